From an optimization exercise on the open Yosys and OpenROAD flow, aimed at small area, a short achievable clock period and few clock cycles; shortcuts taken in it are not production practice.
Where RTL was checked, it was by simulation tests only, not by an equivalence proof against the original.
Order is by start time. A run may have started before the one above it ended, and the first run may already hold edits.
Some runs may be left out. An edit can pass the tests and still lose a function that they never use.
For runs 2, 4, 5, 22 and 23, only the layout was checked, not whether the RTL still works.

File: config.mk
export PLATFORM = sky130hd
export DESIGN_NAME = filter2d
export DESIGN_NICKNAME = filter2d
export VERILOG_FILES = /design/flow/design.v
export SDC_FILE = /design/flow/constraint.sdc
export NUM_CORES = 4
export LEC_CHECK = 0
export CAP_MARGIN = 20
export CORE_MARGIN = 2
export CORE_UTILIZATION = 40
export SLEW_MARGIN = 20
File: constraint.sdc
create_clock -name core_clock -period 10.0 [get_ports {clk}]
set_input_delay 2.0000 -clock core_clock [delete_from_list [all_inputs] [get_ports {clk}]]
set_output_delay 2.0000 -clock core_clock [all_outputs]
set_load 0.01 [all_outputs]
File: design.v
module filter2d(
                input           clk,
                input           rstn,
                input           start,
                output reg      finish,
                output          cs,
                output          we,
                output [16:0]   addr,
                output [7:0]    din,
                input  [7:0]    dout,
                input           h_write,
                input  [3:0]    h_idx,
                input  [7:0]    h_data   
);
reg       on_proc;
reg [3:0] cnt;
reg [7:0] cnt_x;
reg [7:0] cnt_y;
always @(posedge clk or negedge rstn) begin
    if (!rstn) begin
        on_proc <= 1'b0;
        cnt     <= 1'b0;
        cnt_x   <= 1'b0;
        cnt_y   <= 1'b0;
        finish  <= 1'b0;
    end else begin
        if (start == 1'b1) on_proc <= 1'b1;
        else if ((cnt == 11) && (cnt_x == 255) && (cnt_y == 255)) on_proc <= 1'b0;
        if (on_proc == 1'b1) begin
            cnt <= (cnt == 11) ? 0 : cnt+1;
            if (cnt == 11) begin
                cnt_x <= (cnt_x == 255) ? 0 : cnt_x+1;
                if (cnt_x == 255) begin
                    cnt_y <= (cnt_y == 255) ? 0 : cnt_y+1;
                end
            end
        end
        finish <= ((cnt == 11) && (cnt_x == 255) && (cnt_y == 255));
    end
end
reg [15:0] rd_addr;
wire       mem_rd = (cnt >= 0) && (cnt <= 8) && (on_proc == 1'b1);
always @(*) begin
    case(cnt)  
        4'd0:    rd_addr = (cnt_y-1)*256 + cnt_x-1;
        4'd1:    rd_addr = (cnt_y-1)*256 + cnt_x;
        4'd2:    rd_addr = (cnt_y-1)*256 + cnt_x+1;
        4'd3:    rd_addr = (cnt_y  )*256 + cnt_x-1;
        4'd4:    rd_addr = (cnt_y  )*256 + cnt_x;
        4'd5:    rd_addr = (cnt_y  )*256 + cnt_x+1;
        4'd6:    rd_addr = (cnt_y+1)*256 + cnt_x-1;
        4'd7:    rd_addr = (cnt_y+1)*256 + cnt_x;
        4'd8:    rd_addr = (cnt_y+1)*256 + cnt_x+1;
        default: rd_addr = 'bx;
    endcase
end
reg [7:0] pd;
wire pd_en = (cnt >= 1) && (cnt <= 9);  
always @(posedge clk or negedge rstn) begin
    if (!rstn) begin
        pd <= 0;
    end else begin
        if (pd_en == 1'b1) pd <= dout;
    end
end
reg signed [7:0] h[0:8];
always @(posedge clk or negedge rstn) begin
    if (!rstn) begin
        h[0] <= 8'h08;
        h[1] <= 8'h10;
        h[2] <= 8'h08;
        h[3] <= 8'h10;
        h[4] <= 8'h20;
        h[5] <= 8'h10;
        h[6] <= 8'h08;
        h[7] <= 8'h10;
        h[8] <= 8'h08;
    end else begin
        if (h_write == 1'b1) begin
            h[h_idx] <= h_data;
        end
    end
end
wire signed [7:0]  coeff = h[cnt-2];
wire signed [15:0] mul   = pd *coeff;
reg  signed [19:0] acc;
wire signed [19:0] acc_in = (cnt == 1) ? 0 : mul + acc;
reg                acc_en;
always @(*) begin
    acc_en = 1'b0;
    case(cnt)
        4'd 1: acc_en =  1'b1;
        4'd 2: if((cnt_y >   0) && (cnt_x >   0)) acc_en = 1'b1;
        4'd 3: if( cnt_y >   0                  ) acc_en = 1'b1;
        4'd 4: if((cnt_y >   0) && (cnt_x < 255)) acc_en = 1'b1;
        4'd 5: if( cnt_x >   0                  ) acc_en = 1'b1;
        4'd 6:                                    acc_en = 1'b1;
        4'd 7: if( cnt_x < 255                  ) acc_en = 1'b1;
        4'd 8: if((cnt_y < 255) && (cnt_x >   0)) acc_en = 1'b1;
        4'd 9: if( cnt_y < 255                  ) acc_en = 1'b1;
        4'd10: if((cnt_y < 255) && (cnt_x < 255)) acc_en = 1'b1;
        default:                                  acc_en = 1'b0;
    endcase
end
always @(posedge clk or negedge rstn) begin
    if (!rstn) begin
        acc <= 'b0;
    end else begin
        if (acc_en == 1'b1) acc <= acc_in;
    end
end
wire [19:0] pd_rnd_1 = acc + (1<<6);
wire [12:0] pd_rnd   = pd_rnd_1[19:7];
wire [7:0]  pd_out   = (pd_rnd <   0) ? 0
                     : (pd_rnd > 255) ? 255
                     :  pd_rnd[7:0];
assign din = pd_out;
wire mem_wr = (cnt == 11);
wire [16:0] wr_addr = cnt_y * 256 + cnt_x + 256*256;
assign cs = mem_rd | mem_wr;
assign we = mem_wr;
assign addr = (mem_rd == 1'b1) ? rd_addr : wr_addr;
endmodule
File: run.sh
#!/bin/bash
# synth_recipe.tcl (not shown) runs the flow's synth.tcl, then flattens the netlist and writes it again
# the make line also repeats each setting of config.mk as NAME=value (left out here)
make -C /OpenROAD-flow-scripts/flow DESIGN_CONFIG=/design/flow/config.mk WORK_HOME=/design/flow/orfs CLKGATE_MAP_FILE= SYNTH_SCRIPT=/design/flow/synth_recipe.tcl finish
==> results.py, run 1 <==
metrics = {
    "cells_and_area": {
        "seq_area_sq_um": 3060,
        "drive_gt1_share_pct": 12.6,
        "diodes": 0,
        "fill_cells": 2385,
        "multiInputGateArea_sq_um": 6640,
        "layout.nets": 1302,
        "area_delta_synth_final_pct": 13.3,
        "post-route-util_pct": 46.1,
    },
    "timing": {
        "setup_viol": 0,
        "slew_violations": 0,
        "hold_viol_final": 0,
        "setup_tns_ns": 0,
        "period_needed_ns": 8.63,
        "fmax_mhz": 116,
        "finalCritPeriodShare_pct": 86.3,
        "grt_setup_unrepaired": "false",
        "slew_headroom_pct": 19.6,
        "setup_slack_ns": 1.37,
        "hold_ws_ns": 0.487,
        "worstMarginPinSlew_ns": 1.19,
        "fin_skew_ns": 0.0124,
    },
    "setup_path": {
        "path_class": "reg2reg",
        "cp.arrival_ns": 8.93,
        "worst-path-max-fanout": 20,
        "cpMostUsedCell": "inv_1",
        "critPathSlowestCell": "dfrtp_1",
        "start_kind": "register",
        "crit_path_max_incr_delay_ns": 0.66,
        "critPathRequiredTime_ns": 10.31,
        "endpoint_kind": "register",
    },
    "cts": {
        "cts_max_path_buffers": 2,
        "cts_buffers": 17,
        "clkTransAtPathRegs_ns": 0.07,
        "post_cts_buffers": 0,
        "cts_resized": 0,
        "htreeDepth": 4,
        "cts_sinks": 122,
        "hold_buffers": 0,
        "insertion_delay_ns": 0.43,
        "cts_root_buf": "clkbuf_16",
        "tritoncts": "done",
    },
    "global_routing": {
        "use_met1_pct": 28.3,
        "track_usage_pct": 20.8,
        "grt_max_degree": 80,
        "grt_pass1_vias": 8286,
        "use_met2_pct": 34.5,
        "antenna_found_initial": 0,
        "gr-usage-met3_pct": 2.98,
        "grt_busiest_layer": "met2",
        "grt_pass1_wl_um": 44000,
        "overflow": 0,
    },
    "place": {
        "post-place-ws_ns": 1.21,
        "place_congestion": 0.898,
        "portBuffers": 51,
        "dp_hpwl_um": 19600,
    },
    "routing": {
        "viasPerCell": 5.73,
        "firstDrtPassIters": 6,
        "drtIter0Drc": 646,
        "drc": 0,
        "antenna_left": 0,
        "finalWirelength_um": 27100,
        "via_count": 8682,
        "wl_per_cell_um": 17.9,
    },
    "floorplan": {
        "die-area_sq_um": 26900,
        "initial_core_util_pct": 40.7,
        "core_sq_um": 25200,
        "die_h_um": 164,
        "ios": 52,
        "die_x_um": 164,
        "row_count": 58,
    },
    "synth": {
        "syn_avg_cell_area_sq_um": 8.93,
        "synth.distinct_cells": 71,
        "synthFlopType": "dfrtp_1",
        "async_flop_share_pct": 100,
        "yosys_warnings": 2,
        "yosysSeqAreaShare_pct": 29.9,
        "synth-seq-cells": 122,
        "netlist_area_sq_um": 10200,
        "synthCells": 1146,
        "syn-num-nets": 1276,
        "synth_edf_count": 0,
    },
    "job": {
        "drv_cap": 0,
    },
    "worst_hold_path": {
        "hp-class": "reg2reg",
    },
    "run_status": {
        "run_status": "finished clean",
    },
}
-- worst max-delay path: cells and delay by family (launching register included) --
family | cells | cell delay [ns]
flip-flops | 1 | 0.66
buffers and inverters | 5 | 0.43
AND/OR/NAND/NOR | 6 | 1.49
XOR/XNOR | 2 | 0.93
adder cells (fa/ha/maj) | 7 | 2.98
AO/OA/AOI/OAI | 9 | 1.99
-- cell type report --
cell class	instances	area share (%)
inverters	81	2.62
well taps	330	3.56
repair buffers	61	5.20
clock inverters	15	1.33
multi-input cells	889	57.2
flip-flops and latches	122	26.4
clock buffers	17	3.67
-- synthesized netlist by cell type, drive strengths merged, types with 19 or more instances --
master | number | area [sq um]
o21ai | 82 | 410
nand2 | 95 | 357
fa | 37 | 741
xor2 | 20 | 175
o31ai | 20 | 150
ha | 69 | 863
a21oi | 43 | 215
dfrtp | 113 | 2830
nor2 | 106 | 400
a22oi | 19 | 143
or3 | 19 | 119
clkbuf | 40 | 150
xnor2 | 35 | 307
and3 | 21 | 131
nand3 | 26 | 130
mux2 | 76 | 856
nor3 | 26 | 140
inv | 78 | 293
-- flip-flops by register name, summed over array words and instances, names as in the netlist --
name     cells
on_proc      1
h           72
cnt_y        8
cnt_x        8
pd           8
cnt          4
acc         20
finish       1
-- metal layers --
| metal | vias to the layer above | routed length [um] |
|---|---|---|
| met3 | 27 | 1140 |
| met1 | 4270 | 12600 |
| li1 | 4175 | - |
| met4 | 0 | 342 |
| met2 | 210 | 13000 |
| met5 | - | 0 |
-- final timing paths --
check | cells past startpoint | start | slack (ns) | endpoint
max in group asynchronous | 3 | rstn | 7.29 | h[8][3]
min in group asynchronous | 1 | rstn | 1.57 | cnt_y[6]
min | 2 | acc[0] | 0.49 | acc[0]
max reg2reg | 29 | cnt[2] | 1.37 | acc[19]
max | 29 | cnt[2] | 1.37 | acc[19]
min reg2reg | 2 | acc[0] | 0.49 | acc[0]
-- cells by family (layout without fill, tap and decap cells) --
family / count (synthesis) / after routing / share of synthesized area (%)
xor gates and xnor gates: 55 / 55 / 4.70
AOI/OAI and AO/OA: 280 / 280 / 18.1
DFF: 122 / 122 / 29.9
muxes: 79 / 79 / 8.65
and+or+nand+nor: 369 / 369 / 17.6
adders and majority gates: 106 / 106 / 15.7
buffers and inverters: 135 / 174 / 5.32
-- cell usage in the layout, fill, tap and decap left out, types with 11 or more instances in the layout --
cell type / n
dfrtp_1: 113
nor2_1: 105
nand2_1: 95
inv_1: 78
mux2_2: 76
o21ai_0: 74
ha_1: 69
clkdlybuf4s50_1: 50
a21oi_1: 43
fa_1: 37
xnor2_1: 35
nand3_1: 26
nor3_1: 24
and3_1: 21
xor2_1: 20
o31ai_1: 20
or3_1: 19
a22oi_1: 19
clkbuf_16: 17
nand4_1: 14
a22o_1: 14
a211oi_1: 13
a21o_1: 12
a221oi_1: 11
-- stage by stage --
stage	std cells	instance area (sq um)
floorplan	1146	10200
finish	1515	11600
detailed placement	1482	11000
global route	1515	11600
CTS	1514	11600
global placement	1482	11000
Testbench counts, summed over its fixed seeds: cycles 6,291,464.
Power of run 1 is not shown: the default activity estimate is doubtful for this run.
==> run 2: changes to the inputs <==
==> design.v (replaced) <==
module filter2d(
                input           clk,
                input           rstn,
                input           start,
                output reg      finish,
                output          cs,
                output          we,
                output [16:0]   addr,
                output [7:0]    din,
                input  [7:0]    dout,
                input           h_write,
                input  [3:0]    h_idx,
                input  [7:0]    h_data
);
reg        run;
reg  [2:0] t;
reg  [7:0] s;
reg  [7:0] b;
wire t_last = (t == 3'd5);
wire done   = (t == 3'd5) && (s == 8'd1) && b[7];
always @(posedge clk or negedge rstn) begin
    if (!rstn) begin
        run    <= 1'b0;
        t      <= 3'd0;
        s      <= 8'd0;
        b      <= 8'd0;
        finish <= 1'b0;
    end else begin
        finish <= run & done;
        if (start) begin
            run <= 1'b1;
            t   <= 3'd1;
            s   <= 8'd0;
            b   <= 8'd0;
        end else if (run) begin
            if (done) run <= 1'b0;
            t <= t_last ? 3'd0 : t + 3'd1;
            if (t_last) begin
                s <= s + 8'd1;
                if (s == 8'd255) b <= b + 8'd1;
            end
        end
    end
end
reg         cs_q, we_q;
reg  [16:0] addr_q;
reg  [7:0]  din_q;
assign cs   = cs_q;
assign we   = we_q;
assign addr = addr_q;
assign din  = din_q;
wire [6:0] bm1 = b[6:0] - 7'd1;
wire [6:0] bp1 = b[6:0] + 7'd1;
wire       wprev = (s[7:1] == 7'd0);           
wire [6:0] bw  = wprev ? bm1 : b[6:0];
wire [7:0] sw  = s - 8'd2;
reg        n_cs, n_we;
reg [16:0] n_addr;
always @(*) begin
    n_we = 1'b0;
    case (t)
        3'd0: begin n_addr = {1'b0, bm1,    1'b1, s};  n_cs = (b != 8'd0) && !b[7]; end
        3'd1: begin n_addr = {1'b0, b[6:0], 1'b0, s};  n_cs = !b[7]; end
        3'd2: begin n_addr = {1'b1, bw,     1'b0, sw}; n_cs = !((b == 8'd0) && wprev); n_we = 1'b1; end
        3'd3: begin n_addr = {1'b0, b[6:0], 1'b1, s};  n_cs = !b[7]; end
        3'd4: begin n_addr = {1'b1, bw,     1'b1, sw}; n_cs = !((b == 8'd0) && wprev); n_we = 1'b1; end
        default: begin n_addr = {1'b0, bp1, 1'b0, s};  n_cs = (b[6:0] != 7'd127) && !b[7]; end
    endcase
end
always @(posedge clk or negedge rstn) begin
    if (!rstn) begin
        cs_q <= 1'b0;
        we_q <= 1'b0;
    end else begin
        cs_q <= run & n_cs;
        we_q <= run & n_cs & n_we;
    end
end
always @(posedge clk) addr_q <= n_addr;
reg [7:0] h0, h1, h2, h3, h4, h5, h6, h7, h8;
always @(posedge clk or negedge rstn) begin
    if (!rstn) begin
        h0 <= 8'h08; h1 <= 8'h10; h2 <= 8'h08;
        h3 <= 8'h10; h4 <= 8'h20; h5 <= 8'h10;
        h6 <= 8'h08; h7 <= 8'h10; h8 <= 8'h08;
    end else if (h_write) begin
        case (h_idx)
            4'd0: h0 <= h_data;
            4'd1: h1 <= h_data;
            4'd2: h2 <= h_data;
            4'd3: h3 <= h_data;
            4'd4: h4 <= h_data;
            4'd5: h5 <= h_data;
            4'd6: h6 <= h_data;
            4'd7: h7 <= h_data;
            4'd8: h8 <= h_data;
            default: ;
        endcase
    end
end
reg       rv;
reg [7:0] pd;
wire      pd_en = (t == 3'd2) || (t == 3'd3) || (t == 3'd5) || (t == 3'd1);
always @(posedge clk) begin
    rv <= cs_q;
    if (pd_en) pd <= rv ? dout : 8'd0;
end
reg  [2:0] ksel, ksel2;
reg        mfirst;
wire [2:0] kdec = (t == 3'd2 || t == 3'd3) ? 3'b001 :
                  (t == 3'd4 || t == 3'd5) ? 3'b010 : 3'b100;
wire       mfirst_n = (t == 3'd2) ? (s == 8'd0) : mfirst;
always @(posedge clk) begin
    ksel   <= kdec;
    mfirst <= mfirst_n;
    ksel2  <= mfirst_n ? 3'b000 : kdec;
end
wire [7:0] c0 = ({8{ksel[0]}}  & h0) | ({8{ksel[1]}}  & h3) | ({8{ksel[2]}}  & h6);
wire [7:0] c1 = ({8{ksel[0]}}  & h1) | ({8{ksel[1]}}  & h4) | ({8{ksel[2]}}  & h7);
wire [7:0] c2 = ({8{ksel2[0]}} & h2) | ({8{ksel2[1]}} & h5) | ({8{ksel2[2]}} & h8);
reg [15:0] p0, p1, p2;
always @(posedge clk) begin
    p0 <= pd * c0;
    p1 <= pd * c1;
    p2 <= pd * c2;
end
localparam [19:0] K  = 20'hB8040;
localparam [19:0] KM = 20'hD0040;
reg  [2:0] ka;        
reg        mk;        
reg        afirst;
wire [2:0] kadec = (t == 3'd3 || t == 3'd4) ? 3'b001 :
                   (t == 3'd5 || t == 3'd0) ? 3'b010 : 3'b100;
wire       afirst_n = (t == 3'd3) ? (s == 8'd0) : afirst;
always @(posedge clk) begin
    ka     <= kadec;
    afirst <= afirst_n;
    mk     <= afirst_n & kadec[0];
end
wire [19:0] q0 = {4'd0, ~p0[15], p0[14:0]};
wire [19:0] q1 = {4'd0, ~p1[15], p1[14:0]};
wire [19:0] q2 = {4'd0, ~p2[15], p2[14:0]};
reg [19:0] fa, fb, ma, mb, na, nb;
wire [19:0] fres = fa + q2;
wire [19:0] mres = (mk    ? KM : ma) + q1;
wire [19:0] nres = (ka[0] ? K : na) + q0;
always @(posedge clk) begin
    fa <= fb;
    ma <= mb;
    na <= nb;
    fb <= ka[2] ? mres : fres;
    mb <= ka[2] ? nres : mres;
    nb <= nres;
end
wire [7:0] pix = (fres[19:15] != 5'd0) ? 8'hff : fres[14:7];
always @(posedge clk) if (ka[2]) din_q <= pix;
endmodule
==> results.py, run 2 <==
metrics = {
    "run_status": {
        "run_status": "finished clean",
    },
    "worst_hold_path": {
        "worstHoldStart": "fb[5]",
        "hp-class": "reg2reg",
        "hold_depth": 0,
        "hold_end": "fa[5]",
    },
    "cts": {
        "cts_max_path_buffers": 3,
        "cts_buffers": 36,
        "hold_buffers": 0,
        "post_cts_buffers": 0,
        "clkTransAtPathRegs_ns": 0.06,
        "tritoncts": "done",
        "insertion_delay_ns": 0.53,
        "cts_resized": 0,
        "cts_root_buf": "clkbuf_16",
        "cts_sinks": 308,
        "htreeDepth": 2,
    },
    "global_routing": {
        "grt_pass1_wl_um": 69200,
        "grt_max_degree": 80,
        "track_usage_pct": 17.1,
        "antenna_found_initial": 0,
        "grt_pass1_vias": 13600,
        "overflow": 0,
    },
    "routing": {
        "wl_per_cell_um": 16.1,
        "firstDrtPassIters": 9,
        "viasPerCell": 5.18,
        "antenna_left": 0,
        "via_count": 13300,
        "drc": 0,
        "drtIter0Drc": 737,
        "finalWirelength_um": 41400,
    },
    "place": {
        "place_inst": 2501,
        "place_congestion": 0.830,
        "portBuffers": 51,
        "dp_hpwl_um": 30800,
    },
    "synth": {
        "synth.top_cells.by_area": "dfxtp_1, fa_1, dfrtp_1",
        "yosysTopAreaCellShare_pct": 20.7,
        "synth_top_family_by_area": "adder cells",
        "synth_fa_ha_area_share_pct": 22.5,
        "syn_avg_cell_area_sq_um": 10.1,
        "yosysSeqAreaShare_pct": 35.8,
        "syn-num-nets": 2188,
        "synthCells": 1888,
        "yosys_warnings": 1,
        "synth_xor_area_share_pct": 3.86,
        "synth-seq-cells": 308,
        "synth_edf_count": 16,
        "synth.distinct_cells": 72,
        "netlist_area_sq_um": 19100,
        "synth_common_cells": "dfxtp_1, inv_1, nor2b_1",
        "async_flop_share_pct": 30.8,
        "synth.area.mux_share_pct": 5.66,
        "yosysMostFrequentCell": "dfxtp_1",
        "yosysTopAreaCell": "dfxtp_1",
        "synth-simple-area-share_pct": 16.7,
        "synth_compound_area_share_pct": 10.7,
        "synthFlopType": "dfxtp_1",
    },
    "setup_path": {
        "r2r_start": "ksel[0]",
        "r2r_slack_ns": 4.51,
        "worst-path-max-fanout": 16,
        "start_kind": "register",
        "critPathRequiredTime_ns": 10.45,
        "reg2reg_to": "p0[15]",
        "cp.arrival_ns": 5.94,
        "path_class": "reg2reg",
        "r2r_cells": 16,
        "endpoint_kind": "register",
    },
    "cells_and_area": {
        "final_cell_mix": "dfxtp_1, inv_1, nor2b_1, ha_1, fa_1",
        "layout.nets": 2238,
        "diodes": 0,
        "final_common_cell": "dfxtp_1",
        "layout.cells.non_filler": 2571,
        "area_delta_synth_final_pct": 12.6,
        "drive_gt1_share_pct": 10.2,
    },
    "timing": {
        "finalCritPeriodShare_pct": 54.9,
        "hold_viol_final": 0,
        "slew_headroom_pct": 26.8,
        "grt_setup_unrepaired": "false",
        "setup_viol": 0,
        "worstMarginPinSlew_ns": 1.10,
        "fmax_mhz": 182,
        "setup_tns_ns": 0,
        "period_needed_ns": 5.49,
        "fin_skew_ns": 0.0105,
        "slew_violations": 0,
    },
    "floorplan": {
        "ios": 52,
        "die_x_um": 222,
        "die_h_um": 222,
        "initial_core_util_pct": 40.8,
        "core_sq_um": 46800,
        "row_count": 79,
        "die-area_sq_um": 49400,
    },
    "job": {
        "drv_cap": 0,
    },
}
==> run 2: cell types whose count changed after synthesis, sizes merged, moves of 16 or more <==
cell	before	now
edfxtp	0	16
dfrtp	113	86
ha	69	165
and2	6	31
xnor2	35	60
a222oi	1	21
o21ai	82	59
a21oi	43	68
nand2b	3	50
inv	78	189
nor2b	10	182
fa	37	111
dfxtp	0	197
==> run 2: how the worst max path moves through the flow <==
| stage | from | to | slack (ns) | cells past startpoint |
|---|---|---|---|---|
| 2_1_floorplan | ksel[1] | p0[15] | 4.94 | 18 |
| 3_3_place_gp | ksel[0] | p0[15] | 4.64 | 16 |
| 3_5_place_dp | ksel[0] | p0[15] | 4.49 | 16 |
| 4_1_cts | ksel[0] | p0[15] | 4.45 | 16 |
| 5_1_grt | ksel[0] | p0[15] | 4.07 | 16 |
| 6_report | ksel[0] | p0[15] | 4.51 | 16 |
==> run 2: cell type report <==
type	instances	area, sq um
fillers	4411	25300
multi-input cells	1331	11300
flip-flops and latches	308	6810
clock buffers	43	998
well taps	607	759
inverters	190	713
repair buffers	71	643
clock inverters	21	230
==> run 2: critical path, stage by stage (launching register included) <==
cell      delay (ns)
dfxtp_1         0.49
a222oi_1        1.00
nand2b_1        0.24
fa_1            0.45
fa_1            0.49
inv_1           0.05
fa_1            0.53
inv_1           0.05
fa_1            0.53
inv_1           0.04
ha_1            0.29
inv_1           0.09
a21oi_1         0.08
o41a_1          0.35
a41o_1          0.26
o41ai_1         0.30
xnor2_1         0.16
==> run 2: per-stage QoR <==
step / hold WS [ns] / instance area (sq um) / worst slack, ns / util (%)
floorplan: 0.310 / 19100 / 4.94 / -
global placement: 0.310 / 20200 / 4.64 / 43.2
detailed placement: 0.312 / 20200 / 4.49 / 43.2
CTS: 0.320 / 21400 / 4.45 / 45.8
global route: 0.326 / 21500 / 4.07 / 45.9
finish: 0.321 / 21500 / 4.51 / 45.9
==> run 2: cells by family after synthesis <==
family                   count (synthesis)
flip-flops                             308
XOR/XNOR                                84
AND/OR/NAND/NOR                        582
AO/OA/AOI/OAI                          292
buffers and inverters                  249
multiplexers                            97
adder cells (fa/ha/maj)                276
==> run 2: per-layer routing <==
metal / GRT usage, % / vias up / wire (um) / share of wire [%]
met5: 0 / - / 0 / 0
met4: 5.60 / 0 / 1090 / 2.6
met3: 2.31 / 64 / 1550 / 3.7
met2: 28.3 / 259 / 18900 / 46
met1: 23.3 / 6506 / 19900 / 48
li1: - / 6493 / - / -
Power of run 2 is not shown: the default activity estimate is doubtful for this run.
==> run 3: changes to the inputs <==
--- a/design.v
+++ b/design.v
@@ -105,27 +105,28 @@
     rv <= cs_q;
     if (pd_en) pd <= rv ? dout : 8'd0;
 end
-reg  [2:0] ksel, ksel2;
+reg  [7:0] cr0, cr1, cr2;
 reg        mfirst;
 wire [2:0] kdec = (t == 3'd2 || t == 3'd3) ? 3'b001 :
                   (t == 3'd4 || t == 3'd5) ? 3'b010 : 3'b100;
 wire       mfirst_n = (t == 3'd2) ? (s == 8'd0) : mfirst;
 always @(posedge clk) begin
-    ksel   <= kdec;
     mfirst <= mfirst_n;
-    ksel2  <= mfirst_n ? 3'b000 : kdec;
-end
-wire [7:0] c0 = ({8{ksel[0]}}  & h0) | ({8{ksel[1]}}  & h3) | ({8{ksel[2]}}  & h6);
-wire [7:0] c1 = ({8{ksel[0]}}  & h1) | ({8{ksel[1]}}  & h4) | ({8{ksel[2]}}  & h7);
-wire [7:0] c2 = ({8{ksel2[0]}} & h2) | ({8{ksel2[1]}} & h5) | ({8{ksel2[2]}} & h8);
-reg [15:0] p0, p1, p2;
-always @(posedge clk) begin
-    p0 <= pd * c0;
-    p1 <= pd * c1;
-    p2 <= pd * c2;
-end
-localparam [19:0] K  = 20'hB8040;
-localparam [19:0] KM = 20'hD0040;
+    cr0 <= ({8{kdec[0]}} & h0) | ({8{kdec[1]}} & h3) | ({8{kdec[2]}} & h6);
+    cr1 <= ({8{kdec[0]}} & h1) | ({8{kdec[1]}} & h4) | ({8{kdec[2]}} & h7);
+    cr2 <= (({8{kdec[0]}} & h2) | ({8{kdec[1]}} & h5) | ({8{kdec[2]}} & h8)) & {8{~mfirst_n}};
+end
+wire [15:0] ms0, mc0, ms1, mc1, ms2, mc2;
+mul8cs u_m0 (.a(pd), .b(cr0), .s(ms0), .c(mc0));
+mul8cs u_m1 (.a(pd), .b(cr1), .s(ms1), .c(mc1));
+mul8cs u_m2 (.a(pd), .b(cr2), .s(ms2), .c(mc2));
+reg [15:0] ps0, pc0, ps1, pc1, ps2, pc2;
+always @(posedge clk) begin
+    ps0 <= ms0; pc0 <= mc0;
+    ps1 <= ms1; pc1 <= mc1;
+    ps2 <= ms2; pc2 <= mc2;
+end
+localparam [19:0] K = 20'd64;
 reg  [2:0] ka;        
 reg        mk;        
 reg        afirst;
@@ -137,13 +138,19 @@
     afirst <= afirst_n;
     mk     <= afirst_n & kadec[0];
 end
-wire [19:0] q0 = {4'd0, ~p0[15], p0[14:0]};
-wire [19:0] q1 = {4'd0, ~p1[15], p1[14:0]};
-wire [19:0] q2 = {4'd0, ~p2[15], p2[14:0]};
+function [19:0] macc;
+    input [19:0] x;
+    input [15:0] ps, pc;
+    reg   [15:0] p;
+    begin
+        p    = ps + pc;
+        macc = x + {4'd0, ps} + {4'd0, pc} + {{4{p[15]}}, 16'd0};
+    end
+endfunction
 reg [19:0] fa, fb, ma, mb, na, nb;
-wire [19:0] fres = fa + q2;
-wire [19:0] mres = (mk    ? KM : ma) + q1;
-wire [19:0] nres = (ka[0] ? K : na) + q0;
+wire [19:0] fres = macc(fa, ps2, pc2);
+wire [19:0] mres = macc(mk    ? K : ma, ps1, pc1);
+wire [19:0] nres = macc(ka[0] ? K : na, ps0, pc0);
 always @(posedge clk) begin
     fa <= fb;
     ma <= mb;
@@ -155,3 +162,155 @@
 wire [7:0] pix = (fres[19:15] != 5'd0) ? 8'hff : fres[14:7];
 always @(posedge clk) if (ka[2]) din_q <= pix;
 endmodule
+module mul8cs(input [7:0] a, input [7:0] b, output [15:0] s, output [15:0] c);
+wire pp0_0 = a[0] & b[0];
+wire pp0_1 = a[1] & b[0];
+wire pp0_2 = a[2] & b[0];
+wire pp0_3 = a[3] & b[0];
+wire pp0_4 = a[4] & b[0];
+wire pp0_5 = a[5] & b[0];
+wire pp0_6 = a[6] & b[0];
+wire pp0_7 = a[7] & b[0];
+wire pp1_0 = a[0] & b[1];
+wire pp1_1 = a[1] & b[1];
+wire pp1_2 = a[2] & b[1];
+wire pp1_3 = a[3] & b[1];
+wire pp1_4 = a[4] & b[1];
+wire pp1_5 = a[5] & b[1];
+wire pp1_6 = a[6] & b[1];
+wire pp1_7 = a[7] & b[1];
+wire pp2_0 = a[0] & b[2];
+wire pp2_1 = a[1] & b[2];
+wire pp2_2 = a[2] & b[2];
+wire pp2_3 = a[3] & b[2];
+wire pp2_4 = a[4] & b[2];
+wire pp2_5 = a[5] & b[2];
+wire pp2_6 = a[6] & b[2];
+wire pp2_7 = a[7] & b[2];
+wire pp3_0 = a[0] & b[3];
+wire pp3_1 = a[1] & b[3];
+wire pp3_2 = a[2] & b[3];
+wire pp3_3 = a[3] & b[3];
+wire pp3_4 = a[4] & b[3];
+wire pp3_5 = a[5] & b[3];
+wire pp3_6 = a[6] & b[3];
+wire pp3_7 = a[7] & b[3];
+wire pp4_0 = a[0] & b[4];
+wire pp4_1 = a[1] & b[4];
+wire pp4_2 = a[2] & b[4];
+wire pp4_3 = a[3] & b[4];
+wire pp4_4 = a[4] & b[4];
+wire pp4_5 = a[5] & b[4];
+wire pp4_6 = a[6] & b[4];
+wire pp4_7 = a[7] & b[4];
+wire pp5_0 = a[0] & b[5];
+wire pp5_1 = a[1] & b[5];
+wire pp5_2 = a[2] & b[5];
+wire pp5_3 = a[3] & b[5];
+wire pp5_4 = a[4] & b[5];
+wire pp5_5 = a[5] & b[5];
+wire pp5_6 = a[6] & b[5];
+wire pp5_7 = a[7] & b[5];
+wire pp6_0 = a[0] & b[6];
+wire pp6_1 = a[1] & b[6];
+wire pp6_2 = a[2] & b[6];
+wire pp6_3 = a[3] & b[6];
+wire pp6_4 = a[4] & b[6];
+wire pp6_5 = a[5] & b[6];
+wire pp6_6 = a[6] & b[6];
+wire pp6_7 = a[7] & b[6];
+wire pp7_0 = a[0] & b[7];
+wire pp7_1 = a[1] & b[7];
+wire pp7_2 = a[2] & b[7];
+wire pp7_3 = a[3] & b[7];
+wire pp7_4 = a[4] & b[7];
+wire pp7_5 = a[5] & b[7];
+wire pp7_6 = a[6] & b[7];
+wire pp7_7 = a[7] & b[7];
+wire w1 = pp0_6 ^ pp1_5;
+wire w2 = pp0_6 & pp1_5;
+wire w3 = pp0_7 ^ pp1_6 ^ pp2_5;
+wire w4 = (pp0_7 & pp1_6) | (pp0_7 & pp2_5) | (pp1_6 & pp2_5);
+wire w5 = pp3_4 ^ pp4_3;
+wire w6 = pp3_4 & pp4_3;
+wire w7 = pp1_7 ^ pp2_6 ^ pp3_5;
+wire w8 = (pp1_7 & pp2_6) | (pp1_7 & pp3_5) | (pp2_6 & pp3_5);
+wire w9 = pp4_4 ^ pp5_3;
+wire w10 = pp4_4 & pp5_3;
+wire w11 = pp2_7 ^ pp3_6 ^ pp4_5;
+wire w12 = (pp2_7 & pp3_6) | (pp2_7 & pp4_5) | (pp3_6 & pp4_5);
+wire w13 = pp0_4 ^ pp1_3;
+wire w14 = pp0_4 & pp1_3;
+wire w15 = pp0_5 ^ pp1_4 ^ pp2_3;
+wire w16 = (pp0_5 & pp1_4) | (pp0_5 & pp2_3) | (pp1_4 & pp2_3);
+wire w17 = pp3_2 ^ pp4_1;
+wire w18 = pp3_2 & pp4_1;
+wire w19 = w1 ^ pp2_4 ^ pp3_3;
+wire w20 = (w1 & pp2_4) | (w1 & pp3_3) | (pp2_4 & pp3_3);
+wire w21 = pp4_2 ^ pp5_1 ^ pp6_0;
+wire w22 = (pp4_2 & pp5_1) | (pp4_2 & pp6_0) | (pp5_1 & pp6_0);
+wire w23 = w2 ^ w3 ^ w5;
+wire w24 = (w2 & w3) | (w2 & w5) | (w3 & w5);
+wire w25 = pp5_2 ^ pp6_1 ^ pp7_0;
+wire w26 = (pp5_2 & pp6_1) | (pp5_2 & pp7_0) | (pp6_1 & pp7_0);
+wire w27 = w4 ^ w6 ^ w7;
+wire w28 = (w4 & w6) | (w4 & w7) | (w6 & w7);
+wire w29 = w9 ^ pp6_2 ^ pp7_1;
+wire w30 = (w9 & pp6_2) | (w9 & pp7_1) | (pp6_2 & pp7_1);
+wire w31 = w8 ^ w10 ^ w11;
+wire w32 = (w8 & w10) | (w8 & w11) | (w10 & w11);
+wire w33 = pp5_4 ^ pp6_3 ^ pp7_2;
+wire w34 = (pp5_4 & pp6_3) | (pp5_4 & pp7_2) | (pp6_3 & pp7_2);
+wire w35 = w12 ^ pp3_7 ^ pp4_6;
+wire w36 = (w12 & pp3_7) | (w12 & pp4_6) | (pp3_7 & pp4_6);
+wire w37 = pp5_5 ^ pp6_4 ^ pp7_3;
+wire w38 = (pp5_5 & pp6_4) | (pp5_5 & pp7_3) | (pp6_4 & pp7_3);
+wire w39 = pp4_7 ^ pp5_6 ^ pp6_5;
+wire w40 = (pp4_7 & pp5_6) | (pp4_7 & pp6_5) | (pp5_6 & pp6_5);
+wire w41 = pp0_3 ^ pp1_2;
+wire w42 = pp0_3 & pp1_2;
+wire w43 = w13 ^ pp2_2 ^ pp3_1;
+wire w44 = (w13 & pp2_2) | (w13 & pp3_1) | (pp2_2 & pp3_1);
+wire w45 = w14 ^ w15 ^ w17;
+wire w46 = (w14 & w15) | (w14 & w17) | (w15 & w17);
+wire w47 = w16 ^ w18 ^ w19;
+wire w48 = (w16 & w18) | (w16 & w19) | (w18 & w19);
+wire w49 = w20 ^ w22 ^ w23;
+wire w50 = (w20 & w22) | (w20 & w23) | (w22 & w23);
+wire w51 = w24 ^ w26 ^ w27;
+wire w52 = (w24 & w26) | (w24 & w27) | (w26 & w27);
+wire w53 = w28 ^ w30 ^ w31;
+wire w54 = (w28 & w30) | (w28 & w31) | (w30 & w31);
+wire w55 = w32 ^ w34 ^ w35;
+wire w56 = (w32 & w34) | (w32 & w35) | (w34 & w35);
+wire w57 = w36 ^ w38 ^ w39;
+wire w58 = (w36 & w38) | (w36 & w39) | (w38 & w39);
+wire w59 = w40 ^ pp5_7 ^ pp6_6;
+wire w60 = (w40 & pp5_7) | (w40 & pp6_6) | (pp5_7 & pp6_6);
+wire w61 = pp0_2 ^ pp1_1;
+wire w62 = pp0_2 & pp1_1;
+wire w63 = w41 ^ pp2_1 ^ pp3_0;
+wire w64 = (w41 & pp2_1) | (w41 & pp3_0) | (pp2_1 & pp3_0);
+wire w65 = w42 ^ w43 ^ pp4_0;
+wire w66 = (w42 & w43) | (w42 & pp4_0) | (w43 & pp4_0);
+wire w67 = w44 ^ w45 ^ pp5_0;
+wire w68 = (w44 & w45) | (w44 & pp5_0) | (w45 & pp5_0);
+wire w69 = w46 ^ w47 ^ w21;
+wire w70 = (w46 & w47) | (w46 & w21) | (w47 & w21);
+wire w71 = w48 ^ w49 ^ w25;
+wire w72 = (w48 & w49) | (w48 & w25) | (w49 & w25);
+wire w73 = w50 ^ w51 ^ w29;
+wire w74 = (w50 & w51) | (w50 & w29) | (w51 & w29);
+wire w75 = w52 ^ w53 ^ w33;
+wire w76 = (w52 & w53) | (w52 & w33) | (w53 & w33);
+wire w77 = w54 ^ w55 ^ w37;
+wire w78 = (w54 & w55) | (w54 & w37) | (w55 & w37);
+wire w79 = w56 ^ w57 ^ pp7_4;
+wire w80 = (w56 & w57) | (w56 & pp7_4) | (w57 & pp7_4);
+wire w81 = w58 ^ w59 ^ pp7_5;
+wire w82 = (w58 & w59) | (w58 & pp7_5) | (w59 & pp7_5);
+wire w83 = w60 ^ pp6_7 ^ pp7_6;
+wire w84 = (w60 & pp6_7) | (w60 & pp7_6) | (pp6_7 & pp7_6);
+assign s = {1'b0, w84, w82, w80, w78, w76, w74, w72, w70, w68, w66, w64, w62, w61, pp0_1, pp0_0};
+assign c = {1'b0, pp7_7, w83, w81, w79, w77, w75, w73, w71, w69, w67, w65, w63, pp2_0, pp1_0, 1'b0};
+endmodule
==> results.py, run 3 <==
metrics = {
    "timing": {
        "setup_viol": 0,
        "fin_skew_ns": 0.0204,
        "worstMarginPinSlew_ns": 1.10,
        "hold_viol_final": 0,
        "slew_headroom_pct": 26.7,
        "period_needed_ns": 4.06,
        "grt_setup_unrepaired": "false",
        "setup_tns_ns": 0,
        "slew_violations": 0,
        "fmax_mhz": 246,
        "finalCritPeriodShare_pct": 40.6,
    },
    "setup_path": {
        "cp_top_family": "compound AO/OA/AOI/OAI gates",
        "path_buf_inv": 1,
        "crit_path_max_incr_delay_ns": 0.83,
        "endpoint_kind": "register",
        "worst-path-max-fanout": 20,
        "critPathRequiredTime_ns": 10.40,
        "start_kind": "register",
        "critPathSlowestCell": "dfxtp_1",
        "path_cells": "nor2b_1 -> fa_1 -> ha_1 -> inv_1 -> fa_1 -> nor2b_1 -> o31a_1 -> o21ai_0 -> o31ai_1 -> a21oi_1 -> o31ai_1 -> xnor2_1 -> mux2i_1",
        "cp.arrival_ns": 4.46,
        "r2r_slack_ns": 5.94,
        "path_class": "reg2reg",
    },
    "global_routing": {
        "track_usage_pct": 17.2,
        "overflow": 0,
        "antenna_found_initial": 0,
        "grt_pass1_vias": 13200,
        "grt_pass1_wl_um": 69700,
        "grt_max_degree": 75,
    },
    "routing": {
        "antenna_left": 0,
        "firstDrtPassIters": 5,
        "drc": 0,
        "via_count": 12600,
        "wl_per_cell_um": 16.9,
        "drtIter0Drc": 691,
        "finalWirelength_um": 42300,
        "viasPerCell": 5.06,
    },
    "cts": {
        "htreeDepth": 2,
        "tritoncts": "done",
        "cts_buffers": 40,
        "hold_buffers": 0,
        "cts_sinks": 365,
        "insertion_delay_ns": 0.54,
        "cts_resized": 0,
        "cts_root_buf": "clkbuf_16",
        "post_cts_buffers": 0,
        "cts_max_path_buffers": 3,
        "clkTransAtPathRegs_ns": 0.06,
    },
    "place": {
        "place_inst": 2420,
        "place_congestion": 0.851,
        "dp_hpwl_um": 31400,
        "portBuffers": 51,
    },
    "cells_and_area": {
        "layout.nets": 2149,
        "final_common_cell": "dfxtp_1",
        "final_cell_mix": "dfxtp_1, and2_1, fa_1, inv_1, ha_1",
        "layout.cells.non_filler": 2494,
        "diodes": 0,
        "area_delta_synth_final_pct": 13.0,
        "drive_gt1_share_pct": 9.78,
    },
    "job": {
        "drv_cap": 0,
    },
    "floorplan": {
        "die_x_um": 225,
        "die_h_um": 225,
        "die-area_sq_um": 50700,
        "ios": 52,
        "initial_core_util_pct": 40.2,
        "row_count": 81,
        "core_sq_um": 48600,
    },
    "synth": {
        "async_flop_share_pct": 26.0,
        "synth.top_cells.by_area": "dfxtp_1, fa_1, dfrtp_1",
        "yosysSeqAreaShare_pct": 40.7,
        "syn-num-nets": 2108,
        "yosys_warnings": 1,
        "yosysMostFrequentCell": "dfxtp_1",
        "synthCells": 1799,
        "yosysTopAreaCellShare_pct": 26.0,
        "synth_common_cells": "dfxtp_1, and2_1, fa_1",
        "syn_avg_cell_area_sq_um": 10.9,
        "synth_edf_count": 16,
        "synth-seq-cells": 365,
        "netlist_area_sq_um": 19600,
        "yosysTopAreaCell": "dfxtp_1",
        "synth.distinct_cells": 71,
        "synthFlopType": "dfxtp_1",
    },
    "run_status": {
        "run_status": "finished clean",
    },
    "worst_hold_path": {
        "hp-class": "reg2reg",
    },
}
## run 3: cell types whose count changed in the layout (fill, tap and decap cells not counted), moves of 30 or more
cell	previous run	this run
nor2b_1	182	47
and2_1	31	163
dfxtp_1	196	253
inv_1	189	142
nand2b_1	50	8
nand2_1	80	121
fa_1	111	150
ha_1	165	135
## run 3: cells by family after synthesis
group	count (synthesis)	share of synthesized area (%)
flip-flops	365	40.7
buffers and inverters	201	4.00
multiplexers	115	6.41
XOR/XNOR	63	2.89
AO/OA/AOI/OAI	251	8.10
AND/OR/NAND/NOR	518	13.9
adder cells (fa/ha/maj)	286	24.0
## run 3: through the flow
step | area, sq um | worst slack, ns | hold slack [ns] | utilization (%)
global route | 22100 | 5.56 | 0.325 | 45.4
global placement | 20600 | 5.90 | 0.310 | 42.4
detailed placement | 20600 | 5.87 | 0.312 | 42.4
finish | 22100 | 5.94 | 0.325 | 45.4
CTS | 22100 | 5.94 | 0.319 | 45.4
floorplan | 19600 | 6.43 | 0.310 | -
## run 3: cell type report
type	instances	area, sq um
clock inverters	25	354
inverters	144	541
clock buffers	49	1100
well taps	622	778
flip-flops and latches	365	7960
multi-input cells	1233	10800
fillers	4554	26500
repair buffers	56	546
## run 3: worst reg2reg max path: stages (launching register included)
cell and delay (ns):
dfxtp_1 0.83, nor2b_1 0.14, fa_1 0.51, ha_1 0.20
inv_1 0.07, fa_1 0.39, nor2b_1 0.18, o31a_1 0.20
o21ai_0 0.24, o31ai_1 0.40, a21oi_1 0.17, o31ai_1 0.32
xnor2_1 0.18, mux2i_1 0.09
## run 3: final timing paths
check	startpoint	to	cells past startpoint
min in group asynchronous	rstn	b[0]	1
max in group asynchronous	rstn	h8[4]	2
worst max-delay path	mk	mb[19]	13
worst max register to register	mk	mb[19]	13
worst min register to register	mb[13]	ma[13]	0
worst min-delay path	mb[13]	ma[13]	0
## run 3: layer usage
layer  vias to the layer above  global-route usage, %  part of all wire [%]
met3                        59                   2.31                   3.8
met1                      6250                   24.1                    48
met2                       225                   28.2                    46
li1                       6089                      -                     -
met5                         -                      0                     0
met4                         0                   4.32                   1.9
Testbench counts for the RTL of run 3, summed over its fixed seeds: cycles 1,572,960.
Power of run 3 is not shown: the default activity estimate is doubtful for this run.
==> run 4: changes to the inputs <==
--- a/design.v
+++ b/design.v
@@ -147,17 +147,19 @@
         macc = x + {4'd0, ps} + {4'd0, pc} + {{4{p[15]}}, 16'd0};
     end
 endfunction
-reg [19:0] fa, fb, ma, mb, na, nb;
+reg [19:0] fa, fb;
+reg [18:0] ma, mb;
+reg [17:0] na, nb;
 wire [19:0] fres = macc(fa, ps2, pc2);
-wire [19:0] mres = macc(mk    ? K : ma, ps1, pc1);
-wire [19:0] nres = macc(ka[0] ? K : na, ps0, pc0);
+wire [19:0] mres = macc(mk    ? K : {ma[18], ma}, ps1, pc1);
+wire [19:0] nres = macc(ka[0] ? K : {{2{na[17]}}, na}, ps0, pc0);
 always @(posedge clk) begin
     fa <= fb;
     ma <= mb;
     na <= nb;
     fb <= ka[2] ? mres : fres;
-    mb <= ka[2] ? nres : mres;
-    nb <= nres;
+    mb <= ka[2] ? nres[18:0] : mres[18:0];
+    nb <= nres[17:0];
 end
 wire [7:0] pix = (fres[19:15] != 5'd0) ? 8'hff : fres[14:7];
 always @(posedge clk) if (ka[2]) din_q <= pix;
==> flow/run.sh (new file) <==
#!/bin/bash
# Standard layout, with the timing repair aimed at a shorter period than the
# clock's (the SDC is unchanged; only repair_timing's setup margin is raised).
set -euo pipefail
bash standard.sh SETUP_SLACK_MARGIN=6.8 TNS_END_PERCENT=100 finish > standard.log 2>&1
==> standard.sh (new file) <==
#!/bin/bash
# synth_recipe.tcl (not shown) runs the flow's synth.tcl, then flattens the netlist and writes it again
# the make line also repeats each setting of config.mk as NAME=value (left out here)
make -C /OpenROAD-flow-scripts/flow DESIGN_CONFIG=/design/flow/config.mk WORK_HOME=/design/flow/orfs CLKGATE_MAP_FILE= SYNTH_SCRIPT=/design/flow/synth_recipe.tcl "${@:-finish}"
removed: run.sh
==> results.py, run 4 <==
metrics = {
    "global_routing": {
        "antenna_found_initial": 0,
        "grt_max_degree": 79,
        "track_usage_pct": 17.5,
        "grt_pass1_vias": 13600,
        "grt_pass1_wl_um": 70700,
        "overflow": 0,
    },
    "timing": {
        "setup_tns_ns": 0,
        "setup_viol": 0,
        "slew_violations": 0,
        "grt_setup_unrepaired": "true",
        "fin_skew_ns": 0.0274,
        "worstMarginPinSlew_ns": 1.02,
        "finalCritPeriodShare_pct": 34.9,
        "slew_headroom_pct": 32.3,
        "fmax_mhz": 287,
        "period_needed_ns": 3.49,
        "hold_viol_final": 0,
    },
    "place": {
        "portBuffers": 51,
        "dp_hpwl_um": 30800,
        "place_congestion": 0.829,
    },
    "setup_path": {
        "critPathSlowestCell": "fa_1",
        "endpoint_kind": "register",
        "cp.arrival_ns": 3.78,
        "path_class": "reg2reg",
        "worst-path-max-fanout": 8,
        "path_cells": "buf_4 -> fa_1 -> ha_4 -> and3_4 -> nand4_1 -> a2111o_1 -> and3b_1 -> o311ai_4 -> o211ai_2 -> a2111oi_4 -> buf_6 -> nand2_2",
        "critPathRequiredTime_ns": 10.29,
        "start_kind": "register",
        "crit_path_max_incr_delay_ns": 0.49,
    },
    "synth": {
        "async_flop_share_pct": 26.5,
        "synth.distinct_cells": 71,
        "synth_common_cells": "dfxtp_1, nand2_1, and2_1",
        "netlist_area_sq_um": 19400,
        "synth.top_cells.by_area": "dfxtp_1, fa_1, dfrtp_1",
        "synth_top_family_by_area": "adder cells",
        "synth_xor_area_share_pct": 2.22,
        "yosysSeqAreaShare_pct": 40.5,
        "synthCells": 1825,
        "syn_avg_cell_area_sq_um": 10.6,
        "yosysMostFrequentCell": "dfxtp_1",
        "synth.area.mux_share_pct": 5.08,
        "yosysTopAreaCell": "dfxtp_1",
        "synth-seq-cells": 359,
        "synth_compound_area_share_pct": 9.06,
        "synth_fa_ha_area_share_pct": 24.1,
        "syn-num-nets": 2132,
        "synth_edf_count": 16,
        "yosys_warnings": 1,
        "synth-simple-area-share_pct": 15.2,
        "synthFlopType": "dfxtp_1",
        "yosysTopAreaCellShare_pct": 25.6,
    },
    "floorplan": {
        "die_h_um": 224,
        "ios": 52,
        "row_count": 80,
        "core_sq_um": 47700,
        "die-area_sq_um": 50200,
        "initial_core_util_pct": 40.6,
        "die_x_um": 224,
    },
    "cells_and_area": {
        "drive_gt1_share_pct": 18.0,
        "largest_registers": "fa x20, fb x20",
        "diodes": 0,
        "layout.nets": 2228,
        "final_common_cell": "dfxtp_1",
        "final_cell_mix": "dfxtp_1, and2_1, nand2_1, fa_1, inv_1",
        "area_delta_synth_final_pct": 18.8,
    },
    "cts": {
        "tritoncts": "done",
        "htreeDepth": 2,
        "cts_buffers": 39,
        "clkTransAtPathRegs_ns": 0.06,
        "insertion_delay_ns": 0.56,
        "cts_sinks": 359,
        "hold_buffers": 0,
        "cts_max_path_buffers": 3,
        "cts_root_buf": "clkbuf_16",
    },
    "routing": {
        "viasPerCell": 5.05,
        "met1_length_um": 20100,
        "via_count": 13000,
        "wl_met2_um": 20800,
        "drtIter0Drc": 682,
        "finalWirelength_um": 43200,
        "wl_met3_um": 1120,
        "antenna_left": 0,
        "wl_per_cell_um": 16.8,
        "firstDrtPassIters": 5,
        "top_layer": "met4",
        "drc": 0,
    },
    "job": {
        "drv_cap": 0,
    },
    "worst_hold_path": {
        "hp-class": "reg2reg",
    },
    "run_status": {
        "run_status": "finished clean",
    },
}
[run 4: changes by cell type in the layout (fill, tap and decap cells not counted), moves of 13 or more]
cell	change
ha_1	-32
nand2_1	+39
dfxtp_1	-15
ha_4	+23
clkdlybuf4s50_1	-29
nor2b_1	-19
dlygate4sd2_1	+17
a31oi_1	+15
mux2i_1	-27
buf_4	+41
o21ai_0	-13
[run 4: kinds of logic (layout without fill, tap and decap cells)]
logic type / count (synthesis) / count (layout)
mux: 88 / 88
buf+inv: 199 / 326
simple gates: 576 / 576
flops: 359 / 359
fa+ha+maj: 283 / 283
compound gates: 271 / 271
xor+xnor: 49 / 49
[run 4: per-layer routing]
layer | track usage, % | vias to the layer above
met2 | 29.8 | 169
met4 | 5.96 | 0
met5 | 0 | -
met3 | 2.27 | 67
li1 | - | 6298
met1 | 23.0 | 6425
[run 4: layout make-up]
cell class / count / area (sq um)
inverter: 147 / 552
clock buffer: 60 / 1140
multi-input combinational: 1267 / 11600
timing repair buffer: 107 / 946
tap: 615 / 769
fill: 4305 / 24700
sequential: 359 / 7850
clock inverter: 12 / 166
[run 4: critical path: cells and delay by family, from the launching register on]
kind                     cells  cell delay (ns)
flip-flops                   1             0.35
AND/OR/NAND/NOR              4             0.60
adder cells (fa/ha/maj)      2             0.81
AO/OA/AOI/OAI                4             1.14
buffers and inverters        2             0.32
[run 4: final timing paths]
kind	start	to	slack, ns	depth (start not counted)
setup / recovery	pc2[12]	din_q[0]	6.51	12
hold / removal	fb[18]	fa[18]	0.32	0
setup reg to reg	pc2[12]	din_q[0]	6.51	12
hold reg to reg	fb[18]	fa[18]	0.32	0
max in group asynchronous	rstn	h8[0]	7.44	2
min in group asynchronous	rstn	s[0]	1.30	1
[run 4: timing repair]
item	4_1_cts	5_1_grt
setup endpoints to repair	150	105
resized for setup	133	72
buffers inserted	31	15
pin swaps	42	42
cloned	0	0
[run 4: stage by stage]
stage / std cells / utilization, % / hold slack (ns) / setup slack (ns) / instance area (sq um)
floorplan: 1825 / - / 0.310 / 6.59 / 19400
global placement: 2449 / 43.1 / 0.310 / 5.69 / 20600
detailed placement: 2449 / 43.1 / 0.312 / 5.55 / 20600
CTS: 2552 / 47.3 / 0.318 / 6.45 / 22600
global route: 2567 / 48.2 / 0.324 / 6.40 / 23000
finish: 2567 / 48.2 / 0.317 / 6.51 / 23000
Power of run 4 is not shown: the default activity estimate is doubtful for this run.
==> run 5: changes to the inputs <==
==> flow/run.sh (replaced) <==
#!/bin/bash
# Standard layout, with the timing repair aimed at a shorter period than the
# clock's (the SDC is unchanged; only repair_timing's setup margin is raised).
set -euo pipefail
bash standard.sh SETUP_SLACK_MARGIN=6.5 TNS_END_PERCENT=100 finish > standard.log 2>&1
==> results.py, run 5 <==
metrics = {
    "run_status": {
        "run_status": "finished clean",
    },
    "routing": {
        "wl_per_cell_um": 16.5,
        "via_count": 12800,
        "drtIter0Drc": 574,
        "antenna_left": 0,
        "finalWirelength_um": 41900,
        "drc": 0,
        "viasPerCell": 5.06,
        "firstDrtPassIters": 5,
    },
    "synth": {
        "yosys_warnings": 1,
        "synth.distinct_cells": 71,
        "synth.top_cells.by_area": "dfxtp_1, fa_1, dfrtp_1",
        "synthFlopType": "dfxtp_1",
        "yosysTopAreaCell": "dfxtp_1",
        "yosysMostFrequentCell": "dfxtp_1",
        "yosysSeqAreaShare_pct": 40.5,
        "async_flop_share_pct": 26.5,
        "netlist_area_sq_um": 19400,
        "synth_common_cells": "dfxtp_1, nand2_1, and2_1",
        "synth_edf_count": 16,
        "syn_avg_cell_area_sq_um": 10.6,
        "synthCells": 1825,
        "syn-num-nets": 2132,
        "yosysTopAreaCellShare_pct": 25.6,
        "synth-seq-cells": 359,
    },
    "global_routing": {
        "overflow": 0,
        "grt_pass1_wl_um": 69500,
        "grt_pass1_vias": 13300,
        "grt_max_degree": 79,
        "track_usage_pct": 17.2,
        "antenna_found_initial": 0,
    },
    "cells_and_area": {
        "drive_gt1_share_pct": 13.1,
        "largest_registers": "fa x20, fb x20",
        "area_delta_synth_final_pct": 15.4,
        "fill_cells": 4277,
        "final_common_cell": "dfxtp_1",
        "final_cell_mix": "dfxtp_1, nand2_1, and2_1, fa_1, inv_1",
        "diodes": 0,
        "layout.nets": 2195,
    },
    "timing": {
        "fmax_mhz": 285,
        "setup_viol": 0,
        "hold_viol_final": 0,
        "fin_skew_ns": 0.0262,
        "grt_setup_unrepaired": "true",
        "setup_tns_ns": 0,
        "slew_headroom_pct": 30.1,
        "slew_violations": 0,
        "worstMarginPinSlew_ns": 1.05,
        "period_needed_ns": 3.51,
        "finalCritPeriodShare_pct": 35.1,
    },
    "setup_path": {
        "r2r_cells": 14,
        "critPathRequiredTime_ns": 10.30,
        "path_class": "reg2reg",
        "r2r_slack_ns": 6.49,
        "worst-path-max-fanout": 8,
        "cp.arrival_ns": 3.81,
        "reg2reg_to": "din_q[0]",
        "r2r_start": "ps2[12]",
        "endpoint_kind": "register",
        "start_kind": "register",
    },
    "cts": {
        "insertion_delay_ns": 0.56,
        "htreeDepth": 2,
        "cts_root_buf": "clkbuf_16",
        "cts_buffers": 39,
        "hold_buffers": 0,
        "clkTransAtPathRegs_ns": 0.06,
        "cts_sinks": 359,
        "tritoncts": "done",
        "cts_max_path_buffers": 3,
    },
    "place": {
        "place_congestion": 0.847,
        "dp_hpwl_um": 30400,
        "portBuffers": 51,
    },
    "floorplan": {
        "die_h_um": 224,
        "die_x_um": 224,
        "core_sq_um": 47700,
        "ios": 52,
        "initial_core_util_pct": 40.6,
        "die-area_sq_um": 50200,
        "row_count": 80,
    },
    "worst_hold_path": {
        "hold_depth": 0,
        "worstHoldStart": "nb[5]",
        "hp-class": "reg2reg",
        "hold_end": "na[5]",
    },
    "job": {
        "drv_cap": 0,
    },
}
-- run 5: changes by cell type in the layout (fill, tap and decap cells not counted), moves of 10 or more --
cell,change
clkdlybuf4s50_1,+27
clkinv_2,+10
ha_1,+15
buf_4,-26
nand2_1,+10
ha_4,-10
dlygate4sd2_1,-17
-- run 5: per-layer routing --
metal  wire length, um  global-route usage, %  part of all wire [%]  up-vias
met3              1270                   2.28                   3.0       71
met4              1040                   5.48                   2.5        0
met2             20000                   28.6                    48      211
li1                  -                      -                     -     6223
met1             19600                   23.2                    47     6306
met5                 0                      0                     0        -
-- run 5: worst max-delay path by stage --
stage | end | startpoint
global placement | b[6] | start
detailed placement | b[5] | start
finish | din_q[0] | ps2[12]
floorplan | din_q[0] | ps2[12]
global route | din_q[2] | ps2[12]
CTS | din_q[1] | ps2[12]
-- run 5: kinds of logic (layout without fill, tap and decap cells) --
kind of cell	after synthesis	in the layout	synth area share [%]
flip-flops	359	359	40.5
XOR/XNOR	49	49	2.22
AND/OR/NAND/NOR	576	576	15.2
AO/OA/AOI/OAI	271	271	9.06
adder cells (fa/ha/maj)	283	283	24.1
multiplexers	88	88	5.08
buffers and inverters	199	293	3.89
-- run 5: metrics by stage --
step / hold slack, ns / cell area (sq um) / utilization (%) / setup slack [ns] / instances
after floorplan: 0.310 / 19400 / - / 6.54 / 1825
after global placement: 0.310 / 20500 / 42.9 / 5.71 / 2447
after detailed placement: 0.314 / 20500 / 43.0 / 5.54 / 2447
after CTS: 0.324 / 22100 / 46.3 / 6.49 / 2526
after global routing: 0.328 / 22400 / 46.8 / 6.36 / 2534
final: 0.323 / 22400 / 46.8 / 6.49 / 2534
-- run 5: final cells by class --
cell class              instances  area (sq um)  area share, %
multi-input cells            1267         11200           50.1
inverters                     147           552           2.47
clock buffers                  54          1120           5.03
well taps                     615           769           3.44
clock inverters                18           160          0.716
repair buffers                 74           696           3.11
flip-flops and latches        359          7850           35.1
-- run 5: critical path, cell delays in order, from the launching register on --
cell and delay [ns]:
dfxtp_4 0.36, ha_4 0.23, a21o_1 0.17, a21o_1 0.18, a221oi_2 0.33, o21ai_4 0.16, ha_4 0.25, ha_4 0.18
or3_4 0.35, o32ai_4 0.31, a31oi_4 0.06, xnor2_2 0.19, a2111oi_4 0.22, buf_6 0.18, nand2_1 0.06
-- run 5: what timing repair did --
action | 4_1_cts | 5_1_grt
pin swaps | 11 | 17
setup endpoints to repair | 48 | 20
buffers inserted | 7 | 8
gates resized for setup | 46 | 39
Power of run 5 is not shown: the default activity estimate is doubtful for this run.
==> run 6: changes to the inputs <==
--- a/design.v
+++ b/design.v
@@ -12,36 +12,40 @@
                 input  [3:0]    h_idx,
                 input  [7:0]    h_data
 );
-reg        run;
+reg        run, pend;
 reg  [2:0] t;
 reg  [7:0] s;
 reg  [7:0] b;
 wire t_last = (t == 3'd5);
-wire done   = (t == 3'd5) && (s == 8'd1) && b[7];
+wire done   = t_last && (s == 8'd1) && b[7];
+wire go     = (start | pend) && (t_last || (t == 3'd0));
 always @(posedge clk or negedge rstn) begin
     if (!rstn) begin
         run    <= 1'b0;
+        pend   <= 1'b0;
         t      <= 3'd0;
-        s      <= 8'd0;
-        b      <= 8'd0;
         finish <= 1'b0;
     end else begin
+        t      <= t_last ? 3'd0 : t + 3'd1;
         finish <= run & done;
-        if (start) begin
-            run <= 1'b1;
-            t   <= 3'd1;
-            s   <= 8'd0;
-            b   <= 8'd0;
-        end else if (run) begin
-            if (done) run <= 1'b0;
-            t <= t_last ? 3'd0 : t + 3'd1;
-            if (t_last) begin
-                s <= s + 8'd1;
-                if (s == 8'd255) b <= b + 8'd1;
-            end
+        if (go) begin
+            run  <= 1'b1;
+            pend <= 1'b0;
+        end else begin
+            if (start) pend <= 1'b1;
+            if (done)  run  <= 1'b0;
         end
     end
 end
+always @(posedge clk) begin
+    if (go) begin
+        s <= 8'd0;
+        b <= 8'd0;
+    end else if (run && t_last) begin
+        s <= s + 8'd1;
+        if (s == 8'd255) b <= b + 8'd1;
+    end
+end
 reg         cs_q, we_q;
 reg  [16:0] addr_q;
 reg  [7:0]  din_q;
@@ -60,9 +64,9 @@
     n_we = 1'b0;
     case (t)
         3'd0: begin n_addr = {1'b0, bm1,    1'b1, s};  n_cs = (b != 8'd0) && !b[7]; end
-        3'd1: begin n_addr = {1'b0, b[6:0], 1'b0, s};  n_cs = !b[7]; end
+        3'd1: begin n_addr = {1'b0, b[6:0], 1'b1, s};  n_cs = !b[7]; end
         3'd2: begin n_addr = {1'b1, bw,     1'b0, sw}; n_cs = !((b == 8'd0) && wprev); n_we = 1'b1; end
-        3'd3: begin n_addr = {1'b0, b[6:0], 1'b1, s};  n_cs = !b[7]; end
+        3'd3: begin n_addr = {1'b0, b[6:0], 1'b0, s};  n_cs = !b[7]; end
         3'd4: begin n_addr = {1'b1, bw,     1'b1, sw}; n_cs = !((b == 8'd0) && wprev); n_we = 1'b1; end
         default: begin n_addr = {1'b0, bp1, 1'b0, s};  n_cs = (b[6:0] != 7'd127) && !b[7]; end
     endcase
@@ -77,25 +81,64 @@
     end
 end
 always @(posedge clk) addr_q <= n_addr;
-reg [7:0] h0, h1, h2, h3, h4, h5, h6, h7, h8;
+reg  [7:0] q00, q01, q02, q10, q11, q12, q20, q21, q22;
+reg  [1:0] tm3;                       
+always @(*) begin
+    case (t)
+        3'd0, 3'd3: tm3 = 2'd0;
+        3'd1, 3'd4: tm3 = 2'd1;
+        default:    tm3 = 2'd2;
+    endcase
+end
+reg  [1:0] wr, wc;
+reg        wv;
+always @(*) begin
+    wv = h_write;
+    case (h_idx)
+        4'd0: begin wr = 2'd0; wc = 2'd0; end
+        4'd1: begin wr = 2'd0; wc = 2'd1; end
+        4'd2: begin wr = 2'd0; wc = 2'd2; end
+        4'd3: begin wr = 2'd1; wc = 2'd0; end
+        4'd4: begin wr = 2'd1; wc = 2'd1; end
+        4'd5: begin wr = 2'd1; wc = 2'd2; end
+        4'd6: begin wr = 2'd2; wc = 2'd0; end
+        4'd7: begin wr = 2'd2; wc = 2'd1; end
+        4'd8: begin wr = 2'd2; wc = 2'd2; end
+        default: begin wr = 2'd0; wc = 2'd0; wv = 1'b0; end
+    endcase
+end
+reg  [1:0] wp;
+always @(*) begin
+    case ({wr, tm3})
+        {2'd0, 2'd0}, {2'd1, 2'd1}, {2'd2, 2'd2}: wp = 2'd2;
+        {2'd1, 2'd0}, {2'd2, 2'd1}, {2'd0, 2'd2}: wp = 2'd0;
+        default:                                  wp = 2'd1;
+    endcase
+end
+wire w00 = wv && wp == 2'd0 && wc == 2'd0;
+wire w01 = wv && wp == 2'd0 && wc == 2'd1;
+wire w02 = wv && wp == 2'd0 && wc == 2'd2;
+wire w10 = wv && wp == 2'd1 && wc == 2'd0;
+wire w11 = wv && wp == 2'd1 && wc == 2'd1;
+wire w12 = wv && wp == 2'd1 && wc == 2'd2;
+wire w20 = wv && wp == 2'd2 && wc == 2'd0;
+wire w21 = wv && wp == 2'd2 && wc == 2'd1;
+wire w22 = wv && wp == 2'd2 && wc == 2'd2;
 always @(posedge clk or negedge rstn) begin
     if (!rstn) begin
-        h0 <= 8'h08; h1 <= 8'h10; h2 <= 8'h08;
-        h3 <= 8'h10; h4 <= 8'h20; h5 <= 8'h10;
-        h6 <= 8'h08; h7 <= 8'h10; h8 <= 8'h08;
-    end else if (h_write) begin
-        case (h_idx)
-            4'd0: h0 <= h_data;
-            4'd1: h1 <= h_data;
-            4'd2: h2 <= h_data;
-            4'd3: h3 <= h_data;
-            4'd4: h4 <= h_data;
-            4'd5: h5 <= h_data;
-            4'd6: h6 <= h_data;
-            4'd7: h7 <= h_data;
-            4'd8: h8 <= h_data;
-            default: ;
-        endcase
+        q00 <= 8'h08; q01 <= 8'h10; q02 <= 8'h08;
+        q10 <= 8'h10; q11 <= 8'h20; q12 <= 8'h10;
+        q20 <= 8'h08; q21 <= 8'h10; q22 <= 8'h08;
+    end else begin
+        q00 <= w00 ? h_data : q10;
+        q01 <= w01 ? h_data : q11;
+        q02 <= w02 ? h_data : q12;
+        q10 <= w10 ? h_data : q20;
+        q11 <= w11 ? h_data : q21;
+        q12 <= w12 ? h_data : q22;
+        q20 <= w20 ? h_data : q00;
+        q21 <= w21 ? h_data : q01;
+        q22 <= w22 ? h_data : q02;
     end
 end
 reg       rv;
@@ -105,21 +148,14 @@
     rv <= cs_q;
     if (pd_en) pd <= rv ? dout : 8'd0;
 end
-reg  [7:0] cr0, cr1, cr2;
 reg        mfirst;
-wire [2:0] kdec = (t == 3'd2 || t == 3'd3) ? 3'b001 :
-                  (t == 3'd4 || t == 3'd5) ? 3'b010 : 3'b100;
 wire       mfirst_n = (t == 3'd2) ? (s == 8'd0) : mfirst;
-always @(posedge clk) begin
-    mfirst <= mfirst_n;
-    cr0 <= ({8{kdec[0]}} & h0) | ({8{kdec[1]}} & h3) | ({8{kdec[2]}} & h6);
-    cr1 <= ({8{kdec[0]}} & h1) | ({8{kdec[1]}} & h4) | ({8{kdec[2]}} & h7);
-    cr2 <= (({8{kdec[0]}} & h2) | ({8{kdec[1]}} & h5) | ({8{kdec[2]}} & h8)) & {8{~mfirst_n}};
-end
+always @(posedge clk) mfirst <= mfirst_n;
+wire [7:0] cf2 = q02 & {8{~mfirst}};
 wire [15:0] ms0, mc0, ms1, mc1, ms2, mc2;
-mul8cs u_m0 (.a(pd), .b(cr0), .s(ms0), .c(mc0));
-mul8cs u_m1 (.a(pd), .b(cr1), .s(ms1), .c(mc1));
-mul8cs u_m2 (.a(pd), .b(cr2), .s(ms2), .c(mc2));
+mul8cs u_m0 (.a(pd), .b(q00), .s(ms0), .c(mc0));
+mul8cs u_m1 (.a(pd), .b(q01), .s(ms1), .c(mc1));
+mul8cs u_m2 (.a(pd), .b(cf2), .s(ms2), .c(mc2));
 reg [15:0] ps0, pc0, ps1, pc1, ps2, pc2;
 always @(posedge clk) begin
     ps0 <= ms0; pc0 <= mc0;
==> flow/run.sh (replaced) <==
#!/bin/bash
# Standard layout, with the timing repair aimed at a shorter period than the
# clock's (the SDC is unchanged; only repair_timing's setup margin is raised).
set -euo pipefail
bash standard.sh SETUP_SLACK_MARGIN=7 TNS_END_PERCENT=100 finish > standard.log 2>&1
==> results.py, run 6 <==
metrics = {
    "run_status": {
        "run_status": "finished clean",
    },
    "routing": {
        "drtIter0Drc": 596,
        "finalWirelength_um": 44800,
        "wl_per_cell_um": 18.0,
        "drc": 0,
        "firstDrtPassIters": 5,
        "via_count": 12600,
        "antenna_left": 0,
        "viasPerCell": 5.08,
    },
    "cts": {
        "clkTransAtPathRegs_ns": 0.06,
        "cts_sinks": 336,
        "cts_root_buf": "clkbuf_16",
        "htreeDepth": 2,
        "tritoncts": "done",
        "cts_buffers": 38,
        "cts_max_path_buffers": 3,
        "insertion_delay_ns": 0.56,
    },
    "timing": {
        "fmax_mhz": 304,
        "period_needed_ns": 3.29,
        "hold_ws_ns": 0.313,
        "setup_tns_ns": 0,
        "grt_setup_unrepaired": "true",
        "hold_viol_final": 0,
        "slew_headroom_pct": 29.6,
        "fin_skew_ns": 0.0227,
        "worstMarginPinSlew_ns": 1.06,
        "slew_violations": 0,
        "setup_viol": 0,
        "setup_slack_ns": 6.71,
        "finalCritPeriodShare_pct": 32.9,
    },
    "global_routing": {
        "grt_pass1_wl_um": 70800,
        "antenna_found_initial": 0,
        "grt_max_degree": 81,
        "grt_pass1_vias": 13200,
        "overflow": 0,
        "track_usage_pct": 18.7,
    },
    "setup_path": {
        "cpMostUsedCell": "ha_4",
        "endpoint_kind": "register",
        "crit_path_max_incr_delay_ns": 0.46,
        "cp_top_family": "compound AO/OA/AOI/OAI gates",
        "worst-path-max-fanout": 8,
        "path_cells": "ha_4 -> a2111o_1 -> nor2_1 -> o21ai_2 -> a21o_4 -> ha_4 -> nor2b_1 -> a221oi_2 -> o311ai_4 -> a2111oi_4 -> buf_4 -> o211ai_2",
        "start_kind": "register",
        "critPathSlowestCell": "a2111o_1",
        "path_buf_inv": 1,
        "cp.arrival_ns": 3.59,
        "path_class": "reg2reg",
        "critPathRequiredTime_ns": 10.29,
    },
    "synth": {
        "synth.top_cells.by_area": "dfxtp_1, fa_1, dfrtp_1",
        "yosysTopAreaCellShare_pct": 25.6,
        "syn_avg_cell_area_sq_um": 10.8,
        "syn-num-nets": 2041,
        "yosysSeqAreaShare_pct": 39.1,
        "yosys_warnings": 1,
        "synth.distinct_cells": 78,
        "async_flop_share_pct": 23.8,
        "synth_common_cells": "dfxtp_1, and2_1, fa_1",
        "netlist_area_sq_um": 18700,
        "synth_edf_count": 17,
        "yosysTopAreaCell": "dfxtp_1",
        "synthFlopType": "dfxtp_1",
        "synthCells": 1734,
        "synth-seq-cells": 336,
        "yosysMostFrequentCell": "dfxtp_1",
    },
    "cells_and_area": {
        "diodes": 0,
        "largest_registers": "fa x20, fb x20",
        "post-route-util_pct": 50.3,
        "final_common_cell": "dfxtp_1",
        "area_delta_synth_final_pct": 24.8,
        "final_cell_mix": "dfxtp_1, and2_1, inv_1, fa_1, ha_1",
        "drive_gt1_share_pct": 26.4,
        "layout.nets": 2158,
    },
    "place": {
        "portBuffers": 51,
        "place_congestion": 0.859,
        "dp_hpwl_um": 30500,
        "post-place-ws_ns": 5.30,
    },
    "worst_hold_path": {
        "hp-class": "reg2reg",
    },
    "floorplan": {
        "initial_core_util_pct": 40.3,
        "die-area_sq_um": 48400,
        "row_count": 79,
        "die_x_um": 220,
        "ios": 52,
        "die_h_um": 220,
        "core_sq_um": 46400,
    },
    "job": {
        "drv_cap": 0,
    },
}
run 6: per-stage QoR:
step | area (sq um) | cells
2_1_floorplan | 18900 | 1734
3_3_place_gp | 20000 | 2350
3_5_place_dp | 20000 | 2351
4_1_cts | 22300 | 2464
5_1_grt | 23300 | 2488
6_report | 23300 | 2488
run 6: worst register-to-register path: cells and delay by family, from the launching register on:
kind / cells / cell delay, ns
AOI/OAI and AO/OA: 7 / 1.74
adders and majority gates: 2 / 0.54
buffers and inverters: 1 / 0.21
DFF: 1 / 0.35
and+or+nand+nor: 2 / 0.20
run 6: path summary, 6_finish.rpt:
| path | from | endpoint | slack (ns) | depth (start not counted) |
|---|---|---|---|---|
| worst max-delay path | pc2[8] | din_q[6] | 6.71 | 12 |
| min in group asynchronous | rstn | q12[6] | 1.60 | 1 |
| max in group asynchronous | rstn | q00[2] | 7.69 | 1 |
| worst min register to register | mb[4] | ma[4] | 0.31 | 0 |
| worst min-delay path | mb[4] | ma[4] | 0.31 | 0 |
| worst max register to register | pc2[8] | din_q[6] | 6.71 | 12 |
run 6: metal layers:
layer  share of wire, %  wire (um)  track usage (%)
met4                3.1       1410             5.86
met3                3.6       1610             3.00
met2                 47      21000             31.1
met1                 46      20700             25.0
met5                  0          0                0
run 6: final cells by class:
type,count,area [sq um]
Tap cell,607,759
Inverter,148,556
Multi-Input combinational cell,1207,12200
Sequential cell,336,7350
Timing Repair Buffer,120,1140
Fill cell,4059,23100
Clock inverter,17,173
Clock buffer,53,1120
run 6: timing repair:
item                                    CTS  global route
pin swaps                                74            86
hold buffers                              0             0
endpoints found under the setup margin  182           159
gates resized for setup                 328           169
cloned                                    1             1
setup buffers                            42            23
run 6: kinds of logic (layout without fill, tap and decap cells):
| logic type | Yosys count | after routing | synth area share [%] |
|---|---|---|---|
| adders and majority gates | 284 | 284 | 25.0 |
| AOI/OAI and AO/OA | 253 | 253 | 8.94 |
| muxes | 99 | 99 | 5.87 |
| and+or+nand+nor | 518 | 518 | 14.6 |
| buffers and inverters | 192 | 338 | 3.92 |
| DFF | 336 | 336 | 39.1 |
| xor gates and xnor gates | 52 | 53 | 2.48 |
Testbench counts for the RTL of run 6, summed over its fixed seeds: cycles 1,572,980.
Power of run 6 is not shown: the default activity estimate is doubtful for this run.
==> run 7: changes to the inputs <==
==> design.v: back to that of run 3 <==
==> results.py, run 7 <==
metrics = {
    "setup_path": {
        "endpoint_kind": "register",
        "cpMostUsedCell": "ha_4",
        "critPathRequiredTime_ns": 10.30,
        "reg2reg_to": "din_q[3]",
        "crit_path_max_incr_delay_ns": 0.35,
        "worst-path-max-fanout": 7,
        "r2r_cells": 15,
        "path_class": "reg2reg",
        "critPathSlowestCell": "dfxtp_2",
        "cp.arrival_ns": 3.58,
        "r2r_start": "ps2[4]",
        "r2r_slack_ns": 6.72,
        "path_cells": "ha_4 -> o21ai_2 -> o21a_1 -> o21ai_2 -> a21oi_2 -> o21ai_4 -> ha_4 -> ha_4 -> and3_4 -> nand3_4 -> o31ai_4 -> xnor2_2 -> nand4b_1 -> nor2_4 -> nand2_2",
        "setup.worst_path.start": "ps2[4]",
        "start_kind": "register",
    },
    "place": {
        "portBuffers": 51,
        "place_inst": 2419,
        "post-place-ws_ns": 6.08,
        "place_congestion": 0.825,
        "dp_hpwl_um": 31700,
    },
    "cells_and_area": {
        "drive_gt1_share_pct": 22.6,
        "final_cell_mix": "dfxtp_1, and2_1, fa_1, inv_1, nand2_1",
        "layout.cells.non_filler": 2557,
        "final_common_cell": "dfxtp_1",
        "layout.nets": 2211,
        "diodes": 0,
        "post-route-util_pct": 49.0,
        "area_delta_synth_final_pct": 21.9,
    },
    "timing": {
        "fin_skew_ns": 0.0274,
        "grt_setup_unrepaired": "true",
        "fmax_mhz": 305,
        "finalCritPeriodShare_pct": 32.8,
        "hold_viol_final": 0,
        "setup_slack_ns": 6.72,
        "slew_headroom_pct": 36.9,
        "setup_tns_ns": 0,
        "slew_violations": 0,
        "setup_viol": 0,
        "period_needed_ns": 3.28,
        "worstMarginPinSlew_ns": 0.946,
    },
    "job": {
        "drv_cap": 0,
    },
    "global_routing": {
        "grt_pass1_vias": 13700,
        "track_usage_pct": 18.1,
        "antenna_found_initial": 0,
        "grt_pass1_wl_um": 72500,
        "overflow": 0,
        "grt_max_degree": 86,
    },
    "synth": {
        "synth.area.mux_share_pct": 6.41,
        "synth_top_family_by_area": "adder cells",
        "synth_fa_ha_area_share_pct": 24.0,
        "synth_compound_area_share_pct": 8.10,
        "async_flop_share_pct": 26.0,
        "synth-seq-cells": 365,
        "synth.distinct_cells": 71,
        "synthFlopType": "dfxtp_1",
        "synth_edf_count": 16,
        "yosysTopAreaCell": "dfxtp_1",
        "synth_common_cells": "dfxtp_1, and2_1, fa_1",
        "yosysMostFrequentCell": "dfxtp_1",
        "netlist_area_sq_um": 19600,
        "syn-num-nets": 2108,
        "yosysSeqAreaShare_pct": 40.7,
        "synthCells": 1799,
        "syn_avg_cell_area_sq_um": 10.9,
        "synth-simple-area-share_pct": 13.9,
        "yosysTopAreaCellShare_pct": 26.0,
        "synth_xor_area_share_pct": 2.89,
        "synth.top_cells.by_area": "dfxtp_1, fa_1, dfrtp_1",
        "yosys_warnings": 1,
    },
    "floorplan": {
        "die_x_um": 225,
        "initial_core_util_pct": 40.2,
        "ios": 52,
        "die-area_sq_um": 50700,
        "row_count": 81,
        "core_sq_um": 48600,
        "die_h_um": 225,
    },
    "routing": {
        "drc": 0,
        "finalWirelength_um": 45300,
        "antenna_left": 0,
        "via_count": 12900,
        "firstDrtPassIters": 5,
        "drtIter0Drc": 745,
        "wl_per_cell_um": 17.7,
        "viasPerCell": 5.06,
    },
    "worst_hold_path": {
        "hold_depth": 0,
        "hp-class": "reg2reg",
        "worstHoldStart": "fb[7]",
        "hold_end": "fa[7]",
    },
    "cts": {
        "hold_buffers": 0,
        "cts_max_path_buffers": 3,
        "clkTransAtPathRegs_ns": 0.06,
        "cts_sinks": 365,
        "cts_root_buf": "clkbuf_16",
        "cts_buffers": 41,
        "tritoncts": "done",
        "htreeDepth": 2,
        "insertion_delay_ns": 0.57,
    },
    "run_status": {
        "run_status": "finished clean",
    },
}
==> run 7: cell count changes after synthesis, moves of 8 or more <==
cell / before / now
a211oi_1: 10 / 18
nand2_1: 105 / 121
clkbuf_1: 33 / 46
nor3_1: 28 / 19
mux2i_1: 15 / 33
o21ai_0: 61 / 70
nor2_1: 91 / 79
dfxtp_1: 239 / 254
dfrtp_1: 71 / 86
==> run 7: cells by family (layout without fill, tap and decap cells) <==
family,count (synthesis),count (layout)
XOR/XNOR,63,63
multiplexers,115,115
adder cells (fa/ha/maj),286,286
AO/OA/AOI/OAI,251,251
AND/OR/NAND/NOR,518,518
buffers and inverters,201,337
flip-flops,365,365
==> run 7: stage by stage <==
step / instance area (sq um) / hold slack, ns
global route: 23800 / 0.329
detailed placement: 20900 / 0.312
global placement: 20900 / 0.311
finish: 23800 / 0.318
CTS: 23200 / 0.320
floorplan: 19900 / 0.310
==> run 7: timing repair <==
| item | CTS | global route |
|---|---|---|
| resized for setup | 237 | 106 |
| endpoints found under the setup margin | 178 | 109 |
| pin swaps | 44 | 48 |
| hold endpoints to repair | 0 | 0 |
| buffers inserted | 45 | 17 |
==> run 7: final cells by class <==
type | count | area (sq um)
fillers | 4367 | 24800
clock inverters | 19 | 255
clock buffers | 57 | 1190
flip-flops and latches | 365 | 8000
inverters | 144 | 541
repair buffers | 117 | 1080
multi-input cells | 1233 | 12000
well taps | 622 | 778
==> run 7: worst max path at each step <==
stage                     endpoint
after floorplan             mb[19]
after global placement       h6[4]
after detailed placement     h5[1]
after CTS                 din_q[7]
after global routing      din_q[3]
final                     din_q[3]
==> run 7: worst max-delay path: cells and delay by family, from the launching register on <==
kind	cells	cell delay [ns]
AOI/OAI and AO/OA	6	0.95
xor gates and xnor gates	1	0.15
adders and majority gates	3	0.80
DFF	1	0.35
and+or+nand+nor	5	0.80
==> run 7: routing by layer <==
metal	routed length, um	global-route usage (%)	vias up
li1	-	-	6198
met1	21200	24.6	6485
met2	21500	29.7	204
met3	1620	2.61	62
met4	967	5.90	0
met5	0	0	-
Testbench counts for the RTL of run 7, summed over its fixed seeds: cycles 1,572,960.
Power of run 7 is not shown: the default activity estimate is doubtful for this run.
==> run 8: changes to the inputs <==
==> design.v: back to that of run 6 <==
==> flow/run.sh (replaced) <==
#!/bin/bash
# Standard layout, with the timing repair aimed at a shorter period than the
# clock's (the SDC is unchanged; only repair_timing's setup margin is raised).
set -euo pipefail
bash standard.sh SETUP_SLACK_MARGIN=7 CTS_CLUSTER_SIZE=30 CTS_CLUSTER_DIAMETER=100 finish > standard.log 2>&1
==> results.py, run 8 <==
metrics = {
    "routing": {
        "wl_per_cell_um": 17.6,
        "firstDrtPassIters": 5,
        "antenna_left": 0,
        "drc": 0,
        "viasPerCell": 5.07,
        "finalWirelength_um": 43200,
        "drtIter0Drc": 593,
        "via_count": 12400,
    },
    "synth": {
        "synth_common_cells": "dfxtp_1, and2_1, fa_1",
        "syn-num-nets": 2041,
        "synth.top_cells.by_area": "dfxtp_1, fa_1, dfrtp_1",
        "netlist_area_sq_um": 18700,
        "syn_avg_cell_area_sq_um": 10.8,
        "synth_edf_count": 17,
        "yosysMostFrequentCell": "dfxtp_1",
        "synth-seq-cells": 336,
        "yosysSeqAreaShare_pct": 39.1,
        "async_flop_share_pct": 23.8,
        "synth.distinct_cells": 78,
        "synthCells": 1734,
        "yosysTopAreaCellShare_pct": 25.6,
        "yosys_warnings": 1,
        "yosysTopAreaCell": "dfxtp_1",
        "synthFlopType": "dfxtp_1",
    },
    "cts": {
        "tritoncts": "done",
        "cts_sinks": 336,
        "clkTransAtPathRegs_ns": 0.11,
        "htreeDepth": 1,
        "cts_max_path_buffers": 3,
        "insertion_delay_ns": 0.52,
        "cts_root_buf": "clkbuf_16",
        "cts_buffers": 15,
    },
    "setup_path": {
        "cp.arrival_ns": 3.59,
        "r2r_start": "pc2[8]",
        "r2r_slack_ns": 6.69,
        "path_class": "reg2reg",
        "r2r_cells": 14,
        "endpoint_kind": "register",
        "worst-path-max-fanout": 8,
        "critPathRequiredTime_ns": 10.28,
        "reg2reg_to": "din_q[6]",
        "start_kind": "register",
    },
    "timing": {
        "setup_viol": 0,
        "slew_violations": 0,
        "setup_tns_ns": 0,
        "fmax_mhz": 302,
        "worstMarginPinSlew_ns": 1.05,
        "finalCritPeriodShare_pct": 33.1,
        "fin_skew_ns": 0.0159,
        "grt_setup_unrepaired": "true",
        "period_needed_ns": 3.31,
        "slew_headroom_pct": 29.6,
        "hold_viol_final": 0,
    },
    "cells_and_area": {
        "area_delta_synth_final_pct": 19.9,
        "final_common_cell": "dfxtp_1",
        "largest_registers": "fa x20, fb x20",
        "fill_cells": 4155,
        "final_cell_mix": "dfxtp_1, and2_1, fa_1, inv_1, ha_1",
        "drive_gt1_share_pct": 25.2,
        "diodes": 0,
        "layout.nets": 2150,
    },
    "floorplan": {
        "die_x_um": 220,
        "ios": 52,
        "initial_core_util_pct": 40.3,
        "core_sq_um": 46400,
        "die-area_sq_um": 48400,
        "row_count": 79,
        "die_h_um": 220,
    },
    "job": {
        "drv_cap": 0,
    },
    "global_routing": {
        "overflow": 0,
        "track_usage_pct": 18.0,
        "grt_pass1_wl_um": 69000,
        "grt_max_degree": 81,
        "grt_pass1_vias": 12900,
        "antenna_found_initial": 0,
    },
    "worst_hold_path": {
        "hp-class": "reg2reg",
        "hold_end": "ma[4]",
        "worstHoldStart": "mb[4]",
        "hold_depth": 0,
    },
    "place": {
        "place_congestion": 0.859,
        "portBuffers": 51,
        "dp_hpwl_um": 30500,
    },
    "run_status": {
        "run_status": "finished clean",
    },
}
==> run 8: cell types whose count changed after synthesis, sizes merged, moves of 13 or more <==
cell,change
mux2i,-18
nand2,-17
dfrtp,-15
dfxtp,-15
clkbuf,-13
==> run 8: area by class of cell <==
class / count / area, sq um / area share (%)
clock buffer: 21 / 419 / 1.87
clock inverter: 3 / 25.0 / 0.112
inverter: 148 / 558 / 2.49
multi-input combinational: 1206 / 12000 / 53.6
sequential: 336 / 7360 / 32.9
tap: 607 / 759 / 3.39
timing repair buffer: 136 / 1270 / 5.70
==> run 8: kinds of logic (layout without fill, tap and decap cells) <==
logic type,after synthesis,count (layout),synth area share (%)
fa+ha+maj,284,284,25.0
mux,99,99,5.87
xor+xnor,52,52,2.48
buf+inv,192,308,3.92
simple gates,518,518,14.6
flops,336,336,39.1
compound gates,253,253,8.94
==> run 8: timing repair <==
| action | 4_1_cts | 5_1_grt |
|---|---|---|
| buffers inserted | 47 | 33 |
| hold buffers | 0 | 0 |
| gates cloned | 0 | 1 |
| pin swaps | 60 | 81 |
| setup endpoints to repair | 181 | 152 |
| resized for setup | 306 | 153 |
==> run 8: worst max path at each step <==
stage / to / slack [ns] / startpoint / depth (start not counted)
final: din_q[6] / 6.69 / pc2[8] / 14
after global routing: din_q[3] / 6.58 / pc2[8] / 14
after CTS: din_q[6] / 6.70 / pc2[8] / 13
after detailed placement: q22[6] / 5.30 / h_idx[3] / 8
after global placement: q22[3] / 5.44 / h_idx[3] / 8
after floorplan: q22[0] / 6.37 / h_idx[2] / 9
==> run 8: critical path: stages, from the launching register on <==
cell,delay (ns)
dfxtp_4,0.37
ha_4,0.23
a2111o_1,0.41
nor2_1,0.13
o21ai_2,0.09
a21o_4,0.26
ha_4,0.29
ha_4,0.22
nand2_2,0.07
o21bai_2,0.07
buf_4,0.14
a21o_1,0.18
a2111oi_4,0.29
buf_4,0.21
o211ai_2,0.09
==> run 8: through the flow <==
step	worst slack [ns]	hold slack, ns	utilization [%]	std cells	instance area [sq um]
finish	6.69	0.329	48.3	2457	22400
global route	6.58	0.327	48.3	2457	22400
CTS	6.70	0.329	46.2	2422	21400
detailed placement	5.30	0.312	43.1	2351	20000
global placement	5.44	0.310	43.0	2350	20000
floorplan	6.37	0.310	-	1734	18900
==> run 8: metal layers <==
metal | vias up | global-route usage [%] | wire (um)
li1 | 6001 | - | -
met1 | 6176 | 24.7 | 20200
met2 | 220 | 30.9 | 20700
met3 | 50 | 1.48 | 1290
met4 | 0 | 4.36 | 960
met5 | - | 0 | 0
Testbench counts for the RTL of run 8, summed over its fixed seeds: cycles 1,572,980.
Power of run 8 is not shown: the default activity estimate is doubtful for this run.
==> run 9: changes to the inputs <==
==> flow/run.sh (replaced) <==
#!/bin/bash
# Standard layout, with the timing repair aimed at a shorter period than the
# clock's (the SDC is unchanged; only repair_timing's setup margin is raised).
set -euo pipefail
bash standard.sh SETUP_SLACK_MARGIN=7 TNS_END_PERCENT=5 CORE_UTILIZATION=55 finish > standard.log 2>&1
==> results.py, run 9 <==
metrics = {
    "floorplan": {
        "ios": 52,
        "initial_core_util_pct": 55.8,
        "die_h_um": 188,
        "row_count": 67,
        "die-area_sq_um": 35400,
        "core_sq_um": 33400,
        "die_x_um": 188,
    },
    "synth": {
        "yosysSeqAreaShare_pct": 39.1,
        "synth.area.mux_share_pct": 5.87,
        "synth_compound_area_share_pct": 8.94,
        "synthCells": 1734,
        "synth_xor_area_share_pct": 2.48,
        "yosysMostFrequentCell": "dfxtp_1",
        "netlist_area_sq_um": 18700,
        "synth.top_cells.by_area": "dfxtp_1, fa_1, dfrtp_1",
        "synth-seq-cells": 336,
        "synth-simple-area-share_pct": 14.6,
        "yosys_warnings": 1,
        "async_flop_share_pct": 23.8,
        "synth_edf_count": 17,
        "synthFlopType": "dfxtp_1",
        "synth_top_family_by_area": "adder cells",
        "syn_avg_cell_area_sq_um": 10.8,
        "syn-num-nets": 2041,
        "synth.distinct_cells": 78,
        "synth_fa_ha_area_share_pct": 25.0,
        "synth_common_cells": "dfxtp_1, and2_1, fa_1",
        "yosysTopAreaCellShare_pct": 25.6,
        "yosysTopAreaCell": "dfxtp_1",
    },
    "cts": {
        "cts_buffers": 37,
        "cts_sinks": 336,
        "cts_root_buf": "clkbuf_16",
        "tritoncts": "done",
        "htreeDepth": 2,
        "cts_max_path_buffers": 3,
        "insertion_delay_ns": 0.53,
        "clkTransAtPathRegs_ns": 0.06,
    },
    "timing": {
        "slew_headroom_pct": 31.4,
        "finalCritPeriodShare_pct": 32.9,
        "setup_tns_ns": 0,
        "grt_setup_unrepaired": "true",
        "period_needed_ns": 3.29,
        "fmax_mhz": 304,
        "worstMarginPinSlew_ns": 1.03,
        "setup_viol": 0,
        "hold_viol_final": 0,
        "slew_violations": 0,
        "hold_ws_ns": 0.322,
        "fin_skew_ns": 0.0169,
    },
    "routing": {
        "wl_per_cell_um": 18.3,
        "antenna_left": 0,
        "firstDrtPassIters": 5,
        "finalWirelength_um": 41900,
        "viasPerCell": 5.40,
        "drtIter0Drc": 543,
        "drc": 0,
        "via_count": 12400,
    },
    "global_routing": {
        "grt_pass1_wl_um": 67100,
        "overflow": 0,
        "grt_max_degree": 81,
        "track_usage_pct": 24.0,
        "antenna_found_initial": 0,
        "grt_pass1_vias": 12700,
    },
    "setup_path": {
        "crit_path_max_incr_delay_ns": 0.48,
        "critPathSlowestCell": "fa_1",
        "cp_top_family": "compound AO/OA/AOI/OAI gates",
        "cpMostUsedCell": "buf_4",
        "reg2reg_to": "din_q[6]",
        "start_kind": "register",
        "worst-path-max-fanout": 5,
        "path_cells": "fa_1 -> ha_1 -> or3_4 -> or2_0 -> o22ai_2 -> o211ai_1 -> buf_4 -> a221o_1 -> buf_4 -> xnor2_4 -> o211ai_2",
        "path_buf_inv": 2,
        "critPathRequiredTime_ns": 10.27,
        "r2r_start": "ps2[5]",
        "cp.arrival_ns": 3.56,
        "r2r_cells": 11,
        "endpoint_kind": "register",
        "path_class": "reg2reg",
        "r2r_slack_ns": 6.71,
    },
    "cells_and_area": {
        "final_common_cell": "dfxtp_1",
        "diodes": 0,
        "area_delta_synth_final_pct": 18.2,
        "drive_gt1_share_pct": 18.8,
        "design_area_sq_um": 22100,
        "final_cell_mix": "dfxtp_1, and2_1, fa_1, inv_1, ha_1",
        "largest_registers": "fa x20, fb x20",
        "layout.nets": 2123,
    },
    "worst_hold_path": {
        "hold_end": "na[12]",
        "worstHoldStart": "nb[12]",
        "hold_depth": 0,
        "hp-class": "reg2reg",
    },
    "place": {
        "dp_hpwl_um": 29800,
        "place_congestion": 0.825,
        "portBuffers": 51,
        "placed_area_sq_um": 19600,
    },
    "run_status": {
        "run_status": "finished clean",
    },
    "job": {
        "drv_cap": 0,
    },
}
run 9: cell counts after synthesis:
No cell type changed its count.
run 9: logic make-up after synthesis:
kind of cell               after synthesis
muxes                                   99
xor gates and xnor gates                52
buffers and inverters                  192
adders and majority gates              284
AOI/OAI and AO/OA                      253
DFF                                    336
and+or+nand+nor                        518
run 9: how the worst max path moves through the flow:
stage / start / to / depth (start not counted)
4_1_cts: ps2[8] / din_q[0] / 14
6_report: ps2[5] / din_q[6] / 11
3_5_place_dp: h_idx[3] / q22[3] / 8
5_1_grt: ps2[8] / din_q[3] / 13
3_3_place_gp: h_idx[3] / q22[3] / 8
2_1_floorplan: h_idx[2] / q22[0] / 9
run 9: metal layers:
metal  share of wire (%)  track usage (%)  vias up
li1                    -                -     5977
met3                 3.5             3.18       61
met2                  47             39.5      230
met4                 2.0             5.91        0
met5                   0                0        -
met1                  48             33.7     6108
run 9: through the flow:
| step | util, % | cells | setup slack, ns |
|---|---|---|---|
| after detailed placement | 58.7 | 2191 | 5.40 |
| after floorplan | - | 1734 | 6.37 |
| final | 66.0 | 2293 | 6.71 |
| after global placement | 58.7 | 2191 | 5.46 |
| after global routing | 66.0 | 2293 | 6.62 |
| after CTS | 64.5 | 2283 | 6.76 |
run 9: layout make-up:
| cell class | instances | area (sq um) |
|---|---|---|
| flip-flops and latches | 336 | 7330 |
| repair buffers | 86 | 822 |
| well taps | 448 | 561 |
| fillers | 2607 | 11400 |
| inverters | 148 | 556 |
| multi-input cells | 1207 | 11600 |
| clock inverters | 13 | 123 |
| clock buffers | 55 | 1120 |
run 9: what timing repair did:
| item | in CTS | in global routing |
|---|---|---|
| endpoints found under the setup margin | 189 | 173 |
| resized for setup | 153 | 88 |
| setup buffers | 23 | 9 |
| gates cloned | 1 | 1 |
| hold buffers | 0 | 0 |
| pin swaps | 35 | 47 |
run 9: worst reg2reg max path, cell delays in order (launching register included):
cell	delay, ns
dfxtp_1	0.34
fa_1	0.48
ha_1	0.25
or3_4	0.42
or2_0	0.23
o22ai_2	0.19
o211ai_1	0.12
buf_4	0.16
a221o_1	0.34
buf_4	0.16
xnor2_4	0.22
o211ai_2	0.12
Power of run 9 is not shown: the default activity estimate is doubtful for this run.
==> run 10: changes to the inputs <==
==> flow/run.sh (replaced) <==
#!/bin/bash
# Standard layout, with the timing repair aimed at a shorter period than the
# clock's (the SDC is unchanged; only repair_timing's setup margin is raised).
set -euo pipefail
bash standard.sh SETUP_SLACK_MARGIN=7 TNS_END_PERCENT=5 CORE_UTILIZATION=55 CTS_CLUSTER_SIZE=24 CTS_CLUSTER_DIAMETER=80 finish > standard.log 2>&1
==> results.py, run 10 <==
metrics = {
    "floorplan": {
        "die-area_sq_um": 35400,
        "die_x_um": 188,
        "initial_core_util_pct": 55.8,
        "ios": 52,
        "row_count": 67,
        "die_h_um": 188,
        "core_sq_um": 33400,
    },
    "worst_hold_path": {
        "hp-class": "reg2reg",
    },
    "place": {
        "dp_hpwl_um": 29800,
        "placed_area_sq_um": 19600,
        "place_congestion": 0.825,
        "place_inst": 2191,
        "portBuffers": 51,
    },
    "synth": {
        "synthFlopType": "dfxtp_1",
        "synth-seq-cells": 336,
        "async_flop_share_pct": 23.8,
        "syn-num-nets": 2041,
        "syn_avg_cell_area_sq_um": 10.8,
        "synth.distinct_cells": 78,
        "yosysTopAreaCellShare_pct": 25.6,
        "synth_common_cells": "dfxtp_1, and2_1, fa_1",
        "yosysTopAreaCell": "dfxtp_1",
        "yosysSeqAreaShare_pct": 39.1,
        "yosys_warnings": 1,
        "synth.top_cells.by_area": "dfxtp_1, fa_1, dfrtp_1",
        "synthCells": 1734,
        "netlist_area_sq_um": 18700,
        "yosysMostFrequentCell": "dfxtp_1",
        "synth_edf_count": 17,
    },
    "cells_and_area": {
        "layout.nets": 2103,
        "diodes": 0,
        "largest_registers": "fa x20, fb x20",
        "final_common_cell": "dfxtp_1",
        "design_area_sq_um": 21400,
        "area_delta_synth_final_pct": 14.4,
        "layout.cells.non_filler": 2256,
        "final_cell_mix": "dfxtp_1, and2_1, fa_1, inv_1, ha_1",
        "fill_cells": 2683,
        "drive_gt1_share_pct": 17.2,
    },
    "cts": {
        "insertion_delay_ns": 0.53,
        "tritoncts": "done",
        "cts_root_buf": "clkbuf_16",
        "clkTransAtPathRegs_ns": 0.09,
        "cts_buffers": 19,
        "htreeDepth": 1,
        "cts_max_path_buffers": 3,
        "cts_sinks": 336,
    },
    "timing": {
        "setup_viol": 0,
        "fin_skew_ns": 0.0184,
        "fmax_mhz": 301,
        "grt_setup_unrepaired": "true",
        "slew_headroom_pct": 31.9,
        "setup_tns_ns": 0,
        "worstMarginPinSlew_ns": 1.02,
        "hold_viol_final": 0,
        "finalCritPeriodShare_pct": 33.2,
        "period_needed_ns": 3.32,
        "slew_violations": 0,
    },
    "global_routing": {
        "overflow": 0,
        "grt_max_degree": 81,
        "grt_pass1_vias": 12400,
        "antenna_found_initial": 0,
        "track_usage_pct": 23.3,
        "grt_pass1_wl_um": 65800,
    },
    "setup_path": {
        "path_class": "in2reg",
        "endpoint_kind": "register",
        "cpMostUsedCell": "nor2_1",
        "critPathRequiredTime_ns": 10.42,
        "start_kind": "input pin",
        "crit_path_max_incr_delay_ns": 0.41,
        "critPathSlowestCell": "nor2_1",
        "cp.arrival_ns": 3.74,
        "path_cells": "buf_12 -> buf_4 -> nand2_1 -> nor2_1 -> a21oi_1 -> o21ai_2 -> nor2_1 -> nand2_2 -> mux2_2",
        "worst-path-max-fanout": 8,
    },
    "routing": {
        "firstDrtPassIters": 5,
        "finalWirelength_um": 40800,
        "drtIter0Drc": 548,
        "viasPerCell": 5.40,
        "wl_per_cell_um": 18.1,
        "via_count": 12200,
        "drc": 0,
        "antenna_left": 0,
    },
    "run_status": {
        "run_status": "finished clean",
    },
    "job": {
        "drv_cap": 0,
    },
}
run 10: cell counts after synthesis:
No cell type changed its count.
run 10: routing by layer:
| metal | track usage, % | share of wire, % | wire (um) | vias up |
|---|---|---|---|---|
| met4 | 5.15 | 2.1 | 844 | 0 |
| met2 | 38.7 | 47 | 19100 | 210 |
| met5 | 0 | 0 | 0 | - |
| met1 | 33.4 | 48 | 19700 | 6018 |
| met3 | 2.31 | 3.0 | 1210 | 46 |
| li1 | - | - | - | 5911 |
run 10: metrics by stage:
step	worst slack (ns)	hold WS (ns)	util, %
2_1_floorplan	6.37	0.310	-
3_3_place_gp	5.46	0.310	58.7
3_5_place_dp	5.40	0.312	58.7
4_1_cts	6.73	0.331	62.5
5_1_grt	6.57	0.332	63.9
6_report	6.68	0.330	63.9
run 10: timing repair:
action,4_1_cts,5_1_grt
endpoints found under the setup margin,192,170
endpoints found under the hold margin,0,0
setup buffers,22,9
pin swaps,30,48
gates cloned,1,0
hold buffers,0,0
gates resized for setup,149,77
run 10: worst paths after layout:
| path | from | end | slack, ns | cells past startpoint |
|---|---|---|---|---|
| min in group asynchronous | rstn | q12[3] | 1.61 | 1 |
| setup / recovery | h_idx[2] | q10[2] | 6.68 | 9 |
| max in group asynchronous | rstn | finish | 7.75 | 1 |
| hold reg to reg | nb[0] | na[0] | 0.33 | 0 |
| setup reg to reg | ps2[8] | din_q[0] | 6.69 | 13 |
| hold / removal | nb[0] | na[0] | 0.33 | 0 |
run 10: cell families after synthesis:
kind of cell / synth area share, %
XOR/XNOR: 2.48
AND/OR/NAND/NOR: 14.6
buffers and inverters: 3.92
multiplexers: 5.87
AO/OA/AOI/OAI: 8.94
flip-flops: 39.1
adder cells (fa/ha/maj): 25.0
run 10: final cells by class:
| type | count | area (sq um) | area share [%] |
|---|---|---|---|
| Multi-Input combinational cell | 1207 | 11500 | 53.8 |
| Tap cell | 448 | 561 | 2.62 |
| Sequential cell | 336 | 7330 | 34.3 |
| Clock buffer | 25 | 518 | 2.42 |
| Timing Repair Buffer | 84 | 786 | 3.68 |
| Inverter | 148 | 556 | 2.60 |
| Clock inverter | 8 | 118 | 0.550 |
run 10: worst max-delay path: cells and delay by family:
family,cells,cell delay (ns)
AND/OR/NAND/NOR,4,0.85
multiplexers,1,0.34
AO/OA/AOI/OAI,2,0.30
buffers and inverters,2,0.24
Power of run 10 is not shown: the default activity estimate is doubtful for this run.
==> run 11: changes to the inputs <==
==> flow/run.sh (replaced) <==
#!/bin/bash
# Standard layout, with the timing repair aimed at a shorter period than the
# clock's (the SDC is unchanged; only repair_timing's setup margin is raised).
set -euo pipefail
bash standard.sh SETUP_SLACK_MARGIN=7 TNS_END_PERCENT=5 CORE_UTILIZATION=55 CTS_CLUSTER_SIZE=24 CTS_CLUSTER_DIAMETER=80 MATCH_CELL_FOOTPRINT=0 finish > standard.log 2>&1
==> results.py, run 11 <==
metrics = {
    "floorplan": {
        "die_h_um": 188,
        "core_sq_um": 33400,
        "die_x_um": 188,
        "row_count": 67,
        "ios": 52,
        "initial_core_util_pct": 55.8,
        "die-area_sq_um": 35400,
    },
    "global_routing": {
        "antenna_found_initial": 0,
        "grt_max_degree": 81,
        "overflow": 0,
        "track_usage_pct": 23.3,
        "grt_pass1_wl_um": 66200,
        "grt_pass1_vias": 12400,
    },
    "setup_path": {
        "path_class": "reg2reg",
        "worst-path-max-fanout": 8,
        "path_cells": "ha_4 -> a2111o_1 -> nor2_1 -> o21ai_2 -> a21o_4 -> ha_4 -> ha_4 -> inv_4 -> o211ai_1 -> o311a_1 -> o21ai_2 -> a2111oi_4 -> buf_6 -> nand3b_1",
        "crit_path_max_incr_delay_ns": 0.45,
        "setup.worst_path.start": "ps2[8]",
        "critPathRequiredTime_ns": 10.26,
        "start_kind": "register",
        "critPathSlowestCell": "a2111o_1",
        "r2r_start": "ps2[8]",
        "endpoint_kind": "register",
        "cp.arrival_ns": 3.57,
        "cpMostUsedCell": "ha_4",
    },
    "cells_and_area": {
        "largest_registers": "fa x20, fb x20",
        "design_area_sq_um": 21200,
        "drive_gt1_share_pct": 15.6,
        "multiInputGateArea_sq_um": 11300,
        "final_cell_mix": "dfxtp_1, and2_1, fa_1, inv_1, ha_1",
        "layout.nets": 2100,
        "area_delta_synth_final_pct": 13.7,
        "final_common_cell": "dfxtp_1",
        "seq_area_sq_um": 7330,
        "fill_cells": 2726,
        "diodes": 0,
    },
    "cts": {
        "cts_sinks": 336,
        "clkTransAtPathRegs_ns": 0.09,
        "cts_max_path_buffers": 3,
        "cts_buffers": 19,
        "cts_root_buf": "clkbuf_16",
        "insertion_delay_ns": 0.53,
        "tritoncts": "done",
        "htreeDepth": 1,
    },
    "synth": {
        "synth_compound_area_share_pct": 8.94,
        "syn-num-nets": 2041,
        "async_flop_share_pct": 23.8,
        "synth_fa_ha_area_share_pct": 25.0,
        "yosysMostFrequentCell": "dfxtp_1",
        "yosys_warnings": 1,
        "synth-seq-cells": 336,
        "synth_xor_area_share_pct": 2.48,
        "synth_top_family_by_area": "adder cells",
        "netlist_area_sq_um": 18700,
        "synth_edf_count": 17,
        "yosysSeqAreaShare_pct": 39.1,
        "yosysTopAreaCell": "dfxtp_1",
        "synthFlopType": "dfxtp_1",
        "yosysTopAreaCellShare_pct": 25.6,
        "synth-simple-area-share_pct": 14.6,
        "syn_avg_cell_area_sq_um": 10.8,
        "synth_common_cells": "dfxtp_1, and2_1, fa_1",
        "synth.top_cells.by_area": "dfxtp_1, fa_1, dfrtp_1",
        "synth.distinct_cells": 78,
        "synth.area.mux_share_pct": 5.87,
        "synthCells": 1734,
    },
    "routing": {
        "antenna_left": 0,
        "drtIter0Drc": 517,
        "finalWirelength_um": 40300,
        "viasPerCell": 5.36,
        "wl_per_cell_um": 17.9,
        "firstDrtPassIters": 5,
        "drc": 0,
        "via_count": 12100,
    },
    "timing": {
        "fmax_mhz": 302,
        "finalCritPeriodShare_pct": 33.1,
        "period_needed_ns": 3.31,
        "hold_viol_final": 0,
        "setup_viol": 0,
        "setup_tns_ns": 0,
        "grt_setup_unrepaired": "true",
        "fin_skew_ns": 0.0207,
        "slew_violations": 0,
        "slew_headroom_pct": 27.0,
        "worstMarginPinSlew_ns": 1.09,
    },
    "place": {
        "dp_hpwl_um": 29700,
        "placed_area_sq_um": 19700,
        "place_congestion": 0.839,
        "portBuffers": 51,
    },
    "job": {
        "drv_cap": 0,
    },
    "worst_hold_path": {
        "hp-class": "reg2reg",
        "worstHoldStart": "nb[11]",
    },
    "run_status": {
        "run_status": "finished clean",
    },
}
run 11: cell counts after synthesis:
Identical to the previous run, type by type.
run 11: worst paths after layout:
kind,endpoint,cells past startpoint,slack (ns)
worst max register to register,din_q[3],14,6.69
min in group asynchronous,q02[2],1,1.35
worst min register to register,na[11],0,0.33
worst max-delay path,din_q[3],14,6.69
max in group asynchronous,q22[3],2,8.03
worst min-delay path,na[11],0,0.33
run 11: cells by family after synthesis:
group                    count (synthesis)
adder cells (fa/ha/maj)                284
AND/OR/NAND/NOR                        518
multiplexers                            99
XOR/XNOR                                52
buffers and inverters                  192
flip-flops                             336
AO/OA/AOI/OAI                          253
run 11: final cells by class:
| class | instances | area share, % |
|---|---|---|
| clock buffers | 26 | 2.41 |
| flip-flops and latches | 336 | 34.5 |
| well taps | 448 | 2.64 |
| multi-input cells | 1207 | 53.4 |
| inverters | 148 | 2.63 |
| repair buffers | 81 | 4.06 |
| clock inverters | 7 | 0.324 |
run 11: metrics by stage:
| step | util, % | hold WS [ns] | worst slack, ns | cells |
|---|---|---|---|---|
| 6_report | 63.5 | 0.332 | 6.69 | 2253 |
| 5_1_grt | 63.5 | 0.338 | 6.61 | 2253 |
| 4_1_cts | 62.6 | 0.332 | 6.73 | 2245 |
| 3_5_place_dp | 58.7 | 0.312 | 5.40 | 2193 |
| 3_3_place_gp | 58.7 | 0.310 | 5.47 | 2193 |
| 2_1_floorplan | - | 0.310 | 6.37 | 1734 |
run 11: metal layers:
metal	track usage, %	vias to the layer above	part of all wire (%)
met2	38.1	185	46
li1	-	5895	-
met3	2.18	44	3.2
met4	4.85	0	2.1
met5	0	-	0
met1	34.1	5958	49
run 11: critical path: cells and delay by family (launching register included):
family,cells,cell delay [ns]
buf+inv,2,0.22
simple gates,2,0.21
compound gates,7,1.50
flops,1,0.35
fa+ha+maj,3,0.74
run 11: repair_timing:
item                                   in CTS  in global routing
pin swaps                                  30                 25
setup buffers                              18                  7
setup endpoints to repair                 185                170
gates resized for setup                   152                 47
endpoints found under the hold margin       0                  0
cloned                                      1                  0
hold buffers                                0                  0
Power of run 11 is not shown: the default activity estimate is doubtful for this run.
==> run 12: changes to the inputs <==
==> flow/run.sh (replaced) <==
#!/bin/bash
# Standard layout, with the timing repair aimed at a shorter period than the
# clock's (the SDC is unchanged; only repair_timing's setup margin is raised).
set -euo pipefail
bash standard.sh SETUP_SLACK_MARGIN=7 TNS_END_PERCENT=5 CORE_UTILIZATION=65 CTS_CLUSTER_SIZE=24 CTS_CLUSTER_DIAMETER=80 finish > standard.log 2>&1
==> results.py, run 12 <==
metrics = {
    "timing": {
        "fin_skew_ns": 0.0143,
        "grt_setup_unrepaired": "true",
        "hold_ws_ns": 0.332,
        "setup_tns_ns": 0,
        "period_needed_ns": 3.36,
        "hold_viol_final": 0,
        "setup_viol": 0,
        "worstMarginPinSlew_ns": 1.11,
        "finalCritPeriodShare_pct": 33.6,
        "slew_headroom_pct": 26.1,
        "fmax_mhz": 297,
        "slew_violations": 0,
    },
    "setup_path": {
        "path_buf_inv": 1,
        "crit_path_max_incr_delay_ns": 0.50,
        "start_kind": "register",
        "critPathRequiredTime_ns": 10.25,
        "cp.arrival_ns": 3.62,
        "r2r_cells": 10,
        "path_cells": "buf_4 -> fa_1 -> ha_2 -> or3_4 -> or2_0 -> o22ai_4 -> o211ai_1 -> a221o_2 -> xnor2_4 -> o211ai_2",
        "path_class": "reg2reg",
        "cp_top_family": "compound AO/OA/AOI/OAI gates",
        "worst-path-max-fanout": 5,
        "r2r_slack_ns": 6.64,
        "critPathSlowestCell": "a221o_2",
        "endpoint_kind": "register",
        "worstSetupPathDepth": 10,
    },
    "global_routing": {
        "grt_pass1_wl_um": 68100,
        "overflow": 0,
        "use_met1_pct": 37.4,
        "grt_busiest_layer": "met2",
        "grt_max_degree": 81,
        "antenna_found_initial": 0,
        "gr-usage-met3_pct": 2.87,
        "grt_pass1_vias": 13200,
        "track_usage_pct": 28.5,
        "use_met2_pct": 49.9,
    },
    "synth": {
        "yosysTopAreaCellShare_pct": 25.6,
        "synth_compound_area_share_pct": 8.94,
        "synth.distinct_cells": 78,
        "synth_top_family_by_area": "adder cells",
        "yosysMostFrequentCell": "dfxtp_1",
        "synth-seq-cells": 336,
        "synth.top_cells.by_area": "dfxtp_1, fa_1, dfrtp_1",
        "synth-simple-area-share_pct": 14.6,
        "netlist_area_sq_um": 18700,
        "syn_avg_cell_area_sq_um": 10.8,
        "synthCells": 1734,
        "yosys_warnings": 1,
        "synthFlopType": "dfxtp_1",
        "yosysSeqAreaShare_pct": 39.1,
        "synth_common_cells": "dfxtp_1, and2_1, fa_1",
        "synth.area.mux_share_pct": 5.87,
        "synth_fa_ha_area_share_pct": 25.0,
        "yosysTopAreaCell": "dfxtp_1",
        "synth_edf_count": 17,
        "async_flop_share_pct": 23.8,
        "synth_xor_area_share_pct": 2.48,
        "syn-num-nets": 2041,
    },
    "cts": {
        "htreeDepth": 1,
        "cts_root_buf": "clkbuf_16",
        "cts_sinks": 336,
        "hold_buffers": 0,
        "clkTransAtPathRegs_ns": 0.09,
        "cts_buffers": 19,
        "cts_max_path_buffers": 3,
        "tritoncts": "done",
        "insertion_delay_ns": 0.53,
    },
    "routing": {
        "drtIter0Drc": 727,
        "antenna_left": 0,
        "finalWirelength_um": 42000,
        "drc": 0,
        "firstDrtPassIters": 5,
        "via_count": 12500,
        "viasPerCell": 5.69,
        "wl_per_cell_um": 19.1,
    },
    "cells_and_area": {
        "fill_cells": 2040,
        "area_delta_synth_final_pct": 13.7,
        "drive_gt1_share_pct": 17.0,
        "final_common_cell": "dfxtp_1",
        "final_cell_mix": "dfxtp_1, and2_1, inv_1, fa_1, ha_1",
        "largest_registers": "fa x20, fb x20",
        "layout.nets": 2106,
    },
    "floorplan": {
        "row_count": 62,
        "core_sq_um": 28500,
        "die_x_um": 173,
        "initial_core_util_pct": 65.6,
        "die_h_um": 173,
        "die-area_sq_um": 30100,
        "ios": 52,
    },
    "place": {
        "place_congestion": 0.900,
        "portBuffers": 51,
        "dp_hpwl_um": 30200,
    },
    "job": {
        "drv_cap": 0,
    },
    "worst_hold_path": {
        "hold_depth": 0,
        "hp-class": "reg2reg",
    },
    "run_status": {
        "run_status": "finished clean",
    },
}
## run 12: cell families after synthesis
family | Yosys count
buffers and inverters | 192
muxes | 99
DFF | 336
adders and majority gates | 284
AOI/OAI and AO/OA | 253
xor gates and xnor gates | 52
and+or+nand+nor | 518
## run 12: final cells by class
type	instances	area (sq um)	share of cell area (%)
multi-input combinational	1207	11500	54.1
sequential	336	7340	34.5
timing repair buffer	87	786	3.70
inverter	148	556	2.62
clock buffer	25	519	2.45
tap	384	480	2.26
clock inverter	7	63.8	0.300
antenna	1	2.50	0.0118
## run 12: what timing repair did
action                                  4_1_cts  5_1_grt
pin swaps                                    51       17
gates resized for setup                     168       60
setup buffers                                21        6
endpoints found under the setup margin      174      174
cloned                                        1        1
hold endpoints to repair                      0        0
## run 12: stage by stage
stage	std cells	util, %	setup WS [ns]	instance area (sq um)
3_5_place_dp	2133	68.9	5.42	19600
3_3_place_gp	2133	68.9	5.49	19600
6_report	2195	74.6	6.64	21200
4_1_cts	2187	73.4	6.75	20900
2_1_floorplan	1734	-	6.37	18700
5_1_grt	2194	74.6	6.53	21200
## run 12: final timing paths
path | from | endpoint
max in group asynchronous | rstn | q22[6]
worst min-delay path | fb[10] | fa[10]
worst max register to register | ps2[7] | din_q[6]
worst max-delay path | ps2[7] | din_q[6]
worst min register to register | fb[10] | fa[10]
min in group asynchronous | rstn | q21[5]
## run 12: metal layers
layer / up-vias / wire (um)
met2: 277 / 20500
met4: 0 / 1460
li1: 5920 / -
met1: 6210 / 18600
met3: 81 / 1450
met5: - / 0
Power of run 12 is not shown: the default activity estimate is doubtful for this run.
==> run 13: changes to the inputs <==
--- a/design.v
+++ b/design.v
@@ -82,48 +82,24 @@
 end
 always @(posedge clk) addr_q <= n_addr;
 reg  [7:0] q00, q01, q02, q10, q11, q12, q20, q21, q22;
-reg  [1:0] tm3;                       
-always @(*) begin
-    case (t)
-        3'd0, 3'd3: tm3 = 2'd0;
-        3'd1, 3'd4: tm3 = 2'd1;
-        default:    tm3 = 2'd2;
-    endcase
-end
-reg  [1:0] wr, wc;
-reg        wv;
-always @(*) begin
-    wv = h_write;
-    case (h_idx)
-        4'd0: begin wr = 2'd0; wc = 2'd0; end
-        4'd1: begin wr = 2'd0; wc = 2'd1; end
-        4'd2: begin wr = 2'd0; wc = 2'd2; end
-        4'd3: begin wr = 2'd1; wc = 2'd0; end
-        4'd4: begin wr = 2'd1; wc = 2'd1; end
-        4'd5: begin wr = 2'd1; wc = 2'd2; end
-        4'd6: begin wr = 2'd2; wc = 2'd0; end
-        4'd7: begin wr = 2'd2; wc = 2'd1; end
-        4'd8: begin wr = 2'd2; wc = 2'd2; end
-        default: begin wr = 2'd0; wc = 2'd0; wv = 1'b0; end
-    endcase
-end
-reg  [1:0] wp;
-always @(*) begin
-    case ({wr, tm3})
-        {2'd0, 2'd0}, {2'd1, 2'd1}, {2'd2, 2'd2}: wp = 2'd2;
-        {2'd1, 2'd0}, {2'd2, 2'd1}, {2'd0, 2'd2}: wp = 2'd0;
-        default:                                  wp = 2'd1;
-    endcase
-end
-wire w00 = wv && wp == 2'd0 && wc == 2'd0;
-wire w01 = wv && wp == 2'd0 && wc == 2'd1;
-wire w02 = wv && wp == 2'd0 && wc == 2'd2;
-wire w10 = wv && wp == 2'd1 && wc == 2'd0;
-wire w11 = wv && wp == 2'd1 && wc == 2'd1;
-wire w12 = wv && wp == 2'd1 && wc == 2'd2;
-wire w20 = wv && wp == 2'd2 && wc == 2'd0;
-wire w21 = wv && wp == 2'd2 && wc == 2'd1;
-wire w22 = wv && wp == 2'd2 && wc == 2'd2;
+reg  [2:0] wph;
+always @(posedge clk or negedge rstn) begin
+    if (!rstn) wph <= 3'b010;
+    else       wph <= {wph[1:0], wph[2]};
+end
+wire       hw = h_write;
+wire i0 = hw && h_idx == 4'd0, i1 = hw && h_idx == 4'd1, i2 = hw && h_idx == 4'd2;
+wire i3 = hw && h_idx == 4'd3, i4 = hw && h_idx == 4'd4, i5 = hw && h_idx == 4'd5;
+wire i6 = hw && h_idx == 4'd6, i7 = hw && h_idx == 4'd7, i8 = hw && h_idx == 4'd8;
+wire w00 = wph[0] & i0 | wph[1] & i3 | wph[2] & i6;
+wire w01 = wph[0] & i1 | wph[1] & i4 | wph[2] & i7;
+wire w02 = wph[0] & i2 | wph[1] & i5 | wph[2] & i8;
+wire w10 = wph[0] & i3 | wph[1] & i6 | wph[2] & i0;
+wire w11 = wph[0] & i4 | wph[1] & i7 | wph[2] & i1;
+wire w12 = wph[0] & i5 | wph[1] & i8 | wph[2] & i2;
+wire w20 = wph[0] & i6 | wph[1] & i0 | wph[2] & i3;
+wire w21 = wph[0] & i7 | wph[1] & i1 | wph[2] & i4;
+wire w22 = wph[0] & i8 | wph[1] & i2 | wph[2] & i5;
 always @(posedge clk or negedge rstn) begin
     if (!rstn) begin
         q00 <= 8'h08; q01 <= 8'h10; q02 <= 8'h08;
@@ -164,15 +140,12 @@
 end
 localparam [19:0] K = 20'd64;
 reg  [2:0] ka;        
-reg        mk;        
-reg        afirst;
+reg        mkm;       
 wire [2:0] kadec = (t == 3'd3 || t == 3'd4) ? 3'b001 :
                    (t == 3'd5 || t == 3'd0) ? 3'b010 : 3'b100;
-wire       afirst_n = (t == 3'd3) ? (s == 8'd0) : afirst;
 always @(posedge clk) begin
-    ka     <= kadec;
-    afirst <= afirst_n;
-    mk     <= afirst_n & kadec[0];
+    ka  <= kadec;
+    mkm <= (t == 3'd1 || t == 3'd2) && (s == 8'd0);
 end
 function [19:0] macc;
     input [19:0] x;
@@ -187,15 +160,15 @@
 reg [18:0] ma, mb;
 reg [17:0] na, nb;
 wire [19:0] fres = macc(fa, ps2, pc2);
-wire [19:0] mres = macc(mk    ? K : {ma[18], ma}, ps1, pc1);
-wire [19:0] nres = macc(ka[0] ? K : {{2{na[17]}}, na}, ps0, pc0);
+wire [19:0] mres = macc({ma[18], ma}, ps1, pc1);
+wire [19:0] nres = macc({{2{na[17]}}, na}, ps0, pc0);
 always @(posedge clk) begin
     fa <= fb;
     ma <= mb;
     na <= nb;
     fb <= ka[2] ? mres : fres;
-    mb <= ka[2] ? nres[18:0] : mres[18:0];
-    nb <= nres[17:0];
+    mb <= ka[2] ? (mkm ? K[18:0] : nres[18:0]) : mres[18:0];
+    nb <= ka[2] ? K[17:0] : nres[17:0];
 end
 wire [7:0] pix = (fres[19:15] != 5'd0) ? 8'hff : fres[14:7];
 always @(posedge clk) if (ka[2]) din_q <= pix;
==> flow/run.sh (replaced) <==
#!/bin/bash
# Standard layout, with the timing repair aimed at a shorter period than the
# clock's (the SDC is unchanged; only repair_timing's setup margin is raised).
set -euo pipefail
bash standard.sh SETUP_SLACK_MARGIN=7 TNS_END_PERCENT=5 CORE_UTILIZATION=55 CTS_CLUSTER_SIZE=24 CTS_CLUSTER_DIAMETER=80 MATCH_CELL_FOOTPRINT=0 finish > standard.log 2>&1
==> results.py, run 13 <==
metrics = {
    "worst_hold_path": {
        "hp-class": "reg2reg",
    },
    "place": {
        "placed_area_sq_um": 19300,
        "portBuffers": 51,
        "dp_hpwl_um": 28500,
        "place_congestion": 0.848,
    },
    "synth": {
        "yosysTopAreaCellShare_pct": 26.1,
        "synthCells": 1655,
        "netlist_area_sq_um": 18200,
        "syn-num-nets": 1962,
        "yosysMostFrequentCell": "dfxtp_1",
        "synth.top_cells.by_area": "dfxtp_1, fa_1, dfrtp_1",
        "synth_common_cells": "dfxtp_1, and2_1, fa_1",
        "synth.distinct_cells": 71,
        "synth_edf_count": 17,
        "synthFlopType": "dfxtp_1",
        "yosys_warnings": 1,
        "yosysTopAreaCell": "dfxtp_1",
        "async_flop_share_pct": 24.6,
        "yosysSeqAreaShare_pct": 40.4,
        "synth-seq-cells": 337,
        "syn_avg_cell_area_sq_um": 11.0,
    },
    "cells_and_area": {
        "layout.nets": 2018,
        "largest_registers": "fa x20, fb x20",
        "post-route-util_pct": 63.3,
        "design_area_sq_um": 20600,
        "final_common_cell": "dfxtp_1",
        "drive_gt1_share_pct": 14.9,
        "final_cell_mix": "dfxtp_1, and2_1, fa_1, inv_1, ha_1",
        "diodes": 0,
        "area_delta_synth_final_pct": 13.4,
    },
    "job": {
        "drv_cap": 0,
    },
    "timing": {
        "hold_viol_final": 0,
        "finalCritPeriodShare_pct": 34.5,
        "setup_viol": 0,
        "setup_tns_ns": 0,
        "fin_skew_ns": 0.0167,
        "slew_headroom_pct": 33.9,
        "grt_setup_unrepaired": "true",
        "hold_ws_ns": 0.323,
        "worstMarginPinSlew_ns": 0.991,
        "period_needed_ns": 3.45,
        "slew_violations": 0,
        "fmax_mhz": 290,
    },
    "setup_path": {
        "critPathRequiredTime_ns": 10.41,
        "cp.arrival_ns": 3.86,
        "worst-path-max-fanout": 8,
        "endpoint_kind": "register",
        "path_class": "in2reg",
        "start_kind": "input pin",
    },
    "routing": {
        "firstDrtPassIters": 5,
        "drc": 0,
        "antenna_left": 0,
        "viasPerCell": 5.44,
        "via_count": 11800,
        "finalWirelength_um": 38500,
        "drtIter0Drc": 490,
        "wl_per_cell_um": 17.8,
    },
    "global_routing": {
        "overflow": 0,
        "track_usage_pct": 23.5,
        "grt_max_degree": 84,
        "grt_pass1_vias": 12500,
        "antenna_found_initial": 1,
        "grt_pass1_wl_um": 63300,
    },
    "cts": {
        "htreeDepth": 1,
        "clkTransAtPathRegs_ns": 0.09,
        "cts_root_buf": "clkbuf_16",
        "cts_buffers": 20,
        "cts_max_path_buffers": 3,
        "insertion_delay_ns": 0.54,
        "tritoncts": "done",
        "hold_buffers": 0,
        "cts_sinks": 337,
    },
    "floorplan": {
        "die-area_sq_um": 34500,
        "initial_core_util_pct": 55.8,
        "die_h_um": 186,
        "row_count": 66,
        "ios": 52,
        "core_sq_um": 32500,
        "die_x_um": 186,
    },
    "run_status": {
        "run_status": "finished clean",
    },
}
-- run 13: cell types whose count changed after synthesis, sizes merged, moves of 9 or more --
cell   delta
mux2      -9
nand2    +16
inv      -20
o21ai    -16
xor2     +12
o22ai    +12
nor2b    -33
-- run 13: kinds of logic (layout without fill, tap and decap cells) --
group	Yosys count	after routing	synth area share [%]
xor gates and xnor gates	57	57	2.75
adders and majority gates	284	284	25.8
AOI/OAI and AO/OA	236	236	8.36
DFF	337	337	40.4
buffers and inverters	170	238	3.60
muxes	84	84	5.15
and+or+nand+nor	487	487	13.9
-- run 13: final timing paths --
path / slack (ns) / endpoint / startpoint / cells after the start
min in group asynchronous: 1.49 / we_q / rstn / 1
hold reg to reg: 0.32 / ma[6] / mb[6] / 0
hold / removal: 0.32 / ma[6] / mb[6] / 0
setup reg to reg: 6.59 / din_q[4] / fa[1] / 13
setup / recovery: 6.55 / q01[7] / h_idx[2] / 6
max in group asynchronous: 8.00 / q01[7] / rstn / 1
-- run 13: per-stage QoR --
stage / setup WS, ns / instances
global placement: 6.06 / 2112
finish: 6.55 / 2165
detailed placement: 6.01 / 2112
floorplan: 6.77 / 1655
CTS: 6.54 / 2158
global route: 6.42 / 2165
-- run 13: final cells by class --
class	instances	area [sq um]
fill	2719	11900
inverter	128	480
multi-input combinational	1148	10900
tap	442	553
clock inverter	8	106
timing repair buffer	76	713
sequential	337	7360
clock buffer	26	523
-- run 13: critical path, stage by stage --
cell	delay [ns]
clkdlybuf4s50_1	0.62
or3b_4	0.45
nor2_2	0.13
a22oi_1	0.09
nand2_2	0.20
mux2_2	0.37
-- run 13: timing repair --
item / CTS / global route
endpoints found under the setup margin: 169 / 176
buffers inserted: 12 / 7
resized for setup: 63 / 45
pin swaps: 40 / 49
cloned: 0 / 0
-- run 13: routing by layer --
metal  up-vias  share of wire, %  track usage [%]
met5         -                 0                0
met4         0               3.0             6.99
met3        72               3.2             2.47
met2       209                50             42.5
met1      5860                44             29.6
li1       5639                 -                -
Testbench counts for the RTL of run 13, summed over its fixed seeds: cycles 1,572,980.
Power of run 13 is not shown: the default activity estimate is doubtful for this run.
==> run 14: changes to the inputs <==
==> flow/run.sh (replaced) <==
#!/bin/bash
# Standard layout, with the timing repair aimed at a shorter period than the
# clock's (the SDC is unchanged; only repair_timing's setup margin is raised),
# and plain buffers on the ports.
set -euo pipefail
bash standard.sh SETUP_SLACK_MARGIN=7 TNS_END_PERCENT=5 CORE_UTILIZATION=55 CTS_CLUSTER_SIZE=24 CTS_CLUSTER_DIAMETER=80 MATCH_CELL_FOOTPRINT=0 'BUFFER_PORTS_ARGS=-buffer_cell sky130_fd_sc_hd__buf_2' finish > standard.log 2>&1
==> results.py, run 14 <==
metrics = {
    "run_status": {
        "run_status": "finished clean",
    },
    "synth": {
        "yosysSeqAreaShare_pct": 40.4,
        "netlist_area_sq_um": 18200,
        "synthFlopType": "dfxtp_1",
        "synth-seq-cells": 337,
        "synth_top_family_by_area": "adder cells",
        "yosysTopAreaCellShare_pct": 26.1,
        "async_flop_share_pct": 24.6,
        "yosys_warnings": 1,
        "syn_avg_cell_area_sq_um": 11.0,
        "synth_edf_count": 17,
        "synth.top_cells.by_area": "dfxtp_1, fa_1, dfrtp_1",
        "synth_common_cells": "dfxtp_1, and2_1, fa_1",
        "syn-num-nets": 1962,
        "synth_xor_area_share_pct": 2.75,
        "synthCells": 1655,
        "synth_compound_area_share_pct": 8.36,
        "synth-simple-area-share_pct": 13.9,
        "yosysTopAreaCell": "dfxtp_1",
        "synth.area.mux_share_pct": 5.15,
        "synth_fa_ha_area_share_pct": 25.8,
        "synth.distinct_cells": 71,
        "yosysMostFrequentCell": "dfxtp_1",
    },
    "global_routing": {
        "track_usage_pct": 23.2,
        "grt_pass1_vias": 12300,
        "overflow": 0,
        "grt_pass1_wl_um": 62400,
        "antenna_found_initial": 0,
        "grt_max_degree": 84,
    },
    "cells_and_area": {
        "largest_registers": "fa x20, fb x20",
        "diodes": 0,
        "area_delta_synth_final_pct": 13.7,
        "final_common_cell": "dfxtp_1",
        "final_cell_mix": "dfxtp_1, and2_1, fa_1, inv_1, ha_1",
        "layout.nets": 2026,
        "drive_gt1_share_pct": 18.7,
    },
    "routing": {
        "viasPerCell": 5.43,
        "drtIter0Drc": 409,
        "drc": 0,
        "wl_per_cell_um": 17.8,
        "via_count": 11800,
        "finalWirelength_um": 38800,
        "firstDrtPassIters": 5,
        "antenna_left": 0,
    },
    "setup_path": {
        "crit_path_max_incr_delay_ns": 0.38,
        "cp_top_family": "compound AO/OA/AOI/OAI gates",
        "start_kind": "register",
        "worst-path-max-fanout": 3,
        "path_class": "reg2reg",
        "endpoint_kind": "register",
        "critPathRequiredTime_ns": 10.42,
        "path_buf_inv": 0,
        "cp.arrival_ns": 3.78,
        "path_cells": "ha_4 -> a21o_1 -> a21o_1 -> a21oi_2 -> o21ai_2 -> a21oi_2 -> o21ai_2 -> a2111oi_4 -> o31ai_2 -> ha_1 -> ha_4 -> and3_4 -> a221oi_4 -> xor2_1 -> mux2_4",
        "critPathSlowestCell": "a2111oi_4",
    },
    "floorplan": {
        "die_x_um": 186,
        "row_count": 66,
        "die-area_sq_um": 34500,
        "ios": 52,
        "initial_core_util_pct": 55.8,
        "die_h_um": 186,
        "core_sq_um": 32500,
    },
    "timing": {
        "setup_tns_ns": 0,
        "fin_skew_ns": 0.0195,
        "period_needed_ns": 3.36,
        "setup_viol": 0,
        "slew_violations": 0,
        "finalCritPeriodShare_pct": 33.6,
        "slew_headroom_pct": 34.8,
        "fmax_mhz": 298,
        "grt_setup_unrepaired": "true",
        "worstMarginPinSlew_ns": 0.979,
        "hold_viol_final": 0,
    },
    "cts": {
        "htreeDepth": 1,
        "tritoncts": "done",
        "cts_root_buf": "clkbuf_16",
        "cts_max_path_buffers": 3,
        "cts_buffers": 20,
        "cts_sinks": 337,
        "clkTransAtPathRegs_ns": 0.09,
        "insertion_delay_ns": 0.53,
    },
    "place": {
        "dp_hpwl_um": 28200,
        "portBuffers": 51,
        "place_congestion": 0.831,
    },
    "job": {
        "drv_cap": 0,
    },
    "worst_hold_path": {
        "hp-class": "reg2reg",
    },
}
==> run 14: layer usage <==
metal  global-route usage [%]  wire (um)  vias to the layer above
met5                        0          0                        -
met4                     6.30        916                        0
met3                     3.05       1460                       65
met2                     41.4      19300                      179
met1                     29.6      17000                     5912
li1                         -          -                     5665
==> run 14: final cells by class <==
class,count,area (sq um)
Fill cell,2692,11900
Multi-Input combinational cell,1148,11000
Tap cell,442,553
Timing Repair Buffer,84,543
Clock inverter,9,124
Sequential cell,337,7360
Inverter,128,480
Clock buffer,27,548
==> run 14: cell families after synthesis <==
logic type	count (synthesis)
simple gates	487
flops	337
fa+ha+maj	284
compound gates	236
buf+inv	170
mux	84
xor+xnor	57
==> run 14: what timing repair did <==
item	in CTS	in global routing
resized for setup	72	56
buffers inserted	14	10
pin swaps	44	37
endpoints found under the setup margin	107	152
hold buffers	0	0
==> run 14: path summary, 6_finish.rpt <==
path	depth (start not counted)	start	slack [ns]	end
setup reg to reg	15	ps1[2]	6.64	fb[19]
hold reg to reg	0	nb[1]	0.32	na[1]
setup / recovery	15	ps1[2]	6.64	fb[19]
max in group asynchronous	1	rstn	7.99	q22[1]
hold / removal	0	nb[1]	0.32	na[1]
min in group asynchronous	1	rstn	1.48	we_q
==> run 14: stage by stage <==
stage	util, %	std cells	area (sq um)	setup WS (ns)	hold slack [ns]
after floorplan	-	1655	18400	6.77	0.310
after global placement	58.6	2115	19100	6.12	0.310
after detailed placement	58.6	2115	19100	6.11	0.312
after CTS	62.3	2165	20300	6.59	0.331
after global routing	63.4	2175	20600	6.45	0.329
final	63.4	2175	20600	6.64	0.325
Power of run 14 is not shown: the default activity estimate is doubtful for this run.
==> run 15: changes to the inputs <==
--- a/design.v
+++ b/design.v
@@ -17,7 +17,7 @@
 reg  [7:0] s;
 reg  [7:0] b;
 wire t_last = (t == 3'd5);
-wire done   = t_last && (s == 8'd1) && b[7];
+wire done   = (t == 3'd0) && (s == 8'd2) && b[7];
 wire go     = (start | pend) && (t_last || (t == 3'd0));
 always @(posedge clk or negedge rstn) begin
     if (!rstn) begin
@@ -64,11 +64,11 @@
     n_we = 1'b0;
     case (t)
         3'd0: begin n_addr = {1'b0, bm1,    1'b1, s};  n_cs = (b != 8'd0) && !b[7]; end
-        3'd1: begin n_addr = {1'b0, b[6:0], 1'b1, s};  n_cs = !b[7]; end
-        3'd2: begin n_addr = {1'b1, bw,     1'b0, sw}; n_cs = !((b == 8'd0) && wprev); n_we = 1'b1; end
-        3'd3: begin n_addr = {1'b0, b[6:0], 1'b0, s};  n_cs = !b[7]; end
-        3'd4: begin n_addr = {1'b1, bw,     1'b1, sw}; n_cs = !((b == 8'd0) && wprev); n_we = 1'b1; end
-        default: begin n_addr = {1'b0, bp1, 1'b0, s};  n_cs = (b[6:0] != 7'd127) && !b[7]; end
+        3'd1: begin n_addr = {1'b0, bp1,    1'b0, s};  n_cs = (b[6:0] != 7'd127) && !b[7]; end
+        3'd2: begin n_addr = {1'b0, b[6:0], 1'b0, s};  n_cs = !b[7]; end
+        3'd3: begin n_addr = {1'b1, bw,     1'b0, sw}; n_cs = !((b == 8'd0) && wprev); n_we = 1'b1; end
+        3'd4: begin n_addr = {1'b0, b[6:0], 1'b1, s};  n_cs = !b[7]; end
+        default: begin n_addr = {1'b1, bw,  1'b1, sw}; n_cs = !((b == 8'd0) && wprev); n_we = 1'b1; end
     endcase
 end
 always @(posedge clk or negedge rstn) begin
@@ -84,8 +84,8 @@
 reg  [7:0] q00, q01, q02, q10, q11, q12, q20, q21, q22;
 reg  [2:0] wph;
 always @(posedge clk or negedge rstn) begin
-    if (!rstn) wph <= 3'b010;
-    else       wph <= {wph[1:0], wph[2]};
+    if (!rstn) wph <= 3'b100;
+    else       wph <= {wph[0], wph[2:1]};
 end
 wire       hw = h_write;
 wire i0 = hw && h_idx == 4'd0, i1 = hw && h_idx == 4'd1, i2 = hw && h_idx == 4'd2;
@@ -106,28 +106,31 @@
         q10 <= 8'h10; q11 <= 8'h20; q12 <= 8'h10;
         q20 <= 8'h08; q21 <= 8'h10; q22 <= 8'h08;
     end else begin
-        q00 <= w00 ? h_data : q10;
-        q01 <= w01 ? h_data : q11;
-        q02 <= w02 ? h_data : q12;
-        q10 <= w10 ? h_data : q20;
-        q11 <= w11 ? h_data : q21;
-        q12 <= w12 ? h_data : q22;
-        q20 <= w20 ? h_data : q00;
-        q21 <= w21 ? h_data : q01;
-        q22 <= w22 ? h_data : q02;
+        q00 <= w00 ? h_data : q20;
+        q01 <= w01 ? h_data : q21;
+        q02 <= w02 ? h_data : q22;
+        q10 <= w10 ? h_data : q00;
+        q11 <= w11 ? h_data : q01;
+        q12 <= w12 ? h_data : q02;
+        q20 <= w20 ? h_data : q10;
+        q21 <= w21 ? h_data : q11;
+        q22 <= w22 ? h_data : q12;
     end
 end
 reg       rv;
 reg [7:0] pd;
-wire      pd_en = (t == 3'd2) || (t == 3'd3) || (t == 3'd5) || (t == 3'd1);
+wire      pd_en = (t == 3'd2) || (t == 3'd3) || (t == 3'd4) || (t == 3'd0);
 always @(posedge clk) begin
     rv <= cs_q;
     if (pd_en) pd <= rv ? dout : 8'd0;
 end
 reg        mfirst;
+reg  [7:0] cf2;
 wire       mfirst_n = (t == 3'd2) ? (s == 8'd0) : mfirst;
-always @(posedge clk) mfirst <= mfirst_n;
-wire [7:0] cf2 = q02 & {8{~mfirst}};
+always @(posedge clk) begin
+    mfirst <= mfirst_n;
+    cf2    <= q22 & {8{~mfirst_n}};
+end
 wire [15:0] ms0, mc0, ms1, mc1, ms2, mc2;
 mul8cs u_m0 (.a(pd), .b(q00), .s(ms0), .c(mc0));
 mul8cs u_m1 (.a(pd), .b(q01), .s(ms1), .c(mc1));
@@ -139,39 +142,57 @@
     ps2 <= ms2; pc2 <= mc2;
 end
 localparam [19:0] K = 20'd64;
-reg  [2:0] ka;        
-reg        mkm;       
-wire [2:0] kadec = (t == 3'd3 || t == 3'd4) ? 3'b001 :
-                   (t == 3'd5 || t == 3'd0) ? 3'b010 : 3'b100;
-always @(posedge clk) begin
-    ka  <= kadec;
-    mkm <= (t == 3'd1 || t == 3'd2) && (s == 8'd0);
-end
-function [19:0] macc;
+function [21:0] adda;                 
     input [19:0] x;
     input [15:0] ps, pc;
+    reg   [19:0] u, v;
+    reg   [10:0] lo;
+    reg   [9:0]  hi;
     reg   [15:0] p;
     begin
+        u    = x ^ {4'd0, ps} ^ {4'd0, pc};
+        v    = {(x[18:0] & {3'd0, ps[15:0]}) | (x[18:0] & {3'd0, pc[15:0]}) | ({3'd0, ps[15:0]} & {3'd0, pc[15:0]}), 1'b0};
+        lo   = {1'b0, u[9:0]} + {1'b0, v[9:0]};
+        hi   = u[19:10] + v[19:10];
         p    = ps + pc;
-        macc = x + {4'd0, ps} + {4'd0, pc} + {{4{p[15]}}, 16'd0};
+        adda = {p[15], lo[10], hi, lo[9:0]};
+    end
+endfunction
+function [19:0] fin;
+    input [21:0] a;
+    begin
+        fin = {a[19:10] + {9'd0, a[20]} + {{4{a[21]}}, 6'd0}, a[9:0]};
     end
 endfunction
-reg [19:0] fa, fb;
-reg [18:0] ma, mb;
-reg [17:0] na, nb;
-wire [19:0] fres = macc(fa, ps2, pc2);
-wire [19:0] mres = macc({ma[18], ma}, ps1, pc1);
-wire [19:0] nres = macc({{2{na[17]}}, na}, ps0, pc0);
-always @(posedge clk) begin
-    fa <= fb;
-    ma <= mb;
-    na <= nb;
-    fb <= ka[2] ? mres : fres;
-    mb <= ka[2] ? (mkm ? K[18:0] : nres[18:0]) : mres[18:0];
-    nb <= ka[2] ? K[17:0] : nres[17:0];
+reg  [19:0] fa;
+reg  [18:0] ma;
+reg  [17:0] na;
+reg  [21:0] fb;
+reg  [20:0] mb;
+reg  [19:0] nb;
+wire [21:0] fra = adda(fa, ps2, pc2);
+wire [21:0] mra = adda({ma[18], ma}, ps1, pc1);
+wire [21:0] nra = adda({{2{na[17]}}, na}, ps0, pc0);
+always @(posedge clk) begin
+    fb <= fra;
+    mb <= {mra[21:20], mra[18:0]};
+    nb <= {nra[21:20], nra[17:0]};
+end
+reg  trb, mkb;        
+always @(posedge clk) begin
+    trb <= (t == 3'd2) || (t == 3'd3);
+    mkb <= ((t == 3'd2) || (t == 3'd3)) && (s == 8'd0);
+end
+wire [19:0] ff = fin(fb);
+wire [19:0] mf = fin({mb[20:19], 1'b0, mb[18:0]});    
+wire [19:0] nf = fin({nb[19:18], 2'b0, nb[17:0]});    
+always @(posedge clk) begin
+    fa <= trb ? {mf[18], mf[18:0]} : ff;
+    ma <= trb ? (mkb ? K[18:0] : {nf[17], nf[17:0]}) : mf[18:0];
+    na <= trb ? K[17:0] : nf[17:0];
 end
-wire [7:0] pix = (fres[19:15] != 5'd0) ? 8'hff : fres[14:7];
-always @(posedge clk) if (ka[2]) din_q <= pix;
+wire [7:0] pix = (ff[19:15] != 5'd0) ? 8'hff : ff[14:7];
+always @(posedge clk) if (trb) din_q <= pix;
 endmodule
 module mul8cs(input [7:0] a, input [7:0] b, output [15:0] s, output [15:0] c);
 wire pp0_0 = a[0] & b[0];
==> results.py, run 15 <==
metrics = {
    "cts": {
        "cts_buffers": 20,
        "cts_max_path_buffers": 3,
        "cts_sinks": 351,
        "insertion_delay_ns": 0.54,
        "tritoncts": "done",
        "clkTransAtPathRegs_ns": 0.09,
        "cts_root_buf": "clkbuf_16",
        "hold_buffers": 0,
        "htreeDepth": 1,
    },
    "global_routing": {
        "grt_pass1_wl_um": 65000,
        "grt_pass1_vias": 12300,
        "antenna_found_initial": 0,
        "overflow": 0,
        "track_usage_pct": 22.8,
        "grt_max_degree": 84,
    },
    "cells_and_area": {
        "largest_register_ffs": 22,
        "layout.nets": 2053,
        "largest_registers": "fb x22, mb x21",
        "design_area_sq_um": 20400,
        "largest-register": "fb",
        "area_delta_synth_final_pct": 8.07,
        "final_common_cell": "dfxtp_1",
        "drive_gt1_share_pct": 13.4,
        "final_cell_mix": "dfxtp_1, and2_1, inv_1, fa_1, ha_1",
    },
    "setup_path": {
        "path_class": "reg2out",
        "endpoint_kind": "primary output",
        "worst-path-max-fanout": 1,
        "r2r_cells": 7,
        "path_buf_inv": 1,
        "crit_path_max_incr_delay_ns": 0.44,
        "r2r_start": "pd[3]",
        "cp_top_family": "flip-flops",
        "critPathRequiredTime_ns": 8.00,
        "r2r_slack_ns": 7.03,
        "start_kind": "register",
        "cp.arrival_ns": 1.12,
        "path_cells": "buf_6",
        "critPathSlowestCell": "edfxtp_1",
        "reg2reg_to": "pc0[7]",
    },
    "timing": {
        "period_needed_ns": 3.12,
        "finalCritPeriodShare_pct": 31.2,
        "setup_viol": 0,
        "setup_tns_ns": 0,
        "hold_ws_ns": 0.404,
        "slew_headroom_pct": 33.6,
        "fmax_mhz": 321,
        "setup_slack_ns": 6.88,
        "grt_setup_unrepaired": "true",
        "slew_violations": 0,
        "worstMarginPinSlew_ns": 0.996,
        "hold_viol_final": 0,
        "fin_skew_ns": 0.0218,
    },
    "synth": {
        "yosysMostFrequentCell": "dfxtp_1",
        "synthCells": 1707,
        "netlist_area_sq_um": 18900,
        "yosysSeqAreaShare_pct": 40.4,
        "synth-seq-cells": 351,
        "synth_common_cells": "dfxtp_1, and2_1, inv_1",
        "yosysTopAreaCellShare_pct": 26.7,
        "synthFlopType": "dfxtp_1",
        "synth.top_cells.by_area": "dfxtp_1, fa_1, dfrtp_1",
        "yosys_warnings": 1,
        "syn-num-nets": 2013,
        "async_flop_share_pct": 23.6,
        "syn_avg_cell_area_sq_um": 11.1,
        "yosysTopAreaCell": "dfxtp_1",
        "synth.distinct_cells": 85,
        "synth_edf_count": 16,
    },
    "place": {
        "placed_area_sq_um": 19600,
        "portBuffers": 51,
        "place_congestion": 0.856,
        "post-place-ws_ns": 6.49,
        "dp_hpwl_um": 29100,
    },
    "routing": {
        "firstDrtPassIters": 5,
        "antenna_left": 0,
        "drtIter0Drc": 578,
        "drc": 0,
        "via_count": 11900,
        "wl_per_cell_um": 17.9,
        "viasPerCell": 5.37,
        "finalWirelength_um": 39500,
    },
    "floorplan": {
        "die_h_um": 189,
        "ios": 52,
        "initial_core_util_pct": 56.1,
        "core_sq_um": 33600,
        "die-area_sq_um": 35800,
        "row_count": 67,
        "die_x_um": 189,
    },
    "worst_hold_path": {
        "worstHoldStart": "cs_q",
        "hp-class": "reg2reg",
        "hold_depth": 0,
        "hold_end": "rv",
    },
    "job": {
        "drv_cap": 0,
    },
    "run_status": {
        "run_status": "finished clean",
    },
}
[run 15: cell types whose count changed in the layout (fill, tap and decap cells not counted), moves of 17 or more]
cell     delta
dfxtp_1    +24
nor2_1     -21
ha_1       +17
xnor2_1    +30
buf_4      -21
inv_1      +28
ha_4       -18
[run 15: layout make-up]
type                            count  area [sq um]
Multi-Input combinational cell   1154         10600
Clock buffer                       27           547
Inverter                          157           589
Timing Repair Buffer               63           397
Fill cell                        2850         13200
Antenna cell                        2          5.00
Tap cell                          448           561
Clock inverter                      8          85.1
Sequential cell                   351          7620
[run 15: through the flow]
stage / util (%) / instances
CTS: 60.6 / 2208
global route: 60.6 / 2208
global placement: 58.4 / 2164
finish: 60.6 / 2210
detailed placement: 58.4 / 2164
floorplan: - / 1707
[run 15: worst max-delay path by stage]
stage,start,to,slack (ns),depth (start not counted)
CTS,din_q[5],din[5],6.82,1
detailed placement,h_idx[0],q00[0],6.49,6
finish,din_q[2],din[2],6.88,1
floorplan,h_idx[2],q00[0],6.77,5
global route,din_q[5],din[5],6.83,1
global placement,h_idx[0],q00[7],6.52,6
[run 15: cell families after synthesis]
logic type | synth area share, %
AND/OR/NAND/NOR | 14.4
flip-flops | 40.4
adder cells (fa/ha/maj) | 24.9
AO/OA/AOI/OAI | 7.34
buffers and inverters | 4.37
multiplexers | 5.23
XOR/XNOR | 3.44
[run 15: timing repair]
| action | in CTS | in global routing |
|---|---|---|
| buffers inserted | 9 | 0 |
| setup endpoints to repair | 47 | 61 |
| resized for setup | 0 | 1 |
[run 15: layer usage]
layer / vias to the layer above / GRT usage (%) / routed length (um)
met4: 0 / 5.92 / 1090
met2: 218 / 38.3 / 18600
li1: 5754 / - / -
met1: 5831 / 31.6 / 18400
met5: - / 0 / 0
met3: 58 / 2.45 / 1300
Testbench counts for the RTL of run 15, summed over its fixed seeds: cycles 1,573,008.
Power of run 15 is not shown: the default activity estimate is doubtful for this run.
==> run 16: changes to the inputs <==
==> flow/run.sh (replaced) <==
#!/bin/bash
# Standard layout, with the timing repair aimed at a shorter period than the
# clock's (the SDC is unchanged; only repair_timing's setup margin is raised),
# and plain buffers on the ports.
set -euo pipefail
bash standard.sh SETUP_SLACK_MARGIN=7 TNS_END_PERCENT=5 CORE_UTILIZATION=75 CTS_CLUSTER_SIZE=24 CTS_CLUSTER_DIAMETER=80 MATCH_CELL_FOOTPRINT=0 'BUFFER_PORTS_ARGS=-buffer_cell sky130_fd_sc_hd__buf_2' finish > standard.log 2>&1
==> results.py, run 16 <==
metrics = {
    "place": {
        "place_congestion": 0.883,
        "dp_hpwl_um": 26900,
        "place_inst": 2047,
        "portBuffers": 51,
    },
    "routing": {
        "wl_per_cell_um": 18.2,
        "viasPerCell": 5.83,
        "drtIter0Drc": 784,
        "firstDrtPassIters": 5,
        "via_count": 12200,
        "antenna_left": 0,
        "drc": 0,
        "finalWirelength_um": 37900,
    },
    "setup_path": {
        "path_class": "reg2out",
        "critPathSlowestCell": "dfrtp_1",
        "r2r_cells": 7,
        "crit_path_max_incr_delay_ns": 0.39,
        "cp_top_family": "flip-flops",
        "critPathRequiredTime_ns": 8.00,
        "cp.arrival_ns": 1.06,
        "path_buf_inv": 1,
        "endpoint_kind": "primary output",
        "worst-path-max-fanout": 1,
        "path_cells": "buf_2",
        "start_kind": "register",
        "worstSetupPathDepth": 1,
    },
    "synth": {
        "synth_top_family_by_area": "adder cells",
        "yosysTopAreaCell": "dfxtp_1",
        "netlist_area_sq_um": 18900,
        "synth_xor_area_share_pct": 3.44,
        "yosysMostFrequentCell": "dfxtp_1",
        "yosysSeqAreaShare_pct": 40.4,
        "synthFlopType": "dfxtp_1",
        "synth_compound_area_share_pct": 7.34,
        "synth_common_cells": "dfxtp_1, and2_1, inv_1",
        "yosys_warnings": 1,
        "synth.distinct_cells": 85,
        "syn_avg_cell_area_sq_um": 11.1,
        "async_flop_share_pct": 23.6,
        "synth.area.mux_share_pct": 5.23,
        "synth_edf_count": 16,
        "synth_fa_ha_area_share_pct": 24.9,
        "synth-seq-cells": 351,
        "synthCells": 1707,
        "synth.top_cells.by_area": "dfxtp_1, fa_1, dfrtp_1",
        "yosysTopAreaCellShare_pct": 26.7,
        "syn-num-nets": 2013,
        "synth-simple-area-share_pct": 14.4,
    },
    "timing": {
        "slew_violations": 0,
        "setup_tns_ns": 0,
        "fin_skew_ns": 0.0215,
        "worstMarginPinSlew_ns": 1.08,
        "setup_viol": 0,
        "grt_setup_unrepaired": "true",
        "finalCritPeriodShare_pct": 30.6,
        "hold_viol_final": 0,
        "fmax_mhz": 327,
        "period_needed_ns": 3.06,
        "slew_headroom_pct": 27.8,
    },
    "global_routing": {
        "overflow": 0,
        "grt_pass1_wl_um": 61900,
        "grt_pass1_vias": 12700,
        "antenna_found_initial": 0,
        "track_usage_pct": 29.4,
        "grt_max_degree": 84,
    },
    "cells_and_area": {
        "final_cell_mix": "dfxtp_1, and2_1, inv_1, fa_1, ha_1",
        "largest_register_ffs": 22,
        "layout.nets": 2053,
        "fill_cells": 1547,
        "largest_registers": "fb x22, mb x21",
        "largest-register": "fb",
        "area_delta_synth_final_pct": 6.67,
        "seq_area_sq_um": 7620,
        "layout.cells.non_filler": 2086,
        "final_common_cell": "dfxtp_1",
        "diodes": 0,
        "multiInputGateArea_sq_um": 10600,
        "drive_gt1_share_pct": 13.2,
    },
    "floorplan": {
        "die_h_um": 163,
        "ios": 52,
        "row_count": 58,
        "initial_core_util_pct": 75.6,
        "die-area_sq_um": 26400,
        "die_x_um": 163,
        "core_sq_um": 25000,
    },
    "job": {
        "drv_cap": 0,
    },
    "cts": {
        "cts_buffers": 18,
        "cts_root_buf": "clkbuf_16",
        "htreeDepth": 1,
        "hold_buffers": 0,
        "clkTransAtPathRegs_ns": 0.10,
        "cts_max_path_buffers": 3,
        "insertion_delay_ns": 0.53,
        "cts_sinks": 351,
        "tritoncts": "done",
    },
    "worst_hold_path": {
        "hp-class": "reg2reg",
        "hold_depth": 0,
    },
    "run_status": {
        "run_status": "finished clean",
    },
}
[run 16: cell types whose count changed in the layout (fill, tap and decap cells not counted), moves of 2 or more]
cell      before  now
buf_4          6   11
buf_8          2    0
clkbuf_1       5    7
clkinv_8       2    0
diode_2        2    0
inv_6          2    0
inv_8          2    0
[run 16: final timing paths]
check                       start      to  slack [ns]
setup / recovery           finish  finish        6.94
hold / removal               cs_q      rv        0.40
setup reg to reg           q01[1]  pc1[9]        7.04
hold reg to reg              cs_q      rv        0.40
max in group asynchronous    rstn  q12[5]        7.99
min in group asynchronous    rstn    we_q        1.49
[run 16: what timing repair did]
action,CTS,global route
buffers inserted,5,5
hold endpoints to repair,0,0
pin swaps,0,1
resized for setup,0,2
endpoints found under the setup margin,42,83
[run 16: final cells by class]
class                   instances  area share (%)
flip-flops and latches        351            37.9
clock buffers                  28            2.63
clock inverters                 1          0.0311
inverters                     157            2.93
well taps                     330            2.05
multi-input cells            1154            52.6
repair buffers                 65            1.88
[run 16: cell families after synthesis]
logic type | Yosys count
mux | 88
buf+inv | 202
fa+ha+maj | 283
compound gates | 213
flops | 351
xor+xnor | 74
simple gates | 496
[run 16: stage by stage]
stage	cell area (sq um)	util, %	hold slack [ns]	setup WS [ns]
floorplan	19000	-	0.352	6.77
global placement	19500	78.1	0.365	6.54
detailed placement	19500	78.1	0.373	6.48
CTS	20100	80.4	0.403	6.92
global route	20100	80.6	0.411	6.91
finish	20100	80.6	0.397	6.94
[run 16: layer usage]
| layer | track usage (%) | share of wire (%) |
|---|---|---|
| met1 | 38.3 | 42 |
| met2 | 52.8 | 51 |
| met3 | 3.31 | 4.3 |
| met4 | 7.88 | 2.6 |
| met5 | 0 | 0 |
Power of run 16 is not shown: the default activity estimate is doubtful for this run.
==> run 17: changes to the inputs <==
==> flow/run.sh (replaced) <==
#!/bin/bash
# Standard layout, with the timing repair aimed at a shorter period than the
# clock's (the SDC is unchanged; only repair_timing's setup margin is raised),
# and plain buffers on the ports.
set -euo pipefail
bash standard.sh SETUP_SLACK_MARGIN=7.3 TNS_END_PERCENT=5 CORE_UTILIZATION=65 CTS_CLUSTER_SIZE=24 CTS_CLUSTER_DIAMETER=80 MATCH_CELL_FOOTPRINT=0 'BUFFER_PORTS_ARGS=-buffer_cell sky130_fd_sc_hd__buf_2' finish > standard.log 2>&1
==> results.py, run 17 <==
metrics = {
    "run_status": {
        "run_status": "finished clean",
    },
    "synth": {
        "yosysTopAreaCellShare_pct": 26.7,
        "synth.top_cells.by_area": "dfxtp_1, fa_1, dfrtp_1",
        "synth.distinct_cells": 85,
        "synthFlopType": "dfxtp_1",
        "synth-simple-area-share_pct": 14.4,
        "yosys_warnings": 1,
        "synth_fa_ha_area_share_pct": 24.9,
        "synth_compound_area_share_pct": 7.34,
        "netlist_area_sq_um": 18900,
        "syn_avg_cell_area_sq_um": 11.1,
        "synth_common_cells": "dfxtp_1, and2_1, inv_1",
        "synth_edf_count": 16,
        "yosysSeqAreaShare_pct": 40.4,
        "syn-num-nets": 2013,
        "synth_xor_area_share_pct": 3.44,
        "yosysTopAreaCell": "dfxtp_1",
        "synth.area.mux_share_pct": 5.23,
        "synth_top_family_by_area": "adder cells",
        "synth-seq-cells": 351,
        "async_flop_share_pct": 23.6,
        "yosysMostFrequentCell": "dfxtp_1",
        "synthCells": 1707,
    },
    "cells_and_area": {
        "design_area_sq_um": 20300,
        "final_cell_mix": "dfxtp_1, and2_1, inv_1, fa_1, ha_1",
        "largest_register_ffs": 22,
        "area_delta_synth_final_pct": 7.88,
        "final_common_cell": "dfxtp_1",
        "layout.nets": 2067,
        "diodes": 0,
        "largest_registers": "fb x22, mb x21",
        "largest-register": "fb",
        "fill_cells": 2081,
        "drive_gt1_share_pct": 14.6,
    },
    "setup_path": {
        "path_class": "reg2out",
        "critPathRequiredTime_ns": 8.00,
        "path_buf_inv": 1,
        "start_kind": "register",
        "cp_top_family": "flip-flops",
        "cp.arrival_ns": 1.05,
        "worst-path-max-fanout": 1,
        "critPathSlowestCell": "dfrtp_1",
        "crit_path_max_incr_delay_ns": 0.40,
        "endpoint_kind": "primary output",
        "path_cells": "buf_2",
    },
    "cts": {
        "htreeDepth": 1,
        "cts_root_buf": "clkbuf_16",
        "clkTransAtPathRegs_ns": 0.09,
        "cts_sinks": 351,
        "tritoncts": "done",
        "cts_max_path_buffers": 3,
        "insertion_delay_ns": 0.53,
        "cts_buffers": 18,
        "hold_buffers": 0,
    },
    "floorplan": {
        "core_sq_um": 28600,
        "die_x_um": 174,
        "die-area_sq_um": 30400,
        "row_count": 62,
        "ios": 52,
        "die_h_um": 174,
        "initial_core_util_pct": 65.9,
    },
    "routing": {
        "finalWirelength_um": 37900,
        "wl_per_cell_um": 17.6,
        "viasPerCell": 5.57,
        "firstDrtPassIters": 7,
        "drtIter0Drc": 525,
        "via_count": 12000,
        "drc": 0,
        "antenna_left": 0,
    },
    "timing": {
        "setup_viol": 0,
        "hold_ws_ns": 0.442,
        "grt_setup_unrepaired": "true",
        "setup_tns_ns": 0,
        "finalCritPeriodShare_pct": 30.5,
        "fmax_mhz": 328,
        "hold_viol_final": 0,
        "period_needed_ns": 3.05,
        "slew_headroom_pct": 26.4,
        "worstMarginPinSlew_ns": 1.10,
        "slew_violations": 0,
        "fin_skew_ns": 0.0250,
    },
    "place": {
        "dp_hpwl_um": 27200,
        "place_congestion": 0.860,
        "placed_area_sq_um": 19600,
        "portBuffers": 51,
    },
    "global_routing": {
        "track_usage_pct": 25.8,
        "grt_max_degree": 84,
        "grt_pass1_vias": 12800,
        "antenna_found_initial": 0,
        "overflow": 0,
        "grt_pass1_wl_um": 62900,
    },
    "job": {
        "drv_cap": 0,
    },
    "worst_hold_path": {
        "hp-class": "reg2reg",
    },
}
==> run 17: cell counts after synthesis <==
Identical to the previous run, type by type.
==> run 17: logic make-up (layout without fill, tap and decap cells) <==
kind of cell             count (synthesis)  after routing
AO/OA/AOI/OAI                          213            213
AND/OR/NAND/NOR                        496            496
multiplexers                            88             88
buffers and inverters                  202            265
adder cells (fa/ha/maj)                283            283
XOR/XNOR                                74             74
flip-flops                             351            351
==> run 17: path summary, 6_finish.rpt <==
check | start | endpoint | slack (ns) | cells after the start
hold / removal | s[0] | addr_q[0] | 0.44 | 0
max in group asynchronous | rstn | q01[0] | 7.96 | 1
hold reg to reg | s[0] | addr_q[0] | 0.44 | 0
setup reg to reg | pd[5] | pc0[10] | 7.02 | 9
setup / recovery | finish | finish | 6.95 | 1
min in group asynchronous | rstn | we_q | 1.49 | 1
==> run 17: per-layer routing <==
metal	track usage [%]	vias up	wire length [um]
met5	0	-	0
met4	6.90	0	937
li1	-	5769	-
met3	3.63	71	1570
met1	32.9	5940	16600
met2	46.0	222	18800
==> run 17: repair_timing <==
| item | CTS | global route |
|---|---|---|
| gates cloned | 1 | 0 |
| resized for setup | 16 | 1 |
| setup buffers | 21 | 1 |
| endpoints found under the setup margin | 148 | 156 |
| pin swaps | 4 | 0 |
==> run 17: layout make-up <==
| cell class | count | area, sq um | share of cell area [%] |
|---|---|---|---|
| multi-input cells | 1154 | 10600 | 52.1 |
| flip-flops and latches | 351 | 7620 | 37.5 |
| inverters | 157 | 589 | 2.90 |
| clock buffers | 28 | 529 | 2.60 |
| repair buffers | 79 | 517 | 2.54 |
| well taps | 384 | 480 | 2.36 |
| clock inverters | 1 | 7.51 | 0.0369 |
==> run 17: per-stage QoR <==
stage / worst slack (ns) / util, % / std cells
floorplan: 6.77 / - / 1707
global placement: 6.54 / 68.4 / 2102
detailed placement: 6.48 / 68.4 / 2102
CTS: 6.91 / 71.0 / 2153
global route: 6.91 / 71.1 / 2154
finish: 6.95 / 71.1 / 2154
Power of run 17 is not shown: the default activity estimate is doubtful for this run.
==> run 18: changes to the inputs <==
==> flow/run.sh (replaced) <==
#!/bin/bash
# Standard layout, with the timing repair aimed at a shorter period than the
# clock's (the SDC is unchanged; only repair_timing's setup margin is raised),
# and plain buffers on the ports.
set -euo pipefail
bash standard.sh SETUP_SLACK_MARGIN=7 TNS_END_PERCENT=5 CORE_UTILIZATION=65 CTS_CLUSTER_SIZE=24 CTS_CLUSTER_DIAMETER=80 MATCH_CELL_FOOTPRINT=0 'BUFFER_PORTS_ARGS=-buffer_cell sky130_fd_sc_hd__buf_2' finish > standard.log 2>&1
==> results.py, run 18 <==
metrics = {
    "synth": {
        "netlist_area_sq_um": 18900,
        "synthCells": 1707,
        "syn_avg_cell_area_sq_um": 11.1,
        "synth_edf_count": 16,
        "yosysTopAreaCell": "dfxtp_1",
        "yosysSeqAreaShare_pct": 40.4,
        "syn-num-nets": 2013,
        "async_flop_share_pct": 23.6,
        "yosys_warnings": 1,
        "synth.distinct_cells": 85,
        "synthFlopType": "dfxtp_1",
        "yosysTopAreaCellShare_pct": 26.7,
        "synth_common_cells": "dfxtp_1, and2_1, inv_1",
        "synth-seq-cells": 351,
        "yosysMostFrequentCell": "dfxtp_1",
        "synth.top_cells.by_area": "dfxtp_1, fa_1, dfrtp_1",
    },
    "global_routing": {
        "grt_pass1_vias": 12600,
        "use_met2_pct": 45.7,
        "use_met1_pct": 32.7,
        "gr-usage-met3_pct": 3.26,
        "antenna_found_initial": 0,
        "grt_pass1_wl_um": 62200,
        "overflow": 0,
        "grt_max_degree": 84,
        "track_usage_pct": 25.4,
        "grt_busiest_layer": "met2",
    },
    "cts": {
        "cts_buffers": 18,
        "cts_sinks": 351,
        "hold_buffers": 0,
        "cts_root_buf": "clkbuf_16",
        "cts_resized": 0,
        "tritoncts": "done",
        "insertion_delay_ns": 0.53,
        "htreeDepth": 1,
        "cts_max_path_buffers": 3,
        "clkTransAtPathRegs_ns": 0.09,
    },
    "setup_path": {
        "crit_path_max_incr_delay_ns": 0.39,
        "r2r_slack_ns": 7.06,
        "start_kind": "register",
        "reg2reg_to": "pc1[7]",
        "critPathRequiredTime_ns": 8.00,
        "worst-path-max-fanout": 1,
        "path_buf_inv": 1,
        "critPathSlowestCell": "dfrtp_1",
        "r2r_start": "q01[0]",
        "cp.arrival_ns": 1.05,
        "cp_top_family": "flip-flops",
        "path_class": "reg2out",
        "r2r_cells": 7,
        "endpoint_kind": "primary output",
        "path_cells": "buf_2",
    },
    "worst_hold_path": {
        "hold_depth": 0,
        "worstHoldStart": "s[0]",
        "hold_end": "addr_q[0]",
        "hp-class": "reg2reg",
    },
    "routing": {
        "viasPerCell": 5.56,
        "wl_per_cell_um": 17.5,
        "via_count": 11900,
        "antenna_left": 0,
        "firstDrtPassIters": 4,
        "drtIter0Drc": 493,
        "drc": 0,
        "finalWirelength_um": 37500,
    },
    "timing": {
        "fin_skew_ns": 0.0224,
        "slew_violations": 0,
        "setup_tns_ns": 0,
        "slew_headroom_pct": 28.0,
        "grt_setup_unrepaired": "true",
        "fmax_mhz": 328,
        "setup_viol": 0,
        "finalCritPeriodShare_pct": 30.5,
        "setup_slack_ns": 6.95,
        "period_needed_ns": 3.05,
        "hold_viol_final": 0,
        "worstMarginPinSlew_ns": 1.08,
    },
    "run_status": {
        "run_status": "finished clean",
    },
    "cells_and_area": {
        "seq_area_sq_um": 7620,
        "diodes": 0,
        "final_common_cell": "dfxtp_1",
        "largest_registers": "fb x22, mb x21",
        "final_cell_mix": "dfxtp_1, and2_1, inv_1, fa_1, ha_1",
        "largest-register": "fb",
        "area_delta_synth_final_pct": 7.26,
        "largest_register_ffs": 22,
        "design_area_sq_um": 20200,
        "drive_gt1_share_pct": 13.3,
        "layout.nets": 2058,
        "layout.cells.non_filler": 2145,
        "multiInputGateArea_sq_um": 10600,
        "fill_cells": 2110,
    },
    "floorplan": {
        "die_x_um": 174,
        "row_count": 62,
        "initial_core_util_pct": 65.9,
        "core_sq_um": 28600,
        "ios": 52,
        "die-area_sq_um": 30400,
        "die_h_um": 174,
    },
    "place": {
        "post-place-ws_ns": 6.48,
        "place_inst": 2102,
        "portBuffers": 51,
        "place_congestion": 0.860,
        "dp_hpwl_um": 27200,
        "placed_area_sq_um": 19600,
    },
    "job": {
        "drv_cap": 0,
    },
}
==> run 18: stage by stage <==
stage | util, % | hold WS [ns]
floorplan | - | 0.352
detailed placement | 68.4 | 0.368
CTS | 70.4 | 0.400
global route | 70.7 | 0.452
finish | 70.7 | 0.440
global placement | 68.4 | 0.375
==> run 18: layout make-up <==
class,count,area share (%)
multi-input cells,1154,52.3
well taps,384,2.37
repair buffers,70,2.10
clock buffers,28,2.62
inverters,157,2.91
flip-flops and latches,351,37.6
clock inverters,1,0.0371
==> run 18: worst max path at each step <==
| stage | depth (start not counted) | from | slack, ns | to |
|---|---|---|---|---|
| finish | 1 | finish | 6.95 | finish |
| global route | 1 | finish | 6.91 | finish |
| CTS | 1 | finish | 6.91 | finish |
| detailed placement | 6 | h_idx[1] | 6.48 | q12[7] |
| global placement | 6 | h_idx[0] | 6.54 | q00[6] |
| floorplan | 5 | h_idx[2] | 6.77 | q00[0] |
==> run 18: timing repair <==
action | in CTS | in global routing
cloned | 0 | 0
pin swaps | 0 | 0
endpoints found under the setup margin | 40 | 80
buffers inserted | 7 | 7
==> run 18: cells by family after synthesis <==
group / share of synthesized area, %
AND/OR/NAND/NOR: 14.4
flip-flops: 40.4
adder cells (fa/ha/maj): 24.9
AO/OA/AOI/OAI: 7.34
buffers and inverters: 4.37
multiplexers: 5.23
XOR/XNOR: 3.44
==> run 18: per-layer routing <==
layer	vias to the layer above	routed length, um
met4	0	804
met1	5922	16600
met3	63	1270
met2	200	18800
li1	5746	-
met5	-	0
Power of run 18 is not shown: the default activity estimate is doubtful for this run.
==> run 19: changes to the inputs <==
==> flow/run.sh (replaced) <==
#!/bin/bash
# Standard layout, with the timing repair aimed at a shorter period than the
# clock's (the SDC is unchanged; only repair_timing's setup margin is raised),
# and plain buffers on the ports.
set -euo pipefail
bash standard.sh SETUP_SLACK_MARGIN=6.9 TNS_END_PERCENT=5 CORE_UTILIZATION=65 CTS_CLUSTER_SIZE=24 CTS_CLUSTER_DIAMETER=80 MATCH_CELL_FOOTPRINT=0 'BUFFER_PORTS_ARGS=-buffer_cell sky130_fd_sc_hd__buf_2' finish > standard.log 2>&1
==> results.py, run 19 <==
metrics = {
    "run_status": {
        "run_status": "finished clean",
    },
    "cells_and_area": {
        "diodes": 0,
        "drive_gt1_share_pct": 13.0,
        "largest_registers": "fb x22, mb x21",
        "largest_register_ffs": 22,
        "layout.nets": 2051,
        "area_delta_synth_final_pct": 7.05,
        "final_cell_mix": "dfxtp_1, and2_1, inv_1, fa_1, ha_1",
        "final_common_cell": "dfxtp_1",
        "fill_cells": 2109,
        "largest-register": "fb",
    },
    "cts": {
        "cts_resized": 0,
        "cts_max_path_buffers": 3,
        "cts_buffers": 18,
        "tritoncts": "done",
        "insertion_delay_ns": 0.53,
        "cts_root_buf": "clkbuf_16",
        "htreeDepth": 1,
        "cts_sinks": 351,
        "clkTransAtPathRegs_ns": 0.09,
    },
    "timing": {
        "hold_viol_final": 0,
        "setup_viol": 0,
        "grt_setup_unrepaired": "false",
        "fin_skew_ns": 0.0231,
        "setup_tns_ns": 0,
        "finalCritPeriodShare_pct": 30.6,
        "period_needed_ns": 3.06,
        "slew_violations": 0,
        "worstMarginPinSlew_ns": 1.07,
        "fmax_mhz": 327,
        "slew_headroom_pct": 28.6,
    },
    "setup_path": {
        "path_cells": "buf_2",
        "r2r_start": "pd[7]",
        "critPathSlowestCell": "dfrtp_1",
        "r2r_cells": 8,
        "setup.worst_path.start": "finish",
        "reg2reg_to": "pc1[7]",
        "cp_top_family": "flip-flops",
        "path_buf_inv": 1,
        "worst-path-max-fanout": 1,
        "cp.arrival_ns": 1.06,
        "path_class": "reg2out",
        "crit_path_max_incr_delay_ns": 0.40,
        "endpoint_kind": "primary output",
        "start_kind": "register",
        "critPathRequiredTime_ns": 8.00,
        "r2r_slack_ns": 7.05,
    },
    "global_routing": {
        "grt_pass1_wl_um": 62100,
        "overflow": 0,
        "track_usage_pct": 25.4,
        "antenna_found_initial": 0,
        "grt_max_degree": 84,
        "grt_pass1_vias": 12600,
    },
    "floorplan": {
        "row_count": 62,
        "die-area_sq_um": 30400,
        "initial_core_util_pct": 65.9,
        "core_sq_um": 28600,
        "die_x_um": 174,
        "ios": 52,
        "die_h_um": 174,
    },
    "synth": {
        "synth-seq-cells": 351,
        "yosysTopAreaCellShare_pct": 26.7,
        "yosysSeqAreaShare_pct": 40.4,
        "syn-num-nets": 2013,
        "synth.distinct_cells": 85,
        "synthCells": 1707,
        "yosysMostFrequentCell": "dfxtp_1",
        "async_flop_share_pct": 23.6,
        "yosysTopAreaCell": "dfxtp_1",
        "synth_common_cells": "dfxtp_1, and2_1, inv_1",
        "synthFlopType": "dfxtp_1",
        "synth_edf_count": 16,
        "synth.top_cells.by_area": "dfxtp_1, fa_1, dfrtp_1",
        "syn_avg_cell_area_sq_um": 11.1,
        "netlist_area_sq_um": 18900,
        "yosys_warnings": 1,
    },
    "routing": {
        "antenna_left": 0,
        "drtIter0Drc": 456,
        "wl_per_cell_um": 17.4,
        "firstDrtPassIters": 4,
        "via_count": 11900,
        "drc": 0,
        "viasPerCell": 5.56,
        "finalWirelength_um": 37200,
    },
    "worst_hold_path": {
        "worstHoldStart": "cs_q",
        "hold_depth": 0,
        "hold_end": "rv",
        "hp-class": "reg2reg",
    },
    "place": {
        "portBuffers": 51,
        "place_congestion": 0.860,
        "dp_hpwl_um": 27200,
    },
    "job": {
        "drv_cap": 0,
    },
}
run 19: cell counts after synthesis:
No cell type changed its count.
run 19: layout make-up:
type / count / area [sq um] / area share [%]
clock inverter: 1 / 7.51 / 0.0372
multi-input combinational: 1154 / 10600 / 52.4
inverter: 157 / 589 / 2.92
timing repair buffer: 63 / 384 / 1.90
clock buffer: 28 / 529 / 2.62
tap: 384 / 480 / 2.38
sequential: 351 / 7620 / 37.7
run 19: cell families (layout without fill, tap and decap cells):
group / Yosys count / in the layout / share of synthesized area, %
mux: 88 / 88 / 5.23
xor+xnor: 74 / 74 / 3.44
buf+inv: 202 / 249 / 4.37
compound gates: 213 / 213 / 7.34
fa+ha+maj: 283 / 283 / 24.9
simple gates: 496 / 496 / 14.4
flops: 351 / 351 / 40.4
run 19: through the flow:
step	instance area (sq um)	instances	utilization, %	hold slack [ns]	setup slack (ns)
floorplan	19000	1707	-	0.352	6.77
global placement	19600	2102	68.4	0.375	6.54
detailed placement	19600	2102	68.4	0.368	6.48
CTS	20100	2135	70.4	0.400	6.91
global route	20200	2138	70.5	0.413	6.90
finish	20200	2138	70.5	0.394	6.94
run 19: worst max-delay path by stage:
stage	end	slack (ns)	cells after the start
3_3_place_gp	q00[6]	6.54	6
4_1_cts	finish	6.91	1
5_1_grt	cs	6.90	1
2_1_floorplan	q00[0]	6.77	5
3_5_place_dp	q12[7]	6.48	6
6_report	finish	6.94	1
run 19: what timing repair did:
item	in CTS	in global routing
setup buffers	4	3
endpoints found under the setup margin	25	10
hold buffers	0	0
run 19: layer usage:
layer	vias up	track usage [%]	part of all wire, %
li1	5737	-	-
met1	5871	32.5	44
met2	221	45.7	50
met3	60	3.26	3.6
met4	0	6.23	2.1
met5	-	0	0
Power of run 19 is not shown: the default activity estimate is doubtful for this run.
==> run 20: changes to the inputs <==
==> flow/run.sh (replaced) <==
#!/bin/bash
# Standard layout, with the timing repair aimed at a shorter period than the
# clock's (the SDC is unchanged; only repair_timing's setup margin is raised),
# and plain buffers on the ports.
set -euo pipefail
bash standard.sh SETUP_SLACK_MARGIN=6.8 TNS_END_PERCENT=5 CORE_UTILIZATION=65 CTS_CLUSTER_SIZE=24 CTS_CLUSTER_DIAMETER=80 MATCH_CELL_FOOTPRINT=0 'BUFFER_PORTS_ARGS=-buffer_cell sky130_fd_sc_hd__buf_2' finish > standard.log 2>&1
==> results.py, run 20 <==
metrics = {
    "setup_path": {
        "path_class": "reg2reg",
        "endpoint_kind": "register",
        "start_kind": "register",
        "critPathRequiredTime_ns": 10.41,
        "cp.arrival_ns": 3.53,
        "worst-path-max-fanout": 24,
        "r2r_slack_ns": 6.88,
    },
    "synth": {
        "synth_edf_count": 16,
        "synth_common_cells": "dfxtp_1, and2_1, inv_1",
        "synth.distinct_cells": 85,
        "netlist_area_sq_um": 18900,
        "syn_avg_cell_area_sq_um": 11.1,
        "yosys_warnings": 1,
        "async_flop_share_pct": 23.6,
        "yosysSeqAreaShare_pct": 40.4,
        "synth-seq-cells": 351,
        "yosysMostFrequentCell": "dfxtp_1",
        "synthCells": 1707,
        "syn-num-nets": 2013,
        "synth.top_cells.by_area": "dfxtp_1, fa_1, dfrtp_1",
        "yosysTopAreaCellShare_pct": 26.7,
        "yosysTopAreaCell": "dfxtp_1",
        "synthFlopType": "dfxtp_1",
    },
    "cts": {
        "tritoncts": "done",
        "cts_resized": 0,
        "insertion_delay_ns": 0.53,
        "post_cts_buffers": 3,
        "cts_root_buf": "clkbuf_16",
        "cts_buffers": 18,
        "htreeDepth": 1,
        "cts_max_path_buffers": 3,
        "cts_sinks": 351,
        "hold_buffers": 0,
        "clkTransAtPathRegs_ns": 0.10,
    },
    "global_routing": {
        "grt_pass1_vias": 12600,
        "grt_max_degree": 84,
        "antenna_found_initial": 0,
        "track_usage_pct": 25.2,
        "overflow": 0,
        "grt_pass1_wl_um": 61800,
    },
    "floorplan": {
        "initial_core_util_pct": 65.9,
        "core_sq_um": 28600,
        "row_count": 62,
        "die_x_um": 174,
        "ios": 52,
        "die_h_um": 174,
        "die-area_sq_um": 30400,
    },
    "cells_and_area": {
        "layout.nets": 2047,
        "largest-register": "fb",
        "final_cell_mix": "dfxtp_1, and2_1, inv_1, fa_1, ha_1",
        "area_delta_synth_final_pct": 6.74,
        "largest_registers": "fb x22, mb x21",
        "fill_cells": 2119,
        "final_common_cell": "dfxtp_1",
        "drive_gt1_share_pct": 12.8,
        "diodes": 0,
        "largest_register_ffs": 22,
    },
    "worst_hold_path": {
        "hp-class": "reg2reg",
    },
    "timing": {
        "setup_tns_ns": 0,
        "grt_setup_unrepaired": "false",
        "slew_violations": 0,
        "finalCritPeriodShare_pct": 31.2,
        "period_needed_ns": 3.12,
        "worstMarginPinSlew_ns": 1.08,
        "hold_viol_final": 0,
        "fmax_mhz": 320,
        "setup_viol": 0,
        "fin_skew_ns": 0.0233,
        "slew_headroom_pct": 27.9,
    },
    "job": {
        "drv_cap": 0,
    },
    "run_status": {
        "run_status": "finished clean",
    },
    "routing": {
        "finalWirelength_um": 37000,
        "antenna_left": 0,
        "wl_per_cell_um": 17.3,
        "wl_met2_um": 18400,
        "drc": 0,
        "wl_met3_um": 1390,
        "top_layer": "met4",
        "met1_length_um": 16100,
        "firstDrtPassIters": 4,
        "viasPerCell": 5.59,
        "drtIter0Drc": 517,
        "via_count": 11900,
    },
    "place": {
        "dp_hpwl_um": 27200,
        "place_congestion": 0.860,
        "portBuffers": 51,
    },
}
[run 20: changes by cell type in the layout (fill, tap and decap cells not counted)]
cell	previous run	this run
buf_4	8	7
buf_6	3	2
buf_12	2	0
[run 20: metal layers]
| metal | vias up | global-route usage (%) |
|---|---|---|
| li1 | 5724 | - |
| met1 | 5915 | 32.2 |
| met2 | 220 | 45.2 |
| met3 | 64 | 3.19 |
| met4 | 0 | 7.04 |
| met5 | - | 0 |
[run 20: worst max-delay path: stages, from the launching register on]
cell and delay (ns):
edfxtp_1 0.99, and2_1 0.24, ha_1 0.25, fa_1 0.48, inv_1 0.05, fa_1 0.49, inv_1 0.06, fa_1 0.43
[run 20: cell type report]
type	count	area, sq um	share of cell area (%)
well taps	384	480	2.39
clock inverters	1	7.51	0.0373
flip-flops and latches	351	7620	37.8
clock buffers	28	529	2.63
repair buffers	59	325	1.62
multi-input cells	1154	10600	52.6
inverters	157	589	2.93
[run 20: final timing paths]
| kind | startpoint | endpoint | depth (start not counted) |
|---|---|---|---|
| setup / recovery | pd[4] | pc1[7] | 7 |
| hold / removal | cs_q | rv | 0 |
| setup reg to reg | pd[4] | pc1[7] | 7 |
| hold reg to reg | cs_q | rv | 0 |
| max in group asynchronous | rstn | q11[1] | 1 |
| min in group asynchronous | rstn | we_q | 1 |
[run 20: kinds of logic after synthesis]
family / share of synthesized area, %
adders and majority gates: 24.9
DFF: 40.4
and+or+nand+nor: 14.4
muxes: 5.23
xor gates and xnor gates: 3.44
AOI/OAI and AO/OA: 7.34
buffers and inverters: 4.37
[run 20: stage by stage]
stage	utilization, %	area [sq um]	hold WS, ns	cells	setup WS (ns)
floorplan	-	19000	0.352	1707	6.77
global placement	68.4	19600	0.375	2102	6.54
detailed placement	68.4	19600	0.368	2102	6.48
CTS	70.3	20100	0.400	2134	6.90
global route	70.3	20100	0.413	2134	6.80
finish	70.3	20100	0.394	2134	6.88
Power of run 20 is not shown: the default activity estimate is doubtful for this run.
==> run 21: changes to the inputs <==
==> flow/run.sh (replaced) <==
#!/bin/bash
# Standard layout, with the timing repair aimed at a shorter period than the
# clock's (the SDC is unchanged; only repair_timing's setup margin is raised),
# and plain buffers on the ports.
set -euo pipefail
bash standard.sh SETUP_SLACK_MARGIN=7 TNS_END_PERCENT=5 CORE_UTILIZATION=65 CTS_CLUSTER_SIZE=24 CTS_CLUSTER_DIAMETER=80 MATCH_CELL_FOOTPRINT=0 CAP_MARGIN=5 SLEW_MARGIN=5 'BUFFER_PORTS_ARGS=-buffer_cell sky130_fd_sc_hd__buf_2' finish > standard.log 2>&1
==> results.py, run 21 <==
metrics = {
    "run_status": {
        "run_status": "finished clean",
    },
    "setup_path": {
        "critPathSlowestCell": "dfrtp_1",
        "path_cells": "buf_2",
        "setup.worst_path.start": "finish",
        "start_kind": "register",
        "cp.arrival_ns": 1.05,
        "endpoint_kind": "primary output",
        "critPathRequiredTime_ns": 8.00,
        "r2r_start": "q01[0]",
        "path_class": "reg2out",
        "r2r_slack_ns": 7.06,
        "cp_top_family": "flip-flops",
        "crit_path_max_incr_delay_ns": 0.39,
        "path_buf_inv": 1,
        "worst-path-max-fanout": 1,
    },
    "routing": {
        "wl_per_cell_um": 17.5,
        "via_count": 11900,
        "viasPerCell": 5.56,
        "antenna_left": 0,
        "drtIter0Drc": 493,
        "drc": 0,
        "firstDrtPassIters": 4,
        "finalWirelength_um": 37500,
    },
    "global_routing": {
        "grt_max_degree": 84,
        "grt_pass1_wl_um": 62200,
        "antenna_found_initial": 0,
        "overflow": 0,
        "grt_pass1_vias": 12600,
        "track_usage_pct": 25.4,
    },
    "synth": {
        "yosys_warnings": 1,
        "netlist_area_sq_um": 18900,
        "syn-num-nets": 2013,
        "syn_avg_cell_area_sq_um": 11.1,
        "yosysTopAreaCell": "dfxtp_1",
        "synth.distinct_cells": 85,
        "synth.top_cells.by_area": "dfxtp_1, fa_1, dfrtp_1",
        "yosysTopAreaCellShare_pct": 26.7,
        "yosysSeqAreaShare_pct": 40.4,
        "synthCells": 1707,
        "synth_edf_count": 16,
        "synth-seq-cells": 351,
        "async_flop_share_pct": 23.6,
        "yosysMostFrequentCell": "dfxtp_1",
        "synthFlopType": "dfxtp_1",
        "synth_common_cells": "dfxtp_1, and2_1, inv_1",
    },
    "place": {
        "place_congestion": 0.860,
        "portBuffers": 51,
        "dp_hpwl_um": 27200,
    },
    "timing": {
        "period_needed_ns": 3.05,
        "setup_tns_ns": 0,
        "fin_skew_ns": 0.0221,
        "setup_viol": 0,
        "grt_setup_unrepaired": "true",
        "hold_viol_final": 0,
        "fmax_mhz": 328,
        "slew_violations": 0,
        "worstMarginPinSlew_ns": 1.08,
        "slew_headroom_pct": 28.0,
        "finalCritPeriodShare_pct": 30.5,
    },
    "floorplan": {
        "initial_core_util_pct": 65.9,
        "core_sq_um": 28600,
        "die_h_um": 174,
        "die_x_um": 174,
        "ios": 52,
        "die-area_sq_um": 30400,
        "row_count": 62,
    },
    "cells_and_area": {
        "fill_cells": 2109,
        "area_delta_synth_final_pct": 7.24,
        "largest_registers": "fb x22, mb x21",
        "drive_gt1_share_pct": 13.3,
        "largest_register_ffs": 22,
        "layout.nets": 2058,
        "largest-register": "fb",
        "final_cell_mix": "dfxtp_1, and2_1, inv_1, fa_1, ha_1",
        "final_common_cell": "dfxtp_1",
        "diodes": 0,
    },
    "cts": {
        "cts_root_buf": "clkbuf_16",
        "insertion_delay_ns": 0.53,
        "cts_max_path_buffers": 3,
        "tritoncts": "done",
        "hold_buffers": 0,
        "clkTransAtPathRegs_ns": 0.09,
        "htreeDepth": 1,
        "cts_sinks": 351,
        "cts_buffers": 18,
    },
    "worst_hold_path": {
        "hp-class": "reg2reg",
        "worstHoldStart": "s[0]",
    },
    "job": {
        "drv_cap": 0,
    },
}
## run 21: cell counts after synthesis
No cell type changed its count.
## run 21: through the flow
step / hold slack [ns] / std cells / instance area (sq um) / setup slack (ns) / utilization, %
floorplan: 0.352 / 1707 / 19000 / 6.77 / -
global placement: 0.375 / 2102 / 19600 / 6.54 / 68.4
detailed placement: 0.368 / 2102 / 19600 / 6.48 / 68.4
CTS: 0.400 / 2138 / 20200 / 6.91 / 70.4
global route: 0.452 / 2145 / 20200 / 6.91 / 70.7
finish: 0.440 / 2145 / 20200 / 6.95 / 70.7
## run 21: worst paths after layout
kind / endpoint / cells past startpoint
min in group asynchronous: we_q / 1
setup / recovery: finish / 1
hold / removal: addr_q[0] / 0
setup reg to reg: pc1[7] / 7
hold reg to reg: addr_q[0] / 0
max in group asynchronous: q02[0] / 1
## run 21: logic make-up after synthesis
group / count (synthesis) / synth area share [%]
xor gates and xnor gates: 74 / 3.44
and+or+nand+nor: 496 / 14.4
adders and majority gates: 283 / 24.9
DFF: 351 / 40.4
muxes: 88 / 5.23
buffers and inverters: 202 / 4.37
AOI/OAI and AO/OA: 213 / 7.34
## run 21: layer usage
metal	vias up	global-route usage, %	share of wire [%]
met5	-	0	0
met1	5925	32.7	44
met3	60	3.26	3.4
li1	5746	-	-
met2	201	45.7	50
met4	0	6.23	2.1
## run 21: timing repair
action / in CTS / in global routing
setup endpoints to repair: 40 / 80
gates resized for setup: 0 / 0
setup buffers: 7 / 7
## run 21: layout make-up
type / instances / area (sq um) / share of cell area, %
Timing Repair Buffer: 70 / 420 / 2.08
Sequential cell: 351 / 7620 / 37.6
Clock buffer: 28 / 529 / 2.62
Inverter: 157 / 589 / 2.91
Clock inverter: 1 / 7.51 / 0.0371
Tap cell: 384 / 480 / 2.38
Multi-Input combinational cell: 1154 / 10600 / 52.3
Power of run 21 is not shown: the default activity estimate is doubtful for this run.
==> run 22: changes to the inputs <==
--- a/design.v
+++ b/design.v
@@ -192,7 +192,11 @@
     na <= trb ? K[17:0] : nf[17:0];
 end
 wire [7:0] pix = (ff[19:15] != 5'd0) ? 8'hff : ff[14:7];
-always @(posedge clk) if (trb) din_q <= pix;
+reg  [7:0] dh;
+always @(posedge clk) begin
+    if (trb) dh <= pix;
+    din_q <= trb ? pix : dh;
+end
 endmodule
 module mul8cs(input [7:0] a, input [7:0] b, output [15:0] s, output [15:0] c);
 wire pp0_0 = a[0] & b[0];
==> flow/run.sh (replaced) <==
#!/bin/bash
# Standard layout, with the timing repair aimed at a shorter period than the
# clock's (the SDC is unchanged; only repair_timing's setup margin is raised),
# and plain buffers on the ports.
set -euo pipefail
bash standard.sh SETUP_SLACK_MARGIN=7 TNS_END_PERCENT=5 CORE_UTILIZATION=65 CTS_CLUSTER_SIZE=24 CTS_CLUSTER_DIAMETER=80 MATCH_CELL_FOOTPRINT=0 'BUFFER_PORTS_ARGS=-buffer_cell sky130_fd_sc_hd__buf_2' finish > standard.log 2>&1
==> results.py, run 22 <==
metrics = {
    "synth": {
        "yosys_warnings": 1,
        "synth_common_cells": "dfxtp_1, and2_1, inv_1",
        "yosysSeqAreaShare_pct": 40.4,
        "syn-num-nets": 2013,
        "synth_edf_count": 16,
        "yosysMostFrequentCell": "dfxtp_1",
        "synth.top_cells.by_area": "dfxtp_1, fa_1, dfrtp_1",
        "async_flop_share_pct": 23.6,
        "synthCells": 1707,
        "yosysTopAreaCell": "dfxtp_1",
        "netlist_area_sq_um": 18900,
        "synth-seq-cells": 351,
        "yosysTopAreaCellShare_pct": 26.7,
        "syn_avg_cell_area_sq_um": 11.1,
        "synth.distinct_cells": 85,
        "synthFlopType": "dfxtp_1",
    },
    "routing": {
        "via_count": 11900,
        "antenna_left": 0,
        "drc": 0,
        "finalWirelength_um": 37500,
        "drtIter0Drc": 493,
        "viasPerCell": 5.56,
        "firstDrtPassIters": 4,
        "wl_per_cell_um": 17.5,
    },
    "setup_path": {
        "path_class": "reg2out",
        "cp_top_family": "flip-flops",
        "path_cells": "buf_2",
        "r2r_cells": 7,
        "worst-path-max-fanout": 1,
        "critPathSlowestCell": "dfrtp_1",
        "path_buf_inv": 1,
        "crit_path_max_incr_delay_ns": 0.39,
        "endpoint_kind": "primary output",
        "r2r_start": "q01[0]",
        "cp.arrival_ns": 1.05,
        "r2r_slack_ns": 7.06,
        "start_kind": "register",
        "critPathRequiredTime_ns": 8.00,
        "reg2reg_to": "pc1[7]",
    },
    "timing": {
        "slew_violations": 0,
        "setup_viol": 0,
        "fmax_mhz": 328,
        "finalCritPeriodShare_pct": 30.5,
        "period_needed_ns": 3.05,
        "setup_tns_ns": 0,
        "fin_skew_ns": 0.0224,
        "hold_viol_final": 0,
        "worstMarginPinSlew_ns": 1.08,
        "hold_ws_ns": 0.440,
        "grt_setup_unrepaired": "true",
        "slew_headroom_pct": 28.0,
    },
    "cts": {
        "insertion_delay_ns": 0.53,
        "cts_sinks": 351,
        "htreeDepth": 1,
        "cts_max_path_buffers": 3,
        "clkTransAtPathRegs_ns": 0.09,
        "tritoncts": "done",
        "cts_root_buf": "clkbuf_16",
        "cts_buffers": 18,
    },
    "cells_and_area": {
        "area_delta_synth_final_pct": 7.26,
        "largest_register_ffs": 22,
        "largest_registers": "fb x22, mb x21",
        "design_area_sq_um": 20200,
        "largest-register": "fb",
        "diodes": 0,
        "drive_gt1_share_pct": 13.3,
        "layout.nets": 2058,
        "final_cell_mix": "dfxtp_1, and2_1, inv_1, fa_1, ha_1",
        "final_common_cell": "dfxtp_1",
        "post-route-util_pct": 70.7,
    },
    "worst_hold_path": {
        "worstHoldStart": "s[0]",
        "hp-class": "reg2reg",
        "hold_end": "addr_q[0]",
        "hold_depth": 0,
    },
    "global_routing": {
        "grt_max_degree": 84,
        "antenna_found_initial": 0,
        "grt_pass1_vias": 12600,
        "overflow": 0,
        "track_usage_pct": 25.4,
        "grt_pass1_wl_um": 62200,
    },
    "job": {
        "drv_cap": 0,
    },
    "place": {
        "portBuffers": 51,
        "dp_hpwl_um": 27200,
        "place_congestion": 0.860,
        "placed_area_sq_um": 19600,
    },
    "floorplan": {
        "row_count": 62,
        "core_sq_um": 28600,
        "die_h_um": 174,
        "die_x_um": 174,
        "initial_core_util_pct": 65.9,
        "ios": 52,
        "die-area_sq_um": 30400,
    },
    "run_status": {
        "run_status": "finished clean",
    },
}
-- run 22: logic make-up (layout without fill, tap and decap cells) --
| logic type | Yosys count | after routing | share of synthesized area (%) |
|---|---|---|---|
| xor+xnor | 74 | 74 | 3.44 |
| fa+ha+maj | 283 | 283 | 24.9 |
| compound gates | 213 | 213 | 7.34 |
| mux | 88 | 88 | 5.23 |
| flops | 351 | 351 | 40.4 |
| buf+inv | 202 | 256 | 4.37 |
| simple gates | 496 | 496 | 14.4 |
-- run 22: worst max path at each step --
stage | startpoint | endpoint | slack (ns) | depth (start not counted)
floorplan | h_idx[2] | q00[0] | 6.77 | 5
global placement | h_idx[0] | q00[6] | 6.54 | 6
detailed placement | h_idx[1] | q12[7] | 6.48 | 6
CTS | finish | finish | 6.91 | 1
global route | finish | finish | 6.91 | 1
finish | finish | finish | 6.95 | 1
-- run 22: timing repair --
item                       CTS  global route
resized for setup            0             0
setup buffers                7             7
pin swaps                    0             0
setup endpoints to repair   40            80
hold buffers                 0             0
-- run 22: routing by layer --
| layer | share of wire [%] | up-vias | global-route usage [%] | wire, um |
|---|---|---|---|---|
| met2 | 50 | 200 | 45.7 | 18800 |
| met5 | 0 | - | 0 | 0 |
| met3 | 3.4 | 63 | 3.26 | 1270 |
| met4 | 2.1 | 0 | 6.23 | 804 |
| li1 | - | 5746 | - | - |
| met1 | 44 | 5922 | 32.7 | 16600 |
-- run 22: area by class of cell --
type,count,area [sq um]
inverters,157,589
multi-input cells,1154,10600
well taps,384,480
clock inverters,1,7.51
repair buffers,70,424
clock buffers,28,529
flip-flops and latches,351,7620
fillers,2110,8390
-- run 22: stage by stage --
stage               instances  worst slack, ns
floorplan                1707             6.77
global placement         2102             6.54
detailed placement       2102             6.48
CTS                      2138             6.91
global route             2145             6.91
finish                   2145             6.95
-- run 22: worst register-to-register path: cells and delay by family (launching register included) --
kind                       cells  cell delay, ns
adders and majority gates      4            1.93
DFF                            1            0.54
buffers and inverters          2            0.11
and+or+nand+nor                1            0.24
Power of run 22 is not shown: the default activity estimate is doubtful for this run.
==> run 23: changes to the inputs <==
--- a/design.v
+++ b/design.v
@@ -193,9 +193,12 @@
 end
 wire [7:0] pix = (ff[19:15] != 5'd0) ? 8'hff : ff[14:7];
 reg  [7:0] dh;
+reg        in3, in4;      
 always @(posedge clk) begin
-    if (trb) dh <= pix;
-    din_q <= trb ? pix : dh;
+    in3 <= (t == 3'd3);
+    in4 <= (t == 3'd4);
+    if (in3) dh <= pix;
+    din_q <= in4 ? dh : pix;
 end
 endmodule
 module mul8cs(input [7:0] a, input [7:0] b, output [15:0] s, output [15:0] c);
==> results.py, run 23 <==
metrics = {
    "timing": {
        "fmax_mhz": 327,
        "setup_tns_ns": 0,
        "grt_setup_unrepaired": "true",
        "worstMarginPinSlew_ns": 0.978,
        "setup_viol": 0,
        "period_needed_ns": 3.06,
        "slew_violations": 0,
        "slew_headroom_pct": 34.8,
        "hold_viol_final": 0,
        "fin_skew_ns": 0.0328,
        "finalCritPeriodShare_pct": 30.6,
    },
    "place": {
        "place_inst": 2124,
        "dp_hpwl_um": 27800,
        "portBuffers": 51,
        "place_congestion": 0.853,
        "placed_area_sq_um": 19700,
    },
    "cells_and_area": {
        "post-route-util_pct": 70.4,
        "largest_registers": "fb x22, mb x21",
        "design_area_sq_um": 20300,
        "layout.nets": 2076,
        "drive_gt1_share_pct": 11.9,
        "largest_register_ffs": 22,
        "final_cell_mix": "dfxtp_1, and2_1, fa_1, inv_1, ha_1",
        "layout.cells.non_filler": 2163,
        "largest-register": "fb",
        "diodes": 0,
        "final_common_cell": "dfxtp_1",
        "area_delta_synth_final_pct": 6.36,
    },
    "synth": {
        "yosysTopAreaCellShare_pct": 27.4,
        "synth_common_cells": "dfxtp_1, and2_1, fa_1",
        "synth.top_cells.by_area": "dfxtp_1, fa_1, dfrtp_1",
        "syn_avg_cell_area_sq_um": 11.0,
        "yosysSeqAreaShare_pct": 40.9,
        "yosysMostFrequentCell": "dfxtp_1",
        "syn-num-nets": 2043,
        "yosys_warnings": 1,
        "synth_edf_count": 16,
        "netlist_area_sq_um": 19100,
        "synthCells": 1736,
        "async_flop_share_pct": 23.0,
        "synthFlopType": "dfxtp_1",
        "yosysTopAreaCell": "dfxtp_1",
        "synth-seq-cells": 361,
        "synth.distinct_cells": 80,
    },
    "setup_path": {
        "critPathSlowestCell": "dfrtp_1",
        "path_buf_inv": 1,
        "critPathRequiredTime_ns": 8.00,
        "path_cells": "buf_2",
        "start_kind": "register",
        "cp.arrival_ns": 1.06,
        "crit_path_max_incr_delay_ns": 0.40,
        "cp_top_family": "flip-flops",
        "worst-path-max-fanout": 1,
        "path_class": "reg2out",
        "endpoint_kind": "primary output",
    },
    "floorplan": {
        "die-area_sq_um": 30800,
        "core_sq_um": 28900,
        "die_h_um": 175,
        "die_x_um": 175,
        "ios": 52,
        "row_count": 62,
        "initial_core_util_pct": 66.2,
    },
    "cts": {
        "tritoncts": "done",
        "cts_root_buf": "clkbuf_16",
        "cts_sinks": 361,
        "htreeDepth": 1,
        "cts_max_path_buffers": 3,
        "clkTransAtPathRegs_ns": 0.09,
        "cts_buffers": 19,
        "insertion_delay_ns": 0.54,
    },
    "routing": {
        "drtIter0Drc": 655,
        "viasPerCell": 5.63,
        "firstDrtPassIters": 7,
        "finalWirelength_um": 38400,
        "drc": 0,
        "via_count": 12200,
        "antenna_left": 0,
        "wl_per_cell_um": 17.7,
    },
    "worst_hold_path": {
        "hp-class": "reg2reg",
    },
    "global_routing": {
        "overflow": 0,
        "track_usage_pct": 26.2,
        "antenna_found_initial": 1,
        "grt_pass1_vias": 12700,
        "grt_max_degree": 84,
        "grt_pass1_wl_um": 64300,
    },
    "run_status": {
        "run_status": "finished clean",
    },
    "job": {
        "drv_cap": 0,
    },
}
run 23: kinds of logic after synthesis:
| logic type | after synthesis | synth area share (%) |
|---|---|---|
| simple gates | 513 | 14.4 |
| flops | 361 | 40.9 |
| fa+ha+maj | 284 | 24.6 |
| compound gates | 220 | 7.69 |
| buf+inv | 199 | 4.05 |
| mux | 84 | 4.92 |
| xor+xnor | 75 | 3.48 |
run 23: timing repair:
item	4_1_cts	5_1_grt
endpoints found under the setup margin	54	57
gates resized for setup	0	1
hold buffers	0	0
buffers inserted	8	0
run 23: stage by stage:
stage / hold slack (ns) / worst slack (ns)
floorplan: 0.352 / 6.82
global placement: 0.360 / 6.45
detailed placement: 0.359 / 6.37
CTS: 0.395 / 6.91
global route: 0.414 / 6.90
finish: 0.391 / 6.94
run 23: per-layer routing:
metal | vias up | GRT usage, % | wire [um]
li1 | 5834 | - | -
met1 | 6055 | 36.8 | 17700
met2 | 224 | 43.8 | 18200
met3 | 63 | 2.66 | 1380
met4 | 0 | 7.02 | 1110
met5 | - | 0 | 0
run 23: final cells by class:
class	count	area (sq um)
clock buffer	27	515
sequential	361	7820
tap	384	480
timing repair buffer	63	363
inverter	148	556
multi-input combinational	1176	10600
fill	2189	8530
clock inverter	4	26.3
run 23: worst paths after layout:
check	to	slack, ns	start	cells past startpoint
max in group asynchronous	q21[1]	8.00	rstn	1
setup reg to reg	pc1[9]	7.05	pd[3]	7
min in group asynchronous	pend	1.48	rstn	1
setup / recovery	finish	6.94	finish	1
hold reg to reg	rv	0.39	cs_q	0
hold / removal	rv	0.39	cs_q	0
Power of run 23 is not shown: the default activity estimate is doubtful for this run.

## port drivers added, routing unchanged
The flow's constraints put no driver on any port. The routed layouts listed below were extracted and timed again, unchanged, in two steps. Step 1 (the two cells are an assumption about what drives the block):
set clk [get_ports {clk}]
set_driving_cell -lib_cell sky130_fd_sc_hd__clkbuf_16 $clk
set_driving_cell -lib_cell sky130_fd_sc_hd__buf_2 [delete_from_list [all_inputs] $clk]
Step 2, shift: input delay + t, output delay - t, t = (earliest + latest rising clock arrival at the registers) / 2. This alone moves slack from input paths to output paths. Three values: no drivers, after step 1, after step 2; two values: the first two.
run | shift t [ns] | setup slack, ns | worst hold slack (ns)
run 1 | 0.473 | 1.374 / 1.374 / 1.374 | 0.487 / 0.487 / 0.487
run 2 | 0.581 | 4.509 / 4.509 / 4.509 | 0.321 / 0.321 / 0.321
run 3 | 0.587 | 5.937 / 5.937 / 5.840 | 0.325 / 0.325 / 0.325
run 4 | 0.603 | 6.510 / 6.510 / 6.205 | 0.317 / 0.317 / 0.317
run 5 | 0.609 | 6.491 / 6.491 / 6.022 | 0.323 / 0.323 / 0.323
run 6 | 0.607 | 6.708 / 6.708 / 6.130 | 0.313 / 0.313 / 0.313
run 7 | 0.608 | 6.717 / 6.717 / 6.443 | 0.318 / 0.318 / 0.318
run 8 | 0.566 | 6.691 / 6.691 / 6.145 | 0.329 / 0.329 / 0.329
run 9 | 0.580 | 6.710 / 6.710 / 6.184 | 0.322 / 0.322 / 0.322
run 10 | 0.579 | 6.679 / 6.688 / 6.110 | 0.330 / 0.330 / 0.330
run 11 | 0.577 | 6.686 / 6.686 / 6.203 | 0.332 / 0.332 / 0.332
run 12 | 0.573 | 6.635 / 6.635 / 6.166 | 0.332 / 0.332 / 0.332
run 13 | 0.581 | 6.552 / 6.530 / 6.001 | 0.323 / 0.323 / 0.323
run 14 | 0.575 | 6.639 / 6.639 / 6.414 | 0.325 / 0.325 / 0.325
run 15 | 0.581 | 6.880 / 6.828 / 6.492 | 0.404 / 0.404 / 0.404
run 16 | 0.568 | 6.941 / 6.891 / 6.443 | 0.397 / 0.397 / 0.397
run 17 | 0.571 | 6.950 / 6.900 / 6.492 | 0.442 / 0.442 / 0.442
run 18 | 0.570 | 6.949 / 6.899 / 6.490 | 0.440 / 0.440 / 0.440
run 19 | 0.571 | 6.945 / 6.895 / 6.492 | 0.394 / 0.394 / 0.394
run 20 | 0.571 | 6.876 / 6.876 / 6.492 | 0.394 / 0.394 / 0.394
run 21 | 0.570 | 6.949 / 6.899 / 6.490 | 0.440 / 0.440 / 0.440
run 22 | 0.570 | 6.949 / 6.899 / 6.490 | 0.440 / 0.440 / 0.440
run 23 | 0.572 | 6.938 / 6.887 / 6.479 | 0.391 / 0.391 / 0.391
After both steps every run listed still meets setup and hold. The setup slack of run 6, which loses most, moves by 0.000 ns with the drivers and by -0.578 ns with both steps.
